Context: an optimization exercise on an open-source flow, tuned for small area. The choices shown serve that exercise and are no tape-out recipe. The RTL was checked by simulation tests, not by an equivalence proof against the original design. Order is by start time. A run may have started before the one above it ended, and the first run may already hold edits. Some runs may be left out. An edit can pass the tests and still lose a function that they never use. The clock cells of runs 8 to 16 come from the design's own scripts or RTL, not from TritonCTS. The clock port is modelled as an ideal driver, which makes a skipped or thinned clock tree look cheaper than it is; a real chip needs a root buffer or a tree.

## flow/run.sh

```bash
#!/bin/bash
# synth_recipe.tcl (not shown) runs the flow's synth.tcl, then flattens the netlist and writes it again
# the make line also repeats each setting of config.mk as NAME=value (left out here)
make -C /OpenROAD-flow-scripts/flow DESIGN_CONFIG=/design/flow/config.mk WORK_HOME=/design/flow/orfs CLKGATE_MAP_FILE= SYNTH_SCRIPT=/design/flow/synth_recipe.tcl finish
```

## flow/config.mk

```make
export PLATFORM = sky130hd
export DESIGN_NAME = microprocessor
export DESIGN_NICKNAME = microprocessor
export VERILOG_FILES = /design/flow/design.v
export SDC_FILE = /design/flow/constraint.sdc
export NUM_CORES = 4
export LEC_CHECK = 0
export CAP_MARGIN = 20
export CORE_MARGIN = 2
export CORE_UTILIZATION = 40
export SLEW_MARGIN = 20
```

## flow/constraint.sdc

```tcl
create_clock -name core_clock -period 10.0 [get_ports {clk}]
set_input_delay 2.0000 -clock core_clock [delete_from_list [all_inputs] [get_ports {clk}]]
set_output_delay 2.0000 -clock core_clock [all_outputs]
set_load 0.01 [all_outputs]
```

## flow/design.v

```verilog
parameter ADD     = 4'b0000;
parameter SUB     = 4'b0001;
parameter AND     = 4'b0010;
parameter OR      = 4'b0011;
parameter XOR     = 4'b0100;
parameter NOT     = 4'b0101;
parameter MOV     = 4'b0110;
parameter NOP     = 4'b0111;
parameter LOAD    = 4'b1000;
parameter STORE   = 4'b1001;
parameter LOAD_IM = 4'b1010;
parameter BRN_Z   = 4'b1011;
parameter BRN_N   = 4'b1100;
parameter BRN_O   = 4'b1101;
parameter BRN     = 4'b1110;
module ALU  #(parameter N = 8) (
    input logic clk, arstn, rst, en,
    input logic [2:0] OP, 
    input logic signed [N-1:0] A, 
    input logic signed [N-1:0] B, 
    output logic  [2:0] ONZ,
    output logic signed [N-1:0] Result 
);
logic [2:0] temp_ONZ;
logic signed [N-1:0] temp_result;
always_comb begin
    logic Overflow;
    Overflow = 1'b0;
    case (OP)
        3'b000: begin  
            {Overflow, temp_result} = A + B;
            temp_ONZ[2] = Overflow ^ temp_result[N-1];
            temp_ONZ[1] = temp_result[N-1];
            temp_ONZ[0] = &(~temp_result);
        end
        3'b001: begin  
            {Overflow, temp_result} = A - B;
            temp_ONZ[2] = Overflow ^ temp_result[N-1];
            temp_ONZ[1] = temp_result[N-1];
            temp_ONZ[0] = &(~temp_result);
        end
        3'b010: begin  
            temp_result = A & B;
            temp_ONZ[2] = 0;
            temp_ONZ[1] = temp_result[N-1];
            temp_ONZ[0] = &(~temp_result);
        end
        3'b011: begin  
            temp_result = A | B;
            temp_ONZ[2] = 0;
            temp_ONZ[1] = temp_result[N-1];
            temp_ONZ[0] = &(~temp_result);
        end
        3'b100 : begin  
            temp_result = A ^ B;
            temp_ONZ[2] = 0;
            temp_ONZ[1] = temp_result[N-1];
            temp_ONZ[0] = &(~temp_result);
            end
        3'b101 : begin  
            {Overflow, temp_result} = A + 1;
            temp_ONZ[2] = Overflow ^ temp_result[N-1];
            temp_ONZ[1] = temp_result[N-1];
            temp_ONZ[0] = &(~temp_result);
            end
        3'b110 : begin  
            temp_result = A;
            temp_ONZ[2] = 0;
            temp_ONZ[1] = temp_result[N-1];
            temp_ONZ[0] = &(~temp_result);      
            end
        3'b111 : begin  
            temp_result = B;
            temp_ONZ[2] = 0;
            temp_ONZ[1] = temp_result[N-1];
            temp_ONZ[0] = &(~temp_result);
            end
        default: begin
            temp_ONZ = 3'h0;
            temp_result = 0;
        end
    endcase
end
always_ff @(posedge clk or negedge arstn) begin
    if (!arstn) begin
        Result <= 0;
    end
    else begin
        Result <= temp_result;
    end
end
always_ff @(posedge clk or negedge arstn) begin
    if (!arstn) begin
        ONZ <= 0;
    end 
    else if (rst) begin
        ONZ <= 0;
    end 
    else if (en) begin
        ONZ <= temp_ONZ;
    end
end
endmodule
module RF  #(parameter N = 8, parameter addressBits = 2) ( 
    input logic clk,
    input logic rst_n,
    input logic selectDestinationA,
    input logic selectDestinationB,
    input logic [1:0] selectSource,
    input logic [addressBits-1:0] writeAddress,
    input logic write_en,
    input logic [addressBits-1:0] readAddressA,
    input logic [addressBits-1:0] readAddressB,
    input logic [N-1:0] A, 
    input logic [N-1:0] B, 
    input logic [N-1:0] C, 
    output logic [N-1:0] destination1A,
    output logic [N-1:0] destination2A,
    output logic [N-1:0] destination1B,
    output logic [N-1:0] destination2B
);
    logic [N-1:0] mem [(2**addressBits)-1:0];
    logic [N-1:0] sourceData;
    logic [N-1:0] readA, readB;
    always_ff @(posedge clk, negedge rst_n) begin
        if(!rst_n) begin
            for(int i = 0; i < 2**addressBits; i++) begin
                if (i == 1) begin
                    mem[i] <= -1;
                end else begin
                    mem[i] <= 0;
                end
            end
        end else begin
            for(int i = 0; i < 2**addressBits; i++) begin
                if(write_en && writeAddress == i) begin
                    mem[i] <= sourceData;
                end
            end
        end
    end
    always_comb begin
        case (selectSource)
            2'b00: sourceData = A;
            2'b01: sourceData = B;
            2'b10: sourceData = C;
            default: sourceData = 0;
        endcase
        readA = 0;
        readB = 0;
        for(int i = 0; i < 2**addressBits; i++) begin
            if(readAddressA == i) begin
                readA = mem[i];
            end
            if(readAddressB == i) begin
                readB = mem[i];
            end
        end
        if(selectDestinationA) begin
            destination1A = 0;
            destination2A = readA;
        end else begin
            destination1A = readA;
            destination2A = 0;
        end
        if(selectDestinationB) begin
            destination1B = 0;
            destination2B = readB;
        end else begin
            destination1B = readB;
            destination2B = 0;
        end
    end
endmodule
module FSM #(
  parameter M = 4,  
  parameter N = 4,  
  parameter P = 6   
) (
  input  logic clk,
  input  logic rst_n,
  output logic ov_warning,
  output logic [  1:0] select_source,
  output logic [M-1:0] write_address,
  output logic             write_en,
  output logic [M-1:0] read_address_A, read_address_B,
  output logic select_destination_A, select_destination_B,
  output logic [N-1:0] immediate_value,
  output logic [2:0] OP,
  output logic       s_rst,
  input  logic [2:0] ONZ,
  output logic enable,
  input  logic [4+2*M-1:0] instruction_in,
  output logic              en_read_instr,
  output logic [P-1:0] read_address_instr,
  output logic SRAM_readEnable,
  output logic SRAM_writeEnable
);
parameter ADD     = 4'b0000;
parameter SUB     = 4'b0001;
parameter AND     = 4'b0010;
parameter OR      = 4'b0011;
parameter XOR     = 4'b0100;
parameter NOT     = 4'b0101;
parameter MOV     = 4'b0110;
parameter NOP     = 4'b0111;
parameter LOAD    = 4'b1000;
parameter STORE   = 4'b1001;
parameter LOAD_IM = 4'b1010;
parameter BRN_Z   = 4'b1011;
parameter BRN_N   = 4'b1100;
parameter BRN_O   = 4'b1101;
parameter BRN     = 4'b1110;
enum logic [1:0] { idle = 2'b11, fetch = 2'b00, decode = 2'b01, execute= 2'b10} state, next;
logic [  P-1:0] PC     ;
logic [  P-1:0] PC_next;
logic           ov     ;
logic           ov_reg ;
logic [2*M-1:0] offset ;
logic [3:0]       instruction_code;
logic [M-1:0]     ra, rb;
logic [2:0]       ONZ_next, ONZ_reg;
logic [4+2*M-1:0] instruction_next, instruction_reg;
assign ov_warning = ov_reg;
always @(posedge clk, negedge rst_n) begin
  if (!rst_n) begin
    state <= idle;
  end else begin
    state <= next;
  end
end
always_comb begin
  case (state)
    idle:    next = ov_reg ? idle : fetch;
    fetch:   next = decode;
    decode:  next = execute;
    execute: next = ov ? idle : fetch;
    default: next = idle;
  endcase
end
always_comb begin
  instruction_code     = 0;
  read_address_instr   = PC;
  en_read_instr        = 0;
  enable               = 0;
  read_address_A       = 0;
  read_address_B       = 0;
  OP                   = 0;
  select_destination_A = 0;
  select_destination_B = 0;
  SRAM_readEnable      = 0;
  SRAM_writeEnable     = 0;
  select_source        = 0;
  immediate_value      = 0;
  write_address        = 0;
  write_en             = 0;
  s_rst                = 0;
  PC_next              = PC;
  ONZ_next             = 0;
  ov                   = ov_reg;
  offset               = 1;
  ra                   = 0;
  rb                   = 0;
  instruction_next     = instruction_reg;
  case (state)
    idle: begin
      select_source        = 2'b00;
      write_address        = 0;
      write_en             = 1'b0;
      read_address_A       = 0;    
      read_address_B       = 0;
      select_destination_A = 1'b0;
      select_destination_B = 1'b0;
      immediate_value      = 0;
      OP                   = 3'b000;
      s_rst                = 1'b0;
      enable               = 1'b0;
      en_read_instr        = 1'b0;
      read_address_instr   = PC;
      offset               = 1;
      SRAM_readEnable      = 1'b0;
      SRAM_writeEnable     = 1'b0;
    end
    fetch: begin
      select_source        = 2'b00;
      write_address        = 0;
      write_en             = 1'b0;
      read_address_A       = 0;    
      read_address_B       = 0;
      select_destination_A = 1'b0;
      select_destination_B = 1'b0;
      immediate_value      = 0;
      OP                   = 3'b000;
      s_rst                = 1'b0;
      enable               = 1'b0;
      en_read_instr        = 1'b1;
      read_address_instr   = PC;
    end
    decode: begin 
      ONZ_next         = ONZ;
      instruction_next = instruction_in;
      instruction_code = instruction_in[4+2*M-1:2*M];
      ra               = instruction_in[2*M-1 : M];
      rb               = instruction_in[M-1:0];
      case (instruction_code)
        ADD, SUB, AND, OR, XOR     : begin
          read_address_A       = ra;    
          read_address_B       = rb;
          OP                   = instruction_code[2:0];
          enable               = 1'b1;
        end
        NOT     : begin
          read_address_A       = 1;    
          read_address_B       = rb;
          OP                   = 3'b100;
          enable               = 1'b1;
        end
        MOV     : begin
          read_address_A       = ra;    
          read_address_B       = rb;
          OP                   = 3'b111;
          enable               = 1'b1;
        end
        NOP     : begin
        end
        LOAD    : begin
          read_address_A       = ra;    
          read_address_B       = rb;
          select_destination_A = 1'b1;
          select_destination_B = 1'b1;
          SRAM_readEnable      = 1'b1;
        end
        STORE   : begin
          read_address_A       = rb;    
          read_address_B       = ra;
          select_destination_A = 1'b1;
          select_destination_B = 1'b1;
          SRAM_writeEnable     = 1'b1;
        end
        LOAD_IM : begin
          select_source        = 2'b10;
          write_address        = ra;
          write_en             = 1'b1;
          immediate_value      = $signed(rb);
        end
        BRN_Z, BRN_N, BRN_O, BRN : begin
          s_rst                = 1'b1;
        end
      endcase
    end
    execute: begin
      instruction_code = instruction_reg[4+2*M-1:2*M];
      ra               = instruction_reg[2*M-1 : M];
      rb               = instruction_reg[M-1:0];
      case (instruction_code)
        ADD, SUB, AND, OR, XOR, NOT, MOV: begin
          select_source        = 2'b00;
          write_address        = ra;
          write_en             = 1'b1;
          enable               = 1'b0;
          {ov,PC_next}         = PC+1;          
        end
        NOP     : begin
          {ov,PC_next}         = PC+1; 
        end
        LOAD    : begin
          select_source        = 2'b01;
          write_address        = ra;
          write_en             = 1'b1;
          {ov,PC_next}         = PC+1;
        end
        STORE   : begin
          {ov,PC_next}         = PC+1;
        end
        LOAD_IM : begin
          {ov,PC_next}         = PC+1;
        end
        BRN_Z   : begin
          s_rst = 0;
          if(ONZ_reg[0] == 1) 
            offset  = {ra, rb};
          else 
            offset = 1;
          if (offset[2*M-1]==1) begin
            {ov,PC_next} = PC - offset[2*M-2:0];
          end else begin
            {ov,PC_next} = PC + offset[2*M-2:0];
          end
        end
        BRN_N : begin
          s_rst = 0;
          if(ONZ_reg[1] == 1) 
            offset  = {ra, rb};
          else 
            offset = 1;
          if (offset[2*M-1]==1) begin
            {ov,PC_next} = PC - offset[2*M-2:0];
          end else begin
            {ov,PC_next} = PC + offset[2*M-2:0];
          end
        end
        BRN_O   : begin
          s_rst = 0;
          if(ONZ_reg[2] == 1) 
            offset  = {ra, rb};
          else 
            offset = 1;
          if (offset[2*M-1]==1) begin
            {ov,PC_next} = PC - offset[2*M-2:0];
          end else begin
            {ov,PC_next} = PC + offset[2*M-2:0];
          end
        end
        BRN     : begin
          s_rst  = 0;
          offset = {ra, rb};
          if (offset[2*M-1]==1) begin
            {ov,PC_next} = PC - offset[2*M-2:0];
          end else begin
            {ov,PC_next} = PC + offset[2*M-2:0];
          end
        end
      endcase
    end
  endcase
end
always_ff @(posedge clk, negedge rst_n) begin
  if (!rst_n) begin
    instruction_reg <= 0;
    ONZ_reg         <= 0;
    ov_reg          <= 0;
    PC              <= 0;
  end else begin
    instruction_reg <= instruction_next;
    ONZ_reg         <= ONZ_next;
    ov_reg          <= ov;
    PC              <= PC_next;
  end
end
endmodule
module microprocessor #(parameter N = 8, ROM_addressBits = 6, RF_addressBits = 3) (
  input  logic                           clk             ,
  input  logic                           rst_n           ,
  input  logic [ 3+2*(RF_addressBits):0] ROM_data        ,
  input  logic [                  N-1:0] SRAM_data       ,
  output logic                           overflowPC      ,
  output logic                           ROM_readEnable  ,
  output logic                           SRAM_readEnable ,
  output logic                           SRAM_writeEnable,
  output logic [    ROM_addressBits-1:0] ROM_address     ,
  output logic [(2**RF_addressBits)-1:0] SRAM_address    ,
  output logic [                  N-1:0] SRAM_data_in
);
  logic RF_selectDestA, RF_selectDestB, RF_writeEnable;
  logic [1:0] RF_selectSource;
  logic [RF_addressBits-1:0] RF_writeAddress, RF_readAddressA, RF_readAddressB;
  logic [N-1:0] RF_AluRes, RF_Im, RF_destAluA, RF_destAluB;
  RF #(.N(N), .addressBits(RF_addressBits)) rf (
    clk,
    rst_n,
    RF_selectDestA,
    RF_selectDestB,
    RF_selectSource,
    RF_writeAddress,
    RF_writeEnable,
    RF_readAddressA,
    RF_readAddressB,
    RF_AluRes, SRAM_data, RF_Im,
    RF_destAluA, SRAM_data_in, RF_destAluB, SRAM_address);
  logic ALU_rst, ALU_en;
  logic [2:0] ALU_OP, ALU_ONZ;
  ALU #(N) alu (
    clk,
    rst_n,
    ALU_rst,
    ALU_en,
    ALU_OP,
    RF_destAluA,
    RF_destAluB,
    ALU_ONZ,
    RF_AluRes
  );
  FSM #(.N(N), .M(RF_addressBits), .P(ROM_addressBits)) fsm (
    clk,
    rst_n,
    overflowPC,
    RF_selectSource,
    RF_writeAddress,
    RF_writeEnable,
    RF_readAddressA,
    RF_readAddressB,
    RF_selectDestA,
    RF_selectDestB,
    RF_Im,
    ALU_OP,
    ALU_rst,
    ALU_ONZ,
    ALU_en,
    ROM_data,
    ROM_readEnable,
    ROM_address,
    SRAM_readEnable,
    SRAM_writeEnable
  );
endmodule
```

==> results.py, run 1 <==
metrics = {
    "outcome": {
        "outcome": "finished clean",
    },
    "timing": {
        "grt_setup_unrepaired": "false",
        "sum_of_negative_setup_slack_ns": 0,
        "worst_skew_ns": 0.0134,
        "finalCritPeriodShare_pct": 81.6,
        "fin_crit_ns": 8.16,
        "hold_viol": 0,
        "max_freq_mhz": 122,
        "finalMaxSlewViolations": 0,
        "tightestPinTransition_ns": 1.11,
        "timing.final.setup_violations": 0,
        "worst_slew_margin_rel_pct": 25.5,
    },
    "logic_synthesis": {
        "ys_seq_area_share_pct": 27.9,
        "synth_compound_gate_area_share_pct": 28.8,
        "netlist_instances": 1134,
        "yosys.area_share.adder_pct": 9.38,
        "synth-warning-count": 4,
        "synthFlopType": "sky130_fd_sc_hd__dfrtp_1",
        "number_of_enable_flip_flop_cells_after_synthesis": 0,
        "ys_seq_elements": 97,
        "synth_area_um2": 8750,
        "post_synth_mux_area_share_pct": 3.07,
        "net_count_of_the_mapped_netlist": 1216,
        "netlist-cell-type-count": 85,
        "synthXorXnorAreaFrac_pct": 2.79,
        "synth_top_family_by_area": "compound AO/OA/AOI/OAI gates",
        "synth.avg_cell_area_um2": 7.72,
        "yosys.area_share.simple_pct": 22.4,
        "async_reset_ff_share_pct": 100,
    },
    "setup_path": {
        "critical_path_required_ns": 8.00,
        "critical_path.startpoint_type": "input port",
        "cp_data_arrival_time_ns": 6.16,
        "timing.critical_path.fanout_max": 24,
        "worstSetupEndpointType": "primary output",
        "worstSetupPathType": "input port to primary output",
    },
    "floorplanning": {
        "initial_core_util_pct": 40.5,
        "die_x_um": 152,
        "io_pins": 46,
        "rows": 54,
        "die_y_um": 152,
        "design.core.area_um2": 21600,
        "die-area_um2": 23100,
    },
    "clock_network": {
        "clkSlewWorstSetupHoldPaths_ns": 0.07,
        "cts_max_path_buffers": 2,
        "worst_skew_pair.late_latency_ns": 0.37,
        "cts_tree": "yes",
        "clock_tree.htree_level_count": 3,
        "cts-root-buf": "sky130_fd_sc_hd__clkbuf_16",
        "cts-buffers-inserted": 9,
        "post-cts-setup-buffer-count": 0,
        "post_cts_resized": 0,
        "postCtsHoldBufs": 0,
        "tritoncts_num_sinks": 97,
    },
    "job": {
        "cap_viol_max_count": 0,
    },
    "routing": {
        "drt_pass1_iterations": 5,
        "postRouteAntennaNets": 0,
        "dr_total_vias": 8544,
        "post_drt_wl_per_cell_um": 20.4,
        "initialDrtViolationCount": 955,
        "viasPerCell": 6.00,
        "drt-total-wl_mm": 29.0,
        "drcViolationCount": 0,
    },
    "finish": {
        "insertedDiodeCount": 0,
        "layout.cells.most_common": "sky130_fd_sc_hd__nand2_1",
        "filler_cell_count": 2192,
        "layout.cells.most_common_list": "sky130_fd_sc_hd__nand2_1 (168), sky130_fd_sc_hd__o21ai_0 (123), sky130_fd_sc_hd__dfrtp_1 (87)",
        "multi_input_comb_area_um2": 5830,
        "final-seq-area_um2": 2440,
        "largest_register_ffs": 64,
        "area_growth_syn_to_layout_pct": 10.8,
        "drive_above_1_share_pct": 7.08,
        "layout.nets": 1221,
    },
    "global_routing": {
        "via_count_of_the_first_global_routing_pass": 7943,
        "congestion_overflow_gr": 0,
        "grt_pass1_wl_mm": 45.7,
        "gr-usage-all-layers_pct": 24.8,
        "number_of_antenna_violations_at_the_first_check_in_global_routing": 0,
        "grt_start_max_net_pins": 69,
    },
    "place": {
        "finalWeightedCongestion": 0.993,
        "port-buffer-count": 45,
        "place_hpwl_mm": 21.8,
    },
    "hold_path": {
        "hold_path.class": "flip-flop to flip-flop",
    },
}
## worst max-delay path, stage by stage
cell	delay (ns)
sky130_fd_sc_hd__clkdlybuf4s50_1	0.86
sky130_fd_sc_hd__and4bb_4	0.48
sky130_fd_sc_hd__a31o_2	0.27
sky130_fd_sc_hd__nor2_2	0.56
sky130_fd_sc_hd__nand2_1	0.21
sky130_fd_sc_hd__o21ai_1	0.52
sky130_fd_sc_hd__a221oi_1	0.20
sky130_fd_sc_hd__a21oi_1	0.33
sky130_fd_sc_hd__and2_1	0.18
sky130_fd_sc_hd__clkdlybuf4s50_1	0.52
## cell families after synthesis
family / Yosys count
AOI/OAI and AO/OA: 387
adders and majority gates: 62
xor gates and xnor gates: 27
and+or+nand+nor: 414
buffers and inverters: 121
muxes: 26
DFF: 97
## final timing paths
check	startpoint	end	slack [ns]	cells past startpoint
worst min-delay path	rf.mem[1][4]$_DFFE_PN1P_	rf.mem[1][4]$_DFFE_PN1P_	0.50	2
worst max register to register	fsm.state[1]$_DFF_PN1_	alu.ONZ[0]$_DFFE_PN0P_	3.88	21
min in group asynchronous	rst_n	fsm.PC[0]$_DFFE_PN0P_	1.57	1
max in group asynchronous	rst_n	rf.mem[4][4]$_DFFE_PN0P_	7.19	2
worst max-delay path	ROM_data[8]	SRAM_data_in[3]	1.84	10
worst min register to register	rf.mem[1][4]$_DFFE_PN1P_	rf.mem[1][4]$_DFFE_PN1P_	0.50	2
## final cells by class
cell class | instances | share of cell area [%]
tap | 280 | 3.61
sequential | 97 | 25.2
clock inverter | 6 | 0.813
inverter | 58 | 2.25
multi-input combinational | 916 | 60.1
clock buffer | 10 | 2.46
timing repair buffer | 57 | 5.55
## Yosys cell counts (11+ instances only)
master,instances,share of area (%)
sky130_fd_sc_hd__nand2_1,168,7.2
sky130_fd_sc_hd__o21ai_0,123,7.0
sky130_fd_sc_hd__dfrtp_1,87,25
sky130_fd_sc_hd__a21oi_1,85,4.9
sky130_fd_sc_hd__nor2_1,78,3.3
sky130_fd_sc_hd__inv_1,58,2.5
sky130_fd_sc_hd__ha_1,56,8.0
sky130_fd_sc_hd__clkbuf_1,45,1.9
sky130_fd_sc_hd__nand3_1,36,2.1
sky130_fd_sc_hd__a31oi_1,25,1.8
sky130_fd_sc_hd__and2_1,22,1.6
sky130_fd_sc_hd__nor2b_1,22,1.6
sky130_fd_sc_hd__mux2i_1,19,2.2
sky130_fd_sc_hd__nor3_1,19,1.1
sky130_fd_sc_hd__xnor2_1,16,1.6
sky130_fd_sc_hd__nand2b_1,15,1.1
sky130_fd_sc_hd__a211oi_1,12,1.0
sky130_fd_sc_hd__a22oi_1,11,0.94
sky130_fd_sc_hd__buf_2,11,0.63
sky130_fd_sc_hd__o211ai_1,11,0.94
## metal layers
layer  wire, um  part of all wire (%)  up-vias  global-route usage, %
li1           -                     -     4081                      -
met5          0                     0        -                      0
met1      13100                    45     4078                   34.7
met2      13200                    46      335                   39.8
met4        852                   2.9        0                   7.88
met3       1750                   6.0       50                   3.05
## through the flow
step	cells	utilization (%)	setup slack (ns)	hold WS, ns	instance area (um2)
global route	1424	44.8	1.50	0.531	9700
global placement	1408	43.3	2.00	0.466	9370
finish	1424	44.8	1.84	0.497	9700
floorplan	1134	-	3.77	0.448	8750
detailed placement	1408	43.3	1.83	0.487	9370
CTS	1424	44.8	1.95	0.498	9680
Power of run 1 is not shown: the default activity estimate is doubtful for this run.
==> run 2, diff against run 1 <==
==> flow/design.v (replaced) <==
parameter ADD     = 4'b0000;
parameter SUB     = 4'b0001;
parameter AND     = 4'b0010;
parameter OR      = 4'b0011;
parameter XOR     = 4'b0100;
parameter NOT     = 4'b0101;
parameter MOV     = 4'b0110;
parameter NOP     = 4'b0111;
parameter LOAD    = 4'b1000;
parameter STORE   = 4'b1001;
parameter LOAD_IM = 4'b1010;
parameter BRN_Z   = 4'b1011;
parameter BRN_N   = 4'b1100;
parameter BRN_O   = 4'b1101;
parameter BRN     = 4'b1110;
module microprocessor #(parameter N = 8, ROM_addressBits = 6, RF_addressBits = 3) (
  input  logic                           clk             ,
  input  logic                           rst_n           ,
  input  logic [ 3+2*(RF_addressBits):0] ROM_data        ,
  input  logic [                  N-1:0] SRAM_data       ,
  output logic                           overflowPC      ,
  output logic                           ROM_readEnable  ,
  output logic                           SRAM_readEnable ,
  output logic                           SRAM_writeEnable,
  output logic [    ROM_addressBits-1:0] ROM_address     ,
  output logic [(2**RF_addressBits)-1:0] SRAM_address    ,
  output logic [                  N-1:0] SRAM_data_in
);
parameter ADD     = 4'b0000;
parameter SUB     = 4'b0001;
parameter AND     = 4'b0010;
parameter OR      = 4'b0011;
parameter XOR     = 4'b0100;
parameter NOT     = 4'b0101;
parameter MOV     = 4'b0110;
parameter NOP     = 4'b0111;
parameter LOAD    = 4'b1000;
parameter STORE   = 4'b1001;
parameter LOAD_IM = 4'b1010;
parameter BRN_Z   = 4'b1011;
parameter BRN_N   = 4'b1100;
parameter BRN_O   = 4'b1101;
parameter BRN     = 4'b1110;
  localparam logic [1:0] S_INIT = 2'd0, S_RUN = 2'd1, S_LD2 = 2'd2, S_HALT = 2'd3;
  logic [1:0] state;
  logic [2:0] ph;
  wire st_init = (state == S_INIT);
  wire st_run  = (state == S_RUN);
  wire st_ld2  = (state == S_LD2);
  wire ph0 = (ph == 3'd0);
  wire ph7 = (ph == 3'd7);
  wire [3:0] op = ROM_data[9:6];
  wire [2:0] fa = ROM_data[5:3];
  wire [2:0] fb = ROM_data[2:0];
  wire is_alu    = (op[3] == 1'b0) && (op != NOP);
  wire is_addsub = (op[3:1] == 3'b000);
  wire is_sub    = (op == SUB);
  wire is_not    = (op == NOT);
  wire is_load   = (op == LOAD);
  wire is_store  = (op == STORE);
  wire is_ldi    = (op == LOAD_IM);
  wire is_undef  = (op == 4'hF);
  wire is_branch = (op == BRN_Z) || (op == BRN_N) || (op == BRN_O) || (op == BRN);
  logic [7:0] pc;
  wire ov = pc[7];
  always_ff @(posedge clk or negedge rst_n) begin
    if (!rst_n) begin
      state <= S_INIT;
      ph    <= 3'd0;
    end else begin
      ph <= ph + 3'd1;
      if (ph7) begin
        case (state)
          S_INIT: state <= S_RUN;
          S_RUN:  state <= is_load ? S_LD2 : (ov ? S_HALT : S_RUN);
          S_LD2:  state <= ov ? S_HALT : S_RUN;
          default: state <= S_HALT;
        endcase
      end
    end
  end
  assign overflowPC     = (state == S_HALT);
  assign ROM_readEnable = ph7 && !(st_run && is_load);
  assign ROM_address    = pc[6:1];
  logic flag_o, flag_n, flag_z;
  logic [7:0] R [0:7];
  wire [2:0] sel_a = is_not ? 3'd1 : fa;
  wire port_a = R[sel_a][0];
  wire port_b = R[fb][0];
  logic alu_c;
  wire bb   = port_b ^ is_sub;
  wire cin  = ph0 ? is_sub : alu_c;
  wire sum  = port_a ^ bb ^ cin;
  wire cout = (port_a & bb) | (port_a & cin) | (bb & cin);
  logic alu_r;
  always_comb begin
    case (op[2:0])
      3'b000, 3'b001: alu_r = sum;
      3'b010:         alu_r = port_a & port_b;
      3'b011:         alu_r = port_a | port_b;
      3'b110:         alu_r = port_b;
      default:        alu_r = port_a ^ port_b;
    endcase
  end
  always_ff @(posedge clk) begin
    alu_c <= cout;
    if (st_init || (st_run && is_branch && ph7)) begin
      flag_o <= 1'b0;
      flag_n <= 1'b0;
      flag_z <= 1'b0;
    end else if (st_run && is_alu) begin
      flag_o <= is_addsub & (cin ^ cout);
      flag_n <= alu_r;
      flag_z <= ~alu_r & (flag_z | ph0);
    end
  end
  logic [7:1] addr, dreg;
  wire addr_in = is_load ? port_b : port_a;
  assign SRAM_address     = {addr_in, addr[7:1]};
  assign SRAM_data_in     = {port_b, dreg[7:1]};
  assign SRAM_readEnable  = st_run && is_load && ph7;
  assign SRAM_writeEnable = st_run && is_store && ph7;
  always_ff @(posedge clk) begin
    addr <= {addr_in, addr[7:2]};
    dreg <= {(port_b & is_store), dreg[7:2]} | SRAM_data[7:1];
  end
  logic imm;
  always_comb begin
    case (ph)
      3'd0:    imm = fb[0];
      3'd1:    imm = fb[1];
      default: imm = fb[2];
    endcase
  end
  wire wr_run = st_run && (is_alu || is_ldi);
  wire wbit   = st_ld2 ? (SRAM_data[0] | dreg[1]) : (is_ldi ? imm : alu_r);
  always_ff @(posedge clk) begin
    for (int i = 0; i < 8; i++) begin
      if (st_init)
        R[i] <= {(i == 1), R[i][7:1]};
      else if ((wr_run || st_ld2) && fa == i)
        R[i] <= {wbit, R[i][7:1]};
      else
        R[i] <= {R[i][0], R[i][7:1]};
    end
  end
  logic pc_c;
  logic cond;
  always_comb begin
    case (op)
      BRN_Z:   cond = flag_z;
      BRN_N:   cond = flag_n;
      BRN_O:   cond = flag_o;
      default: cond = 1'b1;
    endcase
  end
  wire taken  = st_run && is_branch && cond;
  wire pc_sub = ROM_data[5];
  logic mag;
  always_comb begin
    case (ph)
      3'd0: mag = ROM_data[0];
      3'd1: mag = ROM_data[1];
      3'd2: mag = ROM_data[2];
      3'd3: mag = ROM_data[3];
      3'd4: mag = ROM_data[4];
      default: mag = 1'b0;
    endcase
  end
  wire px   = taken & (pc_sub ^ mag);
  wire pcin = ph0 ? (st_run & (taken ? pc_sub : ~is_undef)) : pc_c;
  wire psum = pc[0] ^ px ^ pcin;
  always_ff @(posedge clk) begin
    pc_c <= (pc[0] & px) | (pc[0] & pcin) | (px & pcin);
    pc   <= {psum & ~st_init, pc[7:1]};
  end
endmodule
==> run 2 against run 1 <==
  * Still clean on timing, DRC and antenna
  * Synthesized cell count down 74%
  * First-iteration DRC count down 81%
  * Worst hold slack worse by 0.17 ns
  * Critical path depth down 3
  * Wire length down 79%
  * Sequential cell count down 1
  * Final cell count down 69%
  * Via count down 74%
==> results.py, run 2 <==
metrics = {
    "logic_synthesis": {
        "synthXorXnorAreaFrac_pct": 1.06,
        "synth-warning-count": 2,
        "post-synth-top-count-cell": "sky130_fd_sc_hd__dfxtp_1",
        "yosysTopAreaCell": "sky130_fd_sc_hd__dfxtp_1",
        "synth_area_um2": 3320,
        "ys_seq_area_share_pct": 58.7,
        "yosys.area_share.adder_pct": 4.22,
        "synthFlopType": "sky130_fd_sc_hd__dfxtp_1",
        "post_synth_mux_area_share_pct": 2.04,
        "synth.avg_cell_area_um2": 11.3,
        "number_of_enable_flip_flop_cells_after_synthesis": 0,
        "netlist_instances": 295,
        "synth_compound_gate_area_share_pct": 13.2,
        "yosys.area_share.simple_pct": 14.1,
        "synth_area_leaders": "sky130_fd_sc_hd__dfxtp_1 (55%), sky130_fd_sc_hd__dfrtp_1 (3.8%), sky130_fd_sc_hd__ha_1 (3.0%), sky130_fd_sc_hd__buf_6 (2.7%), sky130_fd_sc_hd__nor2_1 (2.1%)",
        "net_count_of_the_mapped_netlist": 325,
        "area_fraction_of_the_dominant_cell_type_after_synthesis_pct": 54.9,
        "ys_seq_elements": 96,
        "synth_top_family_by_area": "simple AND/OR/NAND/NOR gates",
        "most_instantiated_cells_after_synthesis": "sky130_fd_sc_hd__dfxtp_1 (91), sky130_fd_sc_hd__nor2_1 (19), sky130_fd_sc_hd__nand2_1 (16)",
        "async_reset_ff_share_pct": 5.21,
        "netlist-cell-type-count": 61,
    },
    "timing": {
        "timing.final.setup_violations": 0,
        "hold_viol": 0,
        "max_freq_mhz": 152,
        "tightestPinTransition_ns": 0.964,
        "finalCritPeriodShare_pct": 65.6,
        "fin_crit_ns": 6.56,
        "grt_setup_unrepaired": "false",
        "finalMaxSlewViolations": 0,
        "worst_slew_margin_rel_pct": 34.8,
        "sum_of_negative_setup_slack_ns": 0,
        "worst_skew_ns": 0.00832,
    },
    "routing": {
        "dr_total_vias": 2193,
        "postRouteAntennaNets": 0,
        "drcViolationCount": 0,
        "initialDrtViolationCount": 178,
        "viasPerCell": 4.98,
        "post_drt_wl_per_cell_um": 13.7,
        "drt_pass1_iterations": 5,
        "drt-total-wl_mm": 6.01,
    },
    "setup_path": {
        "cp_cell_sequence": "clkdlybuf4s50_1 > nor2b_1 > o22ai_1 > a222oi_1 > o31a_1 > mux2i_1 > clkdlybuf4s50_1",
        "delay_of_the_slowest_cell_on_the_worst_path_ns": 0.95,
        "worstSetupEndpointType": "primary output",
        "worstSetupPathType": "input port to primary output",
        "critical_path.startpoint_type": "input port",
        "worst_r2r_path_depth": 10,
        "critical_path.reg2reg.startpoint": "R[7][0]$_DFF_P_",
        "reg2reg_setup_slack_ns": 6.78,
        "critical-path-top-delay-family": "buffers and inverters",
        "timing.critical_path.fanout_max": 24,
        "critical_path_top_delay_cell": "sky130_fd_sc_hd__clkdlybuf4s50_1",
        "cp_data_arrival_time_ns": 4.56,
        "critical_path_required_ns": 8.00,
        "timing.critical_path.mode_cell": "sky130_fd_sc_hd__clkdlybuf4s50_1",
        "worst_r2r_endpoint": "R[3][7]$_SDFF_PP0_",
        "critical_path_buf_inv_count": 2,
    },
    "global_routing": {
        "gr-usage-all-layers_pct": 14.7,
        "via_count_of_the_first_global_routing_pass": 2098,
        "grt_pass1_wl_mm": 10.1,
        "grt_start_max_net_pins": 25,
        "number_of_antenna_violations_at_the_first_check_in_global_routing": 0,
        "congestion_overflow_gr": 0,
    },
    "floorplanning": {
        "rows": 33,
        "io_pins": 46,
        "design.core.area_um2": 8130,
        "die_y_um": 95.1,
        "die_x_um": 95.1,
        "initial_core_util_pct": 40.8,
        "die-area_um2": 9040,
    },
    "clock_network": {
        "post-cts-setup-buffer-count": 0,
        "clock_tree.htree_level_count": 3,
        "worst_skew_pair.late_latency_ns": 0.35,
        "cts-buffers-inserted": 9,
        "cts-root-buf": "sky130_fd_sc_hd__clkbuf_8",
        "cts_max_path_buffers": 2,
        "post_cts_resized": 0,
        "clkSlewWorstSetupHoldPaths_ns": 0.09,
        "cts_tree": "yes",
        "tritoncts_num_sinks": 96,
        "postCtsHoldBufs": 0,
    },
    "finish": {
        "largest-register": "R",
        "insertedDiodeCount": 0,
        "filler_cell_count": 766,
        "largest_register_ffs": 64,
        "layout.cells.most_common_list": "sky130_fd_sc_hd__dfxtp_1 (91), sky130_fd_sc_hd__clkdlybuf4s50_1 (45), sky130_fd_sc_hd__nor2_1 (19)",
        "area_growth_syn_to_layout_pct": 17.8,
        "drive_above_1_share_pct": 9.85,
        "layout.cells.most_common": "sky130_fd_sc_hd__dfxtp_1",
        "final-seq-area_um2": 1950,
        "layout.nets": 360,
        "multi_input_comb_area_um2": 1150,
    },
    "hold_path": {
        "hold_depth": 0,
        "hold_path_startpoint": "R[6][1]$_DFF_P_",
        "hold_path.class": "flip-flop to flip-flop",
        "timing.hold.worst_endpoint": "R[6][0]$_DFF_P_",
    },
    "job": {
        "cap_viol_max_count": 0,
    },
    "outcome": {
        "outcome": "finished clean",
    },
    "place": {
        "port-buffer-count": 45,
        "place_hpwl_mm": 4.18,
        "finalWeightedCongestion": 0.834,
    },
}
run 2: worst max path at each step:
stage,from,to,slack [ns],cells after the start
finish,ROM_data[5],SRAM_address[7],3.44,7
global route,ROM_data[5],SRAM_address[7],3.22,7
CTS,ROM_data[5],SRAM_address[7],3.44,7
detailed placement,ROM_data[5],SRAM_address[7],3.45,7
global placement,ROM_data[6],SRAM_address[7],3.50,4
floorplan,ROM_data[8],SRAM_address[7],4.74,7
run 2: layout make-up:
type                       instances  share of cell area [%]
clock inverter                     6                    1.38
multi-input combinational        164                    29.3
inverter                          14                    1.34
clock buffer                      10                    3.27
timing repair buffer              45                    11.5
sequential                        96                    49.8
tap                              105                    3.36
run 2: metrics by stage:
step                setup slack, ns  util, %  instance area (um2)  std cells  hold slack [ns]
global placement               3.50     45.8                 3730        424            0.310
CTS                            3.44     48.1                 3910        440            0.327
global route                   3.22     48.1                 3910        440            0.336
detailed placement             3.45     45.8                 3730        424            0.312
finish                         3.44     48.1                 3910        440            0.326
floorplan                      4.74        -                 3320        295            0.310
run 2: cells by family after synthesis:
kind of cell / after synthesis
buffers and inverters: 35
AND/OR/NAND/NOR: 84
AO/OA/AOI/OAI: 60
multiplexers: 6
flip-flops: 96
XOR/XNOR: 4
adder cells (fa/ha/maj): 10
run 2: layer usage:
| layer | track usage, % | up-vias | part of all wire, % |
|---|---|---|---|
| li1 | - | 1081 | - |
| met1 | 20.3 | 1030 | 50 |
| met2 | 21.2 | 74 | 42 |
| met3 | 5.06 | 8 | 6.1 |
| met4 | 5.56 | 0 | 1.6 |
| met5 | 0 | - | 0 |
run 2: worst reg2reg max path, delay by kind of cell (launching register included):
kind                       cells  cell delay, ns
AOI/OAI and AO/OA              7            1.83
adders and majority gates      1            0.58
DFF                            1            0.35
muxes                          1            0.27
buffers and inverters          1            0.10
Power of run 2 is not shown: the default activity estimate is doubtful for this run.
==> run 3, diff against run 2 <==
--- a/flow/design.v
+++ b/flow/design.v
@@ -27,19 +27,4 @@
   output logic [                  N-1:0] SRAM_data_in
 );
-parameter ADD     = 4'b0000;
-parameter SUB     = 4'b0001;
-parameter AND     = 4'b0010;
-parameter OR      = 4'b0011;
-parameter XOR     = 4'b0100;
-parameter NOT     = 4'b0101;
-parameter MOV     = 4'b0110;
-parameter NOP     = 4'b0111;
-parameter LOAD    = 4'b1000;
-parameter STORE   = 4'b1001;
-parameter LOAD_IM = 4'b1010;
-parameter BRN_Z   = 4'b1011;
-parameter BRN_N   = 4'b1100;
-parameter BRN_O   = 4'b1101;
-parameter BRN     = 4'b1110;
   localparam logic [1:0] S_INIT = 2'd0, S_RUN = 2'd1, S_LD2 = 2'd2, S_HALT = 2'd3;
   logic [1:0] state;
@@ -53,13 +38,13 @@
   wire [2:0] fa = ROM_data[5:3];
   wire [2:0] fb = ROM_data[2:0];
-  wire is_alu    = (op[3] == 1'b0) && (op != NOP);
-  wire is_addsub = (op[3:1] == 3'b000);
-  wire is_sub    = (op == SUB);
-  wire is_not    = (op == NOT);
-  wire is_load   = (op == LOAD);
-  wire is_store  = (op == STORE);
-  wire is_ldi    = (op == LOAD_IM);
-  wire is_undef  = (op == 4'hF);
-  wire is_branch = (op == BRN_Z) || (op == BRN_N) || (op == BRN_O) || (op == BRN);
+  wire is_alu    = !op[3] && !(op[2] && op[1] && op[0]);
+  wire is_sub    = (op[2:0] == 3'b001);         
+  wire is_addsub = (op[2:1] == 2'b00);          
+  wire is_not    = (op[2:0] == 3'b101);         
+  wire is_load   = (op == 4'b1000);
+  wire is_store  = (op == 4'b1001);
+  wire is_ldi    = (op == 4'b1010);
+  wire is_undef  = (op == 4'b1111);
+  wire is_branch = op[3] && (op[2] ? !(op[1] && op[0]) : (op[1] && op[0]));
   logic [7:0] pc;
   wire ov = pc[7];
@@ -83,5 +68,4 @@
   assign ROM_readEnable = ph7 && !(st_run && is_load);
   assign ROM_address    = pc[6:1];
-  logic flag_o, flag_n, flag_z;
   logic [7:0] R [0:7];
   wire [2:0] sel_a = is_not ? 3'd1 : fa;
@@ -103,11 +87,14 @@
     endcase
   end
+  logic flag_o, flag_n, flag_z;
+  wire flag_clr = ph7 && (st_init || (st_run && is_branch));
+  wire flag_upd = st_run && is_alu;
   always_ff @(posedge clk) begin
     alu_c <= cout;
-    if (st_init || (st_run && is_branch && ph7)) begin
+    if (flag_clr) begin
       flag_o <= 1'b0;
       flag_n <= 1'b0;
       flag_z <= 1'b0;
-    end else if (st_run && is_alu) begin
+    end else if (flag_upd) begin
       flag_o <= is_addsub & (cin ^ cout);
       flag_n <= alu_r;
@@ -125,20 +112,12 @@
     dreg <= {(port_b & is_store), dreg[7:2]} | SRAM_data[7:1];
   end
-  logic imm;
-  always_comb begin
-    case (ph)
-      3'd0:    imm = fb[0];
-      3'd1:    imm = fb[1];
-      default: imm = fb[2];
-    endcase
-  end
-  wire wr_run = st_run && (is_alu || is_ldi);
-  wire wbit   = st_ld2 ? (SRAM_data[0] | dreg[1]) : (is_ldi ? imm : alu_r);
+  wire imm   = ph[1] | ph[2] ? fb[2] : (ph[0] ? fb[1] : fb[0]);
+  wire ldbit = SRAM_data[0] | dreg[1];
+  wire wbit  = op[3] ? (st_ld2 ? ldbit : imm) : alu_r;
+  wire wen   = st_ld2 || (st_run && (is_alu || is_ldi));
   always_ff @(posedge clk) begin
     for (int i = 0; i < 8; i++) begin
-      if (st_init)
-        R[i] <= {(i == 1), R[i][7:1]};
-      else if ((wr_run || st_ld2) && fa == i)
-        R[i] <= {wbit, R[i][7:1]};
+      if (st_init || (wen && fa == i))
+        R[i] <= {(i == 1) ? (wbit | st_init) : (wbit & !st_init), R[i][7:1]};
       else
         R[i] <= {R[i][0], R[i][7:1]};
@@ -148,30 +127,20 @@
   logic cond;
   always_comb begin
-    case (op)
-      BRN_Z:   cond = flag_z;
-      BRN_N:   cond = flag_n;
-      BRN_O:   cond = flag_o;
-      default: cond = 1'b1;
+    case (op[2:0])
+      3'b011:  cond = flag_z;    
+      3'b100:  cond = flag_n;    
+      3'b101:  cond = flag_o;    
+      default: cond = 1'b1;      
     endcase
   end
   wire taken  = st_run && is_branch && cond;
   wire pc_sub = ROM_data[5];
-  logic mag;
-  always_comb begin
-    case (ph)
-      3'd0: mag = ROM_data[0];
-      3'd1: mag = ROM_data[1];
-      3'd2: mag = ROM_data[2];
-      3'd3: mag = ROM_data[3];
-      3'd4: mag = ROM_data[4];
-      default: mag = 1'b0;
-    endcase
-  end
-  wire px   = taken & (pc_sub ^ mag);
-  wire pcin = ph0 ? (st_run & (taken ? pc_sub : ~is_undef)) : pc_c;
-  wire psum = pc[0] ^ px ^ pcin;
+  wire mag    = ph[2] ? (!ph[1] && !ph[0] && ROM_data[4]) : ROM_data[ph[1:0]];
+  wire px     = taken & (pc_sub ^ mag);
+  wire pcin   = ph0 ? (st_run & (taken ? pc_sub : !is_undef)) : pc_c;
+  wire psum   = pc[0] ^ px ^ pcin;
   always_ff @(posedge clk) begin
     pc_c <= (pc[0] & px) | (pc[0] & pcin) | (px & pcin);
-    pc   <= {psum & ~st_init, pc[7:1]};
+    pc   <= {psum & !st_init, pc[7:1]};
   end
 endmodule
--- a/flow/config.mk
+++ b/flow/config.mk
@@ -6,4 +6,5 @@
 export NUM_CORES = 4
 export LEC_CHECK = 0
+export ABC_AREA = 1
 export CAP_MARGIN = 20
 export CORE_MARGIN = 2
==> run 3 against run 2 <==
  * Still clean on timing, DRC and antenna
  * Setup slack gained 0.56 ns
  * Clock skew fell by 0.0010 ns
  * Synthesized cell count grew 10%
  * Sequential cell count unchanged
  * Worst hold slack barely moved
  * Register-to-register slack gained 0.58 ns
  * Utilization up 1.9 points
==> results.py, run 3 <==
metrics = {
    "timing": {
        "sum_of_negative_setup_slack_ns": 0,
        "hold_viol": 0,
        "tightestPinTransition_ns": 0.458,
        "worst_skew_ns": 0.00731,
        "finalMaxSlewViolations": 0,
        "fin_crit_ns": 6.01,
        "max_freq_mhz": 166,
        "timing.final.setup_violations": 0,
        "grt_setup_unrepaired": "false",
        "worst_slew_margin_rel_pct": 69.5,
        "finalCritPeriodShare_pct": 60.1,
    },
    "setup_path": {
        "critical_path_required_ns": 8.00,
        "worstSetupPathType": "input port to primary output",
        "cp_data_arrival_time_ns": 4.01,
        "worstSetupEndpointType": "primary output",
        "reg2reg_setup_slack_ns": 7.36,
        "timing.critical_path.fanout_max": 6,
        "critical_path.startpoint_type": "input port",
    },
    "clock_network": {
        "cts_max_path_buffers": 2,
        "worst_skew_pair.late_latency_ns": 0.35,
        "cts-root-buf": "sky130_fd_sc_hd__clkbuf_8",
        "clkSlewWorstSetupHoldPaths_ns": 0.08,
        "cts_tree": "yes",
        "post_cts_resized": 0,
        "cts-buffers-inserted": 9,
        "clock_tree.htree_level_count": 3,
        "tritoncts_num_sinks": 96,
        "postCtsHoldBufs": 0,
        "post-cts-setup-buffer-count": 0,
    },
    "logic_synthesis": {
        "most_instantiated_cells_after_synthesis": "sky130_fd_sc_hd__dfxtp_1 (91), sky130_fd_sc_hd__nand2_1 (55), sky130_fd_sc_hd__inv_1 (48)",
        "netlist-cell-type-count": 27,
        "ys_seq_area_share_pct": 62.3,
        "yosysTopAreaCell": "sky130_fd_sc_hd__dfxtp_1",
        "synth.avg_cell_area_um2": 9.61,
        "area_fraction_of_the_dominant_cell_type_after_synthesis_pct": 58.3,
        "synth-warning-count": 2,
        "synthFlopType": "sky130_fd_sc_hd__dfxtp_1",
        "netlist_instances": 325,
        "async_reset_ff_share_pct": 5.21,
        "post-synth-top-count-cell": "sky130_fd_sc_hd__dfxtp_1",
        "synth_area_um2": 3120,
        "ys_seq_elements": 96,
        "synth_area_leaders": "sky130_fd_sc_hd__dfxtp_1 (58%), sky130_fd_sc_hd__nand2_1 (6.6%), sky130_fd_sc_hd__inv_1 (5.8%), sky130_fd_sc_hd__nand3_1 (5.0%), sky130_fd_sc_hd__dfrtp_1 (4.0%)",
        "number_of_enable_flip_flop_cells_after_synthesis": 0,
        "net_count_of_the_mapped_netlist": 353,
    },
    "global_routing": {
        "congestion_overflow_gr": 0,
        "grt_pass1_wl_mm": 9.66,
        "via_count_of_the_first_global_routing_pass": 2090,
        "number_of_antenna_violations_at_the_first_check_in_global_routing": 0,
        "grt_start_max_net_pins": 16,
        "gr-usage-all-layers_pct": 14.7,
    },
    "floorplanning": {
        "die_y_um": 92.4,
        "initial_core_util_pct": 40.8,
        "design.core.area_um2": 7650,
        "die-area_um2": 8530,
        "io_pins": 46,
        "die_x_um": 92.4,
        "rows": 32,
    },
    "place": {
        "port-buffer-count": 45,
        "place_hpwl_mm": 4.29,
        "finalWeightedCongestion": 0.857,
    },
    "routing": {
        "dr_total_vias": 2143,
        "initialDrtViolationCount": 73,
        "postRouteAntennaNets": 0,
        "drcViolationCount": 0,
        "post_drt_wl_per_cell_um": 11.8,
        "drt-total-wl_mm": 5.68,
        "viasPerCell": 4.46,
        "drt_pass1_iterations": 5,
    },
    "finish": {
        "largest_register_ffs": 64,
        "layout.nets": 401,
        "filler_cell_count": 729,
        "insertedDiodeCount": 0,
        "area_growth_syn_to_layout_pct": 22.4,
        "layout.cells.most_common": "sky130_fd_sc_hd__dfxtp_1",
        "largest-register": "R",
        "layout.cells.most_common_list": "sky130_fd_sc_hd__dfxtp_1 (91), sky130_fd_sc_hd__nand2_1 (55), sky130_fd_sc_hd__inv_1 (48)",
        "drive_above_1_share_pct": 9.79,
    },
    "outcome": {
        "outcome": "finished clean",
    },
    "hold_path": {
        "hold_path.class": "flip-flop to flip-flop",
    },
    "job": {
        "cap_viol_max_count": 0,
    },
}
-- run 3: stage by stage --
step                      hold slack, ns  setup WS (ns)  util [%]  instances  cell area (um2)
after global routing               0.337           3.80      50.0        480             3820
after global placement             0.310           4.05      47.6        464             3640
after detailed placement           0.312           4.03      47.6        464             3640
final                              0.326           3.99      50.0        480             3820
after CTS                          0.330           4.02      50.0        480             3820
after floorplan                    0.310           5.12         -        325             3120
-- run 3: path summary, 6_finish.rpt --
kind,from,to,cells after the start
max,ROM_data[7],SRAM_address[7],12
min,R[6][4]$_DFF_P_,R[6][3]$_DFF_P_,0
max reg2reg,ph[0]$_DFF_PN0_,R[2][7]$_DFF_P_,16
min reg2reg,R[6][4]$_DFF_P_,R[6][3]$_DFF_P_,0
max in group asynchronous,rst_n,state[0]$_DFFE_PN0P_,1
min in group asynchronous,rst_n,state[1]$_DFFE_PN0P_,1
-- run 3: final cells by class --
cell class	count	area, um2	area share [%]
multi-input combinational	169	921	24.1
clock buffer	13	159	4.16
sequential	96	1950	50.9
timing repair buffer	45	450	11.8
inverter	52	195	5.11
tap	102	128	3.34
clock inverter	3	22.5	0.589
-- run 3: metal layers --
metal,global-route usage [%],up-vias,share of wire (%)
met5,0,-,0
met2,23.5,59,45
met3,6.10,10,7.4
li1,-,1108,-
met4,4.85,0,1.5
met1,17.9,966,46
-- run 3: worst max-delay path, cell delays in order --
cell and delay [ns]:
sky130_fd_sc_hd__clkdlybuf4s50_1 0.52, sky130_fd_sc_hd__inv_1 0.11, sky130_fd_sc_hd__nand3_1 0.21, sky130_fd_sc_hd__nand2_1 0.11, sky130_fd_sc_hd__inv_1 0.07, sky130_fd_sc_hd__nand2_1 0.04
sky130_fd_sc_hd__o211ai_1 0.08, sky130_fd_sc_hd__nand2_1 0.07, sky130_fd_sc_hd__nand3_1 0.09, sky130_fd_sc_hd__nand3_1 0.08, sky130_fd_sc_hd__nand2_1 0.08, sky130_fd_sc_hd__clkdlybuf4s50_1 0.53
-- run 3: cells by family (layout without fill, tap and decap cells) --
family	count (synthesis)	in the layout	share of synthesized area (%)
buffers and inverters	60	113	8.17
adder cells (fa/ha/maj)	8	8	3.69
AO/OA/AOI/OAI	29	29	5.21
flip-flops	96	96	62.3
XOR/XNOR	3	3	0.841
AND/OR/NAND/NOR	129	129	19.8
Power of run 3 is not shown: the default activity estimate is doubtful for this run.
==> run 4, diff against run 3 <==
==> flow/flow/run.sh (new file) <==
#!/bin/bash
# Standard ORFS layout, with the port buffers made from the smallest buffer
# cell and clock tree synthesis without dummy loads.
set -euo pipefail
export BUFFER_PORTS_ARGS="-buffer_cell sky130_fd_sc_hd__buf_1"
export CTS_ARGS="-sink_clustering_enable -repair_clock_nets -dont_use_dummy_load"
bash standard.sh > standard.log 2>&1
==> flow/standard.sh (new file) <==
#!/bin/bash
# synth_recipe.tcl (not shown) runs the flow's synth.tcl, then flattens the netlist and writes it again
# the make line also repeats each setting of config.mk as NAME=value (left out here)
make -C /OpenROAD-flow-scripts/flow DESIGN_CONFIG=/design/flow/config.mk WORK_HOME=/design/flow/orfs CLKGATE_MAP_FILE= SYNTH_SCRIPT=/design/flow/synth_recipe.tcl "${@:-finish}"
removed: flow/run.sh
==> run 4 against run 3 <==
  * Still clean
  * Count of clock-buffer cells in the layout down 4
  * Utilization down 4.4 points
  * Design area down 8.9%
  * Register-to-register slack about the same
  * Global-route usage down 0.46 points
  * Sequential share of layout area up 5.0 points
  * Critical path depth down 2
  * Clock skew up 0.012 ns
  * Via count down 0.42%
  * Maximum frequency up 13%
  * Critical endpoint unchanged
  * Largest cell class unchanged
  * Highest routed layer unchanged
==> results.py, run 4 <==
metrics = {
    "routing": {
        "initialDrtViolationCount": 74,
        "drt-total-wl_mm": 5.63,
        "dr_total_vias": 2134,
        "drcViolationCount": 0,
        "post_drt_wl_per_cell_um": 11.9,
        "viasPerCell": 4.51,
        "postRouteAntennaNets": 0,
        "drt_pass1_iterations": 4,
    },
    "logic_synthesis": {
        "synth_area_leaders": "sky130_fd_sc_hd__dfxtp_1 (58%), sky130_fd_sc_hd__nand2_1 (6.6%), sky130_fd_sc_hd__inv_1 (5.8%), sky130_fd_sc_hd__nand3_1 (5.0%), sky130_fd_sc_hd__dfrtp_1 (4.0%)",
        "yosysTopAreaCell": "sky130_fd_sc_hd__dfxtp_1",
        "most_instantiated_cells_after_synthesis": "sky130_fd_sc_hd__dfxtp_1 (91), sky130_fd_sc_hd__nand2_1 (55), sky130_fd_sc_hd__inv_1 (48)",
        "synth_area_um2": 3120,
        "synth-warning-count": 2,
        "area_fraction_of_the_dominant_cell_type_after_synthesis_pct": 58.3,
        "netlist-cell-type-count": 27,
        "ys_seq_area_share_pct": 62.3,
        "netlist_instances": 325,
        "ys_seq_elements": 96,
        "post-synth-top-count-cell": "sky130_fd_sc_hd__dfxtp_1",
        "number_of_enable_flip_flop_cells_after_synthesis": 0,
        "async_reset_ff_share_pct": 5.21,
        "net_count_of_the_mapped_netlist": 353,
        "synth.avg_cell_area_um2": 9.61,
        "synthFlopType": "sky130_fd_sc_hd__dfxtp_1",
    },
    "timing": {
        "fin_crit_ns": 5.32,
        "finalMaxSlewViolations": 0,
        "max_freq_mhz": 188,
        "worst_skew_ns": 0.0196,
        "grt_setup_unrepaired": "false",
        "tightestPinTransition_ns": 0.478,
        "hold_viol": 0,
        "worst_slew_margin_rel_pct": 68.1,
        "timing.final.setup_violations": 0,
        "sum_of_negative_setup_slack_ns": 0,
        "finalCritPeriodShare_pct": 53.2,
    },
    "finish": {
        "final-seq-area_um2": 1950,
        "layout.cells.most_common_list": "sky130_fd_sc_hd__dfxtp_1 (91), sky130_fd_sc_hd__nand2_1 (55), sky130_fd_sc_hd__inv_1 (48)",
        "drive_above_1_share_pct": 8.63,
        "layout.cells.most_common": "sky130_fd_sc_hd__dfxtp_1",
        "largest_register_ffs": 64,
        "layout.nets": 401,
        "insertedDiodeCount": 0,
        "multi_input_comb_area_um2": 921,
        "filler_cell_count": 768,
        "largest-register": "R",
        "area_growth_syn_to_layout_pct": 11.5,
    },
    "clock_network": {
        "post_cts_resized": 0,
        "clkSlewWorstSetupHoldPaths_ns": 0.08,
        "worst_skew_pair.late_latency_ns": 0.34,
        "post-cts-setup-buffer-count": 0,
        "tritoncts_num_sinks": 96,
        "cts_tree": "yes",
        "postCtsHoldBufs": 0,
        "cts-root-buf": "sky130_fd_sc_hd__clkbuf_8",
        "clock_tree.htree_level_count": 3,
        "cts-buffers-inserted": 9,
        "cts_max_path_buffers": 2,
    },
    "floorplanning": {
        "rows": 32,
        "io_pins": 46,
        "die_x_um": 92.4,
        "die-area_um2": 8530,
        "initial_core_util_pct": 40.8,
        "die_y_um": 92.4,
        "design.core.area_um2": 7650,
    },
    "global_routing": {
        "number_of_antenna_violations_at_the_first_check_in_global_routing": 0,
        "congestion_overflow_gr": 0,
        "grt_start_max_net_pins": 17,
        "grt_pass1_wl_mm": 9.28,
        "gr-usage-all-layers_pct": 14.2,
        "via_count_of_the_first_global_routing_pass": 2028,
    },
    "place": {
        "finalWeightedCongestion": 0.899,
        "place_hpwl_mm": 4.36,
        "port-buffer-count": 45,
    },
    "setup_path": {
        "critical_path_buf_inv_count": 2,
        "cp_data_arrival_time_ns": 3.32,
        "critical_path_required_ns": 8.00,
        "worstSetupPathType": "input port to primary output",
        "timing.critical_path.fanout_max": 6,
        "worstSetupEndpointType": "primary output",
        "critical_path.startpoint_type": "input port",
        "critical-path-top-delay-family": "simple AND/OR/NAND/NOR gates",
        "cp_cell_sequence": "buf_1 > nand3_1 > nand2_1 > nand2_1 > o21ai_0 > o21bai_1 > nand3_1 > nand3_1 > nand2_1 > buf_1",
        "critical_path_top_delay_cell": "sky130_fd_sc_hd__nand3_1",
        "delay_of_the_slowest_cell_on_the_worst_path_ns": 0.27,
    },
    "hold_path": {
        "hold_path.class": "flip-flop to flip-flop",
    },
    "outcome": {
        "outcome": "finished clean",
    },
    "job": {
        "cap_viol_max_count": 0,
    },
}
## run 4: cell count changes in the layout (fill, tap and decap cells not counted), sizes merged
cell and change:
clkbuf -4, buf +45, clkdlybuf4s50 -45, clkinvlp -1
inv -2
## run 4: worst reg2reg max path, stage by stage, from the launching register on
cell and delay [ns]:
sky130_fd_sc_hd__dfrtp_1 0.43, sky130_fd_sc_hd__inv_1 0.12, sky130_fd_sc_hd__ha_1 0.19, sky130_fd_sc_hd__inv_1 0.04, sky130_fd_sc_hd__nor2_1 0.25, sky130_fd_sc_hd__inv_1 0.11, sky130_fd_sc_hd__nand2_1 0.07, sky130_fd_sc_hd__nand2_1 0.09
sky130_fd_sc_hd__fa_1 0.44, sky130_fd_sc_hd__nand2_1 0.08, sky130_fd_sc_hd__nand2_1 0.05, sky130_fd_sc_hd__a21oi_1 0.14, sky130_fd_sc_hd__nand3_2 0.13, sky130_fd_sc_hd__nand2_2 0.18, sky130_fd_sc_hd__nand3_1 0.09, sky130_fd_sc_hd__nand2_1 0.11
sky130_fd_sc_hd__inv_1 0.04
## run 4: cells by family after synthesis
logic type / count (synthesis) / synth area share, %
xor+xnor: 3 / 0.841
flops: 96 / 62.3
buf+inv: 60 / 8.17
simple gates: 129 / 19.8
compound gates: 29 / 5.21
fa+ha+maj: 8 / 3.69
## run 4: metrics by stage
| stage | setup WS, ns | hold WS, ns | utilization [%] | cells | area (um2) |
|---|---|---|---|---|---|
| floorplan | 5.12 | 0.310 | - | 325 | 3120 |
| global route | 4.52 | 0.309 | 45.5 | 473 | 3480 |
| finish | 4.68 | 0.314 | 45.5 | 473 | 3480 |
| detailed placement | 4.70 | 0.312 | 43.9 | 464 | 3360 |
| CTS | 4.70 | 0.312 | 45.5 | 473 | 3480 |
| global placement | 4.80 | 0.310 | 43.9 | 464 | 3360 |
## run 4: layout make-up
type | count | share of cell area (%)
multi-input combinational | 169 | 26.4
inverter | 52 | 5.60
timing repair buffer | 45 | 4.85
tap | 102 | 3.66
sequential | 96 | 55.9
clock buffer | 9 | 3.56
## run 4: metal layers
| layer | vias up | GRT usage [%] | share of wire, % |
|---|---|---|---|
| li1 | 1100 | - | - |
| met1 | 976 | 16.8 | 47 |
| met2 | 50 | 23.5 | 46 |
| met3 | 8 | 4.56 | 5.1 |
| met4 | 0 | 6.47 | 1.9 |
| met5 | - | 0 | 0 |
## run 4: final timing paths
kind                                 startpoint              endpoint  slack, ns  cells after the start
min in group asynchronous                 rst_n  state[1]$_DFFE_PN0P_       1.50                      1
worst max register to register  ph[0]$_DFF_PN0_       R[2][7]$_DFF_P_       7.35                     16
max in group asynchronous                 rst_n  state[0]$_DFFE_PN0P_       8.26                      1
worst min register to register  R[6][5]$_DFF_P_       R[6][4]$_DFF_P_       0.31                      0
worst min-delay path            R[6][5]$_DFF_P_       R[6][4]$_DFF_P_       0.31                      0
worst max-delay path                ROM_data[8]       SRAM_address[7]       4.68                     10
Power of run 4 is not shown: the default activity estimate is doubtful for this run.
==> run 5, diff against run 4 <==
==> flow/flow/run.sh (replaced) <==
#!/bin/bash
# Own layout flow: the standard flow (standard.sh) with three changes:
#  - synthesis is the standard flow's synthesis script, with ABC run with an area-oriented
#    script (flow/abc_area.script) instead of ORFS's;
#  - the port buffers are the smallest buffer cell (buf_1);
#  - clock tree synthesis uses the options in flow/cts_args.txt.
# Each tool's output goes to a log file in this folder (make's output to
# standard.log; ORFS keeps its per-step logs under orfs/logs/).
set -euo pipefail
W=$PWD
{
  echo "proc abc {args} { set i [lsearch \$args -script]; if {\$i >= 0} { lset args [expr {\$i+1}] $W/flow/abc_area.script }; yosys abc {*}\$args }"
  cat "$W/synth_recipe.tcl"
} > "$W/own_synth.tcl"
sed "s#SYNTH_SCRIPT=[^ ]*#SYNTH_SCRIPT=$W/own_synth.tcl#" "$W/standard.sh" > "$W/own_standard.sh"
grep -q "SYNTH_SCRIPT=$W/own_synth.tcl" "$W/own_standard.sh"
export BUFFER_PORTS_ARGS="-buffer_cell sky130_fd_sc_hd__buf_1"
export CTS_ARGS="$(cat "$W/flow/cts_args.txt")"
bash "$W/own_standard.sh" > "$W/standard.log" 2>&1
==> flow/flow/abc_area.script (new file) <==
strash
 &get -n
 &fraig -x
 &put
 scorr
 dc2
 dretime
 strash
 dc2
 strash
 &get -n
 &dch -f
 &nf -p
 &put
==> flow/flow/cts_args.txt (new file) <==
-sink_clustering_enable -repair_clock_nets -dont_use_dummy_load
--- a/flow/config.mk
+++ b/flow/config.mk
@@ -6,5 +6,4 @@
 export NUM_CORES = 4
 export LEC_CHECK = 0
-export ABC_AREA = 1
 export CAP_MARGIN = 20
 export CORE_MARGIN = 2
==> run 5 against run 4 <==
  * Still clean on timing, DRC and antenna
  * Synthesized area down 7.6%
  * Maximum frequency is 6.0% lower
  * Design area down 7.0%
  * Die area down 7.2%
  * Sequential cell count unchanged
  * Final cell count fell by 21%
  * Via count down 18%
  * Synthesized cell count is 29% lower
  * Global-route usage decreased by 0.83 points
  * Critical path depth is 3 lower
  * Worst hold slack worse by 0.0096 ns
  * Sequential share of layout area is 4.2 points higher
  * Critical path type unchanged
==> results.py, run 5 <==
metrics = {
    "outcome": {
        "outcome": "finished clean",
    },
    "clock_network": {
        "clock_tree.htree_level_count": 3,
        "cts-buffers-inserted": 9,
        "post_cts_resized": 0,
        "post-cts-setup-buffer-count": 0,
        "clkSlewWorstSetupHoldPaths_ns": 0.11,
        "postCtsHoldBufs": 0,
        "tritoncts_num_sinks": 96,
        "worst_skew_pair.late_latency_ns": 0.37,
        "cts_max_path_buffers": 2,
        "cts_tree": "yes",
        "cts-root-buf": "sky130_fd_sc_hd__clkbuf_8",
    },
    "finish": {
        "instances_no_fill": 372,
        "area_growth_syn_to_layout_pct": 12.2,
        "largest_register_ffs": 64,
        "drive_above_1_share_pct": 3.99,
        "layout.core_utilization_pct": 46.9,
        "layout.cells.most_common": "sky130_fd_sc_hd__dfxtp_1",
        "largest-register": "R",
        "insertedDiodeCount": 0,
        "layout.cells.most_common_list": "sky130_fd_sc_hd__dfxtp_1 (91), sky130_fd_sc_hd__buf_1 (45), sky130_fd_sc_hd__nand2_1 (12)",
        "layout.nets": 306,
    },
    "setup_path": {
        "timing.critical_path.to": "SRAM_address[7]",
        "worst_r2r_path_depth": 8,
        "timing.critical_path.mode_cell": "sky130_fd_sc_hd__buf_1",
        "critical_path.startpoint_type": "input port",
        "critical_path_buf_inv_count": 3,
        "critical_path.reg2reg.startpoint": "R[6][0]$_DFF_P_",
        "worst_r2r_endpoint": "R[1][7]$_DFF_P_",
        "reg2reg_setup_slack_ns": 6.45,
        "critical_path_required_ns": 8.00,
        "critical_path_top_delay_cell": "sky130_fd_sc_hd__mux4_2",
        "path_depth": 7,
        "worstSetupPathType": "input port to primary output",
        "setup.worst_path.start": "ROM_data[0]",
        "cp_cell_sequence": "buf_1 > mux4_2 > mux2i_1 > clkinv_1 > nand2_1 > o21ai_0 > buf_1",
        "worstSetupEndpointType": "primary output",
        "critical-path-top-delay-family": "multiplexers",
        "cp_data_arrival_time_ns": 3.65,
        "timing.critical_path.fanout_max": 4,
        "delay_of_the_slowest_cell_on_the_worst_path_ns": 0.51,
    },
    "global_routing": {
        "number_of_antenna_violations_at_the_first_check_in_global_routing": 0,
        "congestion_overflow_gr": 0,
        "gr-usage-all-layers_pct": 13.4,
        "grt_pass1_wl_mm": 7.69,
        "via_count_of_the_first_global_routing_pass": 1626,
        "grt_start_max_net_pins": 22,
    },
    "floorplanning": {
        "io_pins": 46,
        "design.core.area_um2": 6910,
        "initial_core_util_pct": 41.8,
        "die_x_um": 89.0,
        "rows": 30,
        "die-area_um2": 7910,
        "die_y_um": 89.0,
    },
    "logic_synthesis": {
        "synth_area_um2": 2890,
        "number_of_enable_flip_flop_cells_after_synthesis": 0,
        "net_count_of_the_mapped_netlist": 258,
        "netlist-cell-type-count": 41,
        "most_instantiated_cells_after_synthesis": "sky130_fd_sc_hd__dfxtp_1 (91), sky130_fd_sc_hd__nand2_1 (12), sky130_fd_sc_hd__clkinv_1 (10), sky130_fd_sc_hd__nor2_1 (10), sky130_fd_sc_hd__a21oi_1 (9)",
        "netlist_instances": 230,
        "yosysTopAreaCell": "sky130_fd_sc_hd__dfxtp_1",
        "area_fraction_of_the_dominant_cell_type_after_synthesis_pct": 63.1,
        "synth.avg_cell_area_um2": 12.6,
        "ys_seq_area_share_pct": 67.4,
        "synth-warning-count": 2,
        "async_reset_ff_share_pct": 5.21,
        "synth_area_leaders": "sky130_fd_sc_hd__dfxtp_1 (63%), sky130_fd_sc_hd__dfrtp_1 (4.3%), sky130_fd_sc_hd__ha_1 (2.6%), sky130_fd_sc_hd__a311oi_1 (2.4%), sky130_fd_sc_hd__buf_4 (2.1%)",
        "ys_seq_elements": 96,
        "synthFlopType": "sky130_fd_sc_hd__dfxtp_1",
        "post-synth-top-count-cell": "sky130_fd_sc_hd__dfxtp_1",
    },
    "timing": {
        "max_freq_mhz": 177,
        "tightestPinTransition_ns": 0.901,
        "worst_skew_ns": 0.0447,
        "fin_crit_ns": 5.65,
        "grt_setup_unrepaired": "false",
        "sum_of_negative_setup_slack_ns": 0,
        "timing.final.setup_violations": 0,
        "final.setup.worst_slack_ns": 4.35,
        "hold_viol": 0,
        "finalCritPeriodShare_pct": 56.5,
        "finalMaxSlewViolations": 0,
        "worst_slew_margin_rel_pct": 39.3,
    },
    "routing": {
        "postRouteAntennaNets": 0,
        "viasPerCell": 4.70,
        "dr_total_vias": 1747,
        "initialDrtViolationCount": 104,
        "drt-total-wl_mm": 4.69,
        "post_drt_wl_per_cell_um": 12.6,
        "drt_pass1_iterations": 4,
        "drcViolationCount": 0,
    },
    "job": {
        "cap_viol_max_count": 0,
    },
    "place": {
        "port-buffer-count": 45,
        "finalWeightedCongestion": 0.818,
        "place_hpwl_mm": 3.39,
        "place_ws_ns": 4.31,
        "dp.cells": 363,
    },
    "hold_path": {
        "hold_path.class": "flip-flop to flip-flop",
    },
}
run 5: changes by cell type after synthesis, moves of 4 or more:
cell | before | now
sky130_fd_sc_hd__inv_2 | 4 | 0
sky130_fd_sc_hd__a21oi_1 | 15 | 9
sky130_fd_sc_hd__nand3_1 | 31 | 2
sky130_fd_sc_hd__inv_1 | 48 | 0
sky130_fd_sc_hd__clkinv_1 | 0 | 10
sky130_fd_sc_hd__or2_2 | 6 | 0
sky130_fd_sc_hd__a311oi_1 | 0 | 8
sky130_fd_sc_hd__or2_0 | 0 | 6
sky130_fd_sc_hd__nand2_1 | 55 | 12
sky130_fd_sc_hd__nor2_1 | 20 | 10
sky130_fd_sc_hd__nor2b_1 | 0 | 7
sky130_fd_sc_hd__mux2i_1 | 0 | 5
run 5: cells by family after synthesis:
logic type / Yosys count / share of synthesized area, %
adders and majority gates: 8 / 3.99
AOI/OAI and AO/OA: 45 / 11.0
DFF: 96 / 67.4
xor gates and xnor gates: 3 / 0.910
muxes: 8 / 3.68
and+or+nand+nor: 52 / 9.58
buffers and inverters: 18 / 3.38
run 5: worst min-delay path by stage:
stage               startpoint         endpoint  slack [ns]  cells after the start
2_1_floorplan  R[0][1]$_DFF_P_  R[0][0]$_DFF_P_        0.31                      0
3_3_place_gp   R[7][2]$_DFF_P_  R[7][1]$_DFF_P_        0.31                      0
3_5_place_dp   R[2][4]$_DFF_P_  R[2][3]$_DFF_P_        0.31                      0
4_1_cts        R[4][2]$_DFF_P_  R[4][1]$_DFF_P_        0.31                      0
5_1_grt        R[4][2]$_DFF_P_  R[4][1]$_DFF_P_        0.31                      0
6_report       R[4][2]$_DFF_P_  R[4][1]$_DFF_P_        0.30                      0
run 5: per-layer routing:
| layer | vias up | track usage [%] | share of wire [%] |
|---|---|---|---|
| met5 | - | 0 | 0 |
| met4 | 0 | 8.68 | 2.6 |
| met3 | 10 | 3.88 | 3.6 |
| met2 | 35 | 19.8 | 43 |
| met1 | 809 | 17.1 | 51 |
| li1 | 893 | - | - |
run 5: through the flow:
| step | instance area (um2) | hold WS, ns |
|---|---|---|
| CTS | 3240 | 0.308 |
| detailed placement | 3120 | 0.312 |
| global route | 3240 | 0.314 |
| finish | 3240 | 0.305 |
| floorplan | 2890 | 0.310 |
| global placement | 3120 | 0.310 |
run 5: worst reg2reg max path, stage by stage, from the launching register on:
cell and delay, ns:
sky130_fd_sc_hd__dfxtp_1 0.34, sky130_fd_sc_hd__mux4_2 0.45, sky130_fd_sc_hd__mux2i_1 0.39, sky130_fd_sc_hd__xor2_1 0.24, sky130_fd_sc_hd__fa_1 0.44, sky130_fd_sc_hd__a222oi_1 0.28, sky130_fd_sc_hd__o211ai_1 0.19, sky130_fd_sc_hd__o21ai_0 0.75
sky130_fd_sc_hd__o221ai_1 0.25
run 5: layout make-up:
class,instances,area (um2)
clock buffers,9,124
fillers,649,3670
inverters,10,37.5
multi-input cells,116,842
flip-flops and latches,96,1950
well taps,96,120
repair buffers,45,169
Power of run 5 is not shown: the default activity estimate is doubtful for this run.
==> run 6, diff against run 5 <==
==> flow/flow/cts_args.txt (replaced) <==
-sink_clustering_enable -repair_clock_nets -dont_use_dummy_load -buf_list sky130_fd_sc_hd__clkbuf_8 -root_buf sky130_fd_sc_hd__clkbuf_8 -sink_clustering_size 25 -sink_clustering_max_diameter 150
==> run 6 against run 5 <==
  * Die area did not move
  * Utilization did not move
  * Sequential share of layout area did not move
  * Highest routed layer unchanged
==> results.py, run 6 <==
metrics = {
    "logic_synthesis": {
        "yosys.area_share.adder_pct": 3.99,
        "area_fraction_of_the_dominant_cell_type_after_synthesis_pct": 63.1,
        "netlist-cell-type-count": 41,
        "ys_seq_area_share_pct": 67.4,
        "synthXorXnorAreaFrac_pct": 0.910,
        "net_count_of_the_mapped_netlist": 258,
        "most_instantiated_cells_after_synthesis": "sky130_fd_sc_hd__dfxtp_1 (91), sky130_fd_sc_hd__nand2_1 (12), sky130_fd_sc_hd__clkinv_1 (10), sky130_fd_sc_hd__nor2_1 (10), sky130_fd_sc_hd__a21oi_1 (9)",
        "synth_compound_gate_area_share_pct": 11.0,
        "synth_area_leaders": "sky130_fd_sc_hd__dfxtp_1 (63%), sky130_fd_sc_hd__dfrtp_1 (4.3%), sky130_fd_sc_hd__ha_1 (2.6%), sky130_fd_sc_hd__a311oi_1 (2.4%), sky130_fd_sc_hd__buf_4 (2.1%)",
        "number_of_enable_flip_flop_cells_after_synthesis": 0,
        "post-synth-top-count-cell": "sky130_fd_sc_hd__dfxtp_1",
        "netlist_instances": 230,
        "synth_area_um2": 2890,
        "yosysTopAreaCell": "sky130_fd_sc_hd__dfxtp_1",
        "synth.avg_cell_area_um2": 12.6,
        "synth-warning-count": 2,
        "synth_top_family_by_area": "compound AO/OA/AOI/OAI gates",
        "async_reset_ff_share_pct": 5.21,
        "yosys.area_share.simple_pct": 9.58,
        "ys_seq_elements": 96,
        "synthFlopType": "sky130_fd_sc_hd__dfxtp_1",
        "post_synth_mux_area_share_pct": 3.68,
    },
    "routing": {
        "viasPerCell": 4.70,
        "dr_total_vias": 1747,
        "initialDrtViolationCount": 104,
        "postRouteAntennaNets": 0,
        "drt-total-wl_mm": 4.69,
        "drcViolationCount": 0,
        "post_drt_wl_per_cell_um": 12.6,
        "drt_pass1_iterations": 4,
    },
    "timing": {
        "worst_slew_margin_rel_pct": 39.3,
        "finalMaxSlewViolations": 0,
        "grt_setup_unrepaired": "false",
        "max_freq_mhz": 177,
        "tightestPinTransition_ns": 0.901,
        "final.setup.worst_slack_ns": 4.35,
        "sum_of_negative_setup_slack_ns": 0,
        "fin_crit_ns": 5.65,
        "timing.final.setup_violations": 0,
        "worst_skew_ns": 0.0447,
        "finalCritPeriodShare_pct": 56.5,
        "hold_viol": 0,
    },
    "clock_network": {
        "postCtsHoldBufs": 0,
        "tritoncts_num_sinks": 96,
        "cts-root-buf": "sky130_fd_sc_hd__clkbuf_8",
        "clock_tree.htree_level_count": 3,
        "post-cts-setup-buffer-count": 0,
        "cts_max_path_buffers": 2,
        "cts_tree": "yes",
        "clkSlewWorstSetupHoldPaths_ns": 0.11,
        "cts-buffers-inserted": 9,
        "worst_skew_pair.late_latency_ns": 0.37,
        "post_cts_resized": 0,
    },
    "setup_path": {
        "worstSetupEndpointType": "primary output",
        "worst_r2r_endpoint": "R[1][7]$_DFF_P_",
        "critical_path.reg2reg.startpoint": "R[6][0]$_DFF_P_",
        "timing.critical_path.fanout_max": 4,
        "critical_path.startpoint_type": "input port",
        "worst_r2r_path_depth": 8,
        "worstSetupPathType": "input port to primary output",
        "critical_path_required_ns": 8.00,
        "reg2reg_setup_slack_ns": 6.45,
        "cp_data_arrival_time_ns": 3.65,
    },
    "finish": {
        "insertedDiodeCount": 0,
        "final-seq-area_um2": 1950,
        "layout.cells.most_common": "sky130_fd_sc_hd__dfxtp_1",
        "layout.nets": 306,
        "drive_above_1_share_pct": 3.99,
        "area_growth_syn_to_layout_pct": 12.2,
        "instances_no_fill": 372,
        "layout.cells.most_common_list": "sky130_fd_sc_hd__dfxtp_1 (91), sky130_fd_sc_hd__buf_1 (45), sky130_fd_sc_hd__nand2_1 (12)",
        "largest_register_ffs": 64,
        "largest-register": "R",
        "final_cell_area_um2": 3240,
        "multi_input_comb_area_um2": 842,
        "filler_cell_count": 649,
    },
    "place": {
        "dp.cells": 363,
        "place_ws_ns": 4.31,
        "place_hpwl_mm": 3.39,
        "finalWeightedCongestion": 0.818,
        "dpl-instance-area_um2": 3120,
        "port-buffer-count": 45,
    },
    "floorplanning": {
        "initial_core_util_pct": 41.8,
        "io_pins": 46,
        "die_x_um": 89.0,
        "die_y_um": 89.0,
        "design.core.area_um2": 6910,
        "die-area_um2": 7910,
        "rows": 30,
    },
    "job": {
        "cap_viol_max_count": 0,
    },
    "hold_path": {
        "hold_depth": 0,
        "hold_path_startpoint": "R[4][2]$_DFF_P_",
        "timing.hold.worst_endpoint": "R[4][1]$_DFF_P_",
        "hold_path.class": "flip-flop to flip-flop",
    },
    "global_routing": {
        "number_of_antenna_violations_at_the_first_check_in_global_routing": 0,
        "grt_pass1_wl_mm": 7.69,
        "gr-usage-all-layers_pct": 13.4,
        "grt_start_max_net_pins": 22,
        "congestion_overflow_gr": 0,
        "via_count_of_the_first_global_routing_pass": 1626,
    },
    "outcome": {
        "outcome": "finished clean",
    },
}
run 6: cell type report:
class | instances | share of cell area (%)
clock buffers | 9 | 3.82
repair buffers | 45 | 5.21
flip-flops and latches | 96 | 60.1
well taps | 96 | 3.71
inverters | 10 | 1.16
multi-input cells | 116 | 26.0
run 6: critical path: stages:
cell	delay, ns
sky130_fd_sc_hd__buf_1	0.17
sky130_fd_sc_hd__mux4_2	0.51
sky130_fd_sc_hd__mux2i_1	0.39
sky130_fd_sc_hd__clkinv_1	0.25
sky130_fd_sc_hd__nand2_1	0.09
sky130_fd_sc_hd__o21ai_0	0.09
sky130_fd_sc_hd__buf_1	0.15
run 6: worst max-delay path by stage:
stage                           start               to
after detailed placement  ROM_data[0]  SRAM_address[7]
after global routing      ROM_data[0]  SRAM_address[7]
after global placement    ROM_data[0]  SRAM_address[7]
after floorplan           ROM_data[0]  SRAM_address[7]
after CTS                 ROM_data[0]  SRAM_address[7]
final                     ROM_data[0]  SRAM_address[7]
run 6: through the flow:
| step | hold slack (ns) | util, % |
|---|---|---|
| final | 0.305 | 46.9 |
| after global routing | 0.314 | 46.9 |
| after CTS | 0.308 | 46.9 |
| after detailed placement | 0.312 | 45.1 |
| after global placement | 0.310 | 45.1 |
| after floorplan | 0.310 | - |
run 6: logic make-up (layout without fill, tap and decap cells):
kind of cell | count (synthesis) | in the layout
fa+ha+maj | 8 | 8
flops | 96 | 96
compound gates | 45 | 45
xor+xnor | 3 | 3
mux | 8 | 8
simple gates | 52 | 52
buf+inv | 18 | 64
run 6: routing by layer:
layer	part of all wire (%)	vias up	global-route usage (%)
met3	3.6	10	3.88
met4	2.6	0	8.68
li1	-	893	-
met2	43	35	19.8
met5	0	-	0
met1	51	809	17.1
Power of run 6 is not shown: the default activity estimate is doubtful for this run.
==> run 7, diff against run 6 <==
==> flow/flow/cts_args.txt (replaced) <==
-sink_clustering_enable -repair_clock_nets -dont_use_dummy_load -buf_list {sky130_fd_sc_hd__clkbuf_4 sky130_fd_sc_hd__clkbuf_8} -sink_clustering_size 12 -sink_clustering_max_diameter 40
==> run 7 against run 6 <==
  * Via count unchanged
  * Clock skew unchanged
  * Design area unchanged
  * Critical path depth unchanged
==> results.py, run 7 <==
metrics = {
    "global_routing": {
        "gr-usage-all-layers_pct": 13.4,
        "grt_pass1_wl_mm": 7.69,
        "number_of_antenna_violations_at_the_first_check_in_global_routing": 0,
        "congestion_overflow_gr": 0,
        "grt_start_max_net_pins": 22,
        "via_count_of_the_first_global_routing_pass": 1626,
    },
    "logic_synthesis": {
        "post-synth-top-count-cell": "sky130_fd_sc_hd__dfxtp_1",
        "net_count_of_the_mapped_netlist": 258,
        "number_of_enable_flip_flop_cells_after_synthesis": 0,
        "ys_seq_area_share_pct": 67.4,
        "synth-warning-count": 2,
        "synth_area_leaders": "sky130_fd_sc_hd__dfxtp_1 (63%), sky130_fd_sc_hd__dfrtp_1 (4.3%), sky130_fd_sc_hd__ha_1 (2.6%), sky130_fd_sc_hd__a311oi_1 (2.4%), sky130_fd_sc_hd__buf_4 (2.1%)",
        "ys_seq_elements": 96,
        "area_fraction_of_the_dominant_cell_type_after_synthesis_pct": 63.1,
        "yosysTopAreaCell": "sky130_fd_sc_hd__dfxtp_1",
        "netlist-cell-type-count": 41,
        "synthFlopType": "sky130_fd_sc_hd__dfxtp_1",
        "most_instantiated_cells_after_synthesis": "sky130_fd_sc_hd__dfxtp_1 (91), sky130_fd_sc_hd__nand2_1 (12), sky130_fd_sc_hd__clkinv_1 (10), sky130_fd_sc_hd__nor2_1 (10), sky130_fd_sc_hd__a21oi_1 (9)",
        "netlist_instances": 230,
        "synth.avg_cell_area_um2": 12.6,
        "async_reset_ff_share_pct": 5.21,
        "synth_area_um2": 2890,
    },
    "job": {
        "cap_viol_max_count": 0,
    },
    "finish": {
        "area_growth_syn_to_layout_pct": 12.2,
        "largest_register_ffs": 64,
        "insertedDiodeCount": 0,
        "layout.core_utilization_pct": 46.9,
        "drive_above_1_share_pct": 3.99,
        "largest-register": "R",
        "layout.cells.most_common_list": "sky130_fd_sc_hd__dfxtp_1 (91), sky130_fd_sc_hd__buf_1 (45), sky130_fd_sc_hd__nand2_1 (12)",
        "layout.nets": 306,
        "layout.cells.most_common": "sky130_fd_sc_hd__dfxtp_1",
        "filler_cell_count": 649,
    },
    "routing": {
        "drt-total-wl_mm": 4.69,
        "initialDrtViolationCount": 104,
        "drt_pass1_iterations": 4,
        "post_drt_wl_per_cell_um": 12.6,
        "viasPerCell": 4.70,
        "dr_total_vias": 1747,
        "postRouteAntennaNets": 0,
        "drcViolationCount": 0,
    },
    "floorplanning": {
        "die_y_um": 89.0,
        "rows": 30,
        "io_pins": 46,
        "die_x_um": 89.0,
        "die-area_um2": 7910,
        "design.core.area_um2": 6910,
        "initial_core_util_pct": 41.8,
    },
    "clock_network": {
        "clock_tree.htree_level_count": 3,
        "post-cts-setup-buffer-count": 0,
        "post_cts_resized": 0,
        "postCtsHoldBufs": 0,
        "clkSlewWorstSetupHoldPaths_ns": 0.11,
        "cts-buffers-inserted": 9,
        "cts-root-buf": "sky130_fd_sc_hd__clkbuf_8",
        "tritoncts_num_sinks": 96,
        "cts_tree": "yes",
        "worst_skew_pair.late_latency_ns": 0.37,
        "cts_max_path_buffers": 2,
    },
    "setup_path": {
        "timing.critical_path.mode_cell": "sky130_fd_sc_hd__buf_1",
        "critical_path_top_delay_cell": "sky130_fd_sc_hd__mux4_2",
        "delay_of_the_slowest_cell_on_the_worst_path_ns": 0.51,
        "timing.critical_path.fanout_max": 4,
        "critical_path_buf_inv_count": 3,
        "critical-path-top-delay-family": "multiplexers",
        "worstSetupEndpointType": "primary output",
        "cp_data_arrival_time_ns": 3.65,
        "critical_path.startpoint_type": "input port",
        "worstSetupPathType": "input port to primary output",
        "cp_cell_sequence": "buf_1 > mux4_2 > mux2i_1 > clkinv_1 > nand2_1 > o21ai_0 > buf_1",
        "critical_path_required_ns": 8.00,
    },
    "place": {
        "finalWeightedCongestion": 0.818,
        "place_hpwl_mm": 3.39,
        "port-buffer-count": 45,
    },
    "timing": {
        "grt_setup_unrepaired": "false",
        "timing.final.setup_violations": 0,
        "finalCritPeriodShare_pct": 56.5,
        "worst_slew_margin_rel_pct": 39.3,
        "sum_of_negative_setup_slack_ns": 0,
        "worst_skew_ns": 0.0447,
        "finalMaxSlewViolations": 0,
        "hold_viol": 0,
        "tightestPinTransition_ns": 0.901,
        "fin_crit_ns": 5.65,
        "max_freq_mhz": 177,
    },
    "outcome": {
        "outcome": "finished clean",
    },
    "hold_path": {
        "hold_path.class": "flip-flop to flip-flop",
    },
}
## run 7: cell counts in the layout (fill, tap and decap cells not counted)
Identical to the previous run, type by type.
## run 7: kinds of logic after synthesis
kind of cell    synth area share, %
compound gates                 11.0
xor+xnor                      0.910
fa+ha+maj                      3.99
buf+inv                        3.38
flops                          67.4
mux                            3.68
simple gates                   9.58
## run 7: final cells by class
| class | count | area [um2] | share of cell area (%) |
|---|---|---|---|
| inverter | 10 | 37.5 | 1.16 |
| clock buffer | 9 | 124 | 3.82 |
| timing repair buffer | 45 | 169 | 5.21 |
| tap | 96 | 120 | 3.71 |
| sequential | 96 | 1950 | 60.1 |
| multi-input combinational | 116 | 842 | 26.0 |
## run 7: worst paths after layout
check	slack [ns]	from	endpoint	cells after the start
max in group asynchronous	8.29	rst_n	ph[0]$_DFF_PN0_	1
max reg2reg	6.45	R[6][0]$_DFF_P_	R[1][7]$_DFF_P_	8
min	0.30	R[4][2]$_DFF_P_	R[4][1]$_DFF_P_	0
min reg2reg	0.30	R[4][2]$_DFF_P_	R[4][1]$_DFF_P_	0
max	4.35	ROM_data[0]	SRAM_address[7]	7
min in group asynchronous	1.50	rst_n	state[1]$_DFFE_PN0P_	1
## run 7: worst reg2reg max path, cell delays in order, from the launching register on
cell and delay, ns:
sky130_fd_sc_hd__dfxtp_1 0.34, sky130_fd_sc_hd__mux4_2 0.45, sky130_fd_sc_hd__mux2i_1 0.39, sky130_fd_sc_hd__xor2_1 0.24
sky130_fd_sc_hd__fa_1 0.44, sky130_fd_sc_hd__a222oi_1 0.28, sky130_fd_sc_hd__o211ai_1 0.19, sky130_fd_sc_hd__o21ai_0 0.75
sky130_fd_sc_hd__o221ai_1 0.25
## run 7: per-stage QoR
step / instances / instance area [um2] / setup slack (ns) / hold slack (ns)
after global routing: 372 / 3240 / 4.15 / 0.314
after CTS: 372 / 3240 / 4.31 / 0.308
after floorplan: 230 / 2890 / 4.74 / 0.310
final: 372 / 3240 / 4.35 / 0.305
after detailed placement: 363 / 3120 / 4.31 / 0.312
after global placement: 363 / 3120 / 4.37 / 0.310
## run 7: per-layer routing
metal  routed length [um]  up-vias  track usage (%)
li1                     -      893                -
met1                 2370      809             17.1
met2                 2020       35             19.8
met3                  168       10             3.88
met4                  124        0             8.68
met5                    0        -                0
Power of run 7 is not shown: the default activity estimate is doubtful for this run.
==> run 8, diff against run 7 <==
--- a/flow/flow/run.sh
+++ b/flow/flow/run.sh
@@ -4,5 +4,7 @@
 #    script (flow/abc_area.script) instead of ORFS's;
 #  - the port buffers are the smallest buffer cell (buf_1);
-#  - clock tree synthesis uses the options in flow/cts_args.txt.
+#  - the clock tree is made by hand (flow/cts_manual.tcl): four clock
+#    buffers of the cell named in flow/cts_buf.txt, one per quarter of the
+#    registers, driven by the clock port.
 # Each tool's output goes to a log file in this folder (make's output to
 # standard.log; ORFS keeps its per-step logs under orfs/logs/).
@@ -16,4 +18,5 @@
 grep -q "SYNTH_SCRIPT=$W/own_synth.tcl" "$W/own_standard.sh"
 export BUFFER_PORTS_ARGS="-buffer_cell sky130_fd_sc_hd__buf_1"
-export CTS_ARGS="$(cat "$W/flow/cts_args.txt")"
+export PRE_CTS_TCL="$W/flow/cts_manual.tcl"
+export OWN_CTS_BUF="$(cat "$W/flow/cts_buf.txt")"
 bash "$W/own_standard.sh" > "$W/standard.log" 2>&1
==> flow/flow/cts_buf.txt (new file) <==
sky130_fd_sc_hd__clkbuf_16
==> flow/flow/cts_manual.tcl (new file) <==
# Clock tree made by hand, run by ORFS's CTS step as its PRE_CTS_TCL hook. The
# design is small: the registers are split into four groups by position
# (halves by x, then each half by y), and each group's clock pins are driven
# by one clock buffer placed at the group's centre; the clock port drives the
# four buffers. TritonCTS is then skipped.
set cts_buf_cell $::env(OWN_CTS_BUF)
set block [ord::get_db_block]
set db [ord::get_db]
set clknet [$block findNet clk]
set master [$db findMaster $cts_buf_cell]
set sinks {}
foreach iterm [$clknet getITerms] {
  set box [[$iterm getInst] getBBox]
  lappend sinks [list $iterm [expr {([$box xMin] + [$box xMax]) / 2}] [expr {([$box yMin] + [$box yMax]) / 2}]]
}
proc halves {items idx} {
  set s [lsort -integer -index $idx $items]
  set h [expr {[llength $s] / 2}]
  return [list [lrange $s 0 [expr {$h - 1}]] [lrange $s $h end]]
}
set groups {}
foreach half [halves $sinks 1] {
  foreach q [halves $half 2] { lappend groups $q }
}
set k 0
foreach g $groups {
  set sx 0
  set sy 0
  foreach s $g {
    set sx [expr {$sx + [lindex $s 1]}]
    set sy [expr {$sy + [lindex $s 2]}]
  }
  set n [llength $g]
  set buf [odb::dbInst_create $block $master clkbuf_leaf_$k]
  set net [odb::dbNet_create $block clk_leaf_$k]
  $net setSigType CLOCK
  foreach s $g {
    set iterm [lindex $s 0]
    $iterm disconnect
    $iterm connect $net
  }
  [$buf findITerm A] connect $clknet
  [$buf findITerm X] connect $net
  $buf setLocation [expr {$sx / $n}] [expr {$sy / $n}]
  $buf setPlacementStatus PLACED
  puts "manual CTS: clkbuf_leaf_$k ($cts_buf_cell) drives $n clock pins"
  incr k
}
set_propagated_clock [all_clocks]
proc clock_tree_synthesis {args} { puts "clock_tree_synthesis skipped: clock tree made by hand" }
removed: flow/flow/cts_args.txt
==> run 8 against run 7 <==
  * Maximum frequency shrank 0.36%
  * Clock skew shrank 0.035 ns
  * Critical path depth is the same
  * Register-to-register slack lost 0.04 ns
  * Die area is the same
  * Worst hold slack gained 0.020 ns
  * Via count shrank 0.63%
  * Utilization shrank 0.34 points
  * Final cell count shrank 1.3%
  * Setup slack lost 0.020 ns
  * Largest cell class unchanged
  * Highest routed layer unchanged
==> results.py, run 8 <==
metrics = {
    "place": {
        "place_hpwl_mm": 3.39,
        "place_ws_ns": 4.31,
        "port-buffer-count": 45,
        "finalWeightedCongestion": 0.818,
    },
    "finish": {
        "layout.cells.most_common": "sky130_fd_sc_hd__dfxtp_1",
        "multi_input_comb_area_um2": 842,
        "layout.nets": 301,
        "drive_above_1_share_pct": 2.21,
        "final-seq-area_um2": 1950,
        "insertedDiodeCount": 0,
        "layout.cells.most_common_list": "sky130_fd_sc_hd__dfxtp_1 (91), sky130_fd_sc_hd__buf_1 (45), sky130_fd_sc_hd__nand2_1 (12)",
        "area_growth_syn_to_layout_pct": 11.4,
        "filler_cell_count": 649,
        "largest_register_ffs": 64,
        "largest-register": "R",
    },
    "global_routing": {
        "via_count_of_the_first_global_routing_pass": 1573,
        "grt_start_max_net_pins": 25,
        "gr-usage-all-layers_pct": 11.8,
        "number_of_antenna_violations_at_the_first_check_in_global_routing": 0,
        "congestion_overflow_gr": 0,
        "grt_pass1_wl_mm": 7.50,
    },
    "floorplanning": {
        "die_x_um": 89.0,
        "io_pins": 46,
        "rows": 30,
        "design.core.area_um2": 6910,
        "initial_core_util_pct": 41.8,
        "die_y_um": 89.0,
        "die-area_um2": 7910,
    },
    "logic_synthesis": {
        "synthFlopType": "sky130_fd_sc_hd__dfxtp_1",
        "netlist-cell-type-count": 41,
        "net_count_of_the_mapped_netlist": 258,
        "area_fraction_of_the_dominant_cell_type_after_synthesis_pct": 63.1,
        "netlist_instances": 230,
        "yosysTopAreaCell": "sky130_fd_sc_hd__dfxtp_1",
        "async_reset_ff_share_pct": 5.21,
        "number_of_enable_flip_flop_cells_after_synthesis": 0,
        "ys_seq_elements": 96,
        "synth-warning-count": 2,
        "most_instantiated_cells_after_synthesis": "sky130_fd_sc_hd__dfxtp_1 (91), sky130_fd_sc_hd__nand2_1 (12), sky130_fd_sc_hd__clkinv_1 (10), sky130_fd_sc_hd__nor2_1 (10), sky130_fd_sc_hd__a21oi_1 (9)",
        "synth.avg_cell_area_um2": 12.6,
        "synth_area_um2": 2890,
        "ys_seq_area_share_pct": 67.4,
        "post-synth-top-count-cell": "sky130_fd_sc_hd__dfxtp_1",
        "synth_area_leaders": "sky130_fd_sc_hd__dfxtp_1 (63%), sky130_fd_sc_hd__dfrtp_1 (4.3%), sky130_fd_sc_hd__ha_1 (2.6%), sky130_fd_sc_hd__a311oi_1 (2.4%), sky130_fd_sc_hd__buf_4 (2.1%)",
    },
    "hold_path": {
        "hold_path.class": "flip-flop to flip-flop",
        "hold_depth": 0,
        "hold_path_startpoint": "R[1][1]$_DFF_P_",
    },
    "routing": {
        "drt-total-wl_mm": 4.70,
        "drcViolationCount": 0,
        "viasPerCell": 4.73,
        "postRouteAntennaNets": 0,
        "initialDrtViolationCount": 91,
        "drt_pass1_iterations": 4,
        "dr_total_vias": 1736,
        "post_drt_wl_per_cell_um": 12.8,
    },
    "timing": {
        "grt_setup_unrepaired": "false",
        "max_freq_mhz": 176,
        "final.setup.worst_slack_ns": 4.33,
        "worst_slew_margin_rel_pct": 35.5,
        "hold_ws_ns": 0.325,
        "finalMaxSlewViolations": 0,
        "finalCritPeriodShare_pct": 56.7,
        "tightestPinTransition_ns": 0.958,
        "hold_viol": 0,
        "timing.final.setup_violations": 0,
        "sum_of_negative_setup_slack_ns": 0,
        "worst_skew_ns": 0.00925,
        "fin_crit_ns": 5.67,
    },
    "setup_path": {
        "timing.critical_path.mode_cell": "sky130_fd_sc_hd__buf_1",
        "critical_path_required_ns": 8.00,
        "worstSetupEndpointType": "primary output",
        "worst_r2r_path_depth": 8,
        "timing.critical_path.fanout_max": 4,
        "worstSetupPathType": "input port to primary output",
        "cp_data_arrival_time_ns": 3.67,
        "critical_path_top_delay_cell": "sky130_fd_sc_hd__mux4_2",
        "cp_cell_sequence": "buf_1 > mux4_2 > mux2i_1 > clkinv_1 > nand2_1 > o21ai_0 > buf_1",
        "delay_of_the_slowest_cell_on_the_worst_path_ns": 0.51,
        "critical_path.startpoint_type": "input port",
        "setup.worst_path.start": "ROM_data[0]",
        "critical_path.reg2reg.startpoint": "R[7][0]$_DFF_P_",
    },
    "clock_network": {
        "clkSlewWorstSetupHoldPaths_ns": 0.09,
        "post_cts_resized": 0,
        "post-cts-setup-buffer-count": 0,
        "worst_skew_pair.late_latency_ns": 0.15,
        "postCtsHoldBufs": 0,
    },
    "outcome": {
        "outcome": "finished clean",
    },
    "job": {
        "cap_viol_max_count": 0,
    },
}
run 8: cell counts after synthesis:
Identical to the previous run, type by type.
run 8: cell type report:
class	instances	area share, %
timing repair buffer	45	5.25
multi-input combinational	116	26.2
inverter	10	1.17
sequential	96	60.5
tap	96	3.74
buffer	4	3.11
run 8: kinds of logic (layout without fill, tap and decap cells):
logic type | count (synthesis) | after routing | synth area share (%)
DFF | 96 | 96 | 67.4
and+or+nand+nor | 52 | 52 | 9.58
AOI/OAI and AO/OA | 45 | 45 | 11.0
buffers and inverters | 18 | 59 | 3.38
adders and majority gates | 8 | 8 | 3.99
muxes | 8 | 8 | 3.68
xor gates and xnor gates | 3 | 3 | 0.910
run 8: stage by stage:
stage	util (%)	std cells	area, um2
global route	46.6	367	3220
floorplan	-	230	2890
finish	46.6	367	3220
global placement	45.1	363	3120
detailed placement	45.1	363	3120
CTS	46.6	367	3220
run 8: final timing paths:
check                                  endpoint  slack (ns)
setup / recovery                SRAM_address[7]        4.33
max in group asynchronous       ph[0]$_DFF_PN0_        8.11
setup reg to reg                R[7][7]$_DFF_P_        6.41
hold / removal                  R[1][0]$_DFF_P_        0.32
hold reg to reg                 R[1][0]$_DFF_P_        0.32
min in group asynchronous  state[1]$_DFFE_PN0P_        1.67
run 8: critical path: cells and delay by family:
kind                   cells  cell delay [ns]
buffers and inverters      3             0.57
AOI/OAI and AO/OA          1             0.09
muxes                      2             0.91
and+or+nand+nor            1             0.10
run 8: layer usage:
metal  vias to the layer above  routed length (um)  GRT usage (%)
met2                        34                2120           20.5
met4                         0                  41           1.09
met1                       819                2320           16.6
met3                         4                 214           1.39
met5                         -                   0              0
li1                        879                   -              -
Power of run 8 is not shown: the default activity estimate is doubtful for this run.
==> run 9, diff against run 8 <==
--- a/flow/flow/run.sh
+++ b/flow/flow/run.sh
@@ -4,7 +4,8 @@
 #    script (flow/abc_area.script) instead of ORFS's;
 #  - the port buffers are the smallest buffer cell (buf_1);
-#  - the clock tree is made by hand (flow/cts_manual.tcl): four clock
-#    buffers of the cell named in flow/cts_buf.txt, one per quarter of the
-#    registers, driven by the clock port.
+#  - the clock tree is made by hand (flow/cts_manual.tcl): the registers
+#    are split into groups by position, each driven by one buffer, and the
+#    clock port drives the buffers; flow/cts_buf.txt names the buffer cell
+#    and the number of groups.
 # Each tool's output goes to a log file in this folder (make's output to
 # standard.log; ORFS keeps its per-step logs under orfs/logs/).
@@ -19,4 +20,5 @@
 export BUFFER_PORTS_ARGS="-buffer_cell sky130_fd_sc_hd__buf_1"
 export PRE_CTS_TCL="$W/flow/cts_manual.tcl"
-export OWN_CTS_BUF="$(cat "$W/flow/cts_buf.txt")"
+read -r OWN_CTS_BUF OWN_CTS_GROUPS < "$W/flow/cts_buf.txt"
+export OWN_CTS_BUF OWN_CTS_GROUPS
 bash "$W/own_standard.sh" > "$W/standard.log" 2>&1
==> flow/flow/cts_buf.txt (replaced) <==
sky130_fd_sc_hd__clkbuf_16 3
==> flow/flow/cts_manual.tcl (replaced) <==
# Clock tree made by hand, run by ORFS's CTS step as its PRE_CTS_TCL hook.
# The design is small: the registers are split into OWN_CTS_GROUPS groups by
# position (k-means on the placed registers) and each group's clock pins are
# driven by one buffer (cell OWN_CTS_BUF) placed at the group's centre; the
# clock port drives these buffers directly. TritonCTS is then skipped.
set cts_buf_cell $::env(OWN_CTS_BUF)
set k_groups $::env(OWN_CTS_GROUPS)
set block [ord::get_db_block]
set db [ord::get_db]
set clknet [$block findNet clk]
set master [$db findMaster $cts_buf_cell]
set sinks {}
foreach iterm [$clknet getITerms] {
  set box [[$iterm getInst] getBBox]
  lappend sinks [list $iterm [expr {([$box xMin] + [$box xMax]) / 2.0}] [expr {([$box yMin] + [$box yMax]) / 2.0}]]
}
# initial centres: spread along x
set sorted [lsort -real -index 1 $sinks]
set n [llength $sorted]
set centres {}
for {set g 0} {$g < $k_groups} {incr g} {
  set s [lindex $sorted [expr {int(($g + 0.5) * $n / $k_groups)}]]
  lappend centres [list [lindex $s 1] [lindex $s 2]]
}
# balanced k-means: each group takes at most ceil(n/k) sinks, nearest first
set cap [expr {($n + $k_groups - 1) / $k_groups}]
for {set iter 0} {$iter < 20} {incr iter} {
  set pairs {}
  set i 0
  foreach s $sinks {
    set g 0
    foreach c $centres {
      set d [expr {abs([lindex $s 1] - [lindex $c 0]) + abs([lindex $s 2] - [lindex $c 1])}]
      lappend pairs [list $d $i $g]
      incr g
    }
    incr i
  }
  set assign [lrepeat $n -1]
  set count [lrepeat $k_groups 0]
  foreach p [lsort -real -index 0 $pairs] {
    lassign $p d i g
    if {[lindex $assign $i] >= 0 || [lindex $count $g] >= $cap} continue
    lset assign $i $g
    lset count $g [expr {[lindex $count $g] + 1}]
  }
  set newc {}
  for {set g 0} {$g < $k_groups} {incr g} {
    set sx 0.0; set sy 0.0; set m 0
    set i 0
    foreach s $sinks {
      if {[lindex $assign $i] == $g} {
        set sx [expr {$sx + [lindex $s 1]}]; set sy [expr {$sy + [lindex $s 2]}]; incr m
      }
      incr i
    }
    lappend newc [list [expr {$sx / $m}] [expr {$sy / $m}]]
  }
  set centres $newc
}
for {set g 0} {$g < $k_groups} {incr g} {
  set buf [odb::dbInst_create $block $master clkbuf_leaf_$g]
  set net [odb::dbNet_create $block clk_leaf_$g]
  $net setSigType CLOCK
  set m 0
  set i 0
  foreach s $sinks {
    if {[lindex $assign $i] == $g} {
      set iterm [lindex $s 0]
      $iterm disconnect
      $iterm connect $net
      incr m
    }
    incr i
  }
  [$buf findITerm A] connect $clknet
  [$buf findITerm X] connect $net
  set c [lindex $centres $g]
  $buf setLocation [expr {int([lindex $c 0])}] [expr {int([lindex $c 1])}]
  $buf setPlacementStatus PLACED
  puts "manual CTS: clkbuf_leaf_$g ($cts_buf_cell) drives $m clock pins"
}
set_propagated_clock [all_clocks]
proc clock_tree_synthesis {args} { puts "clock_tree_synthesis skipped: clock tree made by hand" }
==> run 9 against run 8 <==
  * Still clean on timing, DRC and antenna
  * Die area unchanged
  * Synthesized area stayed put
  * Sequential cell count unchanged
  * Clock skew up 0.0076 ns
==> results.py, run 9 <==
metrics = {
    "routing": {
        "drt_pass1_iterations": 4,
        "postRouteAntennaNets": 0,
        "post_drt_wl_per_cell_um": 12.7,
        "viasPerCell": 4.71,
        "dr_total_vias": 1723,
        "initialDrtViolationCount": 92,
        "drcViolationCount": 0,
        "drt-total-wl_mm": 4.65,
    },
    "logic_synthesis": {
        "synthXorXnorAreaFrac_pct": 0.910,
        "number_of_enable_flip_flop_cells_after_synthesis": 0,
        "synth_area_leaders": "sky130_fd_sc_hd__dfxtp_1 (63%), sky130_fd_sc_hd__dfrtp_1 (4.3%), sky130_fd_sc_hd__ha_1 (2.6%), sky130_fd_sc_hd__a311oi_1 (2.4%), sky130_fd_sc_hd__buf_4 (2.1%)",
        "ys_seq_area_share_pct": 67.4,
        "netlist_instances": 230,
        "netlist-cell-type-count": 41,
        "ys_seq_elements": 96,
        "yosys.area_share.adder_pct": 3.99,
        "synth_top_family_by_area": "compound AO/OA/AOI/OAI gates",
        "async_reset_ff_share_pct": 5.21,
        "yosysTopAreaCell": "sky130_fd_sc_hd__dfxtp_1",
        "synthFlopType": "sky130_fd_sc_hd__dfxtp_1",
        "area_fraction_of_the_dominant_cell_type_after_synthesis_pct": 63.1,
        "most_instantiated_cells_after_synthesis": "sky130_fd_sc_hd__dfxtp_1 (91), sky130_fd_sc_hd__nand2_1 (12), sky130_fd_sc_hd__clkinv_1 (10), sky130_fd_sc_hd__nor2_1 (10), sky130_fd_sc_hd__a21oi_1 (9)",
        "synth_compound_gate_area_share_pct": 11.0,
        "net_count_of_the_mapped_netlist": 258,
        "synth-warning-count": 2,
        "post_synth_mux_area_share_pct": 3.68,
        "synth.avg_cell_area_um2": 12.6,
        "yosys.area_share.simple_pct": 9.58,
        "synth_area_um2": 2890,
        "post-synth-top-count-cell": "sky130_fd_sc_hd__dfxtp_1",
    },
    "setup_path": {
        "cp_data_arrival_time_ns": 3.66,
        "path_depth": 7,
        "critical_path_buf_inv_count": 3,
        "timing.critical_path.to": "SRAM_address[7]",
        "setup.worst_path.start": "ROM_data[0]",
        "delay_of_the_slowest_cell_on_the_worst_path_ns": 0.51,
        "critical_path_top_delay_cell": "sky130_fd_sc_hd__mux4_2",
        "cp_cell_sequence": "buf_1 > mux4_2 > mux2i_1 > clkinv_1 > nand2_1 > o21ai_0 > buf_1",
        "worst_r2r_path_depth": 9,
        "reg2reg_setup_slack_ns": 6.42,
        "worst_r2r_endpoint": "R[7][7]$_DFF_P_",
        "critical_path.reg2reg.startpoint": "ph[0]$_DFF_PN0_",
        "worstSetupEndpointType": "primary output",
        "timing.critical_path.mode_cell": "sky130_fd_sc_hd__buf_1",
        "timing.critical_path.fanout_max": 4,
        "critical-path-top-delay-family": "multiplexers",
        "critical_path_required_ns": 8.00,
        "worstSetupPathType": "input port to primary output",
        "critical_path.startpoint_type": "input port",
    },
    "global_routing": {
        "number_of_antenna_violations_at_the_first_check_in_global_routing": 0,
        "via_count_of_the_first_global_routing_pass": 1569,
        "congestion_overflow_gr": 0,
        "grt_start_max_net_pins": 33,
        "grt_pass1_wl_mm": 7.56,
        "gr-usage-all-layers_pct": 11.9,
    },
    "floorplanning": {
        "die-area_um2": 7910,
        "rows": 30,
        "io_pins": 46,
        "die_y_um": 89.0,
        "design.core.area_um2": 6910,
        "die_x_um": 89.0,
        "initial_core_util_pct": 41.8,
    },
    "finish": {
        "area_growth_syn_to_layout_pct": 10.5,
        "final_cell_area_um2": 3190,
        "layout.cells.most_common_list": "sky130_fd_sc_hd__dfxtp_1 (91), sky130_fd_sc_hd__buf_1 (45), sky130_fd_sc_hd__nand2_1 (12)",
        "layout.nets": 300,
        "insertedDiodeCount": 0,
        "drive_above_1_share_pct": 1.85,
        "filler_cell_count": 652,
        "layout.cells.most_common": "sky130_fd_sc_hd__dfxtp_1",
        "largest_register_ffs": 64,
        "largest-register": "R",
        "final-seq-area_um2": 1950,
        "multi_input_comb_area_um2": 842,
    },
    "place": {
        "dpl-instance-area_um2": 3120,
        "place_hpwl_mm": 3.39,
        "finalWeightedCongestion": 0.818,
        "port-buffer-count": 45,
    },
    "timing": {
        "grt_setup_unrepaired": "false",
        "worst_skew_ns": 0.0169,
        "finalMaxSlewViolations": 0,
        "timing.final.setup_violations": 0,
        "worst_slew_margin_rel_pct": 35.5,
        "sum_of_negative_setup_slack_ns": 0,
        "hold_ws_ns": 0.326,
        "tightestPinTransition_ns": 0.957,
        "hold_viol": 0,
        "max_freq_mhz": 177,
        "fin_crit_ns": 5.66,
        "finalCritPeriodShare_pct": 56.6,
    },
    "clock_network": {
        "post-cts-setup-buffer-count": 0,
        "worst_skew_pair.late_latency_ns": 0.18,
        "post_cts_resized": 0,
        "clkSlewWorstSetupHoldPaths_ns": 0.12,
        "postCtsHoldBufs": 0,
    },
    "outcome": {
        "outcome": "finished clean",
    },
    "hold_path": {
        "hold_path.class": "flip-flop to flip-flop",
    },
    "job": {
        "cap_viol_max_count": 0,
    },
}
run 9: routing by layer:
layer	track usage, %	wire length (um)
met2	20.6	2090
met4	0.814	37
met5	0	0
met3	0.923	121
met1	17.1	2400
run 9: stage by stage:
step                instances  worst slack, ns  utilization (%)
global route              366             4.15             46.2
detailed placement        363             4.31             45.1
CTS                       366             4.31             46.2
global placement          363             4.37             45.1
finish                    366             4.34             46.2
floorplan                 230             4.74                -
run 9: cells by family after synthesis:
kind of cell             count (synthesis)
AO/OA/AOI/OAI                           45
XOR/XNOR                                 3
adder cells (fa/ha/maj)                  8
buffers and inverters                   18
flip-flops                              96
multiplexers                             8
AND/OR/NAND/NOR                         52
run 9: how the worst min path moves through the flow:
| stage | startpoint | to | slack (ns) | cells past startpoint |
|---|---|---|---|---|
| 5_1_grt | R[6][1]$_DFF_P_ | R[6][0]$_DFF_P_ | 0.33 | 0 |
| 6_report | R[7][6]$_DFF_P_ | R[7][5]$_DFF_P_ | 0.33 | 0 |
| 3_3_place_gp | R[7][2]$_DFF_P_ | R[7][1]$_DFF_P_ | 0.31 | 0 |
| 4_1_cts | R[6][1]$_DFF_P_ | R[6][0]$_DFF_P_ | 0.32 | 0 |
| 2_1_floorplan | R[0][1]$_DFF_P_ | R[0][0]$_DFF_P_ | 0.31 | 0 |
| 3_5_place_dp | R[2][4]$_DFF_P_ | R[2][3]$_DFF_P_ | 0.31 | 0 |
run 9: worst reg2reg max path: cells and delay by family, from the launching register on:
kind                     cells  cell delay, ns
AO/OA/AOI/OAI                4            1.52
AND/OR/NAND/NOR              1            0.38
buffers and inverters        1            0.08
adder cells (fa/ha/maj)      2            0.63
flip-flops                   1            0.45
multiplexers                 1            0.36
run 9: cell type report:
cell class | instances | area share [%]
Sequential cell | 96 | 61.0
Multi-Input combinational cell | 116 | 26.4
Timing Repair Buffer | 45 | 5.29
Tap cell | 96 | 3.76
Buffer | 3 | 2.35
Inverter | 10 | 1.18
Power of run 9 is not shown: the default activity estimate is doubtful for this run.
==> run 10, diff against run 9 <==
==> flow/flow/cts_buf.txt (replaced) <==
sky130_fd_sc_hd__buf_12 4
==> run 10 against run 9 <==
  * First-iteration DRC count is 4.3% lower
  * Final cell count is 0.27% higher
  * Utilization is 0.072 points higher
  * Register-to-register slack hardly changed
  * Setup slack worse by 0.0032 ns
  * Global-route usage hardly changed
  * Worst hold slack better by 0.0060 ns
  * Design area is 0.16% higher
==> results.py, run 10 <==
metrics = {
    "logic_synthesis": {
        "post_synth_mux_area_share_pct": 3.68,
        "number_of_enable_flip_flop_cells_after_synthesis": 0,
        "netlist_instances": 230,
        "most_instantiated_cells_after_synthesis": "sky130_fd_sc_hd__dfxtp_1 (91), sky130_fd_sc_hd__nand2_1 (12), sky130_fd_sc_hd__clkinv_1 (10), sky130_fd_sc_hd__nor2_1 (10), sky130_fd_sc_hd__a21oi_1 (9)",
        "yosysTopAreaCell": "sky130_fd_sc_hd__dfxtp_1",
        "synth_top_family_by_area": "compound AO/OA/AOI/OAI gates",
        "synth-warning-count": 2,
        "synthXorXnorAreaFrac_pct": 0.910,
        "yosys.area_share.adder_pct": 3.99,
        "post-synth-top-count-cell": "sky130_fd_sc_hd__dfxtp_1",
        "ys_seq_area_share_pct": 67.4,
        "ys_seq_elements": 96,
        "async_reset_ff_share_pct": 5.21,
        "synthFlopType": "sky130_fd_sc_hd__dfxtp_1",
        "netlist-cell-type-count": 41,
        "yosys.area_share.simple_pct": 9.58,
        "synth.avg_cell_area_um2": 12.6,
        "net_count_of_the_mapped_netlist": 258,
        "synth_area_um2": 2890,
        "area_fraction_of_the_dominant_cell_type_after_synthesis_pct": 63.1,
        "synth_area_leaders": "sky130_fd_sc_hd__dfxtp_1 (63%), sky130_fd_sc_hd__dfrtp_1 (4.3%), sky130_fd_sc_hd__ha_1 (2.6%), sky130_fd_sc_hd__a311oi_1 (2.4%), sky130_fd_sc_hd__buf_4 (2.1%)",
        "synth_compound_gate_area_share_pct": 11.0,
    },
    "routing": {
        "postRouteAntennaNets": 0,
        "drt-total-wl_mm": 4.69,
        "post_drt_wl_per_cell_um": 12.8,
        "viasPerCell": 4.69,
        "dr_total_vias": 1723,
        "drcViolationCount": 0,
        "drt_pass1_iterations": 4,
        "initialDrtViolationCount": 88,
    },
    "setup_path": {
        "worstSetupEndpointType": "primary output",
        "timing.critical_path.fanout_max": 4,
        "critical_path_top_delay_cell": "sky130_fd_sc_hd__mux4_2",
        "critical_path.startpoint_type": "input port",
        "worst_r2r_path_depth": 9,
        "delay_of_the_slowest_cell_on_the_worst_path_ns": 0.51,
        "worstSetupPathType": "input port to primary output",
        "cp_cell_sequence": "buf_1 > mux4_2 > mux2i_1 > clkinv_1 > nand2_1 > o21ai_0 > buf_1",
        "cp_data_arrival_time_ns": 3.67,
        "timing.critical_path.mode_cell": "sky130_fd_sc_hd__buf_1",
        "critical_path_required_ns": 8.00,
    },
    "timing": {
        "timing.final.setup_violations": 0,
        "sum_of_negative_setup_slack_ns": 0,
        "grt_setup_unrepaired": "false",
        "tightestPinTransition_ns": 0.956,
        "finalCritPeriodShare_pct": 56.7,
        "fin_crit_ns": 5.67,
        "finalMaxSlewViolations": 0,
        "worst_skew_ns": 0.00528,
        "max_freq_mhz": 176,
        "worst_slew_margin_rel_pct": 35.6,
        "hold_viol": 0,
    },
    "clock_network": {
        "postCtsHoldBufs": 0,
        "worst_skew_pair.late_latency_ns": 0.13,
        "clkSlewWorstSetupHoldPaths_ns": 0.08,
        "post_cts_resized": 0,
        "post-cts-setup-buffer-count": 0,
    },
    "hold_path": {
        "hold_depth": 0,
        "hold_path.class": "flip-flop to flip-flop",
    },
    "place": {
        "finalWeightedCongestion": 0.818,
        "port-buffer-count": 45,
        "place_hpwl_mm": 3.39,
    },
    "global_routing": {
        "grt_pass1_wl_mm": 7.52,
        "number_of_antenna_violations_at_the_first_check_in_global_routing": 0,
        "via_count_of_the_first_global_routing_pass": 1577,
        "congestion_overflow_gr": 0,
        "gr-usage-all-layers_pct": 11.8,
        "grt_start_max_net_pins": 25,
    },
    "finish": {
        "largest-register": "R",
        "area_growth_syn_to_layout_pct": 10.7,
        "layout.nets": 301,
        "layout.cells.most_common": "sky130_fd_sc_hd__dfxtp_1",
        "insertedDiodeCount": 0,
        "layout.cells.most_common_list": "sky130_fd_sc_hd__dfxtp_1 (91), sky130_fd_sc_hd__buf_1 (45), sky130_fd_sc_hd__nand2_1 (12)",
        "layout.core_utilization_pct": 46.3,
        "largest_register_ffs": 64,
        "drive_above_1_share_pct": 2.21,
    },
    "outcome": {
        "outcome": "finished clean",
    },
    "floorplanning": {
        "rows": 30,
        "io_pins": 46,
        "die_y_um": 89.0,
        "die_x_um": 89.0,
        "die-area_um2": 7910,
        "initial_core_util_pct": 41.8,
        "design.core.area_um2": 6910,
    },
    "job": {
        "cap_viol_max_count": 0,
    },
}
[run 10: cell counts after synthesis]
No cell type changed its count.
[run 10: cells by family after synthesis]
group	Yosys count
flops	96
simple gates	52
compound gates	45
buf+inv	18
mux	8
fa+ha+maj	8
xor+xnor	3
[run 10: through the flow]
stage               cells  instance area, um2  hold WS, ns  worst slack, ns
floorplan             230                2890        0.310             4.74
global placement      363                3120        0.310             4.37
detailed placement    363                3120        0.312             4.31
CTS                   367                3200        0.332             4.31
global route          367                3200        0.337             4.15
finish                367                3200        0.332             4.33
[run 10: path summary, 6_finish.rpt]
kind / from / to / slack (ns)
max reg2reg: ph[0]$_DFF_PN0_ / R[7][7]$_DFF_P_ / 6.42
max in group asynchronous: rst_n / ph[0]$_DFF_PN0_ / 8.09
min reg2reg: R[2][4]$_DFF_P_ / R[2][3]$_DFF_P_ / 0.33
min: R[2][4]$_DFF_P_ / R[2][3]$_DFF_P_ / 0.33
min in group asynchronous: rst_n / state[1]$_DFFE_PN0P_ / 1.70
max: ROM_data[0] / SRAM_address[7] / 4.33
[run 10: worst max-delay path, delay by kind of cell]
kind | cells | cell delay (ns)
buffers and inverters | 3 | 0.57
AND/OR/NAND/NOR | 1 | 0.10
AO/OA/AOI/OAI | 1 | 0.09
multiplexers | 2 | 0.91
[run 10: per-layer routing]
layer  GRT usage (%)  up-vias  part of all wire, %
met5               0        -                    0
met1            16.6      816                   51
met2            20.6       23                   45
met3            1.39        4                  3.4
li1                -      880                    -
met4            1.09        0                  1.0
[run 10: cell type report]
type | instances | area [um2]
sequential | 96 | 1950
timing repair buffer | 45 | 169
buffer | 4 | 80.1
tap | 96 | 120
fill | 655 | 3710
multi-input combinational | 116 | 842
inverter | 10 | 37.5
Power of run 10 is not shown: the default activity estimate is doubtful for this run.
==> run 11, diff against run 10 <==
==> flow/flow/cts_buf.txt (replaced) <==
sky130_fd_sc_hd__buf_12 3
==> run 11 against run 10 <==
  * Still clean
  * Die area is the same
  * Setup slack about the same
  * Via count up 0.12%
  * Maximum frequency hardly changed
  * Critical path depth did not move
==> results.py, run 11 <==
metrics = {
    "clock_network": {
        "post-cts-setup-buffer-count": 0,
        "worst_skew_pair.late_latency_ns": 0.15,
        "post_cts_resized": 0,
        "clkSlewWorstSetupHoldPaths_ns": 0.12,
        "postCtsHoldBufs": 0,
    },
    "setup_path": {
        "worstSetupPathType": "input port to primary output",
        "critical_path_required_ns": 8.00,
        "timing.critical_path.fanout_max": 4,
        "worstSetupEndpointType": "primary output",
        "critical_path.startpoint_type": "input port",
        "cp_data_arrival_time_ns": 3.67,
    },
    "routing": {
        "postRouteAntennaNets": 0,
        "drcViolationCount": 0,
        "viasPerCell": 4.71,
        "post_drt_wl_per_cell_um": 12.7,
        "drt_pass1_iterations": 4,
        "drt-total-wl_mm": 4.66,
        "initialDrtViolationCount": 82,
        "dr_total_vias": 1725,
    },
    "timing": {
        "worst_slew_margin_rel_pct": 35.4,
        "tightestPinTransition_ns": 0.959,
        "max_freq_mhz": 176,
        "finalCritPeriodShare_pct": 56.7,
        "finalMaxSlewViolations": 0,
        "worst_skew_ns": 0.0170,
        "grt_setup_unrepaired": "false",
        "hold_viol": 0,
        "fin_crit_ns": 5.67,
        "timing.final.setup_violations": 0,
        "sum_of_negative_setup_slack_ns": 0,
    },
    "outcome": {
        "outcome": "finished clean",
    },
    "logic_synthesis": {
        "area_fraction_of_the_dominant_cell_type_after_synthesis_pct": 63.1,
        "synth_area_leaders": "sky130_fd_sc_hd__dfxtp_1 (63%), sky130_fd_sc_hd__dfrtp_1 (4.3%), sky130_fd_sc_hd__ha_1 (2.6%), sky130_fd_sc_hd__a311oi_1 (2.4%), sky130_fd_sc_hd__buf_4 (2.1%)",
        "netlist_instances": 230,
        "post-synth-top-count-cell": "sky130_fd_sc_hd__dfxtp_1",
        "synthFlopType": "sky130_fd_sc_hd__dfxtp_1",
        "ys_seq_area_share_pct": 67.4,
        "synth_area_um2": 2890,
        "most_instantiated_cells_after_synthesis": "sky130_fd_sc_hd__dfxtp_1 (91), sky130_fd_sc_hd__nand2_1 (12), sky130_fd_sc_hd__clkinv_1 (10), sky130_fd_sc_hd__nor2_1 (10), sky130_fd_sc_hd__a21oi_1 (9)",
        "ys_seq_elements": 96,
        "yosysTopAreaCell": "sky130_fd_sc_hd__dfxtp_1",
        "number_of_enable_flip_flop_cells_after_synthesis": 0,
        "net_count_of_the_mapped_netlist": 258,
        "async_reset_ff_share_pct": 5.21,
        "netlist-cell-type-count": 41,
        "synth.avg_cell_area_um2": 12.6,
        "synth-warning-count": 2,
    },
    "finish": {
        "area_growth_syn_to_layout_pct": 10.0,
        "layout.nets": 300,
        "largest_register_ffs": 64,
        "drive_above_1_share_pct": 1.85,
        "filler_cell_count": 654,
        "layout.cells.most_common": "sky130_fd_sc_hd__dfxtp_1",
        "insertedDiodeCount": 0,
        "layout.cells.most_common_list": "sky130_fd_sc_hd__dfxtp_1 (91), sky130_fd_sc_hd__buf_1 (45), sky130_fd_sc_hd__nand2_1 (12)",
        "largest-register": "R",
    },
    "floorplanning": {
        "initial_core_util_pct": 41.8,
        "io_pins": 46,
        "rows": 30,
        "die_y_um": 89.0,
        "die_x_um": 89.0,
        "design.core.area_um2": 6910,
        "die-area_um2": 7910,
    },
    "global_routing": {
        "via_count_of_the_first_global_routing_pass": 1554,
        "number_of_antenna_violations_at_the_first_check_in_global_routing": 0,
        "gr-usage-all-layers_pct": 11.8,
        "grt_start_max_net_pins": 33,
        "grt_pass1_wl_mm": 7.51,
        "congestion_overflow_gr": 0,
    },
    "job": {
        "cap_viol_max_count": 0,
    },
    "place": {
        "finalWeightedCongestion": 0.818,
        "place_hpwl_mm": 3.39,
        "port-buffer-count": 45,
    },
    "hold_path": {
        "hold_path.class": "flip-flop to flip-flop",
    },
}
run 11: changes by cell type in the layout (fill, tap and decap cells not counted):
cell	before	now
sky130_fd_sc_hd__buf_12	4	3
run 11: through the flow:
stage	cells	instance area, um2	util (%)	worst slack, ns	hold slack [ns]
after CTS	366	3180	46.0	4.31	0.320
after global placement	363	3120	45.1	4.37	0.310
after floorplan	230	2890	-	4.74	0.310
after detailed placement	363	3120	45.1	4.31	0.312
final	366	3180	46.0	4.33	0.327
after global routing	366	3180	46.0	4.15	0.325
run 11: final timing paths:
check | cells after the start | to | slack [ns] | from
setup / recovery | 7 | SRAM_address[7] | 4.33 | ROM_data[0]
hold / removal | 0 | R[1][1]$_DFF_P_ | 0.33 | R[1][2]$_DFF_P_
setup reg to reg | 8 | R[7][7]$_DFF_P_ | 6.42 | R[7][0]$_DFF_P_
hold reg to reg | 0 | R[1][1]$_DFF_P_ | 0.33 | R[1][2]$_DFF_P_
max in group asynchronous | 1 | ph[1]$_DFF_PN0_ | 8.11 | rst_n
min in group asynchronous | 1 | state[1]$_DFFE_PN0P_ | 1.68 | rst_n
run 11: kinds of logic after synthesis:
group / count (synthesis) / synth area share (%)
muxes: 8 / 3.68
DFF: 96 / 67.4
adders and majority gates: 8 / 3.99
and+or+nand+nor: 52 / 9.58
xor gates and xnor gates: 3 / 0.910
AOI/OAI and AO/OA: 45 / 11.0
buffers and inverters: 18 / 3.38
run 11: per-layer routing:
layer	wire [um]	track usage, %	up-vias	share of wire (%)
li1	-	-	876	-
met1	2390	17.1	817	51
met2	2080	20.4	27	45
met3	152	0.923	5	3.3
met4	38	0.814	0	0.82
met5	0	0	-	0
run 11: cell type report:
class,instances,area (um2),share of cell area (%)
inverters,10,37.5,1.18
multi-input cells,116,842,26.5
flip-flops and latches,96,1950,61.3
well taps,96,120,3.78
plain buffers,3,60.1,1.89
repair buffers,45,169,5.32
run 11: worst max-delay path, cell delays in order:
cell                       delay (ns)
sky130_fd_sc_hd__buf_1           0.17
sky130_fd_sc_hd__mux4_2          0.51
sky130_fd_sc_hd__mux2i_1         0.40
sky130_fd_sc_hd__clkinv_1        0.25
sky130_fd_sc_hd__nand2_1         0.09
sky130_fd_sc_hd__o21ai_0         0.09
sky130_fd_sc_hd__buf_1           0.15
Power of run 11 is not shown: the default activity estimate is doubtful for this run.
==> run 12, diff against run 11 <==
--- a/flow/design.v
+++ b/flow/design.v
@@ -27,5 +27,5 @@
   output logic [                  N-1:0] SRAM_data_in
 );
-  localparam logic [1:0] S_INIT = 2'd0, S_RUN = 2'd1, S_LD2 = 2'd2, S_HALT = 2'd3;
+  localparam logic [1:0] S_INIT = 2'd2, S_RUN = 2'd1, S_LD2 = 2'd0, S_HALT = 2'd3;
   logic [1:0] state;
   logic [2:0] ph;
@@ -38,8 +38,7 @@
   wire [2:0] fa = ROM_data[5:3];
   wire [2:0] fb = ROM_data[2:0];
-  wire is_alu    = !op[3] && !(op[2] && op[1] && op[0]);
+  wire is_alu    = !op[3] && !(op[2] && op[1] && op[0]);    
   wire is_sub    = (op[2:0] == 3'b001);         
   wire is_addsub = (op[2:1] == 2'b00);          
-  wire is_not    = (op[2:0] == 3'b101);         
   wire is_load   = (op == 4'b1000);
   wire is_store  = (op == 4'b1001);
@@ -69,6 +68,5 @@
   assign ROM_address    = pc[6:1];
   logic [7:0] R [0:7];
-  wire [2:0] sel_a = is_not ? 3'd1 : fa;
-  wire port_a = R[sel_a][0];
+  wire port_a = R[fa][0];
   wire port_b = R[fb][0];
   logic alu_c;
@@ -80,9 +78,9 @@
   always_comb begin
     case (op[2:0])
-      3'b000, 3'b001: alu_r = sum;
-      3'b010:         alu_r = port_a & port_b;
-      3'b011:         alu_r = port_a | port_b;
-      3'b110:         alu_r = port_b;
-      default:        alu_r = port_a ^ port_b;
+      3'b010:  alu_r = cout;                
+      3'b011:  alu_r = sum | cout;          
+      3'b101:  alu_r = R[1][0] ^ port_b;    
+      3'b110:  alu_r = port_b;              
+      default: alu_r = sum;                 
     endcase
   end
@@ -91,17 +89,11 @@
   wire flag_upd = st_run && is_alu;
   always_ff @(posedge clk) begin
-    alu_c <= cout;
-    if (flag_clr) begin
-      flag_o <= 1'b0;
-      flag_n <= 1'b0;
-      flag_z <= 1'b0;
-    end else if (flag_upd) begin
-      flag_o <= is_addsub & (cin ^ cout);
-      flag_n <= alu_r;
-      flag_z <= ~alu_r & (flag_z | ph0);
-    end
+    alu_c  <= cout & is_addsub;
+    flag_o <= !flag_clr && (flag_upd ? (is_addsub && (cin ^ cout)) : flag_o);
+    flag_n <= !flag_clr && (flag_upd ? alu_r : flag_n);
+    flag_z <= !flag_clr && !(flag_upd && alu_r) && (flag_z || (flag_upd && ph0));
   end
   logic [7:1] addr, dreg;
-  wire addr_in = is_load ? port_b : port_a;
+  wire addr_in = op[0] ? port_a : port_b;
   assign SRAM_address     = {addr_in, addr[7:1]};
   assign SRAM_data_in     = {port_b, dreg[7:1]};
@@ -110,9 +102,9 @@
   always_ff @(posedge clk) begin
     addr <= {addr_in, addr[7:2]};
-    dreg <= {(port_b & is_store), dreg[7:2]} | SRAM_data[7:1];
+    dreg <= {(port_b & op[0]), dreg[7:2]} | SRAM_data[7:1];
   end
   wire imm   = ph[1] | ph[2] ? fb[2] : (ph[0] ? fb[1] : fb[0]);
   wire ldbit = SRAM_data[0] | dreg[1];
-  wire wbit  = op[3] ? (st_ld2 ? ldbit : imm) : alu_r;
+  wire wbit  = op[3] ? (op[1] ? imm : ldbit) : alu_r;
   wire wen   = st_ld2 || (st_run && (is_alu || is_ldi));
   always_ff @(posedge clk) begin
@@ -127,8 +119,8 @@
   logic cond;
   always_comb begin
-    case (op[2:0])
-      3'b011:  cond = flag_z;    
-      3'b100:  cond = flag_n;    
-      3'b101:  cond = flag_o;    
+    case (op[1:0])
+      2'b11:   cond = flag_z;    
+      2'b00:   cond = flag_n;    
+      2'b01:   cond = flag_o;    
       default: cond = 1'b1;      
     endcase
==> flow/flow/run.sh (replaced) <==
#!/bin/bash
# Own layout flow: the standard flow (standard.sh) with three changes:
#  - synthesis is the standard flow's synthesis script (registers and names unchanged),
#    with ABC run with area-oriented scripts (flow/abc_*.script) instead of
#    ORFS's: each is tried in a synthesis-only run and the one giving the
#    smallest cell area is used for the layout;
#  - the port buffers are the smallest buffer cell (buf_1);
#  - the clock tree is made by hand (flow/cts_manual.tcl): the registers
#    are split into groups by position, each driven by one buffer, and the
#    clock port drives the buffers; flow/cts_buf.txt names the buffer cell
#    and the number of groups.
# Each tool's output goes to a log file in this folder: make's output to
# standard.log (and synth_<script>.log for the trial syntheses); ORFS keeps
# its per-step logs under orfs/logs/ (and try_<script>/logs/).
set -euo pipefail
W=$PWD
mk_synth() {  # $1: abc script, $2: output tcl
  {
    echo "proc abc {args} { set i [lsearch \$args -script]; if {\$i >= 0} { lset args [expr {\$i+1}] $1 }; yosys abc {*}\$args }"
    cat "$W/synth_recipe.tcl"
  } > "$2"
}
best=""
best_area=""
for s in "$W"/flow/abc_*.script; do
  name=$(basename "$s" .script)
  mk_synth "$s" "$W/synth_$name.tcl"
  sed -e "s#SYNTH_SCRIPT=[^ ]*#SYNTH_SCRIPT=$W/synth_$name.tcl#" \
      -e "s#WORK_HOME=[^ ]*#WORK_HOME=$W/try_$name#" "$W/standard.sh" > "$W/try_$name.sh"
  (bash "$W/try_$name.sh" synth > "$W/synth_$name.log" 2>&1 || true) &
done
wait
for s in "$W"/flow/abc_*.script; do
  name=$(basename "$s" .script)
  a=$(grep -h "Chip area for module" "$W"/try_$name/reports/*/microprocessor/base/synth_stat.txt 2>/dev/null | awk '{print $NF}' | head -n 1)
  echo "$name ${a:-failed}" >> "$W/synth_choice.log"
  if [[ -n "$a" ]] && { [[ -z "$best_area" ]] || awk -v a="$a" -v b="$best_area" 'BEGIN{exit !(a < b)}'; }; then
    best=$s; best_area=$a
  fi
done
[[ -n "$best" ]] || best="$W/flow/abc_K.script"
echo "chosen $(basename "$best") $best_area" >> "$W/synth_choice.log"
rm -rf "$W"/try_abc_*
mk_synth "$best" "$W/own_synth.tcl"
sed "s#SYNTH_SCRIPT=[^ ]*#SYNTH_SCRIPT=$W/own_synth.tcl#" "$W/standard.sh" > "$W/own_standard.sh"
grep -q "SYNTH_SCRIPT=$W/own_synth.tcl" "$W/own_standard.sh"
export BUFFER_PORTS_ARGS="-buffer_cell sky130_fd_sc_hd__buf_1"
export PRE_CTS_TCL="$W/flow/cts_manual.tcl"
read -r OWN_CTS_BUF OWN_CTS_GROUPS < "$W/flow/cts_buf.txt"
export OWN_CTS_BUF OWN_CTS_GROUPS
bash "$W/own_standard.sh" > "$W/standard.log" 2>&1
==> flow/flow/abc_J.script (new file) <==
strash
 &get -n
 &fraig -x
 &put
 scorr
 dc2
 dretime
 strash
 dc2
 strash
 &get -n
 &dch -f
 &nf -p -R 1000
 &put
==> flow/flow/abc_K.script (new file) <==
strash
 &get -n
 &fraig -x
 &put
 scorr
 dc2
 dretime
 strash
 dc2
 strash
 dch -f
 amap
 topo
==> flow/flow/abc_N.script (new file) <==
strash
 dc2
 strash
 dch -f
 amap
 topo
==> flow/flow/abc_O.script (new file) <==
strash
 &get -n
 &fraig -x
 &put
 scorr
 dc2
 dretime
 strash
 &get -n
 &syn2
 &dch -f
 &nf -p -R 1000
 &put
==> flow/flow/abc_Q.script (new file) <==
strash
 &get -n
 &fraig -x
 &put
 scorr
 dc2
 dretime
 strash
 &get -n
 &dc2
 &dch -f
 &put
 amap
 topo
==> flow/flow/cts_buf.txt (replaced) <==
sky130_fd_sc_hd__buf_12 4
removed: flow/flow/abc_area.script
==> run 12 against run 11 <==
  * Still clean
  * Critical path depth is the same
  * Maximum frequency shrank 0.80%
  * Design area down 1.3%
  * Via count rose by 1.0%
  * Clock skew up 0.0037 ns
  * Final cell count up 1.4%
  * Critical endpoint unchanged
==> results.py, run 12 <==
metrics = {
    "outcome": {
        "outcome": "finished clean",
    },
    "place": {
        "place_hpwl_mm": 3.46,
        "place_ws_ns": 4.34,
        "finalWeightedCongestion": 0.878,
        "port-buffer-count": 45,
    },
    "finish": {
        "layout.nets": 303,
        "insertedDiodeCount": 0,
        "area_growth_syn_to_layout_pct": 10.9,
        "filler_cell_count": 668,
        "layout.cells.most_common_list": "sky130_fd_sc_hd__dfxtp_1 (91), sky130_fd_sc_hd__buf_1 (45), sky130_fd_sc_hd__nor2_1 (16), sky130_fd_sc_hd__nand3_1 (16), sky130_fd_sc_hd__nand2_1 (15)",
        "largest_register_ffs": 64,
        "drive_above_1_share_pct": 2.55,
        "layout.core_utilization_pct": 45.9,
        "layout.cells.most_common": "sky130_fd_sc_hd__dfxtp_1",
        "largest-register": "R",
    },
    "timing": {
        "worst_skew_ns": 0.0208,
        "sum_of_negative_setup_slack_ns": 0,
        "finalMaxSlewViolations": 0,
        "worst_slew_margin_rel_pct": 40.2,
        "tightestPinTransition_ns": 0.884,
        "finalCritPeriodShare_pct": 57.1,
        "grt_setup_unrepaired": "false",
        "timing.final.setup_violations": 0,
        "hold_viol": 0,
        "fin_crit_ns": 5.71,
        "max_freq_mhz": 175,
        "final.setup.worst_slack_ns": 4.29,
    },
    "floorplanning": {
        "initial_core_util_pct": 41.4,
        "design.core.area_um2": 6830,
        "die-area_um2": 7750,
        "io_pins": 46,
        "die_y_um": 88.0,
        "rows": 30,
        "die_x_um": 88.0,
    },
    "routing": {
        "postRouteAntennaNets": 0,
        "drt_pass1_iterations": 4,
        "drt-total-wl_mm": 4.78,
        "initialDrtViolationCount": 96,
        "dr_total_vias": 1743,
        "drcViolationCount": 0,
        "viasPerCell": 4.70,
        "post_drt_wl_per_cell_um": 12.9,
    },
    "clock_network": {
        "worst_skew_pair.late_latency_ns": 0.14,
        "postCtsHoldBufs": 0,
        "post_cts_resized": 0,
        "clkSlewWorstSetupHoldPaths_ns": 0.11,
        "post-cts-setup-buffer-count": 0,
    },
    "logic_synthesis": {
        "synth.avg_cell_area_um2": 12.1,
        "post-synth-top-count-cell": "sky130_fd_sc_hd__dfxtp_1",
        "most_instantiated_cells_after_synthesis": "sky130_fd_sc_hd__dfxtp_1 (91), sky130_fd_sc_hd__nand3_1 (16), sky130_fd_sc_hd__nor2_1 (16)",
        "ys_seq_elements": 96,
        "async_reset_ff_share_pct": 5.21,
        "area_fraction_of_the_dominant_cell_type_after_synthesis_pct": 64.5,
        "net_count_of_the_mapped_netlist": 260,
        "netlist-cell-type-count": 35,
        "number_of_enable_flip_flop_cells_after_synthesis": 0,
        "synthFlopType": "sky130_fd_sc_hd__dfxtp_1",
        "synth-warning-count": 2,
        "synth_area_leaders": "sky130_fd_sc_hd__dfxtp_1 (64%), sky130_fd_sc_hd__dfrtp_1 (3.5%), sky130_fd_sc_hd__nand3_1 (2.8%), sky130_fd_sc_hd__buf_4 (2.1%), sky130_fd_sc_hd__nor2_1 (2.1%)",
        "synth_area_um2": 2830,
        "yosysTopAreaCell": "sky130_fd_sc_hd__dfxtp_1",
        "ys_seq_area_share_pct": 69.0,
        "netlist_instances": 234,
    },
    "setup_path": {
        "timing.critical_path.fanout_max": 9,
        "worstSetupPathType": "input port to primary output",
        "worstSetupEndpointType": "primary output",
        "critical_path.startpoint_type": "input port",
        "critical_path_required_ns": 8.00,
        "cp_data_arrival_time_ns": 3.71,
    },
    "global_routing": {
        "via_count_of_the_first_global_routing_pass": 1532,
        "gr-usage-all-layers_pct": 12.1,
        "number_of_antenna_violations_at_the_first_check_in_global_routing": 0,
        "grt_start_max_net_pins": 25,
        "grt_pass1_wl_mm": 7.49,
        "congestion_overflow_gr": 0,
    },
    "hold_path": {
        "hold_path.class": "flip-flop to flip-flop",
    },
    "job": {
        "cap_viol_max_count": 0,
    },
}
==> run 12: metal layers <==
layer / up-vias / GRT usage [%] / wire (um)
li1: 871 / - / -
met1: 819 / 17.4 / 2250
met2: 44 / 20.1 / 2240
met3: 9 / 1.51 / 222
met4: 0 / 1.79 / 67
met5: - / 0 / 0
==> run 12: cell type report <==
type / count / area, um2 / area share (%)
Buffer: 4 / 80.1 / 2.55
Multi-Input combinational cell: 124 / 795 / 25.3
Timing Repair Buffer: 45 / 169 / 5.39
Tap cell: 96 / 120 / 3.83
Inverter: 6 / 22.5 / 0.719
Sequential cell: 96 / 1950 / 62.2
==> run 12: metrics by stage <==
step	hold WS (ns)	std cells	area, um2
floorplan	0.310	234	2830
global placement	0.310	367	3050
detailed placement	0.312	367	3050
CTS	0.314	371	3130
global route	0.320	371	3130
finish	0.314	371	3130
==> run 12: kinds of logic (layout without fill, tap and decap cells) <==
kind of cell             Yosys count  in the layout  synth area share (%)
AO/OA/AOI/OAI                     31             31                  7.22
AND/OR/NAND/NOR                   77             77                  13.3
adder cells (fa/ha/maj)            6              6                  3.19
flip-flops                        96             96                  69.0
XOR/XNOR                           3              3                 0.930
multiplexers                       7              7                  3.45
buffers and inverters             14             55                  2.92
==> run 12: final timing paths <==
path / startpoint / endpoint / slack [ns] / cells after the start
worst max-delay path: ROM_data[5] / SRAM_address[7] / 4.29 / 7
min in group asynchronous: rst_n / state[0]$_DFFE_PN0P_ / 1.70 / 1
worst min-delay path: R[7][1]$_DFF_P_ / R[7][0]$_DFF_P_ / 0.31 / 0
worst min register to register: R[7][1]$_DFF_P_ / R[7][0]$_DFF_P_ / 0.31 / 0
max in group asynchronous: rst_n / state[1]$_DFFE_PN1P_ / 8.02 / 1
worst max register to register: R[7][0]$_DFF_P_ / R[6][7]$_DFF_P_ / 6.70 / 12
==> run 12: worst max-delay path, cell delays in order <==
cell	delay [ns]
sky130_fd_sc_hd__buf_1	0.34
sky130_fd_sc_hd__nor2_1	0.18
sky130_fd_sc_hd__a222oi_1	0.39
sky130_fd_sc_hd__nand3_1	0.12
sky130_fd_sc_hd__and2_0	0.20
sky130_fd_sc_hd__mux2_1	0.34
sky130_fd_sc_hd__buf_1	0.14
Power of run 12 is not shown: the default activity estimate is doubtful for this run.
==> run 13, diff against run 12 <==
--- a/flow/flow/run.sh
+++ b/flow/flow/run.sh
@@ -8,6 +8,8 @@
 #  - the clock tree is made by hand (flow/cts_manual.tcl): the registers
 #    are split into groups by position, each driven by one buffer, and the
-#    clock port drives the buffers; flow/cts_buf.txt names the buffer cell
-#    and the number of groups.
+#    clock port drives the buffers; flow/cts_buf.txt holds the buffer cell,
+#    the number of groups, how many sinks over an even share a group may
+#    take, the estimated slew (ns) above which a buffer is replaced, and the
+#    stronger cell that replaces it.
 # Each tool's output goes to a log file in this folder: make's output to
 # standard.log (and synth_<script>.log for the trial syntheses); ORFS keeps
@@ -47,5 +49,5 @@
 export BUFFER_PORTS_ARGS="-buffer_cell sky130_fd_sc_hd__buf_1"
 export PRE_CTS_TCL="$W/flow/cts_manual.tcl"
-read -r OWN_CTS_BUF OWN_CTS_GROUPS < "$W/flow/cts_buf.txt"
-export OWN_CTS_BUF OWN_CTS_GROUPS
+read -r OWN_CTS_BUF OWN_CTS_GROUPS OWN_CTS_SLACK OWN_CTS_SLEW_NS OWN_CTS_BIG_BUF < "$W/flow/cts_buf.txt"
+export OWN_CTS_BUF OWN_CTS_GROUPS OWN_CTS_SLACK OWN_CTS_SLEW_NS OWN_CTS_BIG_BUF
 bash "$W/own_standard.sh" > "$W/standard.log" 2>&1
==> flow/flow/cts_buf.txt (replaced) <==
sky130_fd_sc_hd__buf_12 3 4 0.118 sky130_fd_sc_hd__buf_16
--- a/flow/flow/cts_manual.tcl
+++ b/flow/flow/cts_manual.tcl
@@ -1,7 +1,10 @@
 # Clock tree made by hand, run by ORFS's CTS step as its PRE_CTS_TCL hook.
 # The design is small: the registers are split into OWN_CTS_GROUPS groups by
-# position (k-means on the placed registers) and each group's clock pins are
-# driven by one buffer (cell OWN_CTS_BUF) placed at the group's centre; the
-# clock port drives these buffers directly. TritonCTS is then skipped.
+# position (k-means on the placed registers, each group at most a few sinks
+# over an even share) and each group's clock pins are driven by one buffer
+# (cell OWN_CTS_BUF) placed at the group's centre; the clock port drives
+# these buffers directly. A buffer whose estimated slew at its sinks is over
+# OWN_CTS_SLEW_NS is replaced by the stronger cell OWN_CTS_BIG_BUF.
+# TritonCTS is then skipped.
 set cts_buf_cell $::env(OWN_CTS_BUF)
 set k_groups $::env(OWN_CTS_GROUPS)
@@ -24,5 +27,5 @@
 }
 # balanced k-means: each group takes at most ceil(n/k) sinks, nearest first
-set cap [expr {($n + $k_groups - 1) / $k_groups}]
+set cap [expr {($n + $k_groups - 1) / $k_groups + $::env(OWN_CTS_SLACK)}]
 for {set iter 0} {$iter < 20} {incr iter} {
   set pairs {}
@@ -82,3 +85,20 @@
 }
 set_propagated_clock [all_clocks]
+estimate_parasitics -placement
+for {set g 0} {$g < $k_groups} {incr g} {
+  set worst 0.0
+  foreach pin [get_pins -of_objects [get_nets clk_leaf_$g]] {
+    if {[get_property $pin direction] ne "input"} continue
+    foreach p {slew_max_rise slew_max_fall} {
+      set v [get_property $pin $p]
+      if {$v > $worst} { set worst $v }
+    }
+  }
+  set worst_ns $worst
+  puts "manual CTS: clkbuf_leaf_$g estimated sink slew $worst_ns ns"
+  if {$worst_ns > $::env(OWN_CTS_SLEW_NS)} {
+    replace_cell [get_cells clkbuf_leaf_$g] [get_lib_cells */$::env(OWN_CTS_BIG_BUF)]
+    puts "manual CTS: clkbuf_leaf_$g replaced by $::env(OWN_CTS_BIG_BUF)"
+  }
+}
 proc clock_tree_synthesis {args} { puts "clock_tree_synthesis skipped: clock tree made by hand" }
==> run 13 against run 12 <==
  * Synthesized area unchanged
  * Global-route usage shrank 0.30 points
  * Worst hold slack improved by 0.018 ns
  * Synthesized cell count is the same
  * Register-to-register slack hardly changed
  * Design area is 0.40% lower
  * First-iteration DRC count grew 4.2%
  * Via count is 1.3% lower
  * Clock skew down 0.010 ns
  * Critical endpoint unchanged
==> results.py, run 13 <==
metrics = {
    "timing": {
        "grt_setup_unrepaired": "false",
        "hold_viol": 0,
        "timing.final.setup_violations": 0,
        "finalMaxSlewViolations": 0,
        "max_freq_mhz": 175,
        "finalCritPeriodShare_pct": 57.1,
        "sum_of_negative_setup_slack_ns": 0,
        "worst_skew_ns": 0.0106,
        "worst_slew_margin_rel_pct": 39.5,
        "tightestPinTransition_ns": 0.895,
        "fin_crit_ns": 5.71,
    },
    "routing": {
        "post_drt_wl_per_cell_um": 12.6,
        "postRouteAntennaNets": 0,
        "viasPerCell": 4.65,
        "initialDrtViolationCount": 100,
        "drt-total-wl_mm": 4.65,
        "drt_pass1_iterations": 4,
        "drcViolationCount": 0,
        "dr_total_vias": 1720,
    },
    "clock_network": {
        "clkSlewWorstSetupHoldPaths_ns": 0.11,
        "postCtsHoldBufs": 0,
        "worst_skew_pair.late_latency_ns": 0.14,
        "post_cts_resized": 0,
        "post-cts-setup-buffer-count": 0,
    },
    "setup_path": {
        "worstSetupPathType": "input port to primary output",
        "timing.critical_path.mode_cell": "sky130_fd_sc_hd__buf_1",
        "cp_cell_sequence": "buf_1 > nor2_1 > a222oi_1 > nand3_1 > and2_0 > mux2_1 > buf_1",
        "cp_data_arrival_time_ns": 3.71,
        "critical_path_top_delay_cell": "sky130_fd_sc_hd__a222oi_1",
        "worstSetupEndpointType": "primary output",
        "delay_of_the_slowest_cell_on_the_worst_path_ns": 0.39,
        "critical_path_buf_inv_count": 2,
        "timing.critical_path.fanout_max": 9,
        "critical_path.startpoint_type": "input port",
        "critical-path-top-delay-family": "simple AND/OR/NAND/NOR gates",
        "critical_path_required_ns": 8.00,
    },
    "floorplanning": {
        "die_y_um": 88.0,
        "die-area_um2": 7750,
        "design.core.area_um2": 6830,
        "initial_core_util_pct": 41.4,
        "rows": 30,
        "io_pins": 46,
        "die_x_um": 88.0,
    },
    "logic_synthesis": {
        "synthXorXnorAreaFrac_pct": 0.930,
        "ys_seq_area_share_pct": 69.0,
        "synth_area_um2": 2830,
        "synth_top_family_by_area": "simple AND/OR/NAND/NOR gates",
        "async_reset_ff_share_pct": 5.21,
        "yosysTopAreaCell": "sky130_fd_sc_hd__dfxtp_1",
        "post_synth_mux_area_share_pct": 3.45,
        "area_fraction_of_the_dominant_cell_type_after_synthesis_pct": 64.5,
        "yosys.area_share.adder_pct": 3.19,
        "number_of_enable_flip_flop_cells_after_synthesis": 0,
        "synthFlopType": "sky130_fd_sc_hd__dfxtp_1",
        "ys_seq_elements": 96,
        "netlist_instances": 234,
        "synth_area_leaders": "sky130_fd_sc_hd__dfxtp_1 (64%), sky130_fd_sc_hd__dfrtp_1 (3.5%), sky130_fd_sc_hd__nand3_1 (2.8%), sky130_fd_sc_hd__buf_4 (2.1%), sky130_fd_sc_hd__nor2_1 (2.1%)",
        "synth.avg_cell_area_um2": 12.1,
        "most_instantiated_cells_after_synthesis": "sky130_fd_sc_hd__dfxtp_1 (91), sky130_fd_sc_hd__nand3_1 (16), sky130_fd_sc_hd__nor2_1 (16)",
        "post-synth-top-count-cell": "sky130_fd_sc_hd__dfxtp_1",
        "yosys.area_share.simple_pct": 13.3,
        "netlist-cell-type-count": 35,
        "net_count_of_the_mapped_netlist": 260,
        "synth_compound_gate_area_share_pct": 7.22,
        "synth-warning-count": 2,
    },
    "global_routing": {
        "grt_pass1_wl_mm": 7.36,
        "congestion_overflow_gr": 0,
        "number_of_antenna_violations_at_the_first_check_in_global_routing": 0,
        "via_count_of_the_first_global_routing_pass": 1506,
        "gr-usage-all-layers_pct": 11.8,
        "grt_start_max_net_pins": 36,
    },
    "hold_path": {
        "hold_path.class": "flip-flop to flip-flop",
    },
    "finish": {
        "area_growth_syn_to_layout_pct": 10.5,
        "largest_register_ffs": 64,
        "largest-register": "R",
        "final_cell_area_um2": 3120,
        "layout.nets": 302,
        "insertedDiodeCount": 0,
        "layout.cells.most_common": "sky130_fd_sc_hd__dfxtp_1",
        "drive_above_1_share_pct": 2.19,
        "filler_cell_count": 667,
        "layout.cells.most_common_list": "sky130_fd_sc_hd__dfxtp_1 (91), sky130_fd_sc_hd__buf_1 (45), sky130_fd_sc_hd__nor2_1 (16), sky130_fd_sc_hd__nand3_1 (16), sky130_fd_sc_hd__nand2_1 (15)",
    },
    "job": {
        "cap_viol_max_count": 0,
    },
    "place": {
        "finalWeightedCongestion": 0.878,
        "dpl-instance-area_um2": 3050,
        "port-buffer-count": 45,
        "place_hpwl_mm": 3.46,
    },
    "outcome": {
        "outcome": "finished clean",
    },
}
[run 13: cell counts after synthesis]
Identical to the previous run, type by type.
[run 13: per-stage QoR]
stage	worst slack [ns]	hold WS [ns]	utilization (%)	cells
global placement	4.42	0.310	44.7	367
global route	4.17	0.343	45.7	370
finish	4.29	0.332	45.7	370
floorplan	4.72	0.310	-	234
CTS	4.34	0.339	45.7	370
detailed placement	4.34	0.312	44.7	367
[run 13: final timing paths]
kind,end,depth (start not counted),slack (ns),start
worst max-delay path,SRAM_address[7],7,4.29,ROM_data[5]
min in group asynchronous,ph[0]$_DFF_PN0_,1,1.70,rst_n
worst max register to register,R[6][7]$_DFF_P_,12,6.71,R[7][0]$_DFF_P_
max in group asynchronous,state[1]$_DFFE_PN1P_,1,8.02,rst_n
worst min register to register,R[5][2]$_DFF_P_,0,0.33,R[5][3]$_DFF_P_
worst min-delay path,R[5][2]$_DFF_P_,0,0.33,R[5][3]$_DFF_P_
[run 13: per-layer routing]
metal / global-route usage, % / wire (um) / vias up
li1: - / - / 870
met1: 17.3 / 2190 / 799
met2: 19.6 / 2180 / 43
met3: 1.23 / 221 / 8
met4: 1.38 / 62 / 0
met5: 0 / 0 / -
[run 13: worst register-to-register path: cells and delay by family, from the launching register on]
family          cells  cell delay (ns)
simple gates        3             0.47
xor+xnor            1             0.19
mux                 2             0.88
compound gates      5             0.74
flops               1             0.35
fa+ha+maj           1             0.54
[run 13: cells by family after synthesis]
group / count (synthesis)
flops: 96
simple gates: 77
compound gates: 31
buf+inv: 14
mux: 7
fa+ha+maj: 6
xor+xnor: 3
[run 13: cell type report]
type                       count  area [um2]  area share (%)
sequential                    96        1950            62.4
buffer                         3        67.6            2.16
timing repair buffer          45         169            5.41
tap                           96         120            3.85
multi-input combinational    124         795            25.5
inverter                       6        22.5           0.721
Power of run 13 is not shown: the default activity estimate is doubtful for this run.
==> run 14, diff against run 13 <==
--- a/flow/design.v
+++ b/flow/design.v
@@ -68,6 +68,11 @@
   assign ROM_address    = pc[6:1];
   logic [7:0] R [0:7];
-  wire port_a = R[fa][0];
-  wire port_b = R[fb][0];
+  wire [7:0] q0 = {R[7][0], R[6][0], R[5][0], R[4][0], R[3][0], R[2][0], R[1][0], R[0][0]};
+  wire [3:0] a1 = fa[0] ? {q0[7], q0[5], q0[3], q0[1]} : {q0[6], q0[4], q0[2], q0[0]};
+  wire [1:0] a2 = fa[1] ? {a1[3], a1[1]} : {a1[2], a1[0]};
+  wire port_a = fa[2] ? a2[1] : a2[0];
+  wire [3:0] b1 = fb[0] ? {q0[7], q0[5], q0[3], q0[1]} : {q0[6], q0[4], q0[2], q0[0]};
+  wire [1:0] b2 = fb[1] ? {b1[3], b1[1]} : {b1[2], b1[0]};
+  wire port_b = fb[2] ? b2[1] : b2[0];
   logic alu_c;
   wire bb   = port_b ^ is_sub;
@@ -128,5 +133,7 @@
   wire taken  = st_run && is_branch && cond;
   wire pc_sub = ROM_data[5];
-  wire mag    = ph[2] ? (!ph[1] && !ph[0] && ROM_data[4]) : ROM_data[ph[1:0]];
+  wire [1:0] mg1 = ph[0] ? {ROM_data[3], ROM_data[1]} : {ROM_data[2], ROM_data[0]};
+  wire mg2 = ph[1] ? mg1[1] : mg1[0];
+  wire mag = ph[2] ? (!ph[1] && !ph[0] && ROM_data[4]) : mg2;
   wire px     = taken & (pc_sub ^ mag);
   wire pcin   = ph0 ? (st_run & (taken ? pc_sub : !is_undef)) : pc_c;
==> flow/flow/run.sh (replaced) <==
#!/bin/bash
# Own layout flow: the standard flow (standard.sh) with three changes:
#  - synthesis is the standard flow's synthesis script (registers and names unchanged),
#    with ABC run with area-oriented scripts (flow/abc_*.script) instead of
#    ORFS's, each with and without first mapping 4:1 multiplexer trees to
#    mux4 cells (yosys muxcover, flow/mux4map.v); each variant is tried in a
#    synthesis-only run and the one giving the smallest cell area is used;
#  - the port buffers are the smallest buffer cell (buf_1);
#  - the clock tree is made by hand (flow/cts_manual.tcl): the registers
#    are split into groups by position, each driven by one buffer, and the
#    clock port drives the buffers; flow/cts_buf.txt holds the buffer cell,
#    the number of groups, how many sinks over an even share a group may
#    take, the estimated slew (ns) above which a buffer is replaced, and the
#    stronger cell that replaces it.
# Each tool's output goes to a log file in this folder: make's output to
# standard.log (and synth_<variant>.log for the trial syntheses); ORFS keeps
# its per-step logs under orfs/logs/.
set -euo pipefail
W=$PWD
mk_synth() {  # $1: abc script, $2: 1 to map mux4 first, $3: output tcl
  {
    if [[ "$2" == 1 ]]; then
      pre="yosys muxcover -mux4; yosys techmap -map $W/flow/mux4map.v;"
    else
      pre=""
    fi
    echo "proc abc {args} { set i [lsearch \$args -script]; if {\$i >= 0} { lset args [expr {\$i+1}] $1 }; $pre yosys abc {*}\$args }"
    cat "$W/synth_recipe.tcl"
  } > "$3"
}
best=""
best_area=""
variants=()
for s in "$W"/flow/abc_*.script; do
  for m in 0 1; do variants+=("$s:$m"); done
done
run_variant() {
  local s=${1%:*} m=${1##*:}
  local name="$(basename "$s" .script)_m$m"
  mk_synth "$s" "$m" "$W/synth_$name.tcl"
  sed -e "s#SYNTH_SCRIPT=[^ ]*#SYNTH_SCRIPT=$W/synth_$name.tcl#" \
      -e "s#WORK_HOME=[^ ]*#WORK_HOME=$W/try_$name#" "$W/standard.sh" > "$W/try_$name.sh"
  bash "$W/try_$name.sh" synth > "$W/synth_$name.log" 2>&1 || true
}
n=0
for v in "${variants[@]}"; do
  run_variant "$v" &
  n=$((n + 1))
  if (( n % 4 == 0 )); then wait; fi
done
wait
for v in "${variants[@]}"; do
  s=${v%:*}; m=${v##*:}
  name="$(basename "$s" .script)_m$m"
  a=$(grep -h "Chip area for module" "$W"/try_$name/reports/*/microprocessor/base/synth_stat.txt 2>/dev/null | awk '{print $NF}' | head -n 1)
  echo "$name ${a:-failed}" >> "$W/synth_choice.log"
  if [[ -n "$a" ]] && { [[ -z "$best_area" ]] || awk -v a="$a" -v b="$best_area" 'BEGIN{exit !(a < b)}'; }; then
    best=$v; best_area=$a
  fi
done
[[ -n "$best" ]] || best="$W/flow/abc_K.script:0"
echo "chosen $(basename "${best%:*}") mux4=${best##*:} $best_area" >> "$W/synth_choice.log"
rm -rf "$W"/try_abc_*
mk_synth "${best%:*}" "${best##*:}" "$W/own_synth.tcl"
sed "s#SYNTH_SCRIPT=[^ ]*#SYNTH_SCRIPT=$W/own_synth.tcl#" "$W/standard.sh" > "$W/own_standard.sh"
grep -q "SYNTH_SCRIPT=$W/own_synth.tcl" "$W/own_standard.sh"
export BUFFER_PORTS_ARGS="-buffer_cell sky130_fd_sc_hd__buf_1"
export PRE_CTS_TCL="$W/flow/cts_manual.tcl"
read -r OWN_CTS_BUF OWN_CTS_GROUPS OWN_CTS_SLACK OWN_CTS_SLEW_NS OWN_CTS_BIG_BUF < "$W/flow/cts_buf.txt"
export OWN_CTS_BUF OWN_CTS_GROUPS OWN_CTS_SLACK OWN_CTS_SLEW_NS OWN_CTS_BIG_BUF
bash "$W/own_standard.sh" > "$W/standard.log" 2>&1
==> flow/flow/mux4map.v (new file) <==
module \$_MUX4_ (A, B, C, D, S, T, Y);
  input A, B, C, D, S, T;
  output Y;
  sky130_fd_sc_hd__mux4_2 _TECHMAP_REPLACE_ (.A0(A), .A1(B), .A2(C), .A3(D), .S0(S), .S1(T), .X(Y));
endmodule
==> run 14 against run 13 <==
  * Still clean
  * Design area down 0.80%
  * First-iteration DRC count down 50%
  * Wire length down 4.3%
  * Sequential cell count unchanged
  * Register-to-register slack better by 0.16 ns
  * Die area down 0.84%
  * Setup slack better by 0.27 ns
  * Global-route usage down 0.59 points
  * Via count down 1.7%
  * Critical path type unchanged
==> results.py, run 14 <==
metrics = {
    "routing": {
        "drt_pass1_iterations": 4,
        "viasPerCell": 4.49,
        "post_drt_wl_per_cell_um": 11.8,
        "postRouteAntennaNets": 0,
        "drcViolationCount": 0,
        "initialDrtViolationCount": 50,
        "dr_total_vias": 1690,
        "drt-total-wl_mm": 4.45,
    },
    "logic_synthesis": {
        "area_fraction_of_the_dominant_cell_type_after_synthesis_pct": 65.1,
        "netlist_instances": 240,
        "synth.avg_cell_area_um2": 11.7,
        "ys_seq_area_share_pct": 69.6,
        "post-synth-top-count-cell": "sky130_fd_sc_hd__dfxtp_1",
        "synth-warning-count": 2,
        "synth_area_um2": 2800,
        "async_reset_ff_share_pct": 5.21,
        "ys_seq_elements": 96,
        "netlist-cell-type-count": 28,
        "synthFlopType": "sky130_fd_sc_hd__dfxtp_1",
        "synth_area_leaders": "sky130_fd_sc_hd__dfxtp_1 (65%), sky130_fd_sc_hd__dfrtp_1 (3.6%), sky130_fd_sc_hd__mux4_2 (3.2%), sky130_fd_sc_hd__nor2_1 (3.1%), sky130_fd_sc_hd__a21oi_1 (3.0%)",
        "yosysTopAreaCell": "sky130_fd_sc_hd__dfxtp_1",
        "most_instantiated_cells_after_synthesis": "sky130_fd_sc_hd__dfxtp_1 (91), sky130_fd_sc_hd__nor2_1 (23), sky130_fd_sc_hd__clkinv_1 (21)",
        "net_count_of_the_mapped_netlist": 266,
        "number_of_enable_flip_flop_cells_after_synthesis": 0,
    },
    "setup_path": {
        "worstSetupPathType": "input port to primary output",
        "critical_path_required_ns": 8.00,
        "timing.critical_path.fanout_max": 5,
        "critical_path.startpoint_type": "input port",
        "cp_data_arrival_time_ns": 3.44,
        "worst_r2r_path_depth": 11,
        "worstSetupEndpointType": "primary output",
    },
    "job": {
        "cap_viol_max_count": 0,
    },
    "finish": {
        "largest-register": "R",
        "layout.nets": 308,
        "insertedDiodeCount": 0,
        "filler_cell_count": 641,
        "drive_above_1_share_pct": 2.86,
        "layout.cells.most_common": "sky130_fd_sc_hd__dfxtp_1",
        "largest_register_ffs": 64,
        "area_growth_syn_to_layout_pct": 10.6,
        "layout.cells.most_common_list": "sky130_fd_sc_hd__dfxtp_1 (91), sky130_fd_sc_hd__buf_1 (45), sky130_fd_sc_hd__nor2_1 (23)",
    },
    "clock_network": {
        "postCtsHoldBufs": 0,
        "worst_skew_pair.late_latency_ns": 0.14,
        "clkSlewWorstSetupHoldPaths_ns": 0.11,
        "post-cts-setup-buffer-count": 0,
        "post_cts_resized": 0,
    },
    "timing": {
        "timing.final.setup_violations": 0,
        "hold_viol": 0,
        "finalMaxSlewViolations": 0,
        "finalCritPeriodShare_pct": 54.4,
        "fin_crit_ns": 5.44,
        "tightestPinTransition_ns": 0.430,
        "grt_setup_unrepaired": "false",
        "max_freq_mhz": 184,
        "worst_slew_margin_rel_pct": 70.6,
        "worst_skew_ns": 0.00915,
        "sum_of_negative_setup_slack_ns": 0,
    },
    "outcome": {
        "outcome": "finished clean",
    },
    "global_routing": {
        "grt_start_max_net_pins": 37,
        "gr-usage-all-layers_pct": 11.2,
        "via_count_of_the_first_global_routing_pass": 1474,
        "congestion_overflow_gr": 0,
        "grt_pass1_wl_mm": 7.02,
        "number_of_antenna_violations_at_the_first_check_in_global_routing": 0,
    },
    "hold_path": {
        "hold_depth": 0,
        "hold_path.class": "flip-flop to flip-flop",
    },
    "floorplanning": {
        "die_y_um": 87.7,
        "rows": 30,
        "die-area_um2": 7690,
        "initial_core_util_pct": 41.2,
        "design.core.area_um2": 6790,
        "io_pins": 46,
        "die_x_um": 87.7,
    },
    "place": {
        "place_hpwl_mm": 3.52,
        "finalWeightedCongestion": 0.849,
        "port-buffer-count": 45,
    },
}
-- run 14: worst paths after layout --
path | start | endpoint | slack (ns)
hold reg to reg | R[3][6]$_DFF_P_ | R[3][5]$_DFF_P_ | 0.33
setup / recovery | ROM_data[0] | SRAM_data_in[7] | 4.56
min in group asynchronous | rst_n | ph[0]$_DFF_PN0_ | 1.70
setup reg to reg | R[1][0]$_DFF_P_ | R[5][7]$_DFF_P_ | 6.87
hold / removal | R[3][6]$_DFF_P_ | R[3][5]$_DFF_P_ | 0.33
max in group asynchronous | rst_n | state[1]$_DFFE_PN1P_ | 8.01
-- run 14: layout make-up --
cell class / instances / area [um2] / area share [%]
Buffer: 3 / 67.6 / 2.18
Inverter: 21 / 78.8 / 2.55
Multi-Input combinational cell: 115 / 713 / 23.0
Sequential cell: 96 / 1950 / 62.9
Tap cell: 96 / 120 / 3.88
Timing Repair Buffer: 45 / 169 / 5.45
-- run 14: metrics by stage --
step,hold WS (ns),setup slack (ns),util (%),instances,cell area (um2)
after floorplan,0.310,4.94,-,240,2800
after global placement,0.310,4.59,44.6,373,3030
after detailed placement,0.312,4.53,44.6,373,3030
after CTS,0.339,4.51,45.6,376,3100
after global routing,0.340,4.38,45.6,376,3100
final,0.333,4.56,45.6,376,3100
-- run 14: cells by family after synthesis --
logic type / synth area share, %
flops: 69.6
compound gates: 8.89
simple gates: 10.1
fa+ha+maj: 3.22
buf+inv: 4.96
mux: 3.22
-- run 14: layer usage --
layer	part of all wire (%)	GRT usage [%]	wire (um)	vias up
met1	49	16.7	2190	768
met2	45	18.3	2000	36
li1	-	-	-	882
met5	0	0	0	-
met3	5.1	1.41	225	4
met4	0.97	0.979	43	0
-- run 14: critical path: stages --
cell,delay (ns)
sky130_fd_sc_hd__buf_1,0.18
sky130_fd_sc_hd__mux4_2,0.52
sky130_fd_sc_hd__o22ai_1,0.37
sky130_fd_sc_hd__clkinv_1,0.19
sky130_fd_sc_hd__buf_1,0.17
Power of run 14 is not shown: the default activity estimate is doubtful for this run.
==> run 15, diff against run 14 <==
==> flow/flow/cts_buf.txt (replaced) <==
sky130_fd_sc_hd__buf_12 3 4 0.126 sky130_fd_sc_hd__buf_16
==> run 15 against run 14 <==
  * Die area unchanged
  * Sequential share of layout area increased by 0.15 points
  * Design area down 0.24%
  * Clock skew is 0.0026 ns higher
  * Synthesized cell count did not move
  * Critical endpoint unchanged
==> results.py, run 15 <==
metrics = {
    "job": {
        "cap_viol_max_count": 0,
    },
    "logic_synthesis": {
        "number_of_enable_flip_flop_cells_after_synthesis": 0,
        "netlist_instances": 240,
        "area_fraction_of_the_dominant_cell_type_after_synthesis_pct": 65.1,
        "net_count_of_the_mapped_netlist": 266,
        "synth_area_um2": 2800,
        "async_reset_ff_share_pct": 5.21,
        "netlist-cell-type-count": 28,
        "ys_seq_elements": 96,
        "synth.avg_cell_area_um2": 11.7,
        "ys_seq_area_share_pct": 69.6,
        "synth-warning-count": 2,
        "most_instantiated_cells_after_synthesis": "sky130_fd_sc_hd__dfxtp_1 (91), sky130_fd_sc_hd__nor2_1 (23), sky130_fd_sc_hd__clkinv_1 (21)",
        "synthFlopType": "sky130_fd_sc_hd__dfxtp_1",
        "yosysTopAreaCell": "sky130_fd_sc_hd__dfxtp_1",
        "post-synth-top-count-cell": "sky130_fd_sc_hd__dfxtp_1",
        "synth_area_leaders": "sky130_fd_sc_hd__dfxtp_1 (65%), sky130_fd_sc_hd__dfrtp_1 (3.6%), sky130_fd_sc_hd__mux4_2 (3.2%), sky130_fd_sc_hd__nor2_1 (3.1%), sky130_fd_sc_hd__a21oi_1 (3.0%)",
    },
    "timing": {
        "timing.final.setup_violations": 0,
        "fin_crit_ns": 5.45,
        "worst_slew_margin_rel_pct": 69.1,
        "worst_skew_ns": 0.0118,
        "tightestPinTransition_ns": 0.451,
        "sum_of_negative_setup_slack_ns": 0,
        "finalCritPeriodShare_pct": 54.5,
        "finalMaxSlewViolations": 0,
        "hold_viol": 0,
        "max_freq_mhz": 183,
        "grt_setup_unrepaired": "false",
    },
    "finish": {
        "largest_register_ffs": 64,
        "instances_no_fill": 376,
        "area_growth_syn_to_layout_pct": 10.3,
        "layout.cells.most_common": "sky130_fd_sc_hd__dfxtp_1",
        "largest-register": "R",
        "layout.nets": 308,
        "final_cell_area_um2": 3090,
        "layout.core_utilization_pct": 45.5,
        "drive_above_1_share_pct": 2.86,
        "insertedDiodeCount": 0,
        "layout.cells.most_common_list": "sky130_fd_sc_hd__dfxtp_1 (91), sky130_fd_sc_hd__buf_1 (45), sky130_fd_sc_hd__nor2_1 (23)",
    },
    "setup_path": {
        "critical_path.startpoint_type": "input port",
        "reg2reg_setup_slack_ns": 6.91,
        "cp_cell_sequence": "buf_1 > mux4_2 > o22ai_1 > clkinv_1 > buf_1",
        "cp_data_arrival_time_ns": 3.45,
        "critical_path_top_delay_cell": "sky130_fd_sc_hd__mux4_2",
        "timing.critical_path.fanout_max": 5,
        "delay_of_the_slowest_cell_on_the_worst_path_ns": 0.53,
        "critical_path_required_ns": 8.00,
        "worst_r2r_path_depth": 11,
        "worstSetupPathType": "input port to primary output",
        "critical_path.reg2reg.startpoint": "R[1][0]$_DFF_P_",
        "worst_r2r_endpoint": "R[5][7]$_DFF_P_",
        "timing.critical_path.mode_cell": "sky130_fd_sc_hd__buf_1",
        "worstSetupEndpointType": "primary output",
    },
    "global_routing": {
        "most_used_routing_layer_in_global_routing": "met2",
        "grt.met2_usage_pct": 18.3,
        "grt_use_met3_pct": 1.41,
        "gr-usage-met1_pct": 16.7,
        "grt_pass1_wl_mm": 7.02,
        "grt_start_max_net_pins": 37,
        "congestion_overflow_gr": 0,
        "via_count_of_the_first_global_routing_pass": 1474,
        "gr-usage-all-layers_pct": 11.2,
        "number_of_antenna_violations_at_the_first_check_in_global_routing": 0,
    },
    "routing": {
        "initialDrtViolationCount": 51,
        "drt-total-wl_mm": 4.47,
        "viasPerCell": 4.51,
        "dr_total_vias": 1695,
        "drt_pass1_iterations": 4,
        "postRouteAntennaNets": 0,
        "post_drt_wl_per_cell_um": 11.9,
        "drcViolationCount": 0,
    },
    "floorplanning": {
        "rows": 30,
        "initial_core_util_pct": 41.2,
        "die_x_um": 87.7,
        "die-area_um2": 7690,
        "io_pins": 46,
        "design.core.area_um2": 6790,
        "die_y_um": 87.7,
    },
    "place": {
        "dp.cells": 373,
        "place_hpwl_mm": 3.52,
        "port-buffer-count": 45,
        "finalWeightedCongestion": 0.849,
        "dpl-instance-area_um2": 3030,
    },
    "clock_network": {
        "clkSlewWorstSetupHoldPaths_ns": 0.12,
        "post_cts_resized": 0,
        "postCtsHoldBufs": 0,
        "worst_skew_pair.late_latency_ns": 0.15,
        "post-cts-setup-buffer-count": 0,
    },
    "outcome": {
        "outcome": "finished clean",
    },
    "hold_path": {
        "timing.hold.worst_endpoint": "R[3][5]$_DFF_P_",
        "hold_depth": 0,
        "hold_path_startpoint": "R[3][6]$_DFF_P_",
        "hold_path.class": "flip-flop to flip-flop",
    },
}
[run 15: worst max-delay path: cells and delay by family]
family / cells / cell delay [ns]
AOI/OAI and AO/OA: 1 / 0.37
buffers and inverters: 3 / 0.55
muxes: 1 / 0.53
[run 15: cell type report]
class                           instances  area, um2
Fill cell                             643       3700
Sequential cell                        96       1950
Multi-Input combinational cell        115        713
Timing Repair Buffer                   45        169
Tap cell                               96        120
Inverter                               21       78.8
Buffer                                  3       60.1
[run 15: through the flow]
step	hold slack [ns]	setup slack [ns]
5_1_grt	0.335	4.38
6_report	0.330	4.55
3_5_place_dp	0.312	4.53
4_1_cts	0.337	4.51
3_3_place_gp	0.310	4.59
2_1_floorplan	0.310	4.94
[run 15: cells by family after synthesis]
group / after synthesis / share of synthesized area [%]
flops: 96 / 69.6
simple gates: 63 / 10.1
compound gates: 42 / 8.89
buf+inv: 29 / 4.96
fa+ha+maj: 6 / 3.22
mux: 4 / 3.22
[run 15: how the worst max path moves through the flow]
stage | from | to | slack, ns | depth (start not counted)
finish | ROM_data[0] | SRAM_data_in[7] | 4.55 | 5
global route | ROM_data[0] | SRAM_data_in[7] | 4.38 | 5
floorplan | ROM_data[0] | SRAM_data_in[7] | 4.94 | 4
global placement | ROM_data[0] | SRAM_data_in[7] | 4.59 | 5
detailed placement | ROM_data[0] | SRAM_data_in[7] | 4.53 | 5
CTS | ROM_data[0] | SRAM_data_in[7] | 4.51 | 5
[run 15: layer usage]
layer	up-vias	wire length [um]
met1	767	2180
met2	41	2010
met4	0	43
li1	883	-
met5	-	0
met3	4	239
Power of run 15 is not shown: the default activity estimate is doubtful for this run.
==> run 16, diff against run 15 <==
==> flow/flow/abc_R.script (new file) <==
strash
 &get -n
 &fraig -x
 &put
 scorr
 dc2
 dretime
 strash
 balance
 rewrite
 refactor
 balance
 rewrite
 rewrite -z
 balance
 refactor -z
 rewrite -z
 balance
 dch -f
 amap
 topo
==> run 16 against run 15 <==
  * Still clean
  * Sequential cell count is the same
  * Via count is the same
  * Sequential share of layout area is the same
  * First-iteration DRC count is the same
  * Critical path type unchanged
==> results.py, run 16 <==
metrics = {
    "setup_path": {
        "critical_path.reg2reg.startpoint": "R[1][0]$_DFF_P_",
        "critical_path_required_ns": 8.00,
        "cp_data_arrival_time_ns": 3.45,
        "reg2reg_setup_slack_ns": 6.91,
        "timing.critical_path.fanout_max": 5,
        "worstSetupEndpointType": "primary output",
        "critical_path.startpoint_type": "input port",
        "worst_r2r_endpoint": "R[5][7]$_DFF_P_",
        "worst_r2r_path_depth": 11,
        "worstSetupPathType": "input port to primary output",
        "timing.critical_path.to": "SRAM_data_in[7]",
        "setup.worst_path.start": "ROM_data[0]",
    },
    "finish": {
        "largest-register": "R",
        "insertedDiodeCount": 0,
        "largest_register_ffs": 64,
        "drive_above_1_share_pct": 2.86,
        "instances_no_fill": 376,
        "layout.nets": 308,
        "area_growth_syn_to_layout_pct": 10.3,
        "layout.cells.most_common_list": "sky130_fd_sc_hd__dfxtp_1 (91), sky130_fd_sc_hd__buf_1 (45), sky130_fd_sc_hd__nor2_1 (23)",
        "layout.cells.most_common": "sky130_fd_sc_hd__dfxtp_1",
    },
    "clock_network": {
        "clkSlewWorstSetupHoldPaths_ns": 0.12,
        "worst_skew_pair.late_latency_ns": 0.15,
        "post-cts-setup-buffer-count": 0,
        "postCtsHoldBufs": 0,
        "post_cts_resized": 0,
    },
    "logic_synthesis": {
        "net_count_of_the_mapped_netlist": 266,
        "async_reset_ff_share_pct": 5.21,
        "yosysTopAreaCell": "sky130_fd_sc_hd__dfxtp_1",
        "ys_seq_area_share_pct": 69.6,
        "most_instantiated_cells_after_synthesis": "sky130_fd_sc_hd__dfxtp_1 (91), sky130_fd_sc_hd__nor2_1 (23), sky130_fd_sc_hd__clkinv_1 (21)",
        "ys_seq_elements": 96,
        "netlist-cell-type-count": 28,
        "netlist_instances": 240,
        "post-synth-top-count-cell": "sky130_fd_sc_hd__dfxtp_1",
        "synthFlopType": "sky130_fd_sc_hd__dfxtp_1",
        "synth_area_um2": 2800,
        "synth_area_leaders": "sky130_fd_sc_hd__dfxtp_1 (65%), sky130_fd_sc_hd__dfrtp_1 (3.6%), sky130_fd_sc_hd__mux4_2 (3.2%), sky130_fd_sc_hd__nor2_1 (3.1%), sky130_fd_sc_hd__a21oi_1 (3.0%)",
        "synth-warning-count": 2,
        "number_of_enable_flip_flop_cells_after_synthesis": 0,
        "area_fraction_of_the_dominant_cell_type_after_synthesis_pct": 65.1,
        "synth.avg_cell_area_um2": 11.7,
    },
    "timing": {
        "tightestPinTransition_ns": 0.451,
        "hold_viol": 0,
        "max_freq_mhz": 183,
        "finalMaxSlewViolations": 0,
        "sum_of_negative_setup_slack_ns": 0,
        "worst_skew_ns": 0.0118,
        "fin_crit_ns": 5.45,
        "grt_setup_unrepaired": "false",
        "timing.final.setup_violations": 0,
        "worst_slew_margin_rel_pct": 69.1,
        "finalCritPeriodShare_pct": 54.5,
    },
    "global_routing": {
        "gr-usage-all-layers_pct": 11.2,
        "via_count_of_the_first_global_routing_pass": 1474,
        "congestion_overflow_gr": 0,
        "grt_pass1_wl_mm": 7.02,
        "grt_start_max_net_pins": 37,
        "number_of_antenna_violations_at_the_first_check_in_global_routing": 0,
    },
    "floorplanning": {
        "initial_core_util_pct": 41.2,
        "die-area_um2": 7690,
        "die_x_um": 87.7,
        "rows": 30,
        "design.core.area_um2": 6790,
        "io_pins": 46,
        "die_y_um": 87.7,
    },
    "hold_path": {
        "hold_path_startpoint": "R[3][6]$_DFF_P_",
        "hold_depth": 0,
        "hold_path.class": "flip-flop to flip-flop",
    },
    "job": {
        "cap_viol_max_count": 0,
    },
    "routing": {
        "post_drt_wl_per_cell_um": 11.9,
        "drt_pass1_iterations": 4,
        "drcViolationCount": 0,
        "viasPerCell": 4.51,
        "postRouteAntennaNets": 0,
        "initialDrtViolationCount": 51,
        "dr_total_vias": 1695,
        "drt-total-wl_mm": 4.47,
    },
    "place": {
        "place_hpwl_mm": 3.52,
        "dp.cells": 373,
        "finalWeightedCongestion": 0.849,
        "port-buffer-count": 45,
    },
    "outcome": {
        "outcome": "finished clean",
    },
}
## run 16: cell families after synthesis
family / after synthesis / share of synthesized area, %
AND/OR/NAND/NOR: 63 / 10.1
multiplexers: 4 / 3.22
adder cells (fa/ha/maj): 6 / 3.22
AO/OA/AOI/OAI: 42 / 8.89
flip-flops: 96 / 69.6
buffers and inverters: 29 / 4.96
## run 16: cell type report
cell class	instances	area [um2]
Buffer	3	60.1
Fill cell	643	3700
Inverter	21	78.8
Multi-Input combinational cell	115	713
Sequential cell	96	1950
Tap cell	96	120
Timing Repair Buffer	45	169
## run 16: worst min path at each step
stage / slack, ns / endpoint
2_1_floorplan: 0.31 / R[0][0]$_DFF_P_
3_3_place_gp: 0.31 / R[6][0]$_DFF_P_
3_5_place_dp: 0.31 / R[1][0]$_DFF_P_
4_1_cts: 0.34 / R[3][5]$_DFF_P_
5_1_grt: 0.33 / R[3][5]$_DFF_P_
6_report: 0.33 / R[3][5]$_DFF_P_
## run 16: per-layer routing
layer  vias up  wire (um)  global-route usage (%)
met5         -          0                       0
met4         0         43                   0.979
met3         4        239                    1.41
met2        41       2010                    18.3
met1       767       2180                    16.7
li1        883          -                       -
## run 16: per-stage QoR
step	setup WS (ns)	util [%]	instance area (um2)	hold WS [ns]
finish	4.55	45.5	3090	0.330
global route	4.38	45.5	3090	0.335
CTS	4.51	45.5	3090	0.337
detailed placement	4.53	44.6	3030	0.312
global placement	4.59	44.6	3030	0.310
floorplan	4.94	-	2800	0.310
## run 16: critical path: stages
cell,delay (ns)
sky130_fd_sc_hd__buf_1,0.19
sky130_fd_sc_hd__mux4_2,0.53
sky130_fd_sc_hd__o22ai_1,0.37
sky130_fd_sc_hd__clkinv_1,0.19
sky130_fd_sc_hd__buf_1,0.17
Power of run 16 is not shown: the default activity estimate is doubtful for this run.

static timing again, ports no longer ideal:
The results above use ideal ports. As a check the final layouts listed here were re-extracted and re-timed, cells and wires unchanged.
Step 1 (the two cells are an assumption about what drives the block):
set clk [get_ports {clk}]
set_driving_cell -lib_cell sky130_fd_sc_hd__clkbuf_16 $clk
set_driving_cell -lib_cell sky130_fd_sc_hd__buf_2 [delete_from_list [all_inputs] $clk]
Step 2 adds t to the input delays and takes it off the output delays; t is the mean of the earliest and latest rising clock arrival at the registers after step 1. Input paths then give back, and output paths get back, about the clock's delay inside the block.
a / b / c = ideal ports / drivers / drivers and shift; a / b = the first two.
run	t (ns)	setup slack, ns	hold WS [ns]
run 1	0.403	1.836 / 1.811 / 1.614	0.497 / 0.497 / 0.497
run 2	0.380	3.435 / 3.401 / 3.401	0.326 / 0.326 / 0.326
run 3	0.375	3.991 / 3.959 / 3.959	0.326 / 0.326 / 0.326
run 4	0.359	4.685 / 4.659 / 4.659	0.314 / 0.314 / 0.314
run 5	0.376	4.348 / 4.308 / 4.308	0.305 / 0.305 / 0.305
run 6	0.376	4.348 / 4.308 / 4.308	0.305 / 0.305 / 0.305
run 7	0.376	4.348 / 4.308 / 4.308	0.305 / 0.305 / 0.305
run 8	0.224	4.328 / 4.287 / 4.287	0.325 / 0.325 / 0.325
run 9	0.226	4.335 / 4.294 / 4.294	0.326 / 0.326 / 0.326
run 10	0.204	4.332 / 4.291 / 4.291	0.332 / 0.332 / 0.332
run 11	0.208	4.332 / 4.291 / 4.291	0.327 / 0.327 / 0.327
run 12	0.209	4.286 / 4.260 / 4.260	0.314 / 0.314 / 0.314
run 13	0.211	4.293 / 4.267 / 4.267	0.332 / 0.332 / 0.332
run 14	0.211	4.559 / 4.527 / 4.527	0.333 / 0.334 / 0.334
run 15	0.208	4.549 / 4.517 / 4.517	0.330 / 0.330 / 0.330
run 16	0.208	4.549 / 4.517 / 4.517	0.330 / 0.330 / 0.330
After both steps every run listed still meets setup and hold. The setup slack of run 1, which loses most, moves by -0.025 ns with the drivers and by -0.222 ns with both steps.
